This is an optimization exercise on Yosys and OpenROAD, whose aim is small area, a short achievable clock period and few clock cycles per item, not a production implementation.
In this exercise RTL edits were held to simulation tests only and were not proved equivalent to the original.
Runs are listed by start time; runs that overlapped did not see each other's results, and the first one shown may already differ from the original design.
Not every run is shown, and edits may drop behaviour that the tests do not exercise.

### design.v
module basic_gpu (
  input clk,
  input rst,
  input [31:0] instruction,
  input valid_instruction,
  output reg [31:0] result,
  output reg ready
);
  integer i;
  reg [1023:0] rf;         
  reg          wb_en;      
  reg [4:0]    wb_rd;
  reg [31:0]   mul_a;
  reg [15:0]   enc_one, enc_two, enc_neg;    
  wire [31:0] pend;        
  genvar k;
  generate
    for (k = 0; k < 32; k = k + 1) begin : g_pend
      assign pend[k] = wb_en & (wb_rd == k);
    end
  endgenerate
  wire accept   = valid_instruction & ready & ~rst;
  wire is_mul   = (instruction[31:28] == 4'd2);
  wire mul_done = ~ready;
  wire [31:0] a, b, prod, next_result;
  gpu_datapath u_dp (
    .instruction(instruction), .rf(rf), .pend(pend), .wb_en(wb_en),
    .wb_rd(wb_rd), .result(result), .accept(accept), .mul_done(mul_done),
    .prod(prod), .a(a), .b(b), .next_result(next_result)
  );
  gpu_mul u_mul (.mul_a(mul_a), .enc_one(enc_one), .enc_two(enc_two),
                 .enc_neg(enc_neg), .prod(prod));
  wire [32:0] bx = {b, 1'b0};
  reg  [15:0] b_one, b_two, b_neg;
  always @(*) begin
    for (i = 0; i < 16; i = i + 1) begin
      b_one[i] = bx[2*i+1] ^ bx[2*i];
      b_two[i] = (bx[2*i+2] & ~bx[2*i+1] & ~bx[2*i]) |
                 (~bx[2*i+2] & bx[2*i+1] & bx[2*i]);
      b_neg[i] = bx[2*i+2];
    end
  end
  always @(posedge clk) begin
    mul_a <= a;
    enc_one <= b_one;
    enc_two <= b_two;
    enc_neg <= b_neg;
    wb_rd <= instruction[27:23];
    for (i = 0; i < 32; i = i + 1)
      if (pend[i]) rf[32*i +: 32] <= result;
  end
  always @(posedge clk or posedge rst) begin
    if (rst) begin
      ready  <= 1'b1;
      result <= 32'd0;
      wb_en  <= 1'b0;
    end else begin
      result <= next_result;
      wb_en  <= (accept & ~is_mul) | mul_done;
      ready  <= ~(accept & is_mul);
    end
  end
endmodule
module gpu_datapath (
  input  [31:0]   instruction,
  input  [1023:0] rf,
  input  [31:0]   pend,
  input           wb_en,
  input  [4:0]    wb_rd,
  input  [31:0]   result,
  input           accept,
  input           mul_done,
  input  [31:0]   prod,
  output [31:0]   a,
  output [31:0]   b,
  output [31:0]   next_result
);
  wire [3:0]  opcode   = instruction[31:28];
  wire [12:0] imm      = instruction[12:0];
  wire [32:0] sel1, sel2;
  gpu_rdsel u_sel1 (.src(instruction[22:18]), .pend(pend), .wb_en(wb_en),
                    .wb_rd(wb_rd), .sel(sel1));
  gpu_rdsel u_sel2 (.src(instruction[17:13]), .pend(pend), .wb_en(wb_en),
                    .wb_rd(wb_rd), .sel(sel2));
  gpu_rdmux u_rd1 (.rf(rf), .result(result), .sel(sel1), .q(a));
  gpu_rdmux u_rd2 (.rf(rf), .result(result), .sel(sel2), .q(b));
  wire [31:0] sum;
  gpu_addsub u_add (.a(a), .b(b), .sub(opcode[0]), .s(sum));
  wire s_add  = accept & (opcode == 4'd0 || opcode == 4'd1);
  wire s_and  = accept & (opcode == 4'd3);
  wire s_or   = accept & (opcode == 4'd4);
  wire s_imm  = accept & (opcode == 4'd5);
  wire s_hold = ~mul_done & ~accept;
  assign next_result = ({32{s_add}}    & sum)
                     | ({32{s_and}}    & (a & b))
                     | ({32{s_or}}     & (a | b))
                     | ({32{s_imm}}    & {19'd0, imm})
                     | ({32{mul_done}} & prod)
                     | ({32{s_hold}}   & result);
endmodule
module gpu_rdsel (
  input  [4:0]  src,
  input  [31:0] pend,
  input         wb_en,
  input  [4:0]  wb_rd,
  output [32:0] sel
);
  genvar k;
  generate
    for (k = 0; k < 32; k = k + 1) begin : g_sel
      assign sel[k] = (src == k) & ~pend[k];
    end
  endgenerate
  assign sel[32] = wb_en & (wb_rd == src);
endmodule
module gpu_rdmux (
  input  [1023:0] rf,
  input  [31:0]   result,
  input  [32:0]   sel,
  output reg [31:0] q
);
  integer i;
  always @(*) begin
    q = {32{sel[32]}} & result;
    for (i = 0; i < 32; i = i + 1)
      q = q | ({32{sel[i]}} & rf[32*i +: 32]);
  end
endmodule
module gpu_addsub (
  input  [31:0] a,
  input  [31:0] b,
  input         sub,
  output [31:0] s
);
  wire [31:0] bb = b ^ {32{sub}};
  wire [32:0] g0 = {a & bb, sub};
  wire [32:0] p0 = {a ^ bb, 1'b0};
  wire [32:0] g1, p1, g2, p2, g3, p3, g4, p4, g5, p5;
  genvar i;
  generate
    for (i = 0; i < 33; i = i + 1) begin : g_pfx
      if ((i >> 0) & 1) begin : l0
        assign g1[i] = g0[i] | (p0[i] & g0[(i >> 1 << 1)]);
        assign p1[i] = p0[i] & p0[(i >> 1 << 1)];
      end else begin : l0n
        assign g1[i] = g0[i]; assign p1[i] = p0[i];
      end
      if ((i >> 1) & 1) begin : l1
        assign g2[i] = g1[i] | (p1[i] & g1[(i >> 2 << 2) + 1]);
        assign p2[i] = p1[i] & p1[(i >> 2 << 2) + 1];
      end else begin : l1n
        assign g2[i] = g1[i]; assign p2[i] = p1[i];
      end
      if ((i >> 2) & 1) begin : l2
        assign g3[i] = g2[i] | (p2[i] & g2[(i >> 3 << 3) + 3]);
        assign p3[i] = p2[i] & p2[(i >> 3 << 3) + 3];
      end else begin : l2n
        assign g3[i] = g2[i]; assign p3[i] = p2[i];
      end
      if ((i >> 3) & 1) begin : l3
        assign g4[i] = g3[i] | (p3[i] & g3[(i >> 4 << 4) + 7]);
        assign p4[i] = p3[i] & p3[(i >> 4 << 4) + 7];
      end else begin : l3n
        assign g4[i] = g3[i]; assign p4[i] = p3[i];
      end
      if ((i >> 4) & 1) begin : l4
        assign g5[i] = g4[i] | (p4[i] & g4[(i >> 5 << 5) + 15]);
        assign p5[i] = p4[i] & p4[(i >> 5 << 5) + 15];
      end else begin : l4n
        assign g5[i] = g4[i]; assign p5[i] = p4[i];
      end
    end
  endgenerate
  assign s = p0[32:1] ^ g5[31:0];
endmodule
module gpu_mul (
  input  [31:0] mul_a,
  input  [15:0] enc_one,
  input  [15:0] enc_two,
  input  [15:0] enc_neg,
  output [31:0] prod
);
  wire p0 = (enc_one[0] & mul_a[0]) ^ enc_neg[0];
  wire p1 = ((enc_one[0] & mul_a[1]) | (enc_two[0] & mul_a[0])) ^ enc_neg[0];
  wire p2 = ((enc_one[0] & mul_a[2]) | (enc_two[0] & mul_a[1])) ^ enc_neg[0];
  wire p3 = ((enc_one[0] & mul_a[3]) | (enc_two[0] & mul_a[2])) ^ enc_neg[0];
  wire p4 = ((enc_one[0] & mul_a[4]) | (enc_two[0] & mul_a[3])) ^ enc_neg[0];
  wire p5 = ((enc_one[0] & mul_a[5]) | (enc_two[0] & mul_a[4])) ^ enc_neg[0];
  wire p6 = ((enc_one[0] & mul_a[6]) | (enc_two[0] & mul_a[5])) ^ enc_neg[0];
  wire p7 = ((enc_one[0] & mul_a[7]) | (enc_two[0] & mul_a[6])) ^ enc_neg[0];
  wire p8 = ((enc_one[0] & mul_a[8]) | (enc_two[0] & mul_a[7])) ^ enc_neg[0];
  wire p9 = ((enc_one[0] & mul_a[9]) | (enc_two[0] & mul_a[8])) ^ enc_neg[0];
  wire p10 = ((enc_one[0] & mul_a[10]) | (enc_two[0] & mul_a[9])) ^ enc_neg[0];
  wire p11 = ((enc_one[0] & mul_a[11]) | (enc_two[0] & mul_a[10])) ^ enc_neg[0];
  wire p12 = ((enc_one[0] & mul_a[12]) | (enc_two[0] & mul_a[11])) ^ enc_neg[0];
  wire p13 = ((enc_one[0] & mul_a[13]) | (enc_two[0] & mul_a[12])) ^ enc_neg[0];
  wire p14 = ((enc_one[0] & mul_a[14]) | (enc_two[0] & mul_a[13])) ^ enc_neg[0];
  wire p15 = ((enc_one[0] & mul_a[15]) | (enc_two[0] & mul_a[14])) ^ enc_neg[0];
  wire p16 = ((enc_one[0] & mul_a[16]) | (enc_two[0] & mul_a[15])) ^ enc_neg[0];
  wire p17 = ((enc_one[0] & mul_a[17]) | (enc_two[0] & mul_a[16])) ^ enc_neg[0];
  wire p18 = ((enc_one[0] & mul_a[18]) | (enc_two[0] & mul_a[17])) ^ enc_neg[0];
  wire p19 = ((enc_one[0] & mul_a[19]) | (enc_two[0] & mul_a[18])) ^ enc_neg[0];
  wire p20 = ((enc_one[0] & mul_a[20]) | (enc_two[0] & mul_a[19])) ^ enc_neg[0];
  wire p21 = ((enc_one[0] & mul_a[21]) | (enc_two[0] & mul_a[20])) ^ enc_neg[0];
  wire p22 = ((enc_one[0] & mul_a[22]) | (enc_two[0] & mul_a[21])) ^ enc_neg[0];
  wire p23 = ((enc_one[0] & mul_a[23]) | (enc_two[0] & mul_a[22])) ^ enc_neg[0];
  wire p24 = ((enc_one[0] & mul_a[24]) | (enc_two[0] & mul_a[23])) ^ enc_neg[0];
  wire p25 = ((enc_one[0] & mul_a[25]) | (enc_two[0] & mul_a[24])) ^ enc_neg[0];
  wire p26 = ((enc_one[0] & mul_a[26]) | (enc_two[0] & mul_a[25])) ^ enc_neg[0];
  wire p27 = ((enc_one[0] & mul_a[27]) | (enc_two[0] & mul_a[26])) ^ enc_neg[0];
  wire p28 = ((enc_one[0] & mul_a[28]) | (enc_two[0] & mul_a[27])) ^ enc_neg[0];
  wire p29 = ((enc_one[0] & mul_a[29]) | (enc_two[0] & mul_a[28])) ^ enc_neg[0];
  wire p30 = ((enc_one[0] & mul_a[30]) | (enc_two[0] & mul_a[29])) ^ enc_neg[0];
  wire p31 = ((enc_one[0] & mul_a[31]) | (enc_two[0] & mul_a[30])) ^ enc_neg[0];
  wire p32 = (enc_one[1] & mul_a[0]) ^ enc_neg[1];
  wire p33 = ((enc_one[1] & mul_a[1]) | (enc_two[1] & mul_a[0])) ^ enc_neg[1];
  wire p34 = ((enc_one[1] & mul_a[2]) | (enc_two[1] & mul_a[1])) ^ enc_neg[1];
  wire p35 = ((enc_one[1] & mul_a[3]) | (enc_two[1] & mul_a[2])) ^ enc_neg[1];
  wire p36 = ((enc_one[1] & mul_a[4]) | (enc_two[1] & mul_a[3])) ^ enc_neg[1];
  wire p37 = ((enc_one[1] & mul_a[5]) | (enc_two[1] & mul_a[4])) ^ enc_neg[1];
  wire p38 = ((enc_one[1] & mul_a[6]) | (enc_two[1] & mul_a[5])) ^ enc_neg[1];
  wire p39 = ((enc_one[1] & mul_a[7]) | (enc_two[1] & mul_a[6])) ^ enc_neg[1];
  wire p40 = ((enc_one[1] & mul_a[8]) | (enc_two[1] & mul_a[7])) ^ enc_neg[1];
  wire p41 = ((enc_one[1] & mul_a[9]) | (enc_two[1] & mul_a[8])) ^ enc_neg[1];
  wire p42 = ((enc_one[1] & mul_a[10]) | (enc_two[1] & mul_a[9])) ^ enc_neg[1];
  wire p43 = ((enc_one[1] & mul_a[11]) | (enc_two[1] & mul_a[10])) ^ enc_neg[1];
  wire p44 = ((enc_one[1] & mul_a[12]) | (enc_two[1] & mul_a[11])) ^ enc_neg[1];
  wire p45 = ((enc_one[1] & mul_a[13]) | (enc_two[1] & mul_a[12])) ^ enc_neg[1];
  wire p46 = ((enc_one[1] & mul_a[14]) | (enc_two[1] & mul_a[13])) ^ enc_neg[1];
  wire p47 = ((enc_one[1] & mul_a[15]) | (enc_two[1] & mul_a[14])) ^ enc_neg[1];
  wire p48 = ((enc_one[1] & mul_a[16]) | (enc_two[1] & mul_a[15])) ^ enc_neg[1];
  wire p49 = ((enc_one[1] & mul_a[17]) | (enc_two[1] & mul_a[16])) ^ enc_neg[1];
  wire p50 = ((enc_one[1] & mul_a[18]) | (enc_two[1] & mul_a[17])) ^ enc_neg[1];
  wire p51 = ((enc_one[1] & mul_a[19]) | (enc_two[1] & mul_a[18])) ^ enc_neg[1];
  wire p52 = ((enc_one[1] & mul_a[20]) | (enc_two[1] & mul_a[19])) ^ enc_neg[1];
  wire p53 = ((enc_one[1] & mul_a[21]) | (enc_two[1] & mul_a[20])) ^ enc_neg[1];
  wire p54 = ((enc_one[1] & mul_a[22]) | (enc_two[1] & mul_a[21])) ^ enc_neg[1];
  wire p55 = ((enc_one[1] & mul_a[23]) | (enc_two[1] & mul_a[22])) ^ enc_neg[1];
  wire p56 = ((enc_one[1] & mul_a[24]) | (enc_two[1] & mul_a[23])) ^ enc_neg[1];
  wire p57 = ((enc_one[1] & mul_a[25]) | (enc_two[1] & mul_a[24])) ^ enc_neg[1];
  wire p58 = ((enc_one[1] & mul_a[26]) | (enc_two[1] & mul_a[25])) ^ enc_neg[1];
  wire p59 = ((enc_one[1] & mul_a[27]) | (enc_two[1] & mul_a[26])) ^ enc_neg[1];
  wire p60 = ((enc_one[1] & mul_a[28]) | (enc_two[1] & mul_a[27])) ^ enc_neg[1];
  wire p61 = ((enc_one[1] & mul_a[29]) | (enc_two[1] & mul_a[28])) ^ enc_neg[1];
  wire p62 = (enc_one[2] & mul_a[0]) ^ enc_neg[2];
  wire p63 = ((enc_one[2] & mul_a[1]) | (enc_two[2] & mul_a[0])) ^ enc_neg[2];
  wire p64 = ((enc_one[2] & mul_a[2]) | (enc_two[2] & mul_a[1])) ^ enc_neg[2];
  wire p65 = ((enc_one[2] & mul_a[3]) | (enc_two[2] & mul_a[2])) ^ enc_neg[2];
  wire p66 = ((enc_one[2] & mul_a[4]) | (enc_two[2] & mul_a[3])) ^ enc_neg[2];
  wire p67 = ((enc_one[2] & mul_a[5]) | (enc_two[2] & mul_a[4])) ^ enc_neg[2];
  wire p68 = ((enc_one[2] & mul_a[6]) | (enc_two[2] & mul_a[5])) ^ enc_neg[2];
  wire p69 = ((enc_one[2] & mul_a[7]) | (enc_two[2] & mul_a[6])) ^ enc_neg[2];
  wire p70 = ((enc_one[2] & mul_a[8]) | (enc_two[2] & mul_a[7])) ^ enc_neg[2];
  wire p71 = ((enc_one[2] & mul_a[9]) | (enc_two[2] & mul_a[8])) ^ enc_neg[2];
  wire p72 = ((enc_one[2] & mul_a[10]) | (enc_two[2] & mul_a[9])) ^ enc_neg[2];
  wire p73 = ((enc_one[2] & mul_a[11]) | (enc_two[2] & mul_a[10])) ^ enc_neg[2];
  wire p74 = ((enc_one[2] & mul_a[12]) | (enc_two[2] & mul_a[11])) ^ enc_neg[2];
  wire p75 = ((enc_one[2] & mul_a[13]) | (enc_two[2] & mul_a[12])) ^ enc_neg[2];
  wire p76 = ((enc_one[2] & mul_a[14]) | (enc_two[2] & mul_a[13])) ^ enc_neg[2];
  wire p77 = ((enc_one[2] & mul_a[15]) | (enc_two[2] & mul_a[14])) ^ enc_neg[2];
  wire p78 = ((enc_one[2] & mul_a[16]) | (enc_two[2] & mul_a[15])) ^ enc_neg[2];
  wire p79 = ((enc_one[2] & mul_a[17]) | (enc_two[2] & mul_a[16])) ^ enc_neg[2];
  wire p80 = ((enc_one[2] & mul_a[18]) | (enc_two[2] & mul_a[17])) ^ enc_neg[2];
  wire p81 = ((enc_one[2] & mul_a[19]) | (enc_two[2] & mul_a[18])) ^ enc_neg[2];
  wire p82 = ((enc_one[2] & mul_a[20]) | (enc_two[2] & mul_a[19])) ^ enc_neg[2];
  wire p83 = ((enc_one[2] & mul_a[21]) | (enc_two[2] & mul_a[20])) ^ enc_neg[2];
  wire p84 = ((enc_one[2] & mul_a[22]) | (enc_two[2] & mul_a[21])) ^ enc_neg[2];
  wire p85 = ((enc_one[2] & mul_a[23]) | (enc_two[2] & mul_a[22])) ^ enc_neg[2];
  wire p86 = ((enc_one[2] & mul_a[24]) | (enc_two[2] & mul_a[23])) ^ enc_neg[2];
  wire p87 = ((enc_one[2] & mul_a[25]) | (enc_two[2] & mul_a[24])) ^ enc_neg[2];
  wire p88 = ((enc_one[2] & mul_a[26]) | (enc_two[2] & mul_a[25])) ^ enc_neg[2];
  wire p89 = ((enc_one[2] & mul_a[27]) | (enc_two[2] & mul_a[26])) ^ enc_neg[2];
  wire p90 = (enc_one[3] & mul_a[0]) ^ enc_neg[3];
  wire p91 = ((enc_one[3] & mul_a[1]) | (enc_two[3] & mul_a[0])) ^ enc_neg[3];
  wire p92 = ((enc_one[3] & mul_a[2]) | (enc_two[3] & mul_a[1])) ^ enc_neg[3];
  wire p93 = ((enc_one[3] & mul_a[3]) | (enc_two[3] & mul_a[2])) ^ enc_neg[3];
  wire p94 = ((enc_one[3] & mul_a[4]) | (enc_two[3] & mul_a[3])) ^ enc_neg[3];
  wire p95 = ((enc_one[3] & mul_a[5]) | (enc_two[3] & mul_a[4])) ^ enc_neg[3];
  wire p96 = ((enc_one[3] & mul_a[6]) | (enc_two[3] & mul_a[5])) ^ enc_neg[3];
  wire p97 = ((enc_one[3] & mul_a[7]) | (enc_two[3] & mul_a[6])) ^ enc_neg[3];
  wire p98 = ((enc_one[3] & mul_a[8]) | (enc_two[3] & mul_a[7])) ^ enc_neg[3];
  wire p99 = ((enc_one[3] & mul_a[9]) | (enc_two[3] & mul_a[8])) ^ enc_neg[3];
  wire p100 = ((enc_one[3] & mul_a[10]) | (enc_two[3] & mul_a[9])) ^ enc_neg[3];
  wire p101 = ((enc_one[3] & mul_a[11]) | (enc_two[3] & mul_a[10])) ^ enc_neg[3];
  wire p102 = ((enc_one[3] & mul_a[12]) | (enc_two[3] & mul_a[11])) ^ enc_neg[3];
  wire p103 = ((enc_one[3] & mul_a[13]) | (enc_two[3] & mul_a[12])) ^ enc_neg[3];
  wire p104 = ((enc_one[3] & mul_a[14]) | (enc_two[3] & mul_a[13])) ^ enc_neg[3];
  wire p105 = ((enc_one[3] & mul_a[15]) | (enc_two[3] & mul_a[14])) ^ enc_neg[3];
  wire p106 = ((enc_one[3] & mul_a[16]) | (enc_two[3] & mul_a[15])) ^ enc_neg[3];
  wire p107 = ((enc_one[3] & mul_a[17]) | (enc_two[3] & mul_a[16])) ^ enc_neg[3];
  wire p108 = ((enc_one[3] & mul_a[18]) | (enc_two[3] & mul_a[17])) ^ enc_neg[3];
  wire p109 = ((enc_one[3] & mul_a[19]) | (enc_two[3] & mul_a[18])) ^ enc_neg[3];
  wire p110 = ((enc_one[3] & mul_a[20]) | (enc_two[3] & mul_a[19])) ^ enc_neg[3];
  wire p111 = ((enc_one[3] & mul_a[21]) | (enc_two[3] & mul_a[20])) ^ enc_neg[3];
  wire p112 = ((enc_one[3] & mul_a[22]) | (enc_two[3] & mul_a[21])) ^ enc_neg[3];
  wire p113 = ((enc_one[3] & mul_a[23]) | (enc_two[3] & mul_a[22])) ^ enc_neg[3];
  wire p114 = ((enc_one[3] & mul_a[24]) | (enc_two[3] & mul_a[23])) ^ enc_neg[3];
  wire p115 = ((enc_one[3] & mul_a[25]) | (enc_two[3] & mul_a[24])) ^ enc_neg[3];
  wire p116 = (enc_one[4] & mul_a[0]) ^ enc_neg[4];
  wire p117 = ((enc_one[4] & mul_a[1]) | (enc_two[4] & mul_a[0])) ^ enc_neg[4];
  wire p118 = ((enc_one[4] & mul_a[2]) | (enc_two[4] & mul_a[1])) ^ enc_neg[4];
  wire p119 = ((enc_one[4] & mul_a[3]) | (enc_two[4] & mul_a[2])) ^ enc_neg[4];
  wire p120 = ((enc_one[4] & mul_a[4]) | (enc_two[4] & mul_a[3])) ^ enc_neg[4];
  wire p121 = ((enc_one[4] & mul_a[5]) | (enc_two[4] & mul_a[4])) ^ enc_neg[4];
  wire p122 = ((enc_one[4] & mul_a[6]) | (enc_two[4] & mul_a[5])) ^ enc_neg[4];
  wire p123 = ((enc_one[4] & mul_a[7]) | (enc_two[4] & mul_a[6])) ^ enc_neg[4];
  wire p124 = ((enc_one[4] & mul_a[8]) | (enc_two[4] & mul_a[7])) ^ enc_neg[4];
  wire p125 = ((enc_one[4] & mul_a[9]) | (enc_two[4] & mul_a[8])) ^ enc_neg[4];
  wire p126 = ((enc_one[4] & mul_a[10]) | (enc_two[4] & mul_a[9])) ^ enc_neg[4];
  wire p127 = ((enc_one[4] & mul_a[11]) | (enc_two[4] & mul_a[10])) ^ enc_neg[4];
  wire p128 = ((enc_one[4] & mul_a[12]) | (enc_two[4] & mul_a[11])) ^ enc_neg[4];
  wire p129 = ((enc_one[4] & mul_a[13]) | (enc_two[4] & mul_a[12])) ^ enc_neg[4];
  wire p130 = ((enc_one[4] & mul_a[14]) | (enc_two[4] & mul_a[13])) ^ enc_neg[4];
  wire p131 = ((enc_one[4] & mul_a[15]) | (enc_two[4] & mul_a[14])) ^ enc_neg[4];
  wire p132 = ((enc_one[4] & mul_a[16]) | (enc_two[4] & mul_a[15])) ^ enc_neg[4];
  wire p133 = ((enc_one[4] & mul_a[17]) | (enc_two[4] & mul_a[16])) ^ enc_neg[4];
  wire p134 = ((enc_one[4] & mul_a[18]) | (enc_two[4] & mul_a[17])) ^ enc_neg[4];
  wire p135 = ((enc_one[4] & mul_a[19]) | (enc_two[4] & mul_a[18])) ^ enc_neg[4];
  wire p136 = ((enc_one[4] & mul_a[20]) | (enc_two[4] & mul_a[19])) ^ enc_neg[4];
  wire p137 = ((enc_one[4] & mul_a[21]) | (enc_two[4] & mul_a[20])) ^ enc_neg[4];
  wire p138 = ((enc_one[4] & mul_a[22]) | (enc_two[4] & mul_a[21])) ^ enc_neg[4];
  wire p139 = ((enc_one[4] & mul_a[23]) | (enc_two[4] & mul_a[22])) ^ enc_neg[4];
  wire p140 = (enc_one[5] & mul_a[0]) ^ enc_neg[5];
  wire p141 = ((enc_one[5] & mul_a[1]) | (enc_two[5] & mul_a[0])) ^ enc_neg[5];
  wire p142 = ((enc_one[5] & mul_a[2]) | (enc_two[5] & mul_a[1])) ^ enc_neg[5];
  wire p143 = ((enc_one[5] & mul_a[3]) | (enc_two[5] & mul_a[2])) ^ enc_neg[5];
  wire p144 = ((enc_one[5] & mul_a[4]) | (enc_two[5] & mul_a[3])) ^ enc_neg[5];
  wire p145 = ((enc_one[5] & mul_a[5]) | (enc_two[5] & mul_a[4])) ^ enc_neg[5];
  wire p146 = ((enc_one[5] & mul_a[6]) | (enc_two[5] & mul_a[5])) ^ enc_neg[5];
  wire p147 = ((enc_one[5] & mul_a[7]) | (enc_two[5] & mul_a[6])) ^ enc_neg[5];
  wire p148 = ((enc_one[5] & mul_a[8]) | (enc_two[5] & mul_a[7])) ^ enc_neg[5];
  wire p149 = ((enc_one[5] & mul_a[9]) | (enc_two[5] & mul_a[8])) ^ enc_neg[5];
  wire p150 = ((enc_one[5] & mul_a[10]) | (enc_two[5] & mul_a[9])) ^ enc_neg[5];
  wire p151 = ((enc_one[5] & mul_a[11]) | (enc_two[5] & mul_a[10])) ^ enc_neg[5];
  wire p152 = ((enc_one[5] & mul_a[12]) | (enc_two[5] & mul_a[11])) ^ enc_neg[5];
  wire p153 = ((enc_one[5] & mul_a[13]) | (enc_two[5] & mul_a[12])) ^ enc_neg[5];
  wire p154 = ((enc_one[5] & mul_a[14]) | (enc_two[5] & mul_a[13])) ^ enc_neg[5];
  wire p155 = ((enc_one[5] & mul_a[15]) | (enc_two[5] & mul_a[14])) ^ enc_neg[5];
  wire p156 = ((enc_one[5] & mul_a[16]) | (enc_two[5] & mul_a[15])) ^ enc_neg[5];
  wire p157 = ((enc_one[5] & mul_a[17]) | (enc_two[5] & mul_a[16])) ^ enc_neg[5];
  wire p158 = ((enc_one[5] & mul_a[18]) | (enc_two[5] & mul_a[17])) ^ enc_neg[5];
  wire p159 = ((enc_one[5] & mul_a[19]) | (enc_two[5] & mul_a[18])) ^ enc_neg[5];
  wire p160 = ((enc_one[5] & mul_a[20]) | (enc_two[5] & mul_a[19])) ^ enc_neg[5];
  wire p161 = ((enc_one[5] & mul_a[21]) | (enc_two[5] & mul_a[20])) ^ enc_neg[5];
  wire p162 = (enc_one[6] & mul_a[0]) ^ enc_neg[6];
  wire p163 = ((enc_one[6] & mul_a[1]) | (enc_two[6] & mul_a[0])) ^ enc_neg[6];
  wire p164 = ((enc_one[6] & mul_a[2]) | (enc_two[6] & mul_a[1])) ^ enc_neg[6];
  wire p165 = ((enc_one[6] & mul_a[3]) | (enc_two[6] & mul_a[2])) ^ enc_neg[6];
  wire p166 = ((enc_one[6] & mul_a[4]) | (enc_two[6] & mul_a[3])) ^ enc_neg[6];
  wire p167 = ((enc_one[6] & mul_a[5]) | (enc_two[6] & mul_a[4])) ^ enc_neg[6];
  wire p168 = ((enc_one[6] & mul_a[6]) | (enc_two[6] & mul_a[5])) ^ enc_neg[6];
  wire p169 = ((enc_one[6] & mul_a[7]) | (enc_two[6] & mul_a[6])) ^ enc_neg[6];
  wire p170 = ((enc_one[6] & mul_a[8]) | (enc_two[6] & mul_a[7])) ^ enc_neg[6];
  wire p171 = ((enc_one[6] & mul_a[9]) | (enc_two[6] & mul_a[8])) ^ enc_neg[6];
  wire p172 = ((enc_one[6] & mul_a[10]) | (enc_two[6] & mul_a[9])) ^ enc_neg[6];
  wire p173 = ((enc_one[6] & mul_a[11]) | (enc_two[6] & mul_a[10])) ^ enc_neg[6];
  wire p174 = ((enc_one[6] & mul_a[12]) | (enc_two[6] & mul_a[11])) ^ enc_neg[6];
  wire p175 = ((enc_one[6] & mul_a[13]) | (enc_two[6] & mul_a[12])) ^ enc_neg[6];
  wire p176 = ((enc_one[6] & mul_a[14]) | (enc_two[6] & mul_a[13])) ^ enc_neg[6];
  wire p177 = ((enc_one[6] & mul_a[15]) | (enc_two[6] & mul_a[14])) ^ enc_neg[6];
  wire p178 = ((enc_one[6] & mul_a[16]) | (enc_two[6] & mul_a[15])) ^ enc_neg[6];
  wire p179 = ((enc_one[6] & mul_a[17]) | (enc_two[6] & mul_a[16])) ^ enc_neg[6];
  wire p180 = ((enc_one[6] & mul_a[18]) | (enc_two[6] & mul_a[17])) ^ enc_neg[6];
  wire p181 = ((enc_one[6] & mul_a[19]) | (enc_two[6] & mul_a[18])) ^ enc_neg[6];
  wire p182 = (enc_one[7] & mul_a[0]) ^ enc_neg[7];
  wire p183 = ((enc_one[7] & mul_a[1]) | (enc_two[7] & mul_a[0])) ^ enc_neg[7];
  wire p184 = ((enc_one[7] & mul_a[2]) | (enc_two[7] & mul_a[1])) ^ enc_neg[7];
  wire p185 = ((enc_one[7] & mul_a[3]) | (enc_two[7] & mul_a[2])) ^ enc_neg[7];
  wire p186 = ((enc_one[7] & mul_a[4]) | (enc_two[7] & mul_a[3])) ^ enc_neg[7];
  wire p187 = ((enc_one[7] & mul_a[5]) | (enc_two[7] & mul_a[4])) ^ enc_neg[7];
  wire p188 = ((enc_one[7] & mul_a[6]) | (enc_two[7] & mul_a[5])) ^ enc_neg[7];
  wire p189 = ((enc_one[7] & mul_a[7]) | (enc_two[7] & mul_a[6])) ^ enc_neg[7];
  wire p190 = ((enc_one[7] & mul_a[8]) | (enc_two[7] & mul_a[7])) ^ enc_neg[7];
  wire p191 = ((enc_one[7] & mul_a[9]) | (enc_two[7] & mul_a[8])) ^ enc_neg[7];
  wire p192 = ((enc_one[7] & mul_a[10]) | (enc_two[7] & mul_a[9])) ^ enc_neg[7];
  wire p193 = ((enc_one[7] & mul_a[11]) | (enc_two[7] & mul_a[10])) ^ enc_neg[7];
  wire p194 = ((enc_one[7] & mul_a[12]) | (enc_two[7] & mul_a[11])) ^ enc_neg[7];
  wire p195 = ((enc_one[7] & mul_a[13]) | (enc_two[7] & mul_a[12])) ^ enc_neg[7];
  wire p196 = ((enc_one[7] & mul_a[14]) | (enc_two[7] & mul_a[13])) ^ enc_neg[7];
  wire p197 = ((enc_one[7] & mul_a[15]) | (enc_two[7] & mul_a[14])) ^ enc_neg[7];
  wire p198 = ((enc_one[7] & mul_a[16]) | (enc_two[7] & mul_a[15])) ^ enc_neg[7];
  wire p199 = ((enc_one[7] & mul_a[17]) | (enc_two[7] & mul_a[16])) ^ enc_neg[7];
  wire p200 = (enc_one[8] & mul_a[0]) ^ enc_neg[8];
  wire p201 = ((enc_one[8] & mul_a[1]) | (enc_two[8] & mul_a[0])) ^ enc_neg[8];
  wire p202 = ((enc_one[8] & mul_a[2]) | (enc_two[8] & mul_a[1])) ^ enc_neg[8];
  wire p203 = ((enc_one[8] & mul_a[3]) | (enc_two[8] & mul_a[2])) ^ enc_neg[8];
  wire p204 = ((enc_one[8] & mul_a[4]) | (enc_two[8] & mul_a[3])) ^ enc_neg[8];
  wire p205 = ((enc_one[8] & mul_a[5]) | (enc_two[8] & mul_a[4])) ^ enc_neg[8];
  wire p206 = ((enc_one[8] & mul_a[6]) | (enc_two[8] & mul_a[5])) ^ enc_neg[8];
  wire p207 = ((enc_one[8] & mul_a[7]) | (enc_two[8] & mul_a[6])) ^ enc_neg[8];
  wire p208 = ((enc_one[8] & mul_a[8]) | (enc_two[8] & mul_a[7])) ^ enc_neg[8];
  wire p209 = ((enc_one[8] & mul_a[9]) | (enc_two[8] & mul_a[8])) ^ enc_neg[8];
  wire p210 = ((enc_one[8] & mul_a[10]) | (enc_two[8] & mul_a[9])) ^ enc_neg[8];
  wire p211 = ((enc_one[8] & mul_a[11]) | (enc_two[8] & mul_a[10])) ^ enc_neg[8];
  wire p212 = ((enc_one[8] & mul_a[12]) | (enc_two[8] & mul_a[11])) ^ enc_neg[8];
  wire p213 = ((enc_one[8] & mul_a[13]) | (enc_two[8] & mul_a[12])) ^ enc_neg[8];
  wire p214 = ((enc_one[8] & mul_a[14]) | (enc_two[8] & mul_a[13])) ^ enc_neg[8];
  wire p215 = ((enc_one[8] & mul_a[15]) | (enc_two[8] & mul_a[14])) ^ enc_neg[8];
  wire p216 = (enc_one[9] & mul_a[0]) ^ enc_neg[9];
  wire p217 = ((enc_one[9] & mul_a[1]) | (enc_two[9] & mul_a[0])) ^ enc_neg[9];
  wire p218 = ((enc_one[9] & mul_a[2]) | (enc_two[9] & mul_a[1])) ^ enc_neg[9];
  wire p219 = ((enc_one[9] & mul_a[3]) | (enc_two[9] & mul_a[2])) ^ enc_neg[9];
  wire p220 = ((enc_one[9] & mul_a[4]) | (enc_two[9] & mul_a[3])) ^ enc_neg[9];
  wire p221 = ((enc_one[9] & mul_a[5]) | (enc_two[9] & mul_a[4])) ^ enc_neg[9];
  wire p222 = ((enc_one[9] & mul_a[6]) | (enc_two[9] & mul_a[5])) ^ enc_neg[9];
  wire p223 = ((enc_one[9] & mul_a[7]) | (enc_two[9] & mul_a[6])) ^ enc_neg[9];
  wire p224 = ((enc_one[9] & mul_a[8]) | (enc_two[9] & mul_a[7])) ^ enc_neg[9];
  wire p225 = ((enc_one[9] & mul_a[9]) | (enc_two[9] & mul_a[8])) ^ enc_neg[9];
  wire p226 = ((enc_one[9] & mul_a[10]) | (enc_two[9] & mul_a[9])) ^ enc_neg[9];
  wire p227 = ((enc_one[9] & mul_a[11]) | (enc_two[9] & mul_a[10])) ^ enc_neg[9];
  wire p228 = ((enc_one[9] & mul_a[12]) | (enc_two[9] & mul_a[11])) ^ enc_neg[9];
  wire p229 = ((enc_one[9] & mul_a[13]) | (enc_two[9] & mul_a[12])) ^ enc_neg[9];
  wire p230 = (enc_one[10] & mul_a[0]) ^ enc_neg[10];
  wire p231 = ((enc_one[10] & mul_a[1]) | (enc_two[10] & mul_a[0])) ^ enc_neg[10];
  wire p232 = ((enc_one[10] & mul_a[2]) | (enc_two[10] & mul_a[1])) ^ enc_neg[10];
  wire p233 = ((enc_one[10] & mul_a[3]) | (enc_two[10] & mul_a[2])) ^ enc_neg[10];
  wire p234 = ((enc_one[10] & mul_a[4]) | (enc_two[10] & mul_a[3])) ^ enc_neg[10];
  wire p235 = ((enc_one[10] & mul_a[5]) | (enc_two[10] & mul_a[4])) ^ enc_neg[10];
  wire p236 = ((enc_one[10] & mul_a[6]) | (enc_two[10] & mul_a[5])) ^ enc_neg[10];
  wire p237 = ((enc_one[10] & mul_a[7]) | (enc_two[10] & mul_a[6])) ^ enc_neg[10];
  wire p238 = ((enc_one[10] & mul_a[8]) | (enc_two[10] & mul_a[7])) ^ enc_neg[10];
  wire p239 = ((enc_one[10] & mul_a[9]) | (enc_two[10] & mul_a[8])) ^ enc_neg[10];
  wire p240 = ((enc_one[10] & mul_a[10]) | (enc_two[10] & mul_a[9])) ^ enc_neg[10];
  wire p241 = ((enc_one[10] & mul_a[11]) | (enc_two[10] & mul_a[10])) ^ enc_neg[10];
  wire p242 = (enc_one[11] & mul_a[0]) ^ enc_neg[11];
  wire p243 = ((enc_one[11] & mul_a[1]) | (enc_two[11] & mul_a[0])) ^ enc_neg[11];
  wire p244 = ((enc_one[11] & mul_a[2]) | (enc_two[11] & mul_a[1])) ^ enc_neg[11];
  wire p245 = ((enc_one[11] & mul_a[3]) | (enc_two[11] & mul_a[2])) ^ enc_neg[11];
  wire p246 = ((enc_one[11] & mul_a[4]) | (enc_two[11] & mul_a[3])) ^ enc_neg[11];
  wire p247 = ((enc_one[11] & mul_a[5]) | (enc_two[11] & mul_a[4])) ^ enc_neg[11];
  wire p248 = ((enc_one[11] & mul_a[6]) | (enc_two[11] & mul_a[5])) ^ enc_neg[11];
  wire p249 = ((enc_one[11] & mul_a[7]) | (enc_two[11] & mul_a[6])) ^ enc_neg[11];
  wire p250 = ((enc_one[11] & mul_a[8]) | (enc_two[11] & mul_a[7])) ^ enc_neg[11];
  wire p251 = ((enc_one[11] & mul_a[9]) | (enc_two[11] & mul_a[8])) ^ enc_neg[11];
  wire p252 = (enc_one[12] & mul_a[0]) ^ enc_neg[12];
  wire p253 = ((enc_one[12] & mul_a[1]) | (enc_two[12] & mul_a[0])) ^ enc_neg[12];
  wire p254 = ((enc_one[12] & mul_a[2]) | (enc_two[12] & mul_a[1])) ^ enc_neg[12];
  wire p255 = ((enc_one[12] & mul_a[3]) | (enc_two[12] & mul_a[2])) ^ enc_neg[12];
  wire p256 = ((enc_one[12] & mul_a[4]) | (enc_two[12] & mul_a[3])) ^ enc_neg[12];
  wire p257 = ((enc_one[12] & mul_a[5]) | (enc_two[12] & mul_a[4])) ^ enc_neg[12];
  wire p258 = ((enc_one[12] & mul_a[6]) | (enc_two[12] & mul_a[5])) ^ enc_neg[12];
  wire p259 = ((enc_one[12] & mul_a[7]) | (enc_two[12] & mul_a[6])) ^ enc_neg[12];
  wire p260 = (enc_one[13] & mul_a[0]) ^ enc_neg[13];
  wire p261 = ((enc_one[13] & mul_a[1]) | (enc_two[13] & mul_a[0])) ^ enc_neg[13];
  wire p262 = ((enc_one[13] & mul_a[2]) | (enc_two[13] & mul_a[1])) ^ enc_neg[13];
  wire p263 = ((enc_one[13] & mul_a[3]) | (enc_two[13] & mul_a[2])) ^ enc_neg[13];
  wire p264 = ((enc_one[13] & mul_a[4]) | (enc_two[13] & mul_a[3])) ^ enc_neg[13];
  wire p265 = ((enc_one[13] & mul_a[5]) | (enc_two[13] & mul_a[4])) ^ enc_neg[13];
  wire p266 = (enc_one[14] & mul_a[0]) ^ enc_neg[14];
  wire p267 = ((enc_one[14] & mul_a[1]) | (enc_two[14] & mul_a[0])) ^ enc_neg[14];
  wire p268 = ((enc_one[14] & mul_a[2]) | (enc_two[14] & mul_a[1])) ^ enc_neg[14];
  wire p269 = ((enc_one[14] & mul_a[3]) | (enc_two[14] & mul_a[2])) ^ enc_neg[14];
  wire p270 = (enc_one[15] & mul_a[0]) ^ enc_neg[15];
  wire p271 = ((enc_one[15] & mul_a[1]) | (enc_two[15] & mul_a[0])) ^ enc_neg[15];
  wire x272 = p2 ^ p32;
  wire s273 = x272 ^ enc_neg[1];
  wire c274 = x272 ? enc_neg[1] : p2;
  wire x275 = p4 ^ p34;
  wire x276 = p62 ^ enc_neg[2];
  wire x277 = x275 ^ x276;
  wire o278 = x275 ? p62 : p4;
  wire s279 = x277 ^ 1'b0;
  wire c280 = x277 ? 1'b0 : enc_neg[2];
  wire x281 = p5 ^ p35;
  wire s282 = x281 ^ p63;
  wire c283 = x281 ? p63 : p5;
  wire x284 = p6 ^ p36;
  wire x285 = p64 ^ p90;
  wire x286 = x284 ^ x285;
  wire o287 = x284 ? p64 : p6;
  wire s288 = x286 ^ 1'b0;
  wire c289 = x286 ? 1'b0 : p90;
  wire x290 = p7 ^ p37;
  wire x291 = p65 ^ p91;
  wire x292 = x290 ^ x291;
  wire o293 = x290 ? p65 : p7;
  wire s294 = x292 ^ o287;
  wire c295 = x292 ? o287 : p91;
  wire x296 = p8 ^ p38;
  wire x297 = p66 ^ p92;
  wire x298 = x296 ^ x297;
  wire o299 = x296 ? p66 : p8;
  wire s300 = x298 ^ o293;
  wire c301 = x298 ? o293 : p92;
  wire x302 = p9 ^ p39;
  wire x303 = p67 ^ p93;
  wire x304 = x302 ^ x303;
  wire o305 = x302 ? p67 : p9;
  wire s306 = x304 ^ o299;
  wire c307 = x304 ? o299 : p93;
  wire x308 = p10 ^ p40;
  wire x309 = p68 ^ p94;
  wire x310 = x308 ^ x309;
  wire o311 = x308 ? p68 : p10;
  wire s312 = x310 ^ o305;
  wire c313 = x310 ? o305 : p94;
  wire x314 = p118 ^ p140;
  wire s315 = x314 ^ enc_neg[5];
  wire c316 = x314 ? enc_neg[5] : p118;
  wire x317 = p11 ^ p41;
  wire x318 = p69 ^ p95;
  wire x319 = x317 ^ x318;
  wire o320 = x317 ? p69 : p11;
  wire s321 = x319 ^ o311;
  wire c322 = x319 ? o311 : p95;
  wire x323 = p12 ^ p42;
  wire x324 = p70 ^ p96;
  wire x325 = x323 ^ x324;
  wire o326 = x323 ? p70 : p12;
  wire s327 = x325 ^ o320;
  wire c328 = x325 ? o320 : p96;
  wire x329 = p120 ^ p142;
  wire x330 = p162 ^ enc_neg[6];
  wire x331 = x329 ^ x330;
  wire o332 = x329 ? p162 : p120;
  wire s333 = x331 ^ 1'b0;
  wire c334 = x331 ? 1'b0 : enc_neg[6];
  wire x335 = p13 ^ p43;
  wire x336 = p71 ^ p97;
  wire x337 = x335 ^ x336;
  wire o338 = x335 ? p71 : p13;
  wire s339 = x337 ^ o326;
  wire c340 = x337 ? o326 : p97;
  wire x341 = p121 ^ p143;
  wire s342 = x341 ^ p163;
  wire c343 = x341 ? p163 : p121;
  wire x344 = p14 ^ p44;
  wire x345 = p72 ^ p98;
  wire x346 = x344 ^ x345;
  wire o347 = x344 ? p72 : p14;
  wire s348 = x346 ^ o338;
  wire c349 = x346 ? o338 : p98;
  wire x350 = p122 ^ p144;
  wire x351 = p164 ^ p182;
  wire x352 = x350 ^ x351;
  wire o353 = x350 ? p164 : p122;
  wire s354 = x352 ^ 1'b0;
  wire c355 = x352 ? 1'b0 : p182;
  wire x356 = p15 ^ p45;
  wire x357 = p73 ^ p99;
  wire x358 = x356 ^ x357;
  wire o359 = x356 ? p73 : p15;
  wire s360 = x358 ^ o347;
  wire c361 = x358 ? o347 : p99;
  wire x362 = p123 ^ p145;
  wire x363 = p165 ^ p183;
  wire x364 = x362 ^ x363;
  wire o365 = x362 ? p165 : p123;
  wire s366 = x364 ^ o353;
  wire c367 = x364 ? o353 : p183;
  wire x368 = p16 ^ p46;
  wire x369 = p74 ^ p100;
  wire x370 = x368 ^ x369;
  wire o371 = x368 ? p74 : p16;
  wire s372 = x370 ^ o359;
  wire c373 = x370 ? o359 : p100;
  wire x374 = p124 ^ p146;
  wire x375 = p166 ^ p184;
  wire x376 = x374 ^ x375;
  wire o377 = x374 ? p166 : p124;
  wire s378 = x376 ^ o365;
  wire c379 = x376 ? o365 : p184;
  wire x380 = p17 ^ p47;
  wire x381 = p75 ^ p101;
  wire x382 = x380 ^ x381;
  wire o383 = x380 ? p75 : p17;
  wire s384 = x382 ^ o371;
  wire c385 = x382 ? o371 : p101;
  wire x386 = p125 ^ p147;
  wire x387 = p167 ^ p185;
  wire x388 = x386 ^ x387;
  wire o389 = x386 ? p167 : p125;
  wire s390 = x388 ^ o377;
  wire c391 = x388 ? o377 : p185;
  wire x392 = p18 ^ p48;
  wire x393 = p76 ^ p102;
  wire x394 = x392 ^ x393;
  wire o395 = x392 ? p76 : p18;
  wire s396 = x394 ^ o383;
  wire c397 = x394 ? o383 : p102;
  wire x398 = p126 ^ p148;
  wire x399 = p168 ^ p186;
  wire x400 = x398 ^ x399;
  wire o401 = x398 ? p168 : p126;
  wire s402 = x400 ^ o389;
  wire c403 = x400 ? o389 : p186;
  wire x404 = p202 ^ p216;
  wire s405 = x404 ^ enc_neg[9];
  wire c406 = x404 ? enc_neg[9] : p202;
  wire x407 = p19 ^ p49;
  wire x408 = p77 ^ p103;
  wire x409 = x407 ^ x408;
  wire o410 = x407 ? p77 : p19;
  wire s411 = x409 ^ o395;
  wire c412 = x409 ? o395 : p103;
  wire x413 = p127 ^ p149;
  wire x414 = p169 ^ p187;
  wire x415 = x413 ^ x414;
  wire o416 = x413 ? p169 : p127;
  wire s417 = x415 ^ o401;
  wire c418 = x415 ? o401 : p187;
  wire x419 = p20 ^ p50;
  wire x420 = p78 ^ p104;
  wire x421 = x419 ^ x420;
  wire o422 = x419 ? p78 : p20;
  wire s423 = x421 ^ o410;
  wire c424 = x421 ? o410 : p104;
  wire x425 = p128 ^ p150;
  wire x426 = p170 ^ p188;
  wire x427 = x425 ^ x426;
  wire o428 = x425 ? p170 : p128;
  wire s429 = x427 ^ o416;
  wire c430 = x427 ? o416 : p188;
  wire x431 = p204 ^ p218;
  wire x432 = p230 ^ enc_neg[10];
  wire x433 = x431 ^ x432;
  wire o434 = x431 ? p230 : p204;
  wire s435 = x433 ^ 1'b0;
  wire c436 = x433 ? 1'b0 : enc_neg[10];
  wire x437 = p21 ^ p51;
  wire x438 = p79 ^ p105;
  wire x439 = x437 ^ x438;
  wire o440 = x437 ? p79 : p21;
  wire s441 = x439 ^ o422;
  wire c442 = x439 ? o422 : p105;
  wire x443 = p129 ^ p151;
  wire x444 = p171 ^ p189;
  wire x445 = x443 ^ x444;
  wire o446 = x443 ? p171 : p129;
  wire s447 = x445 ^ o428;
  wire c448 = x445 ? o428 : p189;
  wire x449 = p205 ^ p219;
  wire s450 = x449 ^ p231;
  wire c451 = x449 ? p231 : p205;
  wire x452 = p22 ^ p52;
  wire x453 = p80 ^ p106;
  wire x454 = x452 ^ x453;
  wire o455 = x452 ? p80 : p22;
  wire s456 = x454 ^ o440;
  wire c457 = x454 ? o440 : p106;
  wire x458 = p130 ^ p152;
  wire x459 = p172 ^ p190;
  wire x460 = x458 ^ x459;
  wire o461 = x458 ? p172 : p130;
  wire s462 = x460 ^ o446;
  wire c463 = x460 ? o446 : p190;
  wire x464 = p206 ^ p220;
  wire x465 = p232 ^ p242;
  wire x466 = x464 ^ x465;
  wire o467 = x464 ? p232 : p206;
  wire s468 = x466 ^ 1'b0;
  wire c469 = x466 ? 1'b0 : p242;
  wire x470 = p23 ^ p53;
  wire x471 = p81 ^ p107;
  wire x472 = x470 ^ x471;
  wire o473 = x470 ? p81 : p23;
  wire s474 = x472 ^ o455;
  wire c475 = x472 ? o455 : p107;
  wire x476 = p131 ^ p153;
  wire x477 = p173 ^ p191;
  wire x478 = x476 ^ x477;
  wire o479 = x476 ? p173 : p131;
  wire s480 = x478 ^ o461;
  wire c481 = x478 ? o461 : p191;
  wire x482 = p207 ^ p221;
  wire x483 = p233 ^ p243;
  wire x484 = x482 ^ x483;
  wire o485 = x482 ? p233 : p207;
  wire s486 = x484 ^ o467;
  wire c487 = x484 ? o467 : p243;
  wire x488 = p24 ^ p54;
  wire x489 = p82 ^ p108;
  wire x490 = x488 ^ x489;
  wire o491 = x488 ? p82 : p24;
  wire s492 = x490 ^ o473;
  wire c493 = x490 ? o473 : p108;
  wire x494 = p132 ^ p154;
  wire x495 = p174 ^ p192;
  wire x496 = x494 ^ x495;
  wire o497 = x494 ? p174 : p132;
  wire s498 = x496 ^ o479;
  wire c499 = x496 ? o479 : p192;
  wire x500 = p208 ^ p222;
  wire x501 = p234 ^ p244;
  wire x502 = x500 ^ x501;
  wire o503 = x500 ? p234 : p208;
  wire s504 = x502 ^ o485;
  wire c505 = x502 ? o485 : p244;
  wire x506 = p25 ^ p55;
  wire x507 = p83 ^ p109;
  wire x508 = x506 ^ x507;
  wire o509 = x506 ? p83 : p25;
  wire s510 = x508 ^ o491;
  wire c511 = x508 ? o491 : p109;
  wire x512 = p133 ^ p155;
  wire x513 = p175 ^ p193;
  wire x514 = x512 ^ x513;
  wire o515 = x512 ? p175 : p133;
  wire s516 = x514 ^ o497;
  wire c517 = x514 ? o497 : p193;
  wire x518 = p209 ^ p223;
  wire x519 = p235 ^ p245;
  wire x520 = x518 ^ x519;
  wire o521 = x518 ? p235 : p209;
  wire s522 = x520 ^ o503;
  wire c523 = x520 ? o503 : p245;
  wire x524 = p26 ^ p56;
  wire x525 = p84 ^ p110;
  wire x526 = x524 ^ x525;
  wire o527 = x524 ? p84 : p26;
  wire s528 = x526 ^ o509;
  wire c529 = x526 ? o509 : p110;
  wire x530 = p134 ^ p156;
  wire x531 = p176 ^ p194;
  wire x532 = x530 ^ x531;
  wire o533 = x530 ? p176 : p134;
  wire s534 = x532 ^ o515;
  wire c535 = x532 ? o515 : p194;
  wire x536 = p210 ^ p224;
  wire x537 = p236 ^ p246;
  wire x538 = x536 ^ x537;
  wire o539 = x536 ? p236 : p210;
  wire s540 = x538 ^ o521;
  wire c541 = x538 ? o521 : p246;
  wire x542 = p254 ^ p260;
  wire s543 = x542 ^ enc_neg[13];
  wire c544 = x542 ? enc_neg[13] : p254;
  wire x545 = p27 ^ p57;
  wire x546 = p85 ^ p111;
  wire x547 = x545 ^ x546;
  wire o548 = x545 ? p85 : p27;
  wire s549 = x547 ^ o527;
  wire c550 = x547 ? o527 : p111;
  wire x551 = p135 ^ p157;
  wire x552 = p177 ^ p195;
  wire x553 = x551 ^ x552;
  wire o554 = x551 ? p177 : p135;
  wire s555 = x553 ^ o533;
  wire c556 = x553 ? o533 : p195;
  wire x557 = p211 ^ p225;
  wire x558 = p237 ^ p247;
  wire x559 = x557 ^ x558;
  wire o560 = x557 ? p237 : p211;
  wire s561 = x559 ^ o539;
  wire c562 = x559 ? o539 : p247;
  wire x563 = p28 ^ p58;
  wire x564 = p86 ^ p112;
  wire x565 = x563 ^ x564;
  wire o566 = x563 ? p86 : p28;
  wire s567 = x565 ^ o548;
  wire c568 = x565 ? o548 : p112;
  wire x569 = p136 ^ p158;
  wire x570 = p178 ^ p196;
  wire x571 = x569 ^ x570;
  wire o572 = x569 ? p178 : p136;
  wire s573 = x571 ^ o554;
  wire c574 = x571 ? o554 : p196;
  wire x575 = p212 ^ p226;
  wire x576 = p238 ^ p248;
  wire x577 = x575 ^ x576;
  wire o578 = x575 ? p238 : p212;
  wire s579 = x577 ^ o560;
  wire c580 = x577 ? o560 : p248;
  wire x581 = p256 ^ p262;
  wire x582 = p266 ^ enc_neg[14];
  wire x583 = x581 ^ x582;
  wire o584 = x581 ? p266 : p256;
  wire s585 = x583 ^ 1'b0;
  wire c586 = x583 ? 1'b0 : enc_neg[14];
  wire x587 = p29 ^ p59;
  wire x588 = p87 ^ p113;
  wire x589 = x587 ^ x588;
  wire o590 = x587 ? p87 : p29;
  wire s591 = x589 ^ o566;
  wire c592 = x589 ? o566 : p113;
  wire x593 = p137 ^ p159;
  wire x594 = p179 ^ p197;
  wire x595 = x593 ^ x594;
  wire o596 = x593 ? p179 : p137;
  wire s597 = x595 ^ o572;
  wire c598 = x595 ? o572 : p197;
  wire x599 = p213 ^ p227;
  wire x600 = p239 ^ p249;
  wire x601 = x599 ^ x600;
  wire o602 = x599 ? p239 : p213;
  wire s603 = x601 ^ o578;
  wire c604 = x601 ? o578 : p249;
  wire x605 = p257 ^ p263;
  wire s606 = x605 ^ p267;
  wire c607 = x605 ? p267 : p257;
  wire x608 = p30 ^ p60;
  wire x609 = p88 ^ p114;
  wire x610 = x608 ^ x609;
  wire o611 = x608 ? p88 : p30;
  wire s612 = x610 ^ o590;
  wire c613 = x610 ? o590 : p114;
  wire x614 = p138 ^ p160;
  wire x615 = p180 ^ p198;
  wire x616 = x614 ^ x615;
  wire o617 = x614 ? p180 : p138;
  wire s618 = x616 ^ o596;
  wire c619 = x616 ? o596 : p198;
  wire x620 = p214 ^ p228;
  wire x621 = p240 ^ p250;
  wire x622 = x620 ^ x621;
  wire o623 = x620 ? p240 : p214;
  wire s624 = x622 ^ o602;
  wire c625 = x622 ? o602 : p250;
  wire x626 = p258 ^ p264;
  wire x627 = p268 ^ p270;
  wire x628 = x626 ^ x627;
  wire o629 = x626 ? p268 : p258;
  wire s630 = x628 ^ 1'b0;
  wire c631 = x628 ? 1'b0 : p270;
  wire x632 = p31 ^ p61;
  wire x633 = p89 ^ p115;
  wire x634 = x632 ^ x633;
  wire o635 = x632 ? p89 : p31;
  wire s636 = x634 ^ o611;
  wire c637 = x634 ? o611 : p115;
  wire x638 = p139 ^ p161;
  wire x639 = p181 ^ p199;
  wire x640 = x638 ^ x639;
  wire o641 = x638 ? p181 : p139;
  wire s642 = x640 ^ o617;
  wire c643 = x640 ? o617 : p199;
  wire x644 = p215 ^ p229;
  wire x645 = p241 ^ p251;
  wire x646 = x644 ^ x645;
  wire o647 = x644 ? p241 : p215;
  wire s648 = x646 ^ o623;
  wire c649 = x646 ? o623 : p251;
  wire x650 = p259 ^ p265;
  wire x651 = p269 ^ p271;
  wire x652 = x650 ^ x651;
  wire o653 = x650 ? p269 : p259;
  wire s654 = x652 ^ o629;
  wire c655 = x652 ? o629 : p271;
  wire x656 = c274 ^ p3;
  wire s657 = x656 ^ p33;
  wire c658 = x656 ? p33 : c274;
  wire x659 = c280 ^ s282;
  wire s660 = x659 ^ o278;
  wire c661 = x659 ? o278 : c280;
  wire x662 = c283 ^ s288;
  wire s663 = x662 ^ enc_neg[3];
  wire c664 = x662 ? enc_neg[3] : c283;
  wire x665 = c295 ^ s300;
  wire x666 = p116 ^ enc_neg[4];
  wire x667 = x665 ^ x666;
  wire o668 = x665 ? p116 : c295;
  wire s669 = x667 ^ 1'b0;
  wire c670 = x667 ? 1'b0 : enc_neg[4];
  wire x671 = c301 ^ s306;
  wire s672 = x671 ^ p117;
  wire c673 = x671 ? p117 : c301;
  wire x674 = c307 ^ s312;
  wire s675 = x674 ^ s315;
  wire c676 = x674 ? s315 : c307;
  wire x677 = c313 ^ c316;
  wire x678 = s321 ^ p119;
  wire x679 = x677 ^ x678;
  wire o680 = x677 ? s321 : c313;
  wire s681 = x679 ^ 1'b0;
  wire c682 = x679 ? 1'b0 : p119;
  wire x683 = c322 ^ s327;
  wire s684 = x683 ^ s333;
  wire c685 = x683 ? s333 : c322;
  wire x686 = c328 ^ c334;
  wire x687 = s339 ^ s342;
  wire x688 = x686 ^ x687;
  wire o689 = x686 ? s339 : c328;
  wire s690 = x688 ^ 1'b0;
  wire c691 = x688 ? 1'b0 : s342;
  wire x692 = c340 ^ c343;
  wire x693 = s348 ^ s354;
  wire x694 = x692 ^ x693;
  wire o695 = x692 ? s348 : c340;
  wire s696 = x694 ^ o689;
  wire c697 = x694 ? o689 : s354;
  wire x698 = c349 ^ c355;
  wire x699 = s360 ^ s366;
  wire x700 = x698 ^ x699;
  wire o701 = x698 ? s360 : c349;
  wire s702 = x700 ^ o695;
  wire c703 = x700 ? o695 : s366;
  wire x704 = c361 ^ c367;
  wire x705 = s372 ^ s378;
  wire x706 = x704 ^ x705;
  wire o707 = x704 ? s372 : c361;
  wire s708 = x706 ^ o701;
  wire c709 = x706 ? o701 : s378;
  wire x710 = c373 ^ c379;
  wire x711 = s384 ^ s390;
  wire x712 = x710 ^ x711;
  wire o713 = x710 ? s384 : c373;
  wire s714 = x712 ^ o707;
  wire c715 = x712 ? o707 : s390;
  wire x716 = c385 ^ c391;
  wire x717 = s396 ^ s402;
  wire x718 = x716 ^ x717;
  wire o719 = x716 ? s396 : c385;
  wire s720 = x718 ^ o713;
  wire c721 = x718 ? o713 : s402;
  wire x722 = c397 ^ c403;
  wire x723 = c406 ^ s411;
  wire x724 = x722 ^ x723;
  wire o725 = x722 ? c406 : c397;
  wire s726 = x724 ^ o719;
  wire c727 = x724 ? o719 : s411;
  wire x728 = s417 ^ p203;
  wire s729 = x728 ^ p217;
  wire c730 = x728 ? p217 : s417;
  wire x731 = c412 ^ c418;
  wire x732 = s423 ^ s429;
  wire x733 = x731 ^ x732;
  wire o734 = x731 ? s423 : c412;
  wire s735 = x733 ^ o725;
  wire c736 = x733 ? o725 : s429;
  wire x737 = c424 ^ c430;
  wire x738 = c436 ^ s441;
  wire x739 = x737 ^ x738;
  wire o740 = x737 ? c436 : c424;
  wire s741 = x739 ^ o734;
  wire c742 = x739 ? o734 : s441;
  wire x743 = s447 ^ s450;
  wire s744 = x743 ^ o434;
  wire c745 = x743 ? o434 : s447;
  wire x746 = c442 ^ c448;
  wire x747 = c451 ^ s456;
  wire x748 = x746 ^ x747;
  wire o749 = x746 ? c451 : c442;
  wire s750 = x748 ^ o740;
  wire c751 = x748 ? o740 : s456;
  wire x752 = s462 ^ s468;
  wire s753 = x752 ^ enc_neg[11];
  wire c754 = x752 ? enc_neg[11] : s462;
  wire x755 = c457 ^ c463;
  wire x756 = c469 ^ s474;
  wire x757 = x755 ^ x756;
  wire o758 = x755 ? c469 : c457;
  wire s759 = x757 ^ o749;
  wire c760 = x757 ? o749 : s474;
  wire x761 = c475 ^ c481;
  wire x762 = c487 ^ s492;
  wire x763 = x761 ^ x762;
  wire o764 = x761 ? c487 : c475;
  wire s765 = x763 ^ o758;
  wire c766 = x763 ? o758 : s492;
  wire x767 = s498 ^ s504;
  wire x768 = p252 ^ enc_neg[12];
  wire x769 = x767 ^ x768;
  wire o770 = x767 ? p252 : s498;
  wire s771 = x769 ^ 1'b0;
  wire c772 = x769 ? 1'b0 : enc_neg[12];
  wire x773 = c493 ^ c499;
  wire x774 = c505 ^ s510;
  wire x775 = x773 ^ x774;
  wire o776 = x773 ? c505 : c493;
  wire s777 = x775 ^ o764;
  wire c778 = x775 ? o764 : s510;
  wire x779 = s516 ^ s522;
  wire s780 = x779 ^ p253;
  wire c781 = x779 ? p253 : s516;
  wire x782 = c511 ^ c517;
  wire x783 = c523 ^ s528;
  wire x784 = x782 ^ x783;
  wire o785 = x782 ? c523 : c511;
  wire s786 = x784 ^ o776;
  wire c787 = x784 ? o776 : s528;
  wire x788 = s534 ^ s540;
  wire s789 = x788 ^ s543;
  wire c790 = x788 ? s543 : s534;
  wire x791 = c529 ^ c535;
  wire x792 = c541 ^ c544;
  wire x793 = x791 ^ x792;
  wire o794 = x791 ? c541 : c529;
  wire s795 = x793 ^ o785;
  wire c796 = x793 ? o785 : c544;
  wire x797 = s549 ^ s555;
  wire x798 = s561 ^ p255;
  wire x799 = x797 ^ x798;
  wire o800 = x797 ? s561 : s549;
  wire s801 = x799 ^ 1'b0;
  wire c802 = x799 ? 1'b0 : p255;
  wire x803 = c550 ^ c556;
  wire x804 = c562 ^ s567;
  wire x805 = x803 ^ x804;
  wire o806 = x803 ? c562 : c550;
  wire s807 = x805 ^ o794;
  wire c808 = x805 ? o794 : s567;
  wire x809 = s573 ^ s579;
  wire s810 = x809 ^ s585;
  wire c811 = x809 ? s585 : s573;
  wire x812 = c568 ^ c574;
  wire x813 = c580 ^ c586;
  wire x814 = x812 ^ x813;
  wire o815 = x812 ? c580 : c568;
  wire s816 = x814 ^ o806;
  wire c817 = x814 ? o806 : c586;
  wire x818 = s591 ^ s597;
  wire x819 = s603 ^ s606;
  wire x820 = x818 ^ x819;
  wire o821 = x818 ? s603 : s591;
  wire s822 = x820 ^ 1'b0;
  wire c823 = x820 ? 1'b0 : s606;
  wire x824 = c592 ^ c598;
  wire x825 = c604 ^ c607;
  wire x826 = x824 ^ x825;
  wire o827 = x824 ? c604 : c592;
  wire s828 = x826 ^ o815;
  wire c829 = x826 ? o815 : c607;
  wire x830 = s612 ^ s618;
  wire x831 = s624 ^ s630;
  wire x832 = x830 ^ x831;
  wire o833 = x830 ? s624 : s612;
  wire s834 = x832 ^ o821;
  wire c835 = x832 ? o821 : s630;
  wire x836 = c613 ^ c619;
  wire x837 = c625 ^ c631;
  wire x838 = x836 ^ x837;
  wire o839 = x836 ? c625 : c613;
  wire s840 = x838 ^ o827;
  wire c841 = x838 ? o827 : c631;
  wire x842 = s636 ^ s642;
  wire x843 = s648 ^ s654;
  wire x844 = x842 ^ x843;
  wire o845 = x842 ? s648 : s636;
  wire s846 = x844 ^ o833;
  wire c847 = x844 ? o833 : s654;
  wire x848 = c664 ^ c289;
  wire s849 = x848 ^ s294;
  wire c850 = x848 ? s294 : c664;
  wire x851 = c670 ^ s672;
  wire s852 = x851 ^ o668;
  wire c853 = x851 ? o668 : c670;
  wire x854 = c676 ^ s681;
  wire s855 = x854 ^ p141;
  wire c856 = x854 ? p141 : c676;
  wire x857 = c682 ^ s684;
  wire s858 = x857 ^ o680;
  wire c859 = x857 ? o680 : c682;
  wire x860 = c685 ^ s690;
  wire s861 = x860 ^ o332;
  wire c862 = x860 ? o332 : c685;
  wire x863 = c691 ^ s696;
  wire s864 = x863 ^ enc_neg[7];
  wire c865 = x863 ? enc_neg[7] : c691;
  wire x866 = c703 ^ s708;
  wire x867 = p200 ^ enc_neg[8];
  wire x868 = x866 ^ x867;
  wire o869 = x866 ? p200 : c703;
  wire s870 = x868 ^ 1'b0;
  wire c871 = x868 ? 1'b0 : enc_neg[8];
  wire x872 = c709 ^ s714;
  wire s873 = x872 ^ p201;
  wire c874 = x872 ? p201 : c709;
  wire x875 = c715 ^ s720;
  wire s876 = x875 ^ s405;
  wire c877 = x875 ? s405 : c715;
  wire x878 = c721 ^ s726;
  wire s879 = x878 ^ s729;
  wire c880 = x878 ? s729 : c721;
  wire x881 = c727 ^ c730;
  wire x882 = s735 ^ s435;
  wire x883 = x881 ^ x882;
  wire o884 = x881 ? s735 : c727;
  wire s885 = x883 ^ 1'b0;
  wire c886 = x883 ? 1'b0 : s435;
  wire x887 = c736 ^ s741;
  wire s888 = x887 ^ s744;
  wire c889 = x887 ? s744 : c736;
  wire x890 = c742 ^ c745;
  wire x891 = s750 ^ s753;
  wire x892 = x890 ^ x891;
  wire o893 = x890 ? s750 : c742;
  wire s894 = x892 ^ 1'b0;
  wire c895 = x892 ? 1'b0 : s753;
  wire x896 = c751 ^ c754;
  wire x897 = s759 ^ s480;
  wire x898 = x896 ^ x897;
  wire o899 = x896 ? s759 : c751;
  wire s900 = x898 ^ o893;
  wire c901 = x898 ? o893 : s480;
  wire x902 = c760 ^ s765;
  wire s903 = x902 ^ s771;
  wire c904 = x902 ? s771 : c760;
  wire x905 = c766 ^ c772;
  wire x906 = s777 ^ s780;
  wire x907 = x905 ^ x906;
  wire o908 = x905 ? s777 : c766;
  wire s909 = x907 ^ 1'b0;
  wire c910 = x907 ? 1'b0 : s780;
  wire x911 = c778 ^ c781;
  wire x912 = s786 ^ s789;
  wire x913 = x911 ^ x912;
  wire o914 = x911 ? s786 : c778;
  wire s915 = x913 ^ o908;
  wire c916 = x913 ? o908 : s789;
  wire x917 = c787 ^ c790;
  wire x918 = s795 ^ s801;
  wire x919 = x917 ^ x918;
  wire o920 = x917 ? s795 : c787;
  wire s921 = x919 ^ o914;
  wire c922 = x919 ? o914 : s801;
  wire x923 = c796 ^ c802;
  wire x924 = s807 ^ s810;
  wire x925 = x923 ^ x924;
  wire o926 = x923 ? s807 : c796;
  wire s927 = x925 ^ o920;
  wire c928 = x925 ? o920 : s810;
  wire x929 = c808 ^ c811;
  wire x930 = s816 ^ s822;
  wire x931 = x929 ^ x930;
  wire o932 = x929 ? s816 : c808;
  wire s933 = x931 ^ o926;
  wire c934 = x931 ? o926 : s822;
  wire x935 = c817 ^ c823;
  wire x936 = s828 ^ s834;
  wire x937 = x935 ^ x936;
  wire o938 = x935 ? s828 : c817;
  wire s939 = x937 ^ o932;
  wire c940 = x937 ? o932 : s834;
  wire x941 = c829 ^ c835;
  wire x942 = s840 ^ s846;
  wire x943 = x941 ^ x942;
  wire o944 = x941 ? s840 : c829;
  wire s945 = x943 ^ o938;
  wire c946 = x943 ? o938 : s846;
  wire x947 = c853 ^ c673;
  wire s948 = x947 ^ s675;
  wire c949 = x947 ? s675 : c853;
  wire x950 = c865 ^ c697;
  wire s951 = x950 ^ s702;
  wire c952 = x950 ? s702 : c865;
  wire x953 = c871 ^ s873;
  wire s954 = x953 ^ o869;
  wire c955 = x953 ? o869 : c871;
  wire x956 = c886 ^ s888;
  wire s957 = x956 ^ o884;
  wire c958 = x956 ? o884 : c886;
  wire x959 = c895 ^ s900;
  wire s960 = x959 ^ s486;
  wire c961 = x959 ? s486 : c895;
  wire x962 = c901 ^ s903;
  wire s963 = x962 ^ o899;
  wire c964 = x962 ? o899 : c901;
  wire x965 = c904 ^ s909;
  wire s966 = x965 ^ o770;
  wire c967 = x965 ? o770 : c904;
  wire x968 = c916 ^ s921;
  wire s969 = x968 ^ p261;
  wire c970 = x968 ? p261 : c916;
  wire x971 = c922 ^ s927;
  wire s972 = x971 ^ o800;
  wire c973 = x971 ? o800 : c922;
  wire x974 = c928 ^ s933;
  wire s975 = x974 ^ o584;
  wire c976 = x974 ? o584 : c928;
  wire x977 = c934 ^ s939;
  wire s978 = x977 ^ enc_neg[15];
  wire c979 = x977 ? enc_neg[15] : c934;
  wire x980 = c955 ^ c874;
  wire s981 = x980 ^ s876;
  wire c982 = x980 ? s876 : c955;
  wire x983 = c958 ^ c889;
  wire s984 = x983 ^ s894;
  wire c985 = x983 ? s894 : c958;
  wire x986 = c967 ^ c910;
  wire s987 = x986 ^ s915;
  wire c988 = x986 ? s915 : c967;
  wire x989 = c979 ^ c940;
  wire s990 = x989 ^ s945;
  wire c991 = x989 ? s945 : c979;
  wire x992 = c982 ^ c877;
  wire s993 = x992 ^ s879;
  wire c994 = x992 ? s879 : c982;
  wire x995 = c994 ^ c880;
  wire s996 = x995 ^ s885;
  wire c997 = x995 ? s885 : c994;
  wire g998 = p0 & enc_neg[0];
  wire g999 = p1 & 1'b0;
  wire g1000 = s273 & 1'b0;
  wire g1001 = s657 & 1'b0;
  wire g1002 = c658 & s279;
  wire g1003 = s660 & 1'b0;
  wire g1004 = c661 & s663;
  wire g1005 = s849 & 1'b0;
  wire g1006 = c850 & s669;
  wire g1007 = s852 & 1'b0;
  wire g1008 = s948 & 1'b0;
  wire g1009 = c949 & s855;
  wire g1010 = c856 & s858;
  wire g1011 = c859 & s861;
  wire g1012 = c862 & s864;
  wire g1013 = s951 & 1'b0;
  wire g1014 = c952 & s870;
  wire g1015 = s954 & 1'b0;
  wire g1016 = s981 & 1'b0;
  wire g1017 = s993 & 1'b0;
  wire g1018 = s996 & 1'b0;
  wire g1019 = c997 & s957;
  wire g1020 = s984 & 1'b0;
  wire g1021 = c985 & s960;
  wire g1022 = c961 & s963;
  wire g1023 = c964 & s966;
  wire g1024 = s987 & 1'b0;
  wire g1025 = c988 & s969;
  wire g1026 = c970 & s972;
  wire g1027 = c973 & s975;
  wire g1028 = c976 & s978;
  wire g1029 = s990 & 1'b0;
  wire h1030 = p0 ^ enc_neg[0];
  wire h1031 = p1 ^ 1'b0;
  wire h1032 = s273 ^ 1'b0;
  wire h1033 = s657 ^ 1'b0;
  wire h1034 = c658 ^ s279;
  wire h1035 = s660 ^ 1'b0;
  wire h1036 = c661 ^ s663;
  wire h1037 = s849 ^ 1'b0;
  wire h1038 = c850 ^ s669;
  wire h1039 = s852 ^ 1'b0;
  wire h1040 = s948 ^ 1'b0;
  wire h1041 = c949 ^ s855;
  wire h1042 = c856 ^ s858;
  wire h1043 = c859 ^ s861;
  wire h1044 = c862 ^ s864;
  wire h1045 = s951 ^ 1'b0;
  wire h1046 = c952 ^ s870;
  wire h1047 = s954 ^ 1'b0;
  wire h1048 = s981 ^ 1'b0;
  wire h1049 = s993 ^ 1'b0;
  wire h1050 = s996 ^ 1'b0;
  wire h1051 = c997 ^ s957;
  wire h1052 = s984 ^ 1'b0;
  wire h1053 = c985 ^ s960;
  wire h1054 = c961 ^ s963;
  wire h1055 = c964 ^ s966;
  wire h1056 = s987 ^ 1'b0;
  wire h1057 = c988 ^ s969;
  wire h1058 = c970 ^ s972;
  wire h1059 = c973 ^ s975;
  wire h1060 = c976 ^ s978;
  wire h1061 = s990 ^ 1'b0;
  wire G1062 = g999 | (h1031 & g998);
  wire P1063 = h1031 & h1030;
  wire G1064 = g1001 | (h1033 & g1000);
  wire P1065 = h1033 & h1032;
  wire G1066 = g1003 | (h1035 & g1002);
  wire P1067 = h1035 & h1034;
  wire G1068 = g1005 | (h1037 & g1004);
  wire P1069 = h1037 & h1036;
  wire G1070 = g1007 | (h1039 & g1006);
  wire P1071 = h1039 & h1038;
  wire G1072 = g1009 | (h1041 & g1008);
  wire P1073 = h1041 & h1040;
  wire G1074 = g1011 | (h1043 & g1010);
  wire P1075 = h1043 & h1042;
  wire G1076 = g1013 | (h1045 & g1012);
  wire P1077 = h1045 & h1044;
  wire G1078 = g1015 | (h1047 & g1014);
  wire P1079 = h1047 & h1046;
  wire G1080 = g1017 | (h1049 & g1016);
  wire P1081 = h1049 & h1048;
  wire G1082 = g1019 | (h1051 & g1018);
  wire P1083 = h1051 & h1050;
  wire G1084 = g1021 | (h1053 & g1020);
  wire P1085 = h1053 & h1052;
  wire G1086 = g1023 | (h1055 & g1022);
  wire P1087 = h1055 & h1054;
  wire G1088 = g1025 | (h1057 & g1024);
  wire P1089 = h1057 & h1056;
  wire G1090 = g1027 | (h1059 & g1026);
  wire P1091 = h1059 & h1058;
  wire G1092 = g1029 | (h1061 & g1028);
  wire P1093 = h1061 & h1060;
  wire G1094 = g1000 | (h1032 & G1062);
  wire P1095 = h1032 & P1063;
  wire G1096 = G1064 | (P1065 & G1062);
  wire P1097 = P1065 & P1063;
  wire G1098 = g1004 | (h1036 & G1066);
  wire P1099 = h1036 & P1067;
  wire G1100 = G1068 | (P1069 & G1066);
  wire P1101 = P1069 & P1067;
  wire G1102 = g1008 | (h1040 & G1070);
  wire P1103 = h1040 & P1071;
  wire G1104 = G1072 | (P1073 & G1070);
  wire P1105 = P1073 & P1071;
  wire G1106 = g1012 | (h1044 & G1074);
  wire P1107 = h1044 & P1075;
  wire G1108 = G1076 | (P1077 & G1074);
  wire P1109 = P1077 & P1075;
  wire G1110 = g1016 | (h1048 & G1078);
  wire P1111 = h1048 & P1079;
  wire G1112 = G1080 | (P1081 & G1078);
  wire P1113 = P1081 & P1079;
  wire G1114 = g1020 | (h1052 & G1082);
  wire P1115 = h1052 & P1083;
  wire G1116 = G1084 | (P1085 & G1082);
  wire P1117 = P1085 & P1083;
  wire G1118 = g1024 | (h1056 & G1086);
  wire P1119 = h1056 & P1087;
  wire G1120 = G1088 | (P1089 & G1086);
  wire P1121 = P1089 & P1087;
  wire G1122 = g1028 | (h1060 & G1090);
  wire P1123 = h1060 & P1091;
  wire G1124 = G1092 | (P1093 & G1090);
  wire P1125 = P1093 & P1091;
  wire G1126 = g1002 | (h1034 & G1096);
  wire P1127 = h1034 & P1097;
  wire G1128 = G1066 | (P1067 & G1096);
  wire P1129 = P1067 & P1097;
  wire G1130 = G1098 | (P1099 & G1096);
  wire P1131 = P1099 & P1097;
  wire G1132 = G1100 | (P1101 & G1096);
  wire P1133 = P1101 & P1097;
  wire G1134 = g1010 | (h1042 & G1104);
  wire P1135 = h1042 & P1105;
  wire G1136 = G1074 | (P1075 & G1104);
  wire P1137 = P1075 & P1105;
  wire G1138 = G1106 | (P1107 & G1104);
  wire P1139 = P1107 & P1105;
  wire G1140 = G1108 | (P1109 & G1104);
  wire P1141 = P1109 & P1105;
  wire G1142 = g1018 | (h1050 & G1112);
  wire P1143 = h1050 & P1113;
  wire G1144 = G1082 | (P1083 & G1112);
  wire P1145 = P1083 & P1113;
  wire G1146 = G1114 | (P1115 & G1112);
  wire P1147 = P1115 & P1113;
  wire G1148 = G1116 | (P1117 & G1112);
  wire P1149 = P1117 & P1113;
  wire G1150 = g1026 | (h1058 & G1120);
  wire P1151 = h1058 & P1121;
  wire G1152 = G1090 | (P1091 & G1120);
  wire P1153 = P1091 & P1121;
  wire G1154 = G1122 | (P1123 & G1120);
  wire P1155 = P1123 & P1121;
  wire G1156 = G1124 | (P1125 & G1120);
  wire P1157 = P1125 & P1121;
  wire G1158 = g1006 | (h1038 & G1132);
  wire P1159 = h1038 & P1133;
  wire G1160 = G1070 | (P1071 & G1132);
  wire P1161 = P1071 & P1133;
  wire G1162 = G1102 | (P1103 & G1132);
  wire P1163 = P1103 & P1133;
  wire G1164 = G1104 | (P1105 & G1132);
  wire P1165 = P1105 & P1133;
  wire G1166 = G1134 | (P1135 & G1132);
  wire P1167 = P1135 & P1133;
  wire G1168 = G1136 | (P1137 & G1132);
  wire P1169 = P1137 & P1133;
  wire G1170 = G1138 | (P1139 & G1132);
  wire P1171 = P1139 & P1133;
  wire G1172 = G1140 | (P1141 & G1132);
  wire P1173 = P1141 & P1133;
  wire G1174 = g1022 | (h1054 & G1148);
  wire P1175 = h1054 & P1149;
  wire G1176 = G1086 | (P1087 & G1148);
  wire P1177 = P1087 & P1149;
  wire G1178 = G1118 | (P1119 & G1148);
  wire P1179 = P1119 & P1149;
  wire G1180 = G1120 | (P1121 & G1148);
  wire P1181 = P1121 & P1149;
  wire G1182 = G1150 | (P1151 & G1148);
  wire P1183 = P1151 & P1149;
  wire G1184 = G1152 | (P1153 & G1148);
  wire P1185 = P1153 & P1149;
  wire G1186 = G1154 | (P1155 & G1148);
  wire P1187 = P1155 & P1149;
  wire G1188 = G1156 | (P1157 & G1148);
  wire P1189 = P1157 & P1149;
  wire G1190 = g1014 | (h1046 & G1172);
  wire P1191 = h1046 & P1173;
  wire G1192 = G1078 | (P1079 & G1172);
  wire P1193 = P1079 & P1173;
  wire G1194 = G1110 | (P1111 & G1172);
  wire P1195 = P1111 & P1173;
  wire G1196 = G1112 | (P1113 & G1172);
  wire P1197 = P1113 & P1173;
  wire G1198 = G1142 | (P1143 & G1172);
  wire P1199 = P1143 & P1173;
  wire G1200 = G1144 | (P1145 & G1172);
  wire P1201 = P1145 & P1173;
  wire G1202 = G1146 | (P1147 & G1172);
  wire P1203 = P1147 & P1173;
  wire G1204 = G1148 | (P1149 & G1172);
  wire P1205 = P1149 & P1173;
  wire G1206 = G1174 | (P1175 & G1172);
  wire P1207 = P1175 & P1173;
  wire G1208 = G1176 | (P1177 & G1172);
  wire P1209 = P1177 & P1173;
  wire G1210 = G1178 | (P1179 & G1172);
  wire P1211 = P1179 & P1173;
  wire G1212 = G1180 | (P1181 & G1172);
  wire P1213 = P1181 & P1173;
  wire G1214 = G1182 | (P1183 & G1172);
  wire P1215 = P1183 & P1173;
  wire G1216 = G1184 | (P1185 & G1172);
  wire P1217 = P1185 & P1173;
  wire G1218 = G1186 | (P1187 & G1172);
  wire P1219 = P1187 & P1173;
  wire G1220 = G1188 | (P1189 & G1172);
  wire P1221 = P1189 & P1173;
  assign prod[0] = h1030;
  assign prod[1] = h1031 ^ g998;
  assign prod[2] = h1032 ^ G1062;
  assign prod[3] = h1033 ^ G1094;
  assign prod[4] = h1034 ^ G1096;
  assign prod[5] = h1035 ^ G1126;
  assign prod[6] = h1036 ^ G1128;
  assign prod[7] = h1037 ^ G1130;
  assign prod[8] = h1038 ^ G1132;
  assign prod[9] = h1039 ^ G1158;
  assign prod[10] = h1040 ^ G1160;
  assign prod[11] = h1041 ^ G1162;
  assign prod[12] = h1042 ^ G1164;
  assign prod[13] = h1043 ^ G1166;
  assign prod[14] = h1044 ^ G1168;
  assign prod[15] = h1045 ^ G1170;
  assign prod[16] = h1046 ^ G1172;
  assign prod[17] = h1047 ^ G1190;
  assign prod[18] = h1048 ^ G1192;
  assign prod[19] = h1049 ^ G1194;
  assign prod[20] = h1050 ^ G1196;
  assign prod[21] = h1051 ^ G1198;
  assign prod[22] = h1052 ^ G1200;
  assign prod[23] = h1053 ^ G1202;
  assign prod[24] = h1054 ^ G1204;
  assign prod[25] = h1055 ^ G1206;
  assign prod[26] = h1056 ^ G1208;
  assign prod[27] = h1057 ^ G1210;
  assign prod[28] = h1058 ^ G1212;
  assign prod[29] = h1059 ^ G1214;
  assign prod[30] = h1060 ^ G1216;
  assign prod[31] = h1061 ^ G1218;
endmodule
### run.sh
#!/bin/bash
# synth_recipe.tcl (not shown) runs the flow's synth.tcl, then flattens the netlist and writes it again
# the make line also repeats each setting of config.mk as NAME=value (left out here)
make -C /OpenROAD-flow-scripts/flow DESIGN_CONFIG=/design/flow/config.mk WORK_HOME=/design/flow/orfs CLKGATE_MAP_FILE= SYNTH_SCRIPT=/design/flow/synth_recipe.tcl finish
### config.mk
export PLATFORM = sky130hd
export DESIGN_NAME = basic_gpu
export DESIGN_NICKNAME = basic_gpu
export VERILOG_FILES = /design/flow/design.v
export SDC_FILE = /design/flow/constraint.sdc
export NUM_CORES = 4
export LEC_CHECK = 0
export CAP_MARGIN = 20
export CORE_MARGIN = 2
export CORE_UTILIZATION = 60
export SETUP_SLACK_MARGIN = 5
export SLEW_MARGIN = 20
export SYNTH_HIERARCHICAL = 1
### constraint.sdc
create_clock -name core_clock -period 12.0 [get_ports {clk}]
set_input_delay 2.4000 -clock core_clock [delete_from_list [all_inputs] [get_ports {clk}]]
set_output_delay 2.4000 -clock core_clock [all_outputs]
set_load 0.01 [all_outputs]
==> run_results.csv, run 1 <==
group,metric,value,unit
setup_path,max_stage_delay,0.41,ns
synth,synth-simple-area-share,0.0753,
global_routing,grt_use_total,0.452,
cts,clk_path_buf_depth,3,
drt,first_iter_violations,10300,
setup_path,crit_type,"input port to flip-flop",
sta,setup_ws,5.10,ns
synth,ys_seq_area_frac,0.536,
floorplan,core,103000,um^2
cts,clock_latency,0.72,ns
layout,areaGrowthSynthToFinish,11.3,%
worst_hold_path,worstHoldStart,"ready$_DFF_PP1_",
synth,synthTopCellsByArea,"edfxtp_1, a22oi_1, xnor2_1",
synth,synth.cell_area,62200,um^2
drt,ant_nets,0,
placed_design,preCtsSetupSlack,2.85,ns
synth,synth_xor_area_frac,0.120,
global_routing,antenna_found_initial,11,
job,max-cap-violations,0,
cts,cts.sinks,1143,
drt,vias_per_cell,7.75,
setup_path,crit_arrival,7.45,ns
floorplan,die_area,106000,um^2
sta,period_share,0.575,
synth,synth_top_area_share,0.495,
cts,cts_tree,"done",
cts,cts.htree.levels,3,
global_routing,grt_pass1_vias,48200,
layout,final_common_cell,"a22oi_1",
layout,fill_cells,7549,
drt,drc_errors,0,
global_routing,grt_pass1_wl,344000,um
floorplan,start_util,0.602,
placed_design,io_buffers,67,
worst_hold_path,hold_path_class,"flip-flop to flip-flop",
layout,final_cell_mix,"a22oi_1, edfxtp_1, xnor2_1",
drt,wl_per_cell,37.8,um
setup_path,r2r-start,"wb_en$_DFF_PP0_",
synth,ys_seq_elements,1143,
sta,finClkSkew,0.0456,ns
layout,drive_above_1_share,0.137,
cts,cts_made_buffers,107,
synth,yosys.area.top_type,"edfxtp_1",
floorplan,die_width,326,um
drt,wl,247000,um
cts,clk_pin_slew,0.07,ns
synth,synth_top_family_by_area,"compound AO/OA/AOI/OAI gates",
sta,fmaxAchievable,0.145,GHz
sta,timing.final.crit_period,6.90,ns
sta,max_slew_margin,0.243,
setup_path,required,12.55,ns
synth,muxShareOfSynthArea,0.00580,
floorplan,ios,68,
global_routing,grt.overflow.total,0,
synth,synth_edf_count,1024,
synth,postSynthCellCount,5002,
synth,synth-compound-area-share,0.191,
synth,synth_fa_ha_area_frac,0.0343,
sta,finalMaxSlewViolations,0,
sta,tightest_slew,1.13,ns
global_routing,grt_max_degree,64,
synth,synthFlopType,"edfxtp_1",
cts,cts-hold-fix-buffers,0,
layout,fin_area,69200,um^2
placed_design,finalWeightedCongestion,0.923,
sta,rsz0062_at_grt,"no",
synth,syn_area_per_cell,12.4,um^2
setup_path,worst-path-buf-inv,2,
floorplan,fp-row-count,118,
setup_path,path_max_fanout,26,
setup_path,crit_path_start,"instruction[21]",
cts,cts-root-buf,"clkbuf_16",
layout,seqCellArea,33300,um^2
setup_path,end_kind,"flip-flop",
synth,async_reset_ff_frac,0.0297,
synth,synth.distinct_cells,96,
sta,hold_viol,0,
setup_path,cpMaxStageDelayCell,"nor4_1",
drt,vias,50600,
setup_path,cpLargestDelayFamily,"compound AO/OA/AOI/OAI gates",
outcome,status,"no timing/DRC/antenna violations",
placed_design,place_hpwl,143000,um
setup_path,cpMostUsedCell,"o21bai_1",
drt,dr.pass1.iters,11,
setup_path,crit_chain,"dlymetal6s2s_1 > nand3b_1 > nor3_4 > buf_6 > a22oi_1 > nand4_1 > nor4_1 > nand2_1 > ha_1 > a21oi_1 > o21bai_1 > a221oi_2 > o32ai_4 > a41o_1 > a21boi_1 > o21bai_1 > xor2_1 > a222oi_1 > o221ai_2",
synth,ys_warn_count,8,
sta,finalSetupViolCount,0,
setup_path,reg2reg_slack,5.15,ns
placed_design,place_area,64600,um^2
floorplan,die_y,326,um
sta,setup_tns,0,ns
layout,multi_input_area,27700,um^2
setup_path,start_kind,"input port",
layout,nNetsFinal,5145,
final timing paths:
| path | to | cells after the start |
|---|---|---|
| worst max register to register | result[30]$_DFF_PP0_ | 23 |
| max in group asynchronous | wb_en$_DFF_PP0_ | 2 |
| worst min-delay path | wb_en$_DFF_PP0_ | 1 |
| worst max-delay path | result[30]$_DFF_PP0_ | 19 |
| min in group asynchronous | result[15]$_DFF_PP0_ | 2 |
| worst min register to register | wb_en$_DFF_PP0_ | 1 |
per-module statistics from Yosys, one instance, submodules excluded:
module | cell area (um^2) | cells | copies in the design | flops+latches
basic_gpu | 34000 | 1258 | 1 | 1143
gpu_addsub | 1570 | 200 | 1 | 0
gpu_datapath | 1330 | 191 | 1 | 0
gpu_mul | 13400 | 1631 | 1 | 0
gpu_rdmux | 5560 | 803 | 2 | 0
gpu_rdsel | 397 | 58 | 2 | 0
flip-flops by register name (all words and copies together) (netlist names):
name and count:
enc_two 16, enc_one 16, result 32, wb_rd 5, ready 1, rf 1024, wb_en 1, enc_neg 16
mul_a 32
kinds of logic after synthesis:
group           count (synthesis)
compound gates               1548
flops                        1143
simple gates                  854
xor+xnor                      781
buf+inv                       450
fa+ha+maj                     192
mux                            34
per-layer routing:
metal	wire length, um	vias to the layer above	GRT usage
met4	17700	20	0.253
met1	81700	24300	0.567
li1	-	20100	-
met5	175	-	0.00444
met3	42100	1174	0.177
met2	105000	4930	0.672
per-stage QoR:
stage	std cells	utilization	hold slack (ns)
6_report	6525	0.670	0.536
5_1_grt	6524	0.670	0.561
4_1_cts	6499	0.667	0.533
3_5_place_dp	6273	0.626	0.503
3_3_place_gp	6273	0.626	0.510
2_1_floorplan	5002	-	0.470
Yosys cell counts (85+ instances only):
library cell and count:
a222oi_1 96, a22oi_1 1201, buf_2 204, clkbuf_1 90, dfxtp_1 85, edfxtp_1 1024, maj3_1 121, nand2_1 188
nand4_1 196, nor2_1 98, xnor2_1 559, xor2_1 174
repair_timing:
item	in CTS	in global routing
buffers inserted	27	25
gates resized for setup	131	49
endpoints found under the hold margin	0	0
pin swaps	26	28
endpoints found under the setup margin	26	22
area by class of cell:
class / count / share of cell area
Antenna cell: 1 / 0.0000362
Clock buffer: 136 / 0.0415
Clock inverter: 63 / 0.00781
Inverter: 73 / 0.00396
Multi-Input combinational cell: 3409 / 0.401
Sequential cell: 1143 / 0.482
Tap cell: 1380 / 0.0250
Timing Repair Buffer: 320 / 0.0394
Testbench counts, summed over its fixed seeds: cycles 4,491, instructions 4,000.
Power of run 1 is left out: the tool's default activity adds up to more than one toggle a clock period on the data nets, which glitch-free logic cannot reach.
==> run 2, diff against run 1 <==
--- a/design.v
+++ b/design.v
@@ -3,15 +3,19 @@
   input rst,
   input [31:0] instruction,
   input valid_instruction,
-  output reg [31:0] result,
+  output [31:0] result,
   output reg ready
 );
   integer i;
   reg [1023:0] rf;         
+  reg [31:0]   x, g, p;    
   reg          wb_en;      
   reg [4:0]    wb_rd;
   reg [31:0]   mul_a;
   reg [15:0]   enc_one, enc_two, enc_neg;    
+  wire [3:0]  opcode   = instruction[31:28];
+  wire [12:0] imm      = instruction[12:0];
+  gpu_post u_post (.x(x), .g(g), .p(p), .s(result));
   wire [31:0] pend;        
   genvar k;
   generate
@@ -19,17 +23,27 @@
       assign pend[k] = wb_en & (wb_rd == k);
     end
   endgenerate
-  wire accept   = valid_instruction & ready & ~rst;
-  wire is_mul   = (instruction[31:28] == 4'd2);
-  wire mul_done = ~ready;
-  wire [31:0] a, b, prod, next_result;
-  gpu_datapath u_dp (
-    .instruction(instruction), .rf(rf), .pend(pend), .wb_en(wb_en),
-    .wb_rd(wb_rd), .result(result), .accept(accept), .mul_done(mul_done),
-    .prod(prod), .a(a), .b(b), .next_result(next_result)
-  );
-  gpu_mul u_mul (.mul_a(mul_a), .enc_one(enc_one), .enc_two(enc_two),
-                 .enc_neg(enc_neg), .prod(prod));
+  wire [32:0] sel1, sel2;
+  wire [31:0] a, b;
+  gpu_rdsel u_sel1 (.src(instruction[22:18]), .pend(pend), .wb_en(wb_en),
+                    .wb_rd(wb_rd), .sel(sel1));
+  gpu_rdsel u_sel2 (.src(instruction[17:13]), .pend(pend), .wb_en(wb_en),
+                    .wb_rd(wb_rd), .sel(sel2));
+  gpu_rdmux u_rd1 (.rf(rf), .result(result), .sel(sel1), .q(a));
+  gpu_rdmux u_rd2 (.rf(rf), .result(result), .sel(sel2), .q(b));
+  wire        sub = opcode[0];
+  wire [31:0] xa, ga, pa;
+  gpu_pre u_pre_alu (.a(a), .b(b ^ {32{sub}}), .cin(sub), .x(xa), .g(ga), .p(pa));
+  wire is_add = (opcode == 4'd0) || (opcode == 4'd1);
+  reg [31:0] logic_val;
+  always @(*) begin
+    case (opcode)
+      4'd3:    logic_val = a & b;
+      4'd4:    logic_val = a | b;
+      4'd5:    logic_val = {19'd0, imm};
+      default: logic_val = 32'd0;
+    endcase
+  end
   wire [32:0] bx = {b, 1'b0};
   reg  [15:0] b_one, b_two, b_neg;
   always @(*) begin
@@ -40,64 +54,46 @@
       b_neg[i] = bx[2*i+2];
     end
   end
+  wire [31:0] r0, r1, xm, gm, pm;
+  gpu_mul u_mul (.mul_a(mul_a), .enc_one(enc_one), .enc_two(enc_two),
+                 .enc_neg(enc_neg), .r0(r0), .r1(r1));
+  gpu_pre u_pre_mul (.a(r0), .b(r1), .cin(1'b0), .x(xm), .g(gm), .p(pm));
+  wire accept   = valid_instruction & ready & ~rst;
+  wire is_mul   = (opcode == 4'd2);
+  wire acc_alu  = accept & ~is_mul;
+  wire mul_done = ~ready;
   always @(posedge clk) begin
-    mul_a <= a;
+    mul_a   <= a;
     enc_one <= b_one;
     enc_two <= b_two;
     enc_neg <= b_neg;
-    wb_rd <= instruction[27:23];
+    wb_rd   <= instruction[27:23];
+    p       <= acc_alu ? pa : pm;
     for (i = 0; i < 32; i = i + 1)
       if (pend[i]) rf[32*i +: 32] <= result;
   end
   always @(posedge clk or posedge rst) begin
     if (rst) begin
-      ready  <= 1'b1;
-      result <= 32'd0;
-      wb_en  <= 1'b0;
+      ready <= 1'b1;
+      wb_en <= 1'b0;
+      x     <= 32'd0;
+      g     <= 32'd0;
     end else begin
-      result <= next_result;
-      wb_en  <= (accept & ~is_mul) | mul_done;
-      ready  <= ~(accept & is_mul);
+      if (acc_alu) begin
+        x <= is_add ? xa : logic_val;
+        g <= is_add ? ga : 32'd0;
+      end else if (mul_done) begin
+        x <= xm;
+        g <= gm;
+      end else begin
+        x <= result;
+        g <= 32'd0;
+      end
+      wb_en <= acc_alu | mul_done;
+      ready <= ~(accept & is_mul);
     end
   end
 endmodule
-module gpu_datapath (
-  input  [31:0]   instruction,
-  input  [1023:0] rf,
-  input  [31:0]   pend,
-  input           wb_en,
-  input  [4:0]    wb_rd,
-  input  [31:0]   result,
-  input           accept,
-  input           mul_done,
-  input  [31:0]   prod,
-  output [31:0]   a,
-  output [31:0]   b,
-  output [31:0]   next_result
-);
-  wire [3:0]  opcode   = instruction[31:28];
-  wire [12:0] imm      = instruction[12:0];
-  wire [32:0] sel1, sel2;
-  gpu_rdsel u_sel1 (.src(instruction[22:18]), .pend(pend), .wb_en(wb_en),
-                    .wb_rd(wb_rd), .sel(sel1));
-  gpu_rdsel u_sel2 (.src(instruction[17:13]), .pend(pend), .wb_en(wb_en),
-                    .wb_rd(wb_rd), .sel(sel2));
-  gpu_rdmux u_rd1 (.rf(rf), .result(result), .sel(sel1), .q(a));
-  gpu_rdmux u_rd2 (.rf(rf), .result(result), .sel(sel2), .q(b));
-  wire [31:0] sum;
-  gpu_addsub u_add (.a(a), .b(b), .sub(opcode[0]), .s(sum));
-  wire s_add  = accept & (opcode == 4'd0 || opcode == 4'd1);
-  wire s_and  = accept & (opcode == 4'd3);
-  wire s_or   = accept & (opcode == 4'd4);
-  wire s_imm  = accept & (opcode == 4'd5);
-  wire s_hold = ~mul_done & ~accept;
-  assign next_result = ({32{s_add}}    & sum)
-                     | ({32{s_and}}    & (a & b))
-                     | ({32{s_or}}     & (a | b))
-                     | ({32{s_imm}}    & {19'd0, imm})
-                     | ({32{mul_done}} & prod)
-                     | ({32{s_hold}}   & result);
-endmodule
 module gpu_rdsel (
   input  [4:0]  src,
   input  [31:0] pend,
@@ -126,59 +122,338 @@
       q = q | ({32{sel[i]}} & rf[32*i +: 32]);
   end
 endmodule
-module gpu_addsub (
+module gpu_pre (
   input  [31:0] a,
   input  [31:0] b,
-  input         sub,
+  input         cin,
+  output [31:0] x,
+  output [31:0] g,
+  output [31:0] p
+);
+  wire [31:0] h;
+  gpu_xor32 u_h (.a(a), .b(b), .y(h));
+  assign x = {h[31:1], h[0] ^ cin};
+  wire n0 = (a[0] & b[0]) | ((a[0] | b[0]) & cin);
+  wire n1 = a[1] & b[1];
+  wire n2 = a[2] & b[2];
+  wire n3 = a[3] & b[3];
+  wire n4 = a[4] & b[4];
+  wire n5 = a[5] & b[5];
+  wire n6 = a[6] & b[6];
+  wire n7 = a[7] & b[7];
+  wire n8 = a[8] & b[8];
+  wire n9 = a[9] & b[9];
+  wire n10 = a[10] & b[10];
+  wire n11 = a[11] & b[11];
+  wire n12 = a[12] & b[12];
+  wire n13 = a[13] & b[13];
+  wire n14 = a[14] & b[14];
+  wire n15 = a[15] & b[15];
+  wire n16 = a[16] & b[16];
+  wire n17 = a[17] & b[17];
+  wire n18 = a[18] & b[18];
+  wire n19 = a[19] & b[19];
+  wire n20 = a[20] & b[20];
+  wire n21 = a[21] & b[21];
+  wire n22 = a[22] & b[22];
+  wire n23 = a[23] & b[23];
+  wire n24 = a[24] & b[24];
+  wire n25 = a[25] & b[25];
+  wire n26 = a[26] & b[26];
+  wire n27 = a[27] & b[27];
+  wire n28 = a[28] & b[28];
+  wire n29 = a[29] & b[29];
+  wire n30 = a[30] & b[30];
+  wire n31 = a[31] & b[31];
+  wire n32 = a[0] | b[0];
+  wire n33 = a[1] | b[1];
+  wire n34 = a[2] | b[2];
+  wire n35 = a[3] | b[3];
+  wire n36 = a[4] | b[4];
+  wire n37 = a[5] | b[5];
+  wire n38 = a[6] | b[6];
+  wire n39 = a[7] | b[7];
+  wire n40 = a[8] | b[8];
+  wire n41 = a[9] | b[9];
+  wire n42 = a[10] | b[10];
+  wire n43 = a[11] | b[11];
+  wire n44 = a[12] | b[12];
+  wire n45 = a[13] | b[13];
+  wire n46 = a[14] | b[14];
+  wire n47 = a[15] | b[15];
+  wire n48 = a[16] | b[16];
+  wire n49 = a[17] | b[17];
+  wire n50 = a[18] | b[18];
+  wire n51 = a[19] | b[19];
+  wire n52 = a[20] | b[20];
+  wire n53 = a[21] | b[21];
+  wire n54 = a[22] | b[22];
+  wire n55 = a[23] | b[23];
+  wire n56 = a[24] | b[24];
+  wire n57 = a[25] | b[25];
+  wire n58 = a[26] | b[26];
+  wire n59 = a[27] | b[27];
+  wire n60 = a[28] | b[28];
+  wire n61 = a[29] | b[29];
+  wire n62 = a[30] | b[30];
+  wire n63 = a[31] | b[31];
+  wire n64 = n1 | (n33 & n0);
+  wire n65 = n33 & n32;
+  wire n66 = n3 | (n35 & n2);
+  wire n67 = n35 & n34;
+  wire n68 = n5 | (n37 & n4);
+  wire n69 = n37 & n36;
+  wire n70 = n7 | (n39 & n6);
+  wire n71 = n39 & n38;
+  wire n72 = n9 | (n41 & n8);
+  wire n73 = n41 & n40;
+  wire n74 = n11 | (n43 & n10);
+  wire n75 = n43 & n42;
+  wire n76 = n13 | (n45 & n12);
+  wire n77 = n45 & n44;
+  wire n78 = n15 | (n47 & n14);
+  wire n79 = n47 & n46;
+  wire n80 = n17 | (n49 & n16);
+  wire n81 = n49 & n48;
+  wire n82 = n19 | (n51 & n18);
+  wire n83 = n51 & n50;
+  wire n84 = n21 | (n53 & n20);
+  wire n85 = n53 & n52;
+  wire n86 = n23 | (n55 & n22);
+  wire n87 = n55 & n54;
+  wire n88 = n25 | (n57 & n24);
+  wire n89 = n57 & n56;
+  wire n90 = n27 | (n59 & n26);
+  wire n91 = n59 & n58;
+  wire n92 = n29 | (n61 & n28);
+  wire n93 = n61 & n60;
+  wire n94 = n31 | (n63 & n30);
+  wire n95 = n63 & n62;
+  wire n96 = n2 | (n34 & n64);
+  wire n97 = n34 & n65;
+  wire n98 = n66 | (n67 & n64);
+  wire n99 = n67 & n65;
+  wire n100 = n6 | (n38 & n68);
+  wire n101 = n38 & n69;
+  wire n102 = n70 | (n71 & n68);
+  wire n103 = n71 & n69;
+  wire n104 = n10 | (n42 & n72);
+  wire n105 = n42 & n73;
+  wire n106 = n74 | (n75 & n72);
+  wire n107 = n75 & n73;
+  wire n108 = n14 | (n46 & n76);
+  wire n109 = n46 & n77;
+  wire n110 = n78 | (n79 & n76);
+  wire n111 = n79 & n77;
+  wire n112 = n18 | (n50 & n80);
+  wire n113 = n50 & n81;
+  wire n114 = n82 | (n83 & n80);
+  wire n115 = n83 & n81;
+  wire n116 = n22 | (n54 & n84);
+  wire n117 = n54 & n85;
+  wire n118 = n86 | (n87 & n84);
+  wire n119 = n87 & n85;
+  wire n120 = n26 | (n58 & n88);
+  wire n121 = n58 & n89;
+  wire n122 = n90 | (n91 & n88);
+  wire n123 = n91 & n89;
+  wire n124 = n30 | (n62 & n92);
+  wire n125 = n62 & n93;
+  wire n126 = n94 | (n95 & n92);
+  wire n127 = n95 & n93;
+  assign g[0] = n0;
+  assign p[0] = n32;
+  assign g[1] = n64;
+  assign p[1] = n65;
+  assign g[2] = n96;
+  assign p[2] = n97;
+  assign g[3] = n98;
+  assign p[3] = n99;
+  assign g[4] = n4;
+  assign p[4] = n36;
+  assign g[5] = n68;
+  assign p[5] = n69;
+  assign g[6] = n100;
+  assign p[6] = n101;
+  assign g[7] = n102;
+  assign p[7] = n103;
+  assign g[8] = n8;
+  assign p[8] = n40;
+  assign g[9] = n72;
+  assign p[9] = n73;
+  assign g[10] = n104;
+  assign p[10] = n105;
+  assign g[11] = n106;
+  assign p[11] = n107;
+  assign g[12] = n12;
+  assign p[12] = n44;
+  assign g[13] = n76;
+  assign p[13] = n77;
+  assign g[14] = n108;
+  assign p[14] = n109;
+  assign g[15] = n110;
+  assign p[15] = n111;
+  assign g[16] = n16;
+  assign p[16] = n48;
+  assign g[17] = n80;
+  assign p[17] = n81;
+  assign g[18] = n112;
+  assign p[18] = n113;
+  assign g[19] = n114;
+  assign p[19] = n115;
+  assign g[20] = n20;
+  assign p[20] = n52;
+  assign g[21] = n84;
+  assign p[21] = n85;
+  assign g[22] = n116;
+  assign p[22] = n117;
+  assign g[23] = n118;
+  assign p[23] = n119;
+  assign g[24] = n24;
+  assign p[24] = n56;
+  assign g[25] = n88;
+  assign p[25] = n89;
+  assign g[26] = n120;
+  assign p[26] = n121;
+  assign g[27] = n122;
+  assign p[27] = n123;
+  assign g[28] = n28;
+  assign p[28] = n60;
+  assign g[29] = n92;
+  assign p[29] = n93;
+  assign g[30] = n124;
+  assign p[30] = n125;
+  assign g[31] = n126;
+  assign p[31] = n127;
+endmodule
+module gpu_post (
+  input  [31:0] x,
+  input  [31:0] g,
+  input  [31:0] p,
   output [31:0] s
 );
-  wire [31:0] bb = b ^ {32{sub}};
-  wire [32:0] g0 = {a & bb, sub};
-  wire [32:0] p0 = {a ^ bb, 1'b0};
-  wire [32:0] g1, p1, g2, p2, g3, p3, g4, p4, g5, p5;
-  genvar i;
-  generate
-    for (i = 0; i < 33; i = i + 1) begin : g_pfx
-      if ((i >> 0) & 1) begin : l0
-        assign g1[i] = g0[i] | (p0[i] & g0[(i >> 1 << 1)]);
-        assign p1[i] = p0[i] & p0[(i >> 1 << 1)];
-      end else begin : l0n
-        assign g1[i] = g0[i]; assign p1[i] = p0[i];
-      end
-      if ((i >> 1) & 1) begin : l1
-        assign g2[i] = g1[i] | (p1[i] & g1[(i >> 2 << 2) + 1]);
-        assign p2[i] = p1[i] & p1[(i >> 2 << 2) + 1];
-      end else begin : l1n
-        assign g2[i] = g1[i]; assign p2[i] = p1[i];
-      end
-      if ((i >> 2) & 1) begin : l2
-        assign g3[i] = g2[i] | (p2[i] & g2[(i >> 3 << 3) + 3]);
-        assign p3[i] = p2[i] & p2[(i >> 3 << 3) + 3];
-      end else begin : l2n
-        assign g3[i] = g2[i]; assign p3[i] = p2[i];
-      end
-      if ((i >> 3) & 1) begin : l3
-        assign g4[i] = g3[i] | (p3[i] & g3[(i >> 4 << 4) + 7]);
-        assign p4[i] = p3[i] & p3[(i >> 4 << 4) + 7];
-      end else begin : l3n
-        assign g4[i] = g3[i]; assign p4[i] = p3[i];
-      end
-      if ((i >> 4) & 1) begin : l4
-        assign g5[i] = g4[i] | (p4[i] & g4[(i >> 5 << 5) + 15]);
-        assign p5[i] = p4[i] & p4[(i >> 5 << 5) + 15];
-      end else begin : l4n
-        assign g5[i] = g4[i]; assign p5[i] = p4[i];
-      end
-    end
-  endgenerate
-  assign s = p0[32:1] ^ g5[31:0];
+  wire n0 = g[4] | (p[4] & g[3]);
+  wire n1 = p[4] & p[3];
+  wire n2 = g[5] | (p[5] & g[3]);
+  wire n3 = p[5] & p[3];
+  wire n4 = g[6] | (p[6] & g[3]);
+  wire n5 = p[6] & p[3];
+  wire n6 = g[7] | (p[7] & g[3]);
+  wire n7 = p[7] & p[3];
+  wire n8 = g[12] | (p[12] & g[11]);
+  wire n9 = p[12] & p[11];
+  wire n10 = g[13] | (p[13] & g[11]);
+  wire n11 = p[13] & p[11];
+  wire n12 = g[14] | (p[14] & g[11]);
+  wire n13 = p[14] & p[11];
+  wire n14 = g[15] | (p[15] & g[11]);
+  wire n15 = p[15] & p[11];
+  wire n16 = g[20] | (p[20] & g[19]);
+  wire n17 = p[20] & p[19];
+  wire n18 = g[21] | (p[21] & g[19]);
+  wire n19 = p[21] & p[19];
+  wire n20 = g[22] | (p[22] & g[19]);
+  wire n21 = p[22] & p[19];
+  wire n22 = g[23] | (p[23] & g[19]);
+  wire n23 = p[23] & p[19];
+  wire n24 = g[28] | (p[28] & g[27]);
+  wire n25 = p[28] & p[27];
+  wire n26 = g[29] | (p[29] & g[27]);
+  wire n27 = p[29] & p[27];
+  wire n28 = g[30] | (p[30] & g[27]);
+  wire n29 = p[30] & p[27];
+  wire n30 = g[8] | (p[8] & n6);
+  wire n31 = p[8] & n7;
+  wire n32 = g[9] | (p[9] & n6);
+  wire n33 = p[9] & n7;
+  wire n34 = g[10] | (p[10] & n6);
+  wire n35 = p[10] & n7;
+  wire n36 = g[11] | (p[11] & n6);
+  wire n37 = p[11] & n7;
+  wire n38 = n8 | (n9 & n6);
+  wire n39 = n9 & n7;
+  wire n40 = n10 | (n11 & n6);
+  wire n41 = n11 & n7;
+  wire n42 = n12 | (n13 & n6);
+  wire n43 = n13 & n7;
+  wire n44 = n14 | (n15 & n6);
+  wire n45 = n15 & n7;
+  wire n46 = g[24] | (p[24] & n22);
+  wire n47 = p[24] & n23;
+  wire n48 = g[25] | (p[25] & n22);
+  wire n49 = p[25] & n23;
+  wire n50 = g[26] | (p[26] & n22);
+  wire n51 = p[26] & n23;
+  wire n52 = g[27] | (p[27] & n22);
+  wire n53 = p[27] & n23;
+  wire n54 = n24 | (n25 & n22);
+  wire n55 = n25 & n23;
+  wire n56 = n26 | (n27 & n22);
+  wire n57 = n27 & n23;
+  wire n58 = n28 | (n29 & n22);
+  wire n59 = n29 & n23;
+  wire n60 = g[16] | (p[16] & n44);
+  wire n61 = g[17] | (p[17] & n44);
+  wire n62 = g[18] | (p[18] & n44);
+  wire n63 = g[19] | (p[19] & n44);
+  wire n64 = n16 | (n17 & n44);
+  wire n65 = n18 | (n19 & n44);
+  wire n66 = n20 | (n21 & n44);
+  wire n67 = n22 | (n23 & n44);
+  wire n68 = n46 | (n47 & n44);
+  wire n69 = n48 | (n49 & n44);
+  wire n70 = n50 | (n51 & n44);
+  wire n71 = n52 | (n53 & n44);
+  wire n72 = n54 | (n55 & n44);
+  wire n73 = n56 | (n57 & n44);
+  wire n74 = n58 | (n59 & n44);
+  assign s[0] = x[0];
+  assign s[1] = x[1] ^ g[0];
+  assign s[2] = x[2] ^ g[1];
+  assign s[3] = x[3] ^ g[2];
+  assign s[4] = x[4] ^ g[3];
+  assign s[5] = x[5] ^ n0;
+  assign s[6] = x[6] ^ n2;
+  assign s[7] = x[7] ^ n4;
+  assign s[8] = x[8] ^ n6;
+  assign s[9] = x[9] ^ n30;
+  assign s[10] = x[10] ^ n32;
+  assign s[11] = x[11] ^ n34;
+  assign s[12] = x[12] ^ n36;
+  assign s[13] = x[13] ^ n38;
+  assign s[14] = x[14] ^ n40;
+  assign s[15] = x[15] ^ n42;
+  assign s[16] = x[16] ^ n44;
+  assign s[17] = x[17] ^ n60;
+  assign s[18] = x[18] ^ n61;
+  assign s[19] = x[19] ^ n62;
+  assign s[20] = x[20] ^ n63;
+  assign s[21] = x[21] ^ n64;
+  assign s[22] = x[22] ^ n65;
+  assign s[23] = x[23] ^ n66;
+  assign s[24] = x[24] ^ n67;
+  assign s[25] = x[25] ^ n68;
+  assign s[26] = x[26] ^ n69;
+  assign s[27] = x[27] ^ n70;
+  assign s[28] = x[28] ^ n71;
+  assign s[29] = x[29] ^ n72;
+  assign s[30] = x[30] ^ n73;
+  assign s[31] = x[31] ^ n74;
+endmodule
+module gpu_xor32 (
+  input  [31:0] a,
+  input  [31:0] b,
+  output [31:0] y
+);
+  assign y = a ^ b;
 endmodule
 module gpu_mul (
   input  [31:0] mul_a,
   input  [15:0] enc_one,
   input  [15:0] enc_two,
   input  [15:0] enc_neg,
-  output [31:0] prod
+  output [31:0] r0,
+  output [31:0] r1
 );
   wire p0 = (enc_one[0] & mul_a[0]) ^ enc_neg[0];
   wire p1 = ((enc_one[0] & mul_a[1]) | (enc_two[0] & mul_a[0])) ^ enc_neg[0];
@@ -1178,260 +1453,6 @@
   wire x995 = c994 ^ c880;
   wire s996 = x995 ^ s885;
   wire c997 = x995 ? s885 : c994;
-  wire g998 = p0 & enc_neg[0];
-  wire g999 = p1 & 1'b0;
-  wire g1000 = s273 & 1'b0;
-  wire g1001 = s657 & 1'b0;
-  wire g1002 = c658 & s279;
-  wire g1003 = s660 & 1'b0;
-  wire g1004 = c661 & s663;
-  wire g1005 = s849 & 1'b0;
-  wire g1006 = c850 & s669;
-  wire g1007 = s852 & 1'b0;
-  wire g1008 = s948 & 1'b0;
-  wire g1009 = c949 & s855;
-  wire g1010 = c856 & s858;
-  wire g1011 = c859 & s861;
-  wire g1012 = c862 & s864;
-  wire g1013 = s951 & 1'b0;
-  wire g1014 = c952 & s870;
-  wire g1015 = s954 & 1'b0;
-  wire g1016 = s981 & 1'b0;
-  wire g1017 = s993 & 1'b0;
-  wire g1018 = s996 & 1'b0;
-  wire g1019 = c997 & s957;
-  wire g1020 = s984 & 1'b0;
-  wire g1021 = c985 & s960;
-  wire g1022 = c961 & s963;
-  wire g1023 = c964 & s966;
-  wire g1024 = s987 & 1'b0;
-  wire g1025 = c988 & s969;
-  wire g1026 = c970 & s972;
-  wire g1027 = c973 & s975;
-  wire g1028 = c976 & s978;
-  wire g1029 = s990 & 1'b0;
-  wire h1030 = p0 ^ enc_neg[0];
-  wire h1031 = p1 ^ 1'b0;
-  wire h1032 = s273 ^ 1'b0;
-  wire h1033 = s657 ^ 1'b0;
-  wire h1034 = c658 ^ s279;
-  wire h1035 = s660 ^ 1'b0;
-  wire h1036 = c661 ^ s663;
-  wire h1037 = s849 ^ 1'b0;
-  wire h1038 = c850 ^ s669;
-  wire h1039 = s852 ^ 1'b0;
-  wire h1040 = s948 ^ 1'b0;
-  wire h1041 = c949 ^ s855;
-  wire h1042 = c856 ^ s858;
-  wire h1043 = c859 ^ s861;
-  wire h1044 = c862 ^ s864;
-  wire h1045 = s951 ^ 1'b0;
-  wire h1046 = c952 ^ s870;
-  wire h1047 = s954 ^ 1'b0;
-  wire h1048 = s981 ^ 1'b0;
-  wire h1049 = s993 ^ 1'b0;
-  wire h1050 = s996 ^ 1'b0;
-  wire h1051 = c997 ^ s957;
-  wire h1052 = s984 ^ 1'b0;
-  wire h1053 = c985 ^ s960;
-  wire h1054 = c961 ^ s963;
-  wire h1055 = c964 ^ s966;
-  wire h1056 = s987 ^ 1'b0;
-  wire h1057 = c988 ^ s969;
-  wire h1058 = c970 ^ s972;
-  wire h1059 = c973 ^ s975;
-  wire h1060 = c976 ^ s978;
-  wire h1061 = s990 ^ 1'b0;
-  wire G1062 = g999 | (h1031 & g998);
-  wire P1063 = h1031 & h1030;
-  wire G1064 = g1001 | (h1033 & g1000);
-  wire P1065 = h1033 & h1032;
-  wire G1066 = g1003 | (h1035 & g1002);
-  wire P1067 = h1035 & h1034;
-  wire G1068 = g1005 | (h1037 & g1004);
-  wire P1069 = h1037 & h1036;
-  wire G1070 = g1007 | (h1039 & g1006);
-  wire P1071 = h1039 & h1038;
-  wire G1072 = g1009 | (h1041 & g1008);
-  wire P1073 = h1041 & h1040;
-  wire G1074 = g1011 | (h1043 & g1010);
-  wire P1075 = h1043 & h1042;
-  wire G1076 = g1013 | (h1045 & g1012);
-  wire P1077 = h1045 & h1044;
-  wire G1078 = g1015 | (h1047 & g1014);
-  wire P1079 = h1047 & h1046;
-  wire G1080 = g1017 | (h1049 & g1016);
-  wire P1081 = h1049 & h1048;
-  wire G1082 = g1019 | (h1051 & g1018);
-  wire P1083 = h1051 & h1050;
-  wire G1084 = g1021 | (h1053 & g1020);
-  wire P1085 = h1053 & h1052;
-  wire G1086 = g1023 | (h1055 & g1022);
-  wire P1087 = h1055 & h1054;
-  wire G1088 = g1025 | (h1057 & g1024);
-  wire P1089 = h1057 & h1056;
-  wire G1090 = g1027 | (h1059 & g1026);
-  wire P1091 = h1059 & h1058;
-  wire G1092 = g1029 | (h1061 & g1028);
-  wire P1093 = h1061 & h1060;
-  wire G1094 = g1000 | (h1032 & G1062);
-  wire P1095 = h1032 & P1063;
-  wire G1096 = G1064 | (P1065 & G1062);
-  wire P1097 = P1065 & P1063;
-  wire G1098 = g1004 | (h1036 & G1066);
-  wire P1099 = h1036 & P1067;
-  wire G1100 = G1068 | (P1069 & G1066);
-  wire P1101 = P1069 & P1067;
-  wire G1102 = g1008 | (h1040 & G1070);
-  wire P1103 = h1040 & P1071;
-  wire G1104 = G1072 | (P1073 & G1070);
-  wire P1105 = P1073 & P1071;
-  wire G1106 = g1012 | (h1044 & G1074);
-  wire P1107 = h1044 & P1075;
-  wire G1108 = G1076 | (P1077 & G1074);
-  wire P1109 = P1077 & P1075;
-  wire G1110 = g1016 | (h1048 & G1078);
-  wire P1111 = h1048 & P1079;
-  wire G1112 = G1080 | (P1081 & G1078);
-  wire P1113 = P1081 & P1079;
-  wire G1114 = g1020 | (h1052 & G1082);
-  wire P1115 = h1052 & P1083;
-  wire G1116 = G1084 | (P1085 & G1082);
-  wire P1117 = P1085 & P1083;
-  wire G1118 = g1024 | (h1056 & G1086);
-  wire P1119 = h1056 & P1087;
-  wire G1120 = G1088 | (P1089 & G1086);
-  wire P1121 = P1089 & P1087;
-  wire G1122 = g1028 | (h1060 & G1090);
-  wire P1123 = h1060 & P1091;
-  wire G1124 = G1092 | (P1093 & G1090);
-  wire P1125 = P1093 & P1091;
-  wire G1126 = g1002 | (h1034 & G1096);
-  wire P1127 = h1034 & P1097;
-  wire G1128 = G1066 | (P1067 & G1096);
-  wire P1129 = P1067 & P1097;
-  wire G1130 = G1098 | (P1099 & G1096);
-  wire P1131 = P1099 & P1097;
-  wire G1132 = G1100 | (P1101 & G1096);
-  wire P1133 = P1101 & P1097;
-  wire G1134 = g1010 | (h1042 & G1104);
-  wire P1135 = h1042 & P1105;
-  wire G1136 = G1074 | (P1075 & G1104);
-  wire P1137 = P1075 & P1105;
-  wire G1138 = G1106 | (P1107 & G1104);
-  wire P1139 = P1107 & P1105;
-  wire G1140 = G1108 | (P1109 & G1104);
-  wire P1141 = P1109 & P1105;
-  wire G1142 = g1018 | (h1050 & G1112);
-  wire P1143 = h1050 & P1113;
-  wire G1144 = G1082 | (P1083 & G1112);
-  wire P1145 = P1083 & P1113;
-  wire G1146 = G1114 | (P1115 & G1112);
-  wire P1147 = P1115 & P1113;
-  wire G1148 = G1116 | (P1117 & G1112);
-  wire P1149 = P1117 & P1113;
-  wire G1150 = g1026 | (h1058 & G1120);
-  wire P1151 = h1058 & P1121;
-  wire G1152 = G1090 | (P1091 & G1120);
-  wire P1153 = P1091 & P1121;
-  wire G1154 = G1122 | (P1123 & G1120);
-  wire P1155 = P1123 & P1121;
-  wire G1156 = G1124 | (P1125 & G1120);
-  wire P1157 = P1125 & P1121;
-  wire G1158 = g1006 | (h1038 & G1132);
-  wire P1159 = h1038 & P1133;
-  wire G1160 = G1070 | (P1071 & G1132);
-  wire P1161 = P1071 & P1133;
-  wire G1162 = G1102 | (P1103 & G1132);
-  wire P1163 = P1103 & P1133;
-  wire G1164 = G1104 | (P1105 & G1132);
-  wire P1165 = P1105 & P1133;
-  wire G1166 = G1134 | (P1135 & G1132);
-  wire P1167 = P1135 & P1133;
-  wire G1168 = G1136 | (P1137 & G1132);
-  wire P1169 = P1137 & P1133;
-  wire G1170 = G1138 | (P1139 & G1132);
-  wire P1171 = P1139 & P1133;
-  wire G1172 = G1140 | (P1141 & G1132);
-  wire P1173 = P1141 & P1133;
-  wire G1174 = g1022 | (h1054 & G1148);
-  wire P1175 = h1054 & P1149;
-  wire G1176 = G1086 | (P1087 & G1148);
-  wire P1177 = P1087 & P1149;
-  wire G1178 = G1118 | (P1119 & G1148);
-  wire P1179 = P1119 & P1149;
-  wire G1180 = G1120 | (P1121 & G1148);
-  wire P1181 = P1121 & P1149;
-  wire G1182 = G1150 | (P1151 & G1148);
-  wire P1183 = P1151 & P1149;
-  wire G1184 = G1152 | (P1153 & G1148);
-  wire P1185 = P1153 & P1149;
-  wire G1186 = G1154 | (P1155 & G1148);
-  wire P1187 = P1155 & P1149;
-  wire G1188 = G1156 | (P1157 & G1148);
-  wire P1189 = P1157 & P1149;
-  wire G1190 = g1014 | (h1046 & G1172);
-  wire P1191 = h1046 & P1173;
-  wire G1192 = G1078 | (P1079 & G1172);
-  wire P1193 = P1079 & P1173;
-  wire G1194 = G1110 | (P1111 & G1172);
-  wire P1195 = P1111 & P1173;
-  wire G1196 = G1112 | (P1113 & G1172);
-  wire P1197 = P1113 & P1173;
-  wire G1198 = G1142 | (P1143 & G1172);
-  wire P1199 = P1143 & P1173;
-  wire G1200 = G1144 | (P1145 & G1172);
-  wire P1201 = P1145 & P1173;
-  wire G1202 = G1146 | (P1147 & G1172);
-  wire P1203 = P1147 & P1173;
-  wire G1204 = G1148 | (P1149 & G1172);
-  wire P1205 = P1149 & P1173;
-  wire G1206 = G1174 | (P1175 & G1172);
-  wire P1207 = P1175 & P1173;
-  wire G1208 = G1176 | (P1177 & G1172);
-  wire P1209 = P1177 & P1173;
-  wire G1210 = G1178 | (P1179 & G1172);
-  wire P1211 = P1179 & P1173;
-  wire G1212 = G1180 | (P1181 & G1172);
-  wire P1213 = P1181 & P1173;
-  wire G1214 = G1182 | (P1183 & G1172);
-  wire P1215 = P1183 & P1173;
-  wire G1216 = G1184 | (P1185 & G1172);
-  wire P1217 = P1185 & P1173;
-  wire G1218 = G1186 | (P1187 & G1172);
-  wire P1219 = P1187 & P1173;
-  wire G1220 = G1188 | (P1189 & G1172);
-  wire P1221 = P1189 & P1173;
-  assign prod[0] = h1030;
-  assign prod[1] = h1031 ^ g998;
-  assign prod[2] = h1032 ^ G1062;
-  assign prod[3] = h1033 ^ G1094;
-  assign prod[4] = h1034 ^ G1096;
-  assign prod[5] = h1035 ^ G1126;
-  assign prod[6] = h1036 ^ G1128;
-  assign prod[7] = h1037 ^ G1130;
-  assign prod[8] = h1038 ^ G1132;
-  assign prod[9] = h1039 ^ G1158;
-  assign prod[10] = h1040 ^ G1160;
-  assign prod[11] = h1041 ^ G1162;
-  assign prod[12] = h1042 ^ G1164;
-  assign prod[13] = h1043 ^ G1166;
-  assign prod[14] = h1044 ^ G1168;
-  assign prod[15] = h1045 ^ G1170;
-  assign prod[16] = h1046 ^ G1172;
-  assign prod[17] = h1047 ^ G1190;
-  assign prod[18] = h1048 ^ G1192;
-  assign prod[19] = h1049 ^ G1194;
-  assign prod[20] = h1050 ^ G1196;
-  assign prod[21] = h1051 ^ G1198;
-  assign prod[22] = h1052 ^ G1200;
-  assign prod[23] = h1053 ^ G1202;
-  assign prod[24] = h1054 ^ G1204;
-  assign prod[25] = h1055 ^ G1206;
-  assign prod[26] = h1056 ^ G1208;
-  assign prod[27] = h1057 ^ G1210;
-  assign prod[28] = h1058 ^ G1212;
-  assign prod[29] = h1059 ^ G1214;
-  assign prod[30] = h1060 ^ G1216;
-  assign prod[31] = h1061 ^ G1218;
+  assign r0 = {s990, c976, c973, c970, c988, s987, c964, c961, c985, s984, c997, s996, s993, s981, s954, c952, s951, c862, c859, c856, c949, s948, s852, c850, s849, c661, s660, c658, s657, s273, p1, p0};
+  assign r1 = {1'b0, s978, s975, s972, s969, 1'b0, s966, s963, s960, 1'b0, s957, 1'b0, 1'b0, 1'b0, 1'b0, s870, 1'b0, s864, s861, s858, s855, 1'b0, 1'b0, s669, 1'b0, s663, 1'b0, s279, 1'b0, 1'b0, 1'b0, enc_neg[0]};
 endmodule
==> flow/run.sh (new file) <==
#!/bin/bash
# The standard layout (standard.sh, standard synthesis unchanged),
# with these changes to how the layout is optimised:
#  - repair_timing may resize cells to any footprint,
#  - ports are buffered with buf_4 instead of the flow's default buffer,
#  - repair_timing aims for more setup slack.
set -euo pipefail
bash standard.sh \
  MATCH_CELL_FOOTPRINT=0 \
  "BUFFER_PORTS_ARGS=-buffer_cell sky130_fd_sc_hd__buf_4" \
  SETUP_SLACK_MARGIN=7 \
  finish > flow.log 2>&1
==> standard.sh (new file) <==
#!/bin/bash
# synth_recipe.tcl (not shown) runs the flow's synth.tcl, then flattens the netlist and writes it again
# the make line also repeats each setting of config.mk as NAME=value (left out here)
make -C /OpenROAD-flow-scripts/flow DESIGN_CONFIG=/design/flow/config.mk WORK_HOME=/design/flow/orfs CLKGATE_MAP_FILE= SYNTH_SCRIPT=/design/flow/synth_recipe.tcl "${@:-finish}"
removed: run.sh
==> run_results.csv, run 2 <==
group,metric,value,unit
layout,drive_above_1_share,0.175,
global_routing,grt_use_total,0.462,
layout,multi_input_area,29900,um^2
setup_path,crit_type,"flip-flop to output pin",
floorplan,fp-row-count,121,
setup_path,path_max_fanout,7,
sta,tightest_slew,1.14,ns
cts,cts-root-buf,"clkbuf_16",
sta,timing.final.crit_period,5.07,ns
floorplan,ios,68,
floorplan,die_width,336,um
floorplan,core,109000,um^2
cts,cts-hold-fix-buffers,0,
job,max-cap-violations,0,
global_routing,antenna_found_initial,7,
drt,drc_errors,0,
drt,wl,268000,um
sta,finalSetupViolCount,0,
layout,fill_cells,8064,
setup_path,crit_arrival,2.67,ns
setup_path,end_kind,"output pin",
drt,vias,53700,
sta,rsz0062_at_grt,"yes",
sta,period_share,0.423,
floorplan,die_y,336,um
setup_path,required,9.60,ns
drt,dr.pass1.iters,9,
cts,clock_latency,0.75,ns
cts,cts.sinks,1201,
synth,postSynthCellCount,5510,
global_routing,grt.overflow.total,0,
drt,vias_per_cell,7.68,
drt,first_iter_violations,10500,
layout,post-route-util,0.680,
layout,final_common_cell,"a22oi_1",
worst_hold_path,hold_path_class,"flip-flop to flip-flop",
placed_design,place_hpwl,150000,um
cts,clk_path_buf_depth,3,
synth,ys_warn_count,8,
sta,fmaxAchievable,0.197,GHz
global_routing,grt_max_degree,79,
layout,areaGrowthSynthToFinish,12.1,%
floorplan,die_area,113000,um^2
drt,wl_per_cell,38.3,um
outcome,status,"no timing/DRC/antenna violations",
cts,cts_tree,"done",
sta,max_slew_margin,0.243,
sta,hold_viol,0,
sta,setup_tns,0,ns
layout,reg_top3,"rf (1024), mul_a (32), x (32)",
layout,nNetsFinal,5444,
synth,syn_area_per_cell,12.0,um^2
layout,largest_reg_flops,1024,
cts,clk_pin_slew,0.06,ns
layout,final_cell_mix,"a22oi_1, edfxtp_1, xnor2_1",
global_routing,grt_pass1_wl,370000,um
floorplan,start_util,0.607,
placed_design,io_buffers,67,
setup_path,start_kind,"flip-flop",
cts,cts.htree.levels,3,
layout,seqCellArea,34700,um^2
placed_design,finalWeightedCongestion,0.929,
layout,regMostFlops,"rf",
sta,finalMaxSlewViolations,0,
global_routing,grt_pass1_vias,50500,
synth,synth.cell_area,66300,um^2
sta,finClkSkew,0.0348,ns
cts,cts_made_buffers,116,
drt,ant_nets,0,
[run 2: cell type report]
class                           instances  area share
Antenna cell                            4    0.000135
Clock buffer                          148      0.0411
Clock inverter                         74      0.0111
Inverter                               89     0.00451
Multi-Input combinational cell       3646       0.402
Sequential cell                      1201       0.466
Tap cell                             1476      0.0248
Timing Repair Buffer                  353      0.0499
[run 2: through the flow]
| step | std cells | setup WS [ns] | area [um^2] | hold WS, ns |
|---|---|---|---|---|
| CTS | 6956 | 6.91 | 73200 | 0.568 |
| global placement | 6695 | 5.37 | 67700 | 0.551 |
| finish | 6991 | 6.93 | 74400 | 0.572 |
| floorplan | 5527 | 6.80 | 66600 | 0.476 |
| detailed placement | 6696 | 5.36 | 67700 | 0.554 |
| global route | 6987 | 6.88 | 74400 | 0.595 |
[run 2: final timing paths]
path,start,to,slack (ns),cells after the start
max in group asynchronous,rst,g[28]$_DFF_PP0_,9.23,3
worst max-delay path,g[3]$_DFF_PP0_,result[25],6.93,6
min in group asynchronous,rst,x[8]$_DFF_PP0_,1.66,2
worst max register to register,enc_two[3]$_DFF_P_,p[23]$_DFF_P_,7.09,18
worst min-delay path,rf[895]$_DFFE_PP_,mul_a[31]$_DFF_P_,0.57,2
worst min register to register,rf[895]$_DFFE_PP_,mul_a[31]$_DFF_P_,0.57,2
[run 2: what timing repair did]
action | in CTS | in global routing
pin swaps | 29 | 30
buffers inserted | 29 | 26
gates resized for setup | 254 | 203
setup endpoints to repair | 125 | 84
cloned | 9 | 5
endpoints found under the hold margin | 0 | 0
[run 2: critical path: stages (launching register included)]
cell,delay [ns]
dfrtp_2,0.45
a21o_4,0.29
a221o_2,0.47
a31oi_4,0.27
xnor2_4,0.17
buf_12,0.17
buf_6,0.10
[run 2: per-layer routing]
| metal | up-vias | share of wire | global-route usage |
|---|---|---|---|
| li1 | 21100 | - | - |
| met1 | 26000 | 0.34 | 0.580 |
| met2 | 5152 | 0.43 | 0.693 |
| met3 | 1355 | 0.16 | 0.151 |
| met4 | 6 | 0.075 | 0.289 |
| met5 | - | 0.00017 | 0.000851 |
Testbench counts for the RTL of run 2, summed over its fixed seeds: cycles 4,491, instructions 4,000.
Power of run 2 is left out for the same reason.
==> run 3, diff against run 2 <==
--- a/design.v
+++ b/design.v
@@ -15,7 +15,9 @@
   reg [15:0]   enc_one, enc_two, enc_neg;    
   wire [3:0]  opcode   = instruction[31:28];
   wire [12:0] imm      = instruction[12:0];
-  gpu_post u_post (.x(x), .g(g), .p(p), .s(result));
+  wire [31:0] res;
+  gpu_post u_post_out (.x(x), .g(g), .p(p), .s(result));
+  gpu_post u_post     (.x(x), .g(g), .p(p), .s(res));
   wire [31:0] pend;        
   genvar k;
   generate
@@ -29,8 +31,8 @@
                     .wb_rd(wb_rd), .sel(sel1));
   gpu_rdsel u_sel2 (.src(instruction[17:13]), .pend(pend), .wb_en(wb_en),
                     .wb_rd(wb_rd), .sel(sel2));
-  gpu_rdmux u_rd1 (.rf(rf), .result(result), .sel(sel1), .q(a));
-  gpu_rdmux u_rd2 (.rf(rf), .result(result), .sel(sel2), .q(b));
+  gpu_rdmux u_rd1 (.rf(rf), .result(res), .sel(sel1), .q(a));
+  gpu_rdmux u_rd2 (.rf(rf), .result(res), .sel(sel2), .q(b));
   wire        sub = opcode[0];
   wire [31:0] xa, ga, pa;
   gpu_pre u_pre_alu (.a(a), .b(b ^ {32{sub}}), .cin(sub), .x(xa), .g(ga), .p(pa));
@@ -70,7 +72,7 @@
     wb_rd   <= instruction[27:23];
     p       <= acc_alu ? pa : pm;
     for (i = 0; i < 32; i = i + 1)
-      if (pend[i]) rf[32*i +: 32] <= result;
+      if (pend[i]) rf[32*i +: 32] <= res;
   end
   always @(posedge clk or posedge rst) begin
     if (rst) begin
@@ -86,7 +88,7 @@
         x <= xm;
         g <= gm;
       end else begin
-        x <= result;
+        x <= res;
         g <= 32'd0;
       end
       wb_en <= acc_alu | mul_done;
==> run_results.csv, run 3 <==
group,metric,value,unit
cts,cts.sinks,1201,
sta,setup_tns,0,ns
layout,multi_input_area,30500,um^2
drt,drc_errors,0,
floorplan,ios,68,
layout,final_cells,7057,
floorplan,die_y,338,um
setup_path,required,9.60,ns
layout,fill_cells,8235,
cts,cts_tree,"done",
sta,tightest_slew,1.09,ns
layout,reg_top3,"rf (1024), mul_a (32), x (32)",
drt,ant_nets,0,
sta,finalSetupViolCount,0,
drt,wl_per_cell,37.8,um
setup_path,path_max_fanout,8,
job,max-cap-violations,0,
global_routing,grt_use_total,0.457,
floorplan,core,111000,um^2
layout,final_cell_mix,"a22oi_1, edfxtp_1, xnor2_1",
drt,vias,53900,
synth,syn_area_per_cell,12.0,um^2
setup_path,crit_arrival,2.68,ns
floorplan,fp-row-count,122,
sta,rsz0062_at_grt,"yes",
outcome,status,"no timing/DRC/antenna violations",
sta,hold_viol,0,
layout,seqCellArea,34700,um^2
layout,largest_reg_flops,1024,
cts,cts.htree.levels,3,
floorplan,start_util,0.605,
placed_design,place_area,68200,um^2
drt,wl,266000,um
layout,final_common_cell,"a22oi_1",
sta,fmaxAchievable,0.197,GHz
placed_design,finalWeightedCongestion,0.916,
drt,first_iter_violations,10800,
sta,max_slew_margin,0.276,
cts,clk_path_buf_depth,3,
layout,drive_above_1_share,0.172,
global_routing,antenna_found_initial,6,
cts,cts_made_buffers,117,
layout,areaGrowthSynthToFinish,11.3,%
global_routing,grt_max_degree,66,
layout,nNetsFinal,5501,
floorplan,die_area,114000,um^2
setup_path,crit_type,"flip-flop to output pin",
drt,vias_per_cell,7.63,
synth,synth.cell_area,66900,um^2
global_routing,grt.overflow.total,0,
placed_design,place_hpwl,149000,um
synth,postSynthCellCount,5591,
synth,ys_warn_count,8,
layout,regMostFlops,"rf",
setup_path,end_kind,"output pin",
setup_path,r2r-start,"wb_rd[1]$_DFF_P_",
setup_path,start_kind,"flip-flop",
cts,clock_latency,0.76,ns
cts,cts-root-buf,"clkbuf_16",
floorplan,die_width,338,um
sta,finClkSkew,0.0632,ns
sta,timing.final.crit_period,5.08,ns
global_routing,grt_pass1_wl,367000,um
sta,finalMaxSlewViolations,0,
placed_design,io_buffers,67,
cts,clk_pin_slew,0.07,ns
placed_design,place_inst,6788,
worst_hold_path,hold_path_class,"flip-flop to flip-flop",
cts,cts-hold-fix-buffers,0,
drt,dr.pass1.iters,12,
layout,fin_area,74400,um^2
worst_hold_path,worstHoldStart,"rf[928]$_DFFE_PP_",
sta,period_share,0.423,
global_routing,grt_pass1_vias,50500,
setup_path,crit_path_start,"p[19]$_DFF_P_",
run 3: stage by stage:
| step | hold slack (ns) | setup slack [ns] | util |
|---|---|---|---|
| 6_report | 0.600 | 6.92 | 0.673 |
| 5_1_grt | 0.640 | 6.89 | 0.672 |
| 4_1_cts | 0.609 | 6.87 | 0.662 |
| 3_5_place_dp | 0.592 | 5.31 | 0.617 |
| 3_3_place_gp | 0.586 | 5.34 | 0.616 |
| 2_1_floorplan | 0.476 | 6.93 | - |
run 3: path summary, 6_finish.rpt:
path | end | slack (ns) | depth (start not counted)
hold reg to reg | enc_one[0]$_DFF_P_ | 0.60 | 2
min in group asynchronous | x[0]$_DFF_PP0_ | 1.60 | 2
setup reg to reg | g[15]$_DFF_PP0_ | 7.09 | 14
max in group asynchronous | x[26]$_DFF_PP0_ | 9.14 | 3
setup / recovery | result[30] | 6.92 | 6
hold / removal | enc_one[0]$_DFF_P_ | 0.60 | 2
run 3: what timing repair did:
item,4_1_cts,5_1_grt
resized for setup,188,205
gates cloned,0,1
endpoints found under the setup margin,145,70
setup buffers,16,28
pin swaps,25,52
run 3: area by class of cell:
class                           count  share of cell area
Clock buffer                      147              0.0420
Timing Repair Buffer              330              0.0414
Clock inverter                     72              0.0114
Inverter                           95             0.00479
Tap cell                         1488              0.0250
Antenna cell                        5            0.000168
Sequential cell                  1201               0.466
Multi-Input combinational cell   3719               0.409
run 3: worst max-delay path, stage by stage, from the launching register on:
cell and delay [ns]:
dfxtp_2 0.41, and3_1 0.23, a22oi_2 0.15, o21a_4 0.27, buf_6 0.13, o311ai_4 0.55, buf_6 0.19
run 3: routing by layer:
layer,share of wire,track usage,wire [um],vias to the layer above
met5,0.00020,0,54,-
met4,0.067,0.244,17700,6
met3,0.16,0.165,43800,1174
met2,0.42,0.675,113000,5032
met1,0.35,0.590,92100,26300
li1,-,-,-,21400
Testbench counts for the RTL of run 3, summed over its fixed seeds: cycles 4,491, instructions 4,000.
Power of run 3 is left out for the same reason.
==> run 4, diff against run 3 <==
--- a/design.v
+++ b/design.v
@@ -15,9 +15,7 @@
   reg [15:0]   enc_one, enc_two, enc_neg;    
   wire [3:0]  opcode   = instruction[31:28];
   wire [12:0] imm      = instruction[12:0];
-  wire [31:0] res;
-  gpu_post u_post_out (.x(x), .g(g), .p(p), .s(result));
-  gpu_post u_post     (.x(x), .g(g), .p(p), .s(res));
+  gpu_post u_post (.x(x), .g(g), .p(p), .s(result));
   wire [31:0] pend;        
   genvar k;
   generate
@@ -31,8 +29,8 @@
                     .wb_rd(wb_rd), .sel(sel1));
   gpu_rdsel u_sel2 (.src(instruction[17:13]), .pend(pend), .wb_en(wb_en),
                     .wb_rd(wb_rd), .sel(sel2));
-  gpu_rdmux u_rd1 (.rf(rf), .result(res), .sel(sel1), .q(a));
-  gpu_rdmux u_rd2 (.rf(rf), .result(res), .sel(sel2), .q(b));
+  gpu_rdmux u_rd1 (.rf(rf), .result(result), .sel(sel1), .q(a));
+  gpu_rdmux u_rd2 (.rf(rf), .result(result), .sel(sel2), .q(b));
   wire        sub = opcode[0];
   wire [31:0] xa, ga, pa;
   gpu_pre u_pre_alu (.a(a), .b(b ^ {32{sub}}), .cin(sub), .x(xa), .g(ga), .p(pa));
@@ -72,7 +70,7 @@
     wb_rd   <= instruction[27:23];
     p       <= acc_alu ? pa : pm;
     for (i = 0; i < 32; i = i + 1)
-      if (pend[i]) rf[32*i +: 32] <= res;
+      if (pend[i]) rf[32*i +: 32] <= result;
   end
   always @(posedge clk or posedge rst) begin
     if (rst) begin
@@ -88,7 +86,7 @@
         x <= xm;
         g <= gm;
       end else begin
-        x <= res;
+        x <= result;
         g <= 32'd0;
       end
       wb_en <= acc_alu | mul_done;
@@ -729,732 +727,696 @@
   wire p269 = ((enc_one[14] & mul_a[3]) | (enc_two[14] & mul_a[2])) ^ enc_neg[14];
   wire p270 = (enc_one[15] & mul_a[0]) ^ enc_neg[15];
   wire p271 = ((enc_one[15] & mul_a[1]) | (enc_two[15] & mul_a[0])) ^ enc_neg[15];
-  wire x272 = p2 ^ p32;
-  wire s273 = x272 ^ enc_neg[1];
-  wire c274 = x272 ? enc_neg[1] : p2;
-  wire x275 = p4 ^ p34;
-  wire x276 = p62 ^ enc_neg[2];
-  wire x277 = x275 ^ x276;
-  wire o278 = x275 ? p62 : p4;
-  wire s279 = x277 ^ 1'b0;
-  wire c280 = x277 ? 1'b0 : enc_neg[2];
-  wire x281 = p5 ^ p35;
-  wire s282 = x281 ^ p63;
-  wire c283 = x281 ? p63 : p5;
-  wire x284 = p6 ^ p36;
-  wire x285 = p64 ^ p90;
-  wire x286 = x284 ^ x285;
-  wire o287 = x284 ? p64 : p6;
-  wire s288 = x286 ^ 1'b0;
-  wire c289 = x286 ? 1'b0 : p90;
-  wire x290 = p7 ^ p37;
-  wire x291 = p65 ^ p91;
-  wire x292 = x290 ^ x291;
-  wire o293 = x290 ? p65 : p7;
-  wire s294 = x292 ^ o287;
-  wire c295 = x292 ? o287 : p91;
-  wire x296 = p8 ^ p38;
-  wire x297 = p66 ^ p92;
-  wire x298 = x296 ^ x297;
-  wire o299 = x296 ? p66 : p8;
-  wire s300 = x298 ^ o293;
-  wire c301 = x298 ? o293 : p92;
-  wire x302 = p9 ^ p39;
-  wire x303 = p67 ^ p93;
-  wire x304 = x302 ^ x303;
-  wire o305 = x302 ? p67 : p9;
-  wire s306 = x304 ^ o299;
-  wire c307 = x304 ? o299 : p93;
-  wire x308 = p10 ^ p40;
-  wire x309 = p68 ^ p94;
-  wire x310 = x308 ^ x309;
-  wire o311 = x308 ? p68 : p10;
-  wire s312 = x310 ^ o305;
-  wire c313 = x310 ? o305 : p94;
-  wire x314 = p118 ^ p140;
-  wire s315 = x314 ^ enc_neg[5];
-  wire c316 = x314 ? enc_neg[5] : p118;
-  wire x317 = p11 ^ p41;
-  wire x318 = p69 ^ p95;
-  wire x319 = x317 ^ x318;
-  wire o320 = x317 ? p69 : p11;
-  wire s321 = x319 ^ o311;
-  wire c322 = x319 ? o311 : p95;
-  wire x323 = p12 ^ p42;
-  wire x324 = p70 ^ p96;
-  wire x325 = x323 ^ x324;
-  wire o326 = x323 ? p70 : p12;
-  wire s327 = x325 ^ o320;
-  wire c328 = x325 ? o320 : p96;
-  wire x329 = p120 ^ p142;
-  wire x330 = p162 ^ enc_neg[6];
-  wire x331 = x329 ^ x330;
-  wire o332 = x329 ? p162 : p120;
-  wire s333 = x331 ^ 1'b0;
-  wire c334 = x331 ? 1'b0 : enc_neg[6];
-  wire x335 = p13 ^ p43;
-  wire x336 = p71 ^ p97;
-  wire x337 = x335 ^ x336;
-  wire o338 = x335 ? p71 : p13;
-  wire s339 = x337 ^ o326;
-  wire c340 = x337 ? o326 : p97;
-  wire x341 = p121 ^ p143;
-  wire s342 = x341 ^ p163;
-  wire c343 = x341 ? p163 : p121;
-  wire x344 = p14 ^ p44;
-  wire x345 = p72 ^ p98;
-  wire x346 = x344 ^ x345;
-  wire o347 = x344 ? p72 : p14;
-  wire s348 = x346 ^ o338;
-  wire c349 = x346 ? o338 : p98;
-  wire x350 = p122 ^ p144;
-  wire x351 = p164 ^ p182;
-  wire x352 = x350 ^ x351;
-  wire o353 = x350 ? p164 : p122;
-  wire s354 = x352 ^ 1'b0;
-  wire c355 = x352 ? 1'b0 : p182;
-  wire x356 = p15 ^ p45;
-  wire x357 = p73 ^ p99;
-  wire x358 = x356 ^ x357;
-  wire o359 = x356 ? p73 : p15;
-  wire s360 = x358 ^ o347;
-  wire c361 = x358 ? o347 : p99;
-  wire x362 = p123 ^ p145;
-  wire x363 = p165 ^ p183;
-  wire x364 = x362 ^ x363;
-  wire o365 = x362 ? p165 : p123;
-  wire s366 = x364 ^ o353;
-  wire c367 = x364 ? o353 : p183;
-  wire x368 = p16 ^ p46;
-  wire x369 = p74 ^ p100;
-  wire x370 = x368 ^ x369;
-  wire o371 = x368 ? p74 : p16;
-  wire s372 = x370 ^ o359;
-  wire c373 = x370 ? o359 : p100;
-  wire x374 = p124 ^ p146;
-  wire x375 = p166 ^ p184;
-  wire x376 = x374 ^ x375;
-  wire o377 = x374 ? p166 : p124;
-  wire s378 = x376 ^ o365;
-  wire c379 = x376 ? o365 : p184;
-  wire x380 = p17 ^ p47;
-  wire x381 = p75 ^ p101;
-  wire x382 = x380 ^ x381;
-  wire o383 = x380 ? p75 : p17;
-  wire s384 = x382 ^ o371;
-  wire c385 = x382 ? o371 : p101;
-  wire x386 = p125 ^ p147;
-  wire x387 = p167 ^ p185;
-  wire x388 = x386 ^ x387;
-  wire o389 = x386 ? p167 : p125;
-  wire s390 = x388 ^ o377;
-  wire c391 = x388 ? o377 : p185;
-  wire x392 = p18 ^ p48;
-  wire x393 = p76 ^ p102;
-  wire x394 = x392 ^ x393;
-  wire o395 = x392 ? p76 : p18;
-  wire s396 = x394 ^ o383;
-  wire c397 = x394 ? o383 : p102;
-  wire x398 = p126 ^ p148;
-  wire x399 = p168 ^ p186;
-  wire x400 = x398 ^ x399;
-  wire o401 = x398 ? p168 : p126;
-  wire s402 = x400 ^ o389;
-  wire c403 = x400 ? o389 : p186;
-  wire x404 = p202 ^ p216;
-  wire s405 = x404 ^ enc_neg[9];
-  wire c406 = x404 ? enc_neg[9] : p202;
-  wire x407 = p19 ^ p49;
-  wire x408 = p77 ^ p103;
-  wire x409 = x407 ^ x408;
-  wire o410 = x407 ? p77 : p19;
-  wire s411 = x409 ^ o395;
-  wire c412 = x409 ? o395 : p103;
-  wire x413 = p127 ^ p149;
-  wire x414 = p169 ^ p187;
-  wire x415 = x413 ^ x414;
-  wire o416 = x413 ? p169 : p127;
-  wire s417 = x415 ^ o401;
-  wire c418 = x415 ? o401 : p187;
-  wire x419 = p20 ^ p50;
-  wire x420 = p78 ^ p104;
-  wire x421 = x419 ^ x420;
-  wire o422 = x419 ? p78 : p20;
-  wire s423 = x421 ^ o410;
-  wire c424 = x421 ? o410 : p104;
-  wire x425 = p128 ^ p150;
-  wire x426 = p170 ^ p188;
-  wire x427 = x425 ^ x426;
-  wire o428 = x425 ? p170 : p128;
-  wire s429 = x427 ^ o416;
-  wire c430 = x427 ? o416 : p188;
-  wire x431 = p204 ^ p218;
-  wire x432 = p230 ^ enc_neg[10];
-  wire x433 = x431 ^ x432;
-  wire o434 = x431 ? p230 : p204;
-  wire s435 = x433 ^ 1'b0;
-  wire c436 = x433 ? 1'b0 : enc_neg[10];
-  wire x437 = p21 ^ p51;
-  wire x438 = p79 ^ p105;
-  wire x439 = x437 ^ x438;
-  wire o440 = x437 ? p79 : p21;
-  wire s441 = x439 ^ o422;
-  wire c442 = x439 ? o422 : p105;
-  wire x443 = p129 ^ p151;
-  wire x444 = p171 ^ p189;
-  wire x445 = x443 ^ x444;
-  wire o446 = x443 ? p171 : p129;
-  wire s447 = x445 ^ o428;
-  wire c448 = x445 ? o428 : p189;
-  wire x449 = p205 ^ p219;
-  wire s450 = x449 ^ p231;
-  wire c451 = x449 ? p231 : p205;
-  wire x452 = p22 ^ p52;
-  wire x453 = p80 ^ p106;
-  wire x454 = x452 ^ x453;
-  wire o455 = x452 ? p80 : p22;
-  wire s456 = x454 ^ o440;
-  wire c457 = x454 ? o440 : p106;
-  wire x458 = p130 ^ p152;
-  wire x459 = p172 ^ p190;
-  wire x460 = x458 ^ x459;
-  wire o461 = x458 ? p172 : p130;
-  wire s462 = x460 ^ o446;
-  wire c463 = x460 ? o446 : p190;
-  wire x464 = p206 ^ p220;
-  wire x465 = p232 ^ p242;
-  wire x466 = x464 ^ x465;
-  wire o467 = x464 ? p232 : p206;
-  wire s468 = x466 ^ 1'b0;
-  wire c469 = x466 ? 1'b0 : p242;
-  wire x470 = p23 ^ p53;
-  wire x471 = p81 ^ p107;
-  wire x472 = x470 ^ x471;
-  wire o473 = x470 ? p81 : p23;
-  wire s474 = x472 ^ o455;
-  wire c475 = x472 ? o455 : p107;
-  wire x476 = p131 ^ p153;
-  wire x477 = p173 ^ p191;
-  wire x478 = x476 ^ x477;
-  wire o479 = x476 ? p173 : p131;
-  wire s480 = x478 ^ o461;
-  wire c481 = x478 ? o461 : p191;
-  wire x482 = p207 ^ p221;
-  wire x483 = p233 ^ p243;
-  wire x484 = x482 ^ x483;
-  wire o485 = x482 ? p233 : p207;
-  wire s486 = x484 ^ o467;
-  wire c487 = x484 ? o467 : p243;
-  wire x488 = p24 ^ p54;
-  wire x489 = p82 ^ p108;
-  wire x490 = x488 ^ x489;
-  wire o491 = x488 ? p82 : p24;
-  wire s492 = x490 ^ o473;
-  wire c493 = x490 ? o473 : p108;
-  wire x494 = p132 ^ p154;
-  wire x495 = p174 ^ p192;
-  wire x496 = x494 ^ x495;
-  wire o497 = x494 ? p174 : p132;
-  wire s498 = x496 ^ o479;
-  wire c499 = x496 ? o479 : p192;
-  wire x500 = p208 ^ p222;
-  wire x501 = p234 ^ p244;
-  wire x502 = x500 ^ x501;
-  wire o503 = x500 ? p234 : p208;
-  wire s504 = x502 ^ o485;
-  wire c505 = x502 ? o485 : p244;
-  wire x506 = p25 ^ p55;
-  wire x507 = p83 ^ p109;
-  wire x508 = x506 ^ x507;
-  wire o509 = x506 ? p83 : p25;
-  wire s510 = x508 ^ o491;
-  wire c511 = x508 ? o491 : p109;
-  wire x512 = p133 ^ p155;
-  wire x513 = p175 ^ p193;
-  wire x514 = x512 ^ x513;
-  wire o515 = x512 ? p175 : p133;
-  wire s516 = x514 ^ o497;
-  wire c517 = x514 ? o497 : p193;
-  wire x518 = p209 ^ p223;
-  wire x519 = p235 ^ p245;
-  wire x520 = x518 ^ x519;
-  wire o521 = x518 ? p235 : p209;
-  wire s522 = x520 ^ o503;
-  wire c523 = x520 ? o503 : p245;
-  wire x524 = p26 ^ p56;
-  wire x525 = p84 ^ p110;
-  wire x526 = x524 ^ x525;
-  wire o527 = x524 ? p84 : p26;
-  wire s528 = x526 ^ o509;
-  wire c529 = x526 ? o509 : p110;
-  wire x530 = p134 ^ p156;
-  wire x531 = p176 ^ p194;
-  wire x532 = x530 ^ x531;
-  wire o533 = x530 ? p176 : p134;
-  wire s534 = x532 ^ o515;
-  wire c535 = x532 ? o515 : p194;
-  wire x536 = p210 ^ p224;
-  wire x537 = p236 ^ p246;
-  wire x538 = x536 ^ x537;
-  wire o539 = x536 ? p236 : p210;
-  wire s540 = x538 ^ o521;
-  wire c541 = x538 ? o521 : p246;
-  wire x542 = p254 ^ p260;
-  wire s543 = x542 ^ enc_neg[13];
-  wire c544 = x542 ? enc_neg[13] : p254;
-  wire x545 = p27 ^ p57;
-  wire x546 = p85 ^ p111;
-  wire x547 = x545 ^ x546;
-  wire o548 = x545 ? p85 : p27;
-  wire s549 = x547 ^ o527;
-  wire c550 = x547 ? o527 : p111;
-  wire x551 = p135 ^ p157;
-  wire x552 = p177 ^ p195;
-  wire x553 = x551 ^ x552;
-  wire o554 = x551 ? p177 : p135;
-  wire s555 = x553 ^ o533;
-  wire c556 = x553 ? o533 : p195;
-  wire x557 = p211 ^ p225;
-  wire x558 = p237 ^ p247;
-  wire x559 = x557 ^ x558;
-  wire o560 = x557 ? p237 : p211;
-  wire s561 = x559 ^ o539;
-  wire c562 = x559 ? o539 : p247;
-  wire x563 = p28 ^ p58;
-  wire x564 = p86 ^ p112;
-  wire x565 = x563 ^ x564;
-  wire o566 = x563 ? p86 : p28;
-  wire s567 = x565 ^ o548;
-  wire c568 = x565 ? o548 : p112;
-  wire x569 = p136 ^ p158;
-  wire x570 = p178 ^ p196;
-  wire x571 = x569 ^ x570;
-  wire o572 = x569 ? p178 : p136;
-  wire s573 = x571 ^ o554;
-  wire c574 = x571 ? o554 : p196;
-  wire x575 = p212 ^ p226;
-  wire x576 = p238 ^ p248;
-  wire x577 = x575 ^ x576;
-  wire o578 = x575 ? p238 : p212;
-  wire s579 = x577 ^ o560;
-  wire c580 = x577 ? o560 : p248;
-  wire x581 = p256 ^ p262;
-  wire x582 = p266 ^ enc_neg[14];
-  wire x583 = x581 ^ x582;
-  wire o584 = x581 ? p266 : p256;
-  wire s585 = x583 ^ 1'b0;
-  wire c586 = x583 ? 1'b0 : enc_neg[14];
-  wire x587 = p29 ^ p59;
-  wire x588 = p87 ^ p113;
-  wire x589 = x587 ^ x588;
-  wire o590 = x587 ? p87 : p29;
-  wire s591 = x589 ^ o566;
-  wire c592 = x589 ? o566 : p113;
-  wire x593 = p137 ^ p159;
-  wire x594 = p179 ^ p197;
-  wire x595 = x593 ^ x594;
-  wire o596 = x593 ? p179 : p137;
-  wire s597 = x595 ^ o572;
-  wire c598 = x595 ? o572 : p197;
-  wire x599 = p213 ^ p227;
-  wire x600 = p239 ^ p249;
-  wire x601 = x599 ^ x600;
-  wire o602 = x599 ? p239 : p213;
-  wire s603 = x601 ^ o578;
-  wire c604 = x601 ? o578 : p249;
-  wire x605 = p257 ^ p263;
-  wire s606 = x605 ^ p267;
-  wire c607 = x605 ? p267 : p257;
-  wire x608 = p30 ^ p60;
-  wire x609 = p88 ^ p114;
-  wire x610 = x608 ^ x609;
-  wire o611 = x608 ? p88 : p30;
-  wire s612 = x610 ^ o590;
-  wire c613 = x610 ? o590 : p114;
-  wire x614 = p138 ^ p160;
-  wire x615 = p180 ^ p198;
-  wire x616 = x614 ^ x615;
-  wire o617 = x614 ? p180 : p138;
-  wire s618 = x616 ^ o596;
-  wire c619 = x616 ? o596 : p198;
-  wire x620 = p214 ^ p228;
-  wire x621 = p240 ^ p250;
-  wire x622 = x620 ^ x621;
-  wire o623 = x620 ? p240 : p214;
-  wire s624 = x622 ^ o602;
-  wire c625 = x622 ? o602 : p250;
-  wire x626 = p258 ^ p264;
-  wire x627 = p268 ^ p270;
-  wire x628 = x626 ^ x627;
-  wire o629 = x626 ? p268 : p258;
-  wire s630 = x628 ^ 1'b0;
-  wire c631 = x628 ? 1'b0 : p270;
-  wire x632 = p31 ^ p61;
-  wire x633 = p89 ^ p115;
-  wire x634 = x632 ^ x633;
-  wire o635 = x632 ? p89 : p31;
-  wire s636 = x634 ^ o611;
-  wire c637 = x634 ? o611 : p115;
-  wire x638 = p139 ^ p161;
-  wire x639 = p181 ^ p199;
-  wire x640 = x638 ^ x639;
-  wire o641 = x638 ? p181 : p139;
-  wire s642 = x640 ^ o617;
-  wire c643 = x640 ? o617 : p199;
-  wire x644 = p215 ^ p229;
-  wire x645 = p241 ^ p251;
-  wire x646 = x644 ^ x645;
-  wire o647 = x644 ? p241 : p215;
-  wire s648 = x646 ^ o623;
-  wire c649 = x646 ? o623 : p251;
-  wire x650 = p259 ^ p265;
-  wire x651 = p269 ^ p271;
-  wire x652 = x650 ^ x651;
-  wire o653 = x650 ? p269 : p259;
-  wire s654 = x652 ^ o629;
-  wire c655 = x652 ? o629 : p271;
-  wire x656 = c274 ^ p3;
-  wire s657 = x656 ^ p33;
-  wire c658 = x656 ? p33 : c274;
-  wire x659 = c280 ^ s282;
-  wire s660 = x659 ^ o278;
-  wire c661 = x659 ? o278 : c280;
-  wire x662 = c283 ^ s288;
-  wire s663 = x662 ^ enc_neg[3];
-  wire c664 = x662 ? enc_neg[3] : c283;
-  wire x665 = c295 ^ s300;
-  wire x666 = p116 ^ enc_neg[4];
-  wire x667 = x665 ^ x666;
-  wire o668 = x665 ? p116 : c295;
-  wire s669 = x667 ^ 1'b0;
-  wire c670 = x667 ? 1'b0 : enc_neg[4];
-  wire x671 = c301 ^ s306;
-  wire s672 = x671 ^ p117;
-  wire c673 = x671 ? p117 : c301;
-  wire x674 = c307 ^ s312;
-  wire s675 = x674 ^ s315;
-  wire c676 = x674 ? s315 : c307;
-  wire x677 = c313 ^ c316;
-  wire x678 = s321 ^ p119;
-  wire x679 = x677 ^ x678;
-  wire o680 = x677 ? s321 : c313;
-  wire s681 = x679 ^ 1'b0;
-  wire c682 = x679 ? 1'b0 : p119;
-  wire x683 = c322 ^ s327;
-  wire s684 = x683 ^ s333;
-  wire c685 = x683 ? s333 : c322;
-  wire x686 = c328 ^ c334;
-  wire x687 = s339 ^ s342;
-  wire x688 = x686 ^ x687;
-  wire o689 = x686 ? s339 : c328;
-  wire s690 = x688 ^ 1'b0;
-  wire c691 = x688 ? 1'b0 : s342;
-  wire x692 = c340 ^ c343;
-  wire x693 = s348 ^ s354;
-  wire x694 = x692 ^ x693;
-  wire o695 = x692 ? s348 : c340;
-  wire s696 = x694 ^ o689;
-  wire c697 = x694 ? o689 : s354;
-  wire x698 = c349 ^ c355;
-  wire x699 = s360 ^ s366;
-  wire x700 = x698 ^ x699;
-  wire o701 = x698 ? s360 : c349;
-  wire s702 = x700 ^ o695;
-  wire c703 = x700 ? o695 : s366;
-  wire x704 = c361 ^ c367;
-  wire x705 = s372 ^ s378;
-  wire x706 = x704 ^ x705;
-  wire o707 = x704 ? s372 : c361;
-  wire s708 = x706 ^ o701;
-  wire c709 = x706 ? o701 : s378;
-  wire x710 = c373 ^ c379;
-  wire x711 = s384 ^ s390;
-  wire x712 = x710 ^ x711;
-  wire o713 = x710 ? s384 : c373;
-  wire s714 = x712 ^ o707;
-  wire c715 = x712 ? o707 : s390;
-  wire x716 = c385 ^ c391;
-  wire x717 = s396 ^ s402;
-  wire x718 = x716 ^ x717;
-  wire o719 = x716 ? s396 : c385;
-  wire s720 = x718 ^ o713;
-  wire c721 = x718 ? o713 : s402;
-  wire x722 = c397 ^ c403;
-  wire x723 = c406 ^ s411;
-  wire x724 = x722 ^ x723;
-  wire o725 = x722 ? c406 : c397;
-  wire s726 = x724 ^ o719;
-  wire c727 = x724 ? o719 : s411;
-  wire x728 = s417 ^ p203;
-  wire s729 = x728 ^ p217;
-  wire c730 = x728 ? p217 : s417;
-  wire x731 = c412 ^ c418;
-  wire x732 = s423 ^ s429;
-  wire x733 = x731 ^ x732;
-  wire o734 = x731 ? s423 : c412;
-  wire s735 = x733 ^ o725;
-  wire c736 = x733 ? o725 : s429;
-  wire x737 = c424 ^ c430;
-  wire x738 = c436 ^ s441;
-  wire x739 = x737 ^ x738;
-  wire o740 = x737 ? c436 : c424;
-  wire s741 = x739 ^ o734;
-  wire c742 = x739 ? o734 : s441;
-  wire x743 = s447 ^ s450;
-  wire s744 = x743 ^ o434;
-  wire c745 = x743 ? o434 : s447;
-  wire x746 = c442 ^ c448;
-  wire x747 = c451 ^ s456;
-  wire x748 = x746 ^ x747;
-  wire o749 = x746 ? c451 : c442;
-  wire s750 = x748 ^ o740;
-  wire c751 = x748 ? o740 : s456;
-  wire x752 = s462 ^ s468;
-  wire s753 = x752 ^ enc_neg[11];
-  wire c754 = x752 ? enc_neg[11] : s462;
-  wire x755 = c457 ^ c463;
-  wire x756 = c469 ^ s474;
-  wire x757 = x755 ^ x756;
-  wire o758 = x755 ? c469 : c457;
-  wire s759 = x757 ^ o749;
-  wire c760 = x757 ? o749 : s474;
-  wire x761 = c475 ^ c481;
-  wire x762 = c487 ^ s492;
-  wire x763 = x761 ^ x762;
-  wire o764 = x761 ? c487 : c475;
-  wire s765 = x763 ^ o758;
-  wire c766 = x763 ? o758 : s492;
-  wire x767 = s498 ^ s504;
-  wire x768 = p252 ^ enc_neg[12];
-  wire x769 = x767 ^ x768;
-  wire o770 = x767 ? p252 : s498;
-  wire s771 = x769 ^ 1'b0;
-  wire c772 = x769 ? 1'b0 : enc_neg[12];
-  wire x773 = c493 ^ c499;
-  wire x774 = c505 ^ s510;
-  wire x775 = x773 ^ x774;
-  wire o776 = x773 ? c505 : c493;
-  wire s777 = x775 ^ o764;
-  wire c778 = x775 ? o764 : s510;
-  wire x779 = s516 ^ s522;
-  wire s780 = x779 ^ p253;
-  wire c781 = x779 ? p253 : s516;
-  wire x782 = c511 ^ c517;
-  wire x783 = c523 ^ s528;
-  wire x784 = x782 ^ x783;
-  wire o785 = x782 ? c523 : c511;
-  wire s786 = x784 ^ o776;
-  wire c787 = x784 ? o776 : s528;
-  wire x788 = s534 ^ s540;
-  wire s789 = x788 ^ s543;
-  wire c790 = x788 ? s543 : s534;
-  wire x791 = c529 ^ c535;
-  wire x792 = c541 ^ c544;
-  wire x793 = x791 ^ x792;
-  wire o794 = x791 ? c541 : c529;
-  wire s795 = x793 ^ o785;
-  wire c796 = x793 ? o785 : c544;
-  wire x797 = s549 ^ s555;
-  wire x798 = s561 ^ p255;
-  wire x799 = x797 ^ x798;
-  wire o800 = x797 ? s561 : s549;
-  wire s801 = x799 ^ 1'b0;
-  wire c802 = x799 ? 1'b0 : p255;
-  wire x803 = c550 ^ c556;
-  wire x804 = c562 ^ s567;
-  wire x805 = x803 ^ x804;
-  wire o806 = x803 ? c562 : c550;
-  wire s807 = x805 ^ o794;
-  wire c808 = x805 ? o794 : s567;
-  wire x809 = s573 ^ s579;
-  wire s810 = x809 ^ s585;
-  wire c811 = x809 ? s585 : s573;
-  wire x812 = c568 ^ c574;
-  wire x813 = c580 ^ c586;
-  wire x814 = x812 ^ x813;
-  wire o815 = x812 ? c580 : c568;
-  wire s816 = x814 ^ o806;
-  wire c817 = x814 ? o806 : c586;
-  wire x818 = s591 ^ s597;
-  wire x819 = s603 ^ s606;
-  wire x820 = x818 ^ x819;
-  wire o821 = x818 ? s603 : s591;
-  wire s822 = x820 ^ 1'b0;
-  wire c823 = x820 ? 1'b0 : s606;
-  wire x824 = c592 ^ c598;
-  wire x825 = c604 ^ c607;
-  wire x826 = x824 ^ x825;
-  wire o827 = x824 ? c604 : c592;
-  wire s828 = x826 ^ o815;
-  wire c829 = x826 ? o815 : c607;
-  wire x830 = s612 ^ s618;
-  wire x831 = s624 ^ s630;
-  wire x832 = x830 ^ x831;
-  wire o833 = x830 ? s624 : s612;
-  wire s834 = x832 ^ o821;
-  wire c835 = x832 ? o821 : s630;
-  wire x836 = c613 ^ c619;
-  wire x837 = c625 ^ c631;
-  wire x838 = x836 ^ x837;
-  wire o839 = x836 ? c625 : c613;
-  wire s840 = x838 ^ o827;
-  wire c841 = x838 ? o827 : c631;
-  wire x842 = s636 ^ s642;
-  wire x843 = s648 ^ s654;
-  wire x844 = x842 ^ x843;
-  wire o845 = x842 ? s648 : s636;
-  wire s846 = x844 ^ o833;
-  wire c847 = x844 ? o833 : s654;
-  wire x848 = c664 ^ c289;
-  wire s849 = x848 ^ s294;
-  wire c850 = x848 ? s294 : c664;
-  wire x851 = c670 ^ s672;
-  wire s852 = x851 ^ o668;
-  wire c853 = x851 ? o668 : c670;
-  wire x854 = c676 ^ s681;
-  wire s855 = x854 ^ p141;
-  wire c856 = x854 ? p141 : c676;
-  wire x857 = c682 ^ s684;
-  wire s858 = x857 ^ o680;
-  wire c859 = x857 ? o680 : c682;
-  wire x860 = c685 ^ s690;
-  wire s861 = x860 ^ o332;
-  wire c862 = x860 ? o332 : c685;
-  wire x863 = c691 ^ s696;
-  wire s864 = x863 ^ enc_neg[7];
-  wire c865 = x863 ? enc_neg[7] : c691;
-  wire x866 = c703 ^ s708;
-  wire x867 = p200 ^ enc_neg[8];
-  wire x868 = x866 ^ x867;
-  wire o869 = x866 ? p200 : c703;
-  wire s870 = x868 ^ 1'b0;
-  wire c871 = x868 ? 1'b0 : enc_neg[8];
-  wire x872 = c709 ^ s714;
-  wire s873 = x872 ^ p201;
-  wire c874 = x872 ? p201 : c709;
-  wire x875 = c715 ^ s720;
-  wire s876 = x875 ^ s405;
-  wire c877 = x875 ? s405 : c715;
-  wire x878 = c721 ^ s726;
-  wire s879 = x878 ^ s729;
-  wire c880 = x878 ? s729 : c721;
-  wire x881 = c727 ^ c730;
-  wire x882 = s735 ^ s435;
-  wire x883 = x881 ^ x882;
-  wire o884 = x881 ? s735 : c727;
-  wire s885 = x883 ^ 1'b0;
-  wire c886 = x883 ? 1'b0 : s435;
-  wire x887 = c736 ^ s741;
-  wire s888 = x887 ^ s744;
-  wire c889 = x887 ? s744 : c736;
-  wire x890 = c742 ^ c745;
-  wire x891 = s750 ^ s753;
-  wire x892 = x890 ^ x891;
-  wire o893 = x890 ? s750 : c742;
-  wire s894 = x892 ^ 1'b0;
-  wire c895 = x892 ? 1'b0 : s753;
-  wire x896 = c751 ^ c754;
-  wire x897 = s759 ^ s480;
-  wire x898 = x896 ^ x897;
-  wire o899 = x896 ? s759 : c751;
-  wire s900 = x898 ^ o893;
-  wire c901 = x898 ? o893 : s480;
-  wire x902 = c760 ^ s765;
-  wire s903 = x902 ^ s771;
-  wire c904 = x902 ? s771 : c760;
-  wire x905 = c766 ^ c772;
-  wire x906 = s777 ^ s780;
-  wire x907 = x905 ^ x906;
-  wire o908 = x905 ? s777 : c766;
-  wire s909 = x907 ^ 1'b0;
-  wire c910 = x907 ? 1'b0 : s780;
-  wire x911 = c778 ^ c781;
-  wire x912 = s786 ^ s789;
-  wire x913 = x911 ^ x912;
-  wire o914 = x911 ? s786 : c778;
-  wire s915 = x913 ^ o908;
-  wire c916 = x913 ? o908 : s789;
-  wire x917 = c787 ^ c790;
-  wire x918 = s795 ^ s801;
-  wire x919 = x917 ^ x918;
-  wire o920 = x917 ? s795 : c787;
-  wire s921 = x919 ^ o914;
-  wire c922 = x919 ? o914 : s801;
-  wire x923 = c796 ^ c802;
-  wire x924 = s807 ^ s810;
-  wire x925 = x923 ^ x924;
-  wire o926 = x923 ? s807 : c796;
-  wire s927 = x925 ^ o920;
-  wire c928 = x925 ? o920 : s810;
-  wire x929 = c808 ^ c811;
-  wire x930 = s816 ^ s822;
-  wire x931 = x929 ^ x930;
-  wire o932 = x929 ? s816 : c808;
-  wire s933 = x931 ^ o926;
-  wire c934 = x931 ? o926 : s822;
-  wire x935 = c817 ^ c823;
-  wire x936 = s828 ^ s834;
-  wire x937 = x935 ^ x936;
-  wire o938 = x935 ? s828 : c817;
-  wire s939 = x937 ^ o932;
-  wire c940 = x937 ? o932 : s834;
-  wire x941 = c829 ^ c835;
-  wire x942 = s840 ^ s846;
-  wire x943 = x941 ^ x942;
-  wire o944 = x941 ? s840 : c829;
-  wire s945 = x943 ^ o938;
-  wire c946 = x943 ? o938 : s846;
-  wire x947 = c853 ^ c673;
-  wire s948 = x947 ^ s675;
-  wire c949 = x947 ? s675 : c853;
-  wire x950 = c865 ^ c697;
-  wire s951 = x950 ^ s702;
-  wire c952 = x950 ? s702 : c865;
-  wire x953 = c871 ^ s873;
-  wire s954 = x953 ^ o869;
-  wire c955 = x953 ? o869 : c871;
-  wire x956 = c886 ^ s888;
-  wire s957 = x956 ^ o884;
-  wire c958 = x956 ? o884 : c886;
-  wire x959 = c895 ^ s900;
-  wire s960 = x959 ^ s486;
-  wire c961 = x959 ? s486 : c895;
-  wire x962 = c901 ^ s903;
-  wire s963 = x962 ^ o899;
-  wire c964 = x962 ? o899 : c901;
-  wire x965 = c904 ^ s909;
-  wire s966 = x965 ^ o770;
-  wire c967 = x965 ? o770 : c904;
-  wire x968 = c916 ^ s921;
-  wire s969 = x968 ^ p261;
-  wire c970 = x968 ? p261 : c916;
-  wire x971 = c922 ^ s927;
-  wire s972 = x971 ^ o800;
-  wire c973 = x971 ? o800 : c922;
-  wire x974 = c928 ^ s933;
-  wire s975 = x974 ^ o584;
-  wire c976 = x974 ? o584 : c928;
-  wire x977 = c934 ^ s939;
-  wire s978 = x977 ^ enc_neg[15];
-  wire c979 = x977 ? enc_neg[15] : c934;
-  wire x980 = c955 ^ c874;
-  wire s981 = x980 ^ s876;
-  wire c982 = x980 ? s876 : c955;
-  wire x983 = c958 ^ c889;
-  wire s984 = x983 ^ s894;
-  wire c985 = x983 ? s894 : c958;
-  wire x986 = c967 ^ c910;
-  wire s987 = x986 ^ s915;
-  wire c988 = x986 ? s915 : c967;
-  wire x989 = c979 ^ c940;
-  wire s990 = x989 ^ s945;
-  wire c991 = x989 ? s945 : c979;
-  wire x992 = c982 ^ c877;
-  wire s993 = x992 ^ s879;
-  wire c994 = x992 ? s879 : c982;
-  wire x995 = c994 ^ c880;
-  wire s996 = x995 ^ s885;
-  wire c997 = x995 ? s885 : c994;
-  assign r0 = {s990, c976, c973, c970, c988, s987, c964, c961, c985, s984, c997, s996, s993, s981, s954, c952, s951, c862, c859, c856, c949, s948, s852, c850, s849, c661, s660, c658, s657, s273, p1, p0};
-  assign r1 = {1'b0, s978, s975, s972, s969, 1'b0, s966, s963, s960, 1'b0, s957, 1'b0, 1'b0, 1'b0, 1'b0, s870, 1'b0, s864, s861, s858, s855, 1'b0, 1'b0, s669, 1'b0, s663, 1'b0, s279, 1'b0, 1'b0, 1'b0, enc_neg[0]};
+  wire s272 = p24 ^ p54;
+  wire c273 = p24 & p54;
+  wire s274 = p25 ^ p55;
+  wire c275 = p25 & p55;
+  wire x276 = p26 ^ p56;
+  wire s277 = x276 ^ p84;
+  wire c278 = x276 ? p84 : p26;
+  wire s279 = p110 ^ p134;
+  wire c280 = p110 & p134;
+  wire x281 = p27 ^ p57;
+  wire s282 = x281 ^ p85;
+  wire c283 = x281 ? p85 : p27;
+  wire s284 = p111 ^ p135;
+  wire c285 = p111 & p135;
+  wire x286 = p28 ^ p58;
+  wire s287 = x286 ^ p86;
+  wire c288 = x286 ? p86 : p28;
+  wire x289 = p112 ^ p136;
+  wire s290 = x289 ^ p158;
+  wire c291 = x289 ? p158 : p112;
+  wire s292 = p178 ^ p196;
+  wire c293 = p178 & p196;
+  wire x294 = p29 ^ p59;
+  wire s295 = x294 ^ p87;
+  wire c296 = x294 ? p87 : p29;
+  wire x297 = p113 ^ p137;
+  wire s298 = x297 ^ p159;
+  wire c299 = x297 ? p159 : p113;
+  wire s300 = p179 ^ p197;
+  wire c301 = p179 & p197;
+  wire x302 = p30 ^ p60;
+  wire s303 = x302 ^ p88;
+  wire c304 = x302 ? p88 : p30;
+  wire x305 = p114 ^ p138;
+  wire s306 = x305 ^ p160;
+  wire c307 = x305 ? p160 : p114;
+  wire x308 = p180 ^ p198;
+  wire s309 = x308 ^ p214;
+  wire c310 = x308 ? p214 : p180;
+  wire s311 = p228 ^ p240;
+  wire c312 = p228 & p240;
+  wire x313 = p31 ^ p61;
+  wire s314 = x313 ^ p89;
+  wire c315 = x313 ? p89 : p31;
+  wire x316 = p115 ^ p139;
+  wire s317 = x316 ^ p161;
+  wire c318 = x316 ? p161 : p115;
+  wire x319 = p181 ^ p199;
+  wire s320 = x319 ^ p215;
+  wire c321 = x319 ? p215 : p181;
+  wire s322 = p229 ^ p241;
+  wire c323 = p229 & p241;
+  wire s324 = p16 ^ p46;
+  wire c325 = p16 & p46;
+  wire s326 = p17 ^ p47;
+  wire c327 = p17 & p47;
+  wire x328 = p18 ^ p48;
+  wire s329 = x328 ^ p76;
+  wire c330 = x328 ? p76 : p18;
+  wire s331 = p102 ^ p126;
+  wire c332 = p102 & p126;
+  wire x333 = p19 ^ p49;
+  wire s334 = x333 ^ p77;
+  wire c335 = x333 ? p77 : p19;
+  wire s336 = p103 ^ p127;
+  wire c337 = p103 & p127;
+  wire x338 = p20 ^ p50;
+  wire s339 = x338 ^ p78;
+  wire c340 = x338 ? p78 : p20;
+  wire x341 = p104 ^ p128;
+  wire s342 = x341 ^ p150;
+  wire c343 = x341 ? p150 : p104;
+  wire s344 = p170 ^ p188;
+  wire c345 = p170 & p188;
+  wire x346 = p21 ^ p51;
+  wire s347 = x346 ^ p79;
+  wire c348 = x346 ? p79 : p21;
+  wire x349 = p105 ^ p129;
+  wire s350 = x349 ^ p151;
+  wire c351 = x349 ? p151 : p105;
+  wire s352 = p171 ^ p189;
+  wire c353 = p171 & p189;
+  wire x354 = p22 ^ p52;
+  wire s355 = x354 ^ p80;
+  wire c356 = x354 ? p80 : p22;
+  wire x357 = p106 ^ p130;
+  wire s358 = x357 ^ p152;
+  wire c359 = x357 ? p152 : p106;
+  wire x360 = p172 ^ p190;
+  wire s361 = x360 ^ p206;
+  wire c362 = x360 ? p206 : p172;
+  wire s363 = p220 ^ p232;
+  wire c364 = p220 & p232;
+  wire x365 = p23 ^ p53;
+  wire s366 = x365 ^ p81;
+  wire c367 = x365 ? p81 : p23;
+  wire x368 = p107 ^ p131;
+  wire s369 = x368 ^ p153;
+  wire c370 = x368 ? p153 : p107;
+  wire x371 = p173 ^ p191;
+  wire s372 = x371 ^ p207;
+  wire c373 = x371 ? p207 : p173;
+  wire s374 = p221 ^ p233;
+  wire c375 = p221 & p233;
+  wire x376 = p82 ^ p108;
+  wire s377 = x376 ^ p132;
+  wire c378 = x376 ? p132 : p82;
+  wire x379 = p154 ^ p174;
+  wire s380 = x379 ^ p192;
+  wire c381 = x379 ? p192 : p154;
+  wire x382 = p208 ^ p222;
+  wire s383 = x382 ^ p234;
+  wire c384 = x382 ? p234 : p208;
+  wire x385 = p244 ^ p252;
+  wire s386 = x385 ^ enc_neg[12];
+  wire c387 = x385 ? enc_neg[12] : p244;
+  wire x388 = p83 ^ p109;
+  wire s389 = x388 ^ p133;
+  wire c390 = x388 ? p133 : p83;
+  wire x391 = p155 ^ p175;
+  wire s392 = x391 ^ p193;
+  wire c393 = x391 ? p193 : p155;
+  wire x394 = p209 ^ p223;
+  wire s395 = x394 ^ p235;
+  wire c396 = x394 ? p235 : p209;
+  wire x397 = p245 ^ p253;
+  wire s398 = x397 ^ s274;
+  wire c399 = x397 ? s274 : p245;
+  wire x400 = p156 ^ p176;
+  wire s401 = x400 ^ p194;
+  wire c402 = x400 ? p194 : p156;
+  wire x403 = p210 ^ p224;
+  wire s404 = x403 ^ p236;
+  wire c405 = x403 ? p236 : p210;
+  wire x406 = p246 ^ p254;
+  wire s407 = x406 ^ p260;
+  wire c408 = x406 ? p260 : p246;
+  wire x409 = enc_neg[13] ^ s277;
+  wire s410 = x409 ^ s279;
+  wire c411 = x409 ? s279 : enc_neg[13];
+  wire x412 = p157 ^ p177;
+  wire s413 = x412 ^ p195;
+  wire c414 = x412 ? p195 : p157;
+  wire x415 = p211 ^ p225;
+  wire s416 = x415 ^ p237;
+  wire c417 = x415 ? p237 : p211;
+  wire x418 = p247 ^ p255;
+  wire s419 = x418 ^ p261;
+  wire c420 = x418 ? p261 : p247;
+  wire x421 = s282 ^ s284;
+  wire s422 = x421 ^ c278;
+  wire c423 = x421 ? c278 : s282;
+  wire x424 = p212 ^ p226;
+  wire s425 = x424 ^ p238;
+  wire c426 = x424 ? p238 : p212;
+  wire x427 = p248 ^ p256;
+  wire s428 = x427 ^ p262;
+  wire c429 = x427 ? p262 : p248;
+  wire x430 = p266 ^ enc_neg[14];
+  wire s431 = x430 ^ s287;
+  wire c432 = x430 ? s287 : p266;
+  wire x433 = s290 ^ s292;
+  wire s434 = x433 ^ c283;
+  wire c435 = x433 ? c283 : s290;
+  wire x436 = p213 ^ p227;
+  wire s437 = x436 ^ p239;
+  wire c438 = x436 ? p239 : p213;
+  wire x439 = p249 ^ p257;
+  wire s440 = x439 ^ p263;
+  wire c441 = x439 ? p263 : p249;
+  wire x442 = p267 ^ s295;
+  wire s443 = x442 ^ s298;
+  wire c444 = x442 ? s298 : p267;
+  wire x445 = s300 ^ c288;
+  wire s446 = x445 ^ c291;
+  wire c447 = x445 ? c291 : s300;
+  wire x448 = p250 ^ p258;
+  wire s449 = x448 ^ p264;
+  wire c450 = x448 ? p264 : p250;
+  wire x451 = p268 ^ p270;
+  wire s452 = x451 ^ enc_neg[15];
+  wire c453 = x451 ? enc_neg[15] : p268;
+  wire x454 = s303 ^ s306;
+  wire s455 = x454 ^ s309;
+  wire c456 = x454 ? s309 : s303;
+  wire x457 = s311 ^ c296;
+  wire s458 = x457 ^ c299;
+  wire c459 = x457 ? c299 : s311;
+  wire x460 = p251 ^ p259;
+  wire s461 = x460 ^ p265;
+  wire c462 = x460 ? p265 : p251;
+  wire x463 = p269 ^ p271;
+  wire s464 = x463 ^ s314;
+  wire c465 = x463 ? s314 : p269;
+  wire x466 = s317 ^ s320;
+  wire s467 = x466 ^ s322;
+  wire c468 = x466 ? s322 : s317;
+  wire x469 = c304 ^ c307;
+  wire s470 = x469 ^ c310;
+  wire c471 = x469 ? c310 : c304;
+  wire s472 = p10 ^ p40;
+  wire c473 = p10 & p40;
+  wire s474 = p11 ^ p41;
+  wire c475 = p11 & p41;
+  wire x476 = p12 ^ p42;
+  wire s477 = x476 ^ p70;
+  wire c478 = x476 ? p70 : p12;
+  wire s479 = p96 ^ p120;
+  wire c480 = p96 & p120;
+  wire x481 = p13 ^ p43;
+  wire s482 = x481 ^ p71;
+  wire c483 = x481 ? p71 : p13;
+  wire s484 = p97 ^ p121;
+  wire c485 = p97 & p121;
+  wire x486 = p14 ^ p44;
+  wire s487 = x486 ^ p72;
+  wire c488 = x486 ? p72 : p14;
+  wire x489 = p98 ^ p122;
+  wire s490 = x489 ^ p144;
+  wire c491 = x489 ? p144 : p98;
+  wire s492 = p164 ^ p182;
+  wire c493 = p164 & p182;
+  wire x494 = p15 ^ p45;
+  wire s495 = x494 ^ p73;
+  wire c496 = x494 ? p73 : p15;
+  wire x497 = p99 ^ p123;
+  wire s498 = x497 ^ p145;
+  wire c499 = x497 ? p145 : p99;
+  wire s500 = p165 ^ p183;
+  wire c501 = p165 & p183;
+  wire x502 = p74 ^ p100;
+  wire s503 = x502 ^ p124;
+  wire c504 = x502 ? p124 : p74;
+  wire x505 = p146 ^ p166;
+  wire s506 = x505 ^ p184;
+  wire c507 = x505 ? p184 : p146;
+  wire x508 = p200 ^ enc_neg[8];
+  wire s509 = x508 ^ s324;
+  wire c510 = x508 ? s324 : p200;
+  wire x511 = p75 ^ p101;
+  wire s512 = x511 ^ p125;
+  wire c513 = x511 ? p125 : p75;
+  wire x514 = p147 ^ p167;
+  wire s515 = x514 ^ p185;
+  wire c516 = x514 ? p185 : p147;
+  wire x517 = p201 ^ s326;
+  wire s518 = x517 ^ c325;
+  wire c519 = x517 ? c325 : p201;
+  wire x520 = p148 ^ p168;
+  wire s521 = x520 ^ p186;
+  wire c522 = x520 ? p186 : p148;
+  wire x523 = p202 ^ p216;
+  wire s524 = x523 ^ enc_neg[9];
+  wire c525 = x523 ? enc_neg[9] : p202;
+  wire x526 = s329 ^ s331;
+  wire s527 = x526 ^ c327;
+  wire c528 = x526 ? c327 : s329;
+  wire x529 = p149 ^ p169;
+  wire s530 = x529 ^ p187;
+  wire c531 = x529 ? p187 : p149;
+  wire x532 = p203 ^ p217;
+  wire s533 = x532 ^ s334;
+  wire c534 = x532 ? s334 : p203;
+  wire x535 = s336 ^ c330;
+  wire s536 = x535 ^ c332;
+  wire c537 = x535 ? c332 : s336;
+  wire x538 = p204 ^ p218;
+  wire s539 = x538 ^ p230;
+  wire c540 = x538 ? p230 : p204;
+  wire x541 = enc_neg[10] ^ s339;
+  wire s542 = x541 ^ s342;
+  wire c543 = x541 ? s342 : enc_neg[10];
+  wire x544 = s344 ^ c335;
+  wire s545 = x544 ^ c337;
+  wire c546 = x544 ? c337 : s344;
+  wire x547 = p205 ^ p219;
+  wire s548 = x547 ^ p231;
+  wire c549 = x547 ? p231 : p205;
+  wire x550 = s347 ^ s350;
+  wire s551 = x550 ^ s352;
+  wire c552 = x550 ? s352 : s347;
+  wire x553 = c340 ^ c343;
+  wire s554 = x553 ^ c345;
+  wire c555 = x553 ? c345 : c340;
+  wire x556 = p242 ^ enc_neg[11];
+  wire s557 = x556 ^ s355;
+  wire c558 = x556 ? s355 : p242;
+  wire x559 = s358 ^ s361;
+  wire s560 = x559 ^ s363;
+  wire c561 = x559 ? s363 : s358;
+  wire x562 = c348 ^ c351;
+  wire s563 = x562 ^ c353;
+  wire c564 = x562 ? c353 : c348;
+  wire x565 = p243 ^ s366;
+  wire s566 = x565 ^ s369;
+  wire c567 = x565 ? s369 : p243;
+  wire x568 = s372 ^ s374;
+  wire s569 = x568 ^ c356;
+  wire c570 = x568 ? c356 : s372;
+  wire x571 = c359 ^ c362;
+  wire s572 = x571 ^ c364;
+  wire c573 = x571 ? c364 : c359;
+  wire x574 = s272 ^ s377;
+  wire s575 = x574 ^ s380;
+  wire c576 = x574 ? s380 : s272;
+  wire x577 = s383 ^ s386;
+  wire s578 = x577 ^ c367;
+  wire c579 = x577 ? c367 : s383;
+  wire x580 = c370 ^ c373;
+  wire s581 = x580 ^ c375;
+  wire c582 = x580 ? c375 : c370;
+  wire x583 = c273 ^ s389;
+  wire s584 = x583 ^ s392;
+  wire c585 = x583 ? s392 : c273;
+  wire x586 = s395 ^ s398;
+  wire s587 = x586 ^ c378;
+  wire c588 = x586 ? c378 : s395;
+  wire x589 = c381 ^ c384;
+  wire s590 = x589 ^ c387;
+  wire c591 = x589 ? c387 : c381;
+  wire x592 = c275 ^ s401;
+  wire s593 = x592 ^ s404;
+  wire c594 = x592 ? s404 : c275;
+  wire x595 = s407 ^ s410;
+  wire s596 = x595 ^ c390;
+  wire c597 = x595 ? c390 : s407;
+  wire x598 = c393 ^ c396;
+  wire s599 = x598 ^ c399;
+  wire c600 = x598 ? c399 : c393;
+  wire x601 = c280 ^ s413;
+  wire s602 = x601 ^ s416;
+  wire c603 = x601 ? s416 : c280;
+  wire x604 = s419 ^ s422;
+  wire s605 = x604 ^ c402;
+  wire c606 = x604 ? c402 : s419;
+  wire x607 = c405 ^ c408;
+  wire s608 = x607 ^ c411;
+  wire c609 = x607 ? c411 : c405;
+  wire x610 = c285 ^ s425;
+  wire s611 = x610 ^ s428;
+  wire c612 = x610 ? s428 : c285;
+  wire x613 = s431 ^ s434;
+  wire s614 = x613 ^ c414;
+  wire c615 = x613 ? c414 : s431;
+  wire x616 = c417 ^ c420;
+  wire s617 = x616 ^ c423;
+  wire c618 = x616 ? c423 : c417;
+  wire x619 = c293 ^ s437;
+  wire s620 = x619 ^ s440;
+  wire c621 = x619 ? s440 : c293;
+  wire x622 = s443 ^ s446;
+  wire s623 = x622 ^ c426;
+  wire c624 = x622 ? c426 : s443;
+  wire x625 = c429 ^ c432;
+  wire s626 = x625 ^ c435;
+  wire c627 = x625 ? c435 : c429;
+  wire x628 = c301 ^ s449;
+  wire s629 = x628 ^ s452;
+  wire c630 = x628 ? s452 : c301;
+  wire x631 = s455 ^ s458;
+  wire s632 = x631 ^ c438;
+  wire c633 = x631 ? c438 : s455;
+  wire x634 = c441 ^ c444;
+  wire s635 = x634 ^ c447;
+  wire c636 = x634 ? c447 : c441;
+  wire x637 = c312 ^ s461;
+  wire s638 = x637 ^ s464;
+  wire c639 = x637 ? s464 : c312;
+  wire x640 = s467 ^ s470;
+  wire s641 = x640 ^ c450;
+  wire c642 = x640 ? c450 : s467;
+  wire x643 = c453 ^ c456;
+  wire s644 = x643 ^ c459;
+  wire c645 = x643 ? c459 : c453;
+  wire s646 = p6 ^ p36;
+  wire c647 = p6 & p36;
+  wire s648 = p7 ^ p37;
+  wire c649 = p7 & p37;
+  wire x650 = p8 ^ p38;
+  wire s651 = x650 ^ p66;
+  wire c652 = x650 ? p66 : p8;
+  wire s653 = p92 ^ p116;
+  wire c654 = p92 & p116;
+  wire x655 = p9 ^ p39;
+  wire s656 = x655 ^ p67;
+  wire c657 = x655 ? p67 : p9;
+  wire s658 = p93 ^ p117;
+  wire c659 = p93 & p117;
+  wire x660 = p68 ^ p94;
+  wire s661 = x660 ^ p118;
+  wire c662 = x660 ? p118 : p68;
+  wire x663 = p140 ^ enc_neg[5];
+  wire s664 = x663 ^ s472;
+  wire c665 = x663 ? s472 : p140;
+  wire x666 = p69 ^ p95;
+  wire s667 = x666 ^ p119;
+  wire c668 = x666 ? p119 : p69;
+  wire x669 = p141 ^ s474;
+  wire s670 = x669 ^ c473;
+  wire c671 = x669 ? c473 : p141;
+  wire x672 = p142 ^ p162;
+  wire s673 = x672 ^ enc_neg[6];
+  wire c674 = x672 ? enc_neg[6] : p142;
+  wire x675 = s477 ^ s479;
+  wire s676 = x675 ^ c475;
+  wire c677 = x675 ? c475 : s477;
+  wire x678 = p143 ^ p163;
+  wire s679 = x678 ^ s482;
+  wire c680 = x678 ? s482 : p143;
+  wire x681 = s484 ^ c478;
+  wire s682 = x681 ^ c480;
+  wire c683 = x681 ? c480 : s484;
+  wire x684 = enc_neg[7] ^ s487;
+  wire s685 = x684 ^ s490;
+  wire c686 = x684 ? s490 : enc_neg[7];
+  wire x687 = s492 ^ c483;
+  wire s688 = x687 ^ c485;
+  wire c689 = x687 ? c485 : s492;
+  wire x690 = s495 ^ s498;
+  wire s691 = x690 ^ s500;
+  wire c692 = x690 ? s500 : s495;
+  wire x693 = c488 ^ c491;
+  wire s694 = x693 ^ c493;
+  wire c695 = x693 ? c493 : c488;
+  wire x696 = s503 ^ s506;
+  wire s697 = x696 ^ s509;
+  wire c698 = x696 ? s509 : s503;
+  wire x699 = c496 ^ c499;
+  wire s700 = x699 ^ c501;
+  wire c701 = x699 ? c501 : c496;
+  wire x702 = s512 ^ s515;
+  wire s703 = x702 ^ s518;
+  wire c704 = x702 ? s518 : s512;
+  wire x705 = c504 ^ c507;
+  wire s706 = x705 ^ c510;
+  wire c707 = x705 ? c510 : c504;
+  wire x708 = s521 ^ s524;
+  wire s709 = x708 ^ s527;
+  wire c710 = x708 ? s527 : s521;
+  wire x711 = c513 ^ c516;
+  wire s712 = x711 ^ c519;
+  wire c713 = x711 ? c519 : c513;
+  wire x714 = s530 ^ s533;
+  wire s715 = x714 ^ s536;
+  wire c716 = x714 ? s536 : s530;
+  wire x717 = c522 ^ c525;
+  wire s718 = x717 ^ c528;
+  wire c719 = x717 ? c528 : c522;
+  wire x720 = s539 ^ s542;
+  wire s721 = x720 ^ s545;
+  wire c722 = x720 ? s545 : s539;
+  wire x723 = c531 ^ c534;
+  wire s724 = x723 ^ c537;
+  wire c725 = x723 ? c537 : c531;
+  wire x726 = s548 ^ s551;
+  wire s727 = x726 ^ s554;
+  wire c728 = x726 ? s554 : s548;
+  wire x729 = c540 ^ c543;
+  wire s730 = x729 ^ c546;
+  wire c731 = x729 ? c546 : c540;
+  wire x732 = s557 ^ s560;
+  wire s733 = x732 ^ s563;
+  wire c734 = x732 ? s563 : s557;
+  wire x735 = c549 ^ c552;
+  wire s736 = x735 ^ c555;
+  wire c737 = x735 ? c555 : c549;
+  wire x738 = s566 ^ s569;
+  wire s739 = x738 ^ s572;
+  wire c740 = x738 ? s572 : s566;
+  wire x741 = c558 ^ c561;
+  wire s742 = x741 ^ c564;
+  wire c743 = x741 ? c564 : c558;
+  wire x744 = s575 ^ s578;
+  wire s745 = x744 ^ s581;
+  wire c746 = x744 ? s581 : s575;
+  wire x747 = c567 ^ c570;
+  wire s748 = x747 ^ c573;
+  wire c749 = x747 ? c573 : c567;
+  wire x750 = s584 ^ s587;
+  wire s751 = x750 ^ s590;
+  wire c752 = x750 ? s590 : s584;
+  wire x753 = c576 ^ c579;
+  wire s754 = x753 ^ c582;
+  wire c755 = x753 ? c582 : c576;
+  wire x756 = s593 ^ s596;
+  wire s757 = x756 ^ s599;
+  wire c758 = x756 ? s599 : s593;
+  wire x759 = c585 ^ c588;
+  wire s760 = x759 ^ c591;
+  wire c761 = x759 ? c591 : c585;
+  wire x762 = s602 ^ s605;
+  wire s763 = x762 ^ s608;
+  wire c764 = x762 ? s608 : s602;
+  wire x765 = c594 ^ c597;
+  wire s766 = x765 ^ c600;
+  wire c767 = x765 ? c600 : c594;
+  wire x768 = s611 ^ s614;
+  wire s769 = x768 ^ s617;
+  wire c770 = x768 ? s617 : s611;
+  wire x771 = c603 ^ c606;
+  wire s772 = x771 ^ c609;
+  wire c773 = x771 ? c609 : c603;
+  wire x774 = s620 ^ s623;
+  wire s775 = x774 ^ s626;
+  wire c776 = x774 ? s626 : s620;
+  wire x777 = c612 ^ c615;
+  wire s778 = x777 ^ c618;
+  wire c779 = x777 ? c618 : c612;
+  wire x780 = s629 ^ s632;
+  wire s781 = x780 ^ s635;
+  wire c782 = x780 ? s635 : s629;
+  wire x783 = c621 ^ c624;
+  wire s784 = x783 ^ c627;
+  wire c785 = x783 ? c627 : c621;
+  wire x786 = s638 ^ s641;
+  wire s787 = x786 ^ s644;
+  wire c788 = x786 ? s644 : s638;
+  wire x789 = c630 ^ c633;
+  wire s790 = x789 ^ c636;
+  wire c791 = x789 ? c636 : c630;
+  wire s792 = p4 ^ p34;
+  wire c793 = p4 & p34;
+  wire s794 = p5 ^ p35;
+  wire c795 = p5 & p35;
+  wire x796 = p64 ^ p90;
+  wire s797 = x796 ^ enc_neg[3];
+  wire c798 = x796 ? enc_neg[3] : p64;
+  wire x799 = p65 ^ p91;
+  wire s800 = x799 ^ s648;
+  wire c801 = x799 ? s648 : p65;
+  wire x802 = enc_neg[4] ^ s651;
+  wire s803 = x802 ^ s653;
+  wire c804 = x802 ? s653 : enc_neg[4];
+  wire x805 = s656 ^ s658;
+  wire s806 = x805 ^ c652;
+  wire c807 = x805 ? c652 : s656;
+  wire x808 = s661 ^ s664;
+  wire s809 = x808 ^ c657;
+  wire c810 = x808 ? c657 : s661;
+  wire x811 = s667 ^ s670;
+  wire s812 = x811 ^ c662;
+  wire c813 = x811 ? c662 : s667;
+  wire x814 = s673 ^ s676;
+  wire s815 = x814 ^ c668;
+  wire c816 = x814 ? c668 : s673;
+  wire x817 = s679 ^ s682;
+  wire s818 = x817 ^ c674;
+  wire c819 = x817 ? c674 : s679;
+  wire x820 = s685 ^ s688;
+  wire s821 = x820 ^ c680;
+  wire c822 = x820 ? c680 : s685;
+  wire x823 = s691 ^ s694;
+  wire s824 = x823 ^ c686;
+  wire c825 = x823 ? c686 : s691;
+  wire x826 = s697 ^ s700;
+  wire s827 = x826 ^ c692;
+  wire c828 = x826 ? c692 : s697;
+  wire x829 = s703 ^ s706;
+  wire s830 = x829 ^ c698;
+  wire c831 = x829 ? c698 : s703;
+  wire x832 = s709 ^ s712;
+  wire s833 = x832 ^ c704;
+  wire c834 = x832 ? c704 : s709;
+  wire x835 = s715 ^ s718;
+  wire s836 = x835 ^ c710;
+  wire c837 = x835 ? c710 : s715;
+  wire x838 = s721 ^ s724;
+  wire s839 = x838 ^ c716;
+  wire c840 = x838 ? c716 : s721;
+  wire x841 = s727 ^ s730;
+  wire s842 = x841 ^ c722;
+  wire c843 = x841 ? c722 : s727;
+  wire x844 = s733 ^ s736;
+  wire s845 = x844 ^ c728;
+  wire c846 = x844 ? c728 : s733;
+  wire x847 = s739 ^ s742;
+  wire s848 = x847 ^ c734;
+  wire c849 = x847 ? c734 : s739;
+  wire x850 = s745 ^ s748;
+  wire s851 = x850 ^ c740;
+  wire c852 = x850 ? c740 : s745;
+  wire x853 = s751 ^ s754;
+  wire s854 = x853 ^ c746;
+  wire c855 = x853 ? c746 : s751;
+  wire x856 = s757 ^ s760;
+  wire s857 = x856 ^ c752;
+  wire c858 = x856 ? c752 : s757;
+  wire x859 = s763 ^ s766;
+  wire s860 = x859 ^ c758;
+  wire c861 = x859 ? c758 : s763;
+  wire x862 = s769 ^ s772;
+  wire s863 = x862 ^ c764;
+  wire c864 = x862 ? c764 : s769;
+  wire x865 = s775 ^ s778;
+  wire s866 = x865 ^ c770;
+  wire c867 = x865 ? c770 : s775;
+  wire x868 = s781 ^ s784;
+  wire s869 = x868 ^ c776;
+  wire c870 = x868 ? c776 : s781;
+  wire x871 = s787 ^ s790;
+  wire s872 = x871 ^ c782;
+  wire c873 = x871 ? c782 : s787;
+  wire s874 = p2 ^ p32;
+  wire c875 = p2 & p32;
+  wire s876 = p3 ^ p33;
+  wire c877 = p3 & p33;
+  wire x878 = p62 ^ enc_neg[2];
+  wire s879 = x878 ^ s792;
+  wire c880 = x878 ? s792 : p62;
+  wire x881 = p63 ^ s794;
+  wire s882 = x881 ^ c793;
+  wire c883 = x881 ? c793 : p63;
+  wire x884 = s646 ^ s797;
+  wire s885 = x884 ^ c795;
+  wire c886 = x884 ? c795 : s646;
+  wire x887 = c647 ^ s800;
+  wire s888 = x887 ^ c798;
+  wire c889 = x887 ? c798 : c647;
+  wire x890 = c649 ^ s803;
+  wire s891 = x890 ^ c801;
+  wire c892 = x890 ? c801 : c649;
+  wire x893 = c654 ^ s806;
+  wire s894 = x893 ^ c804;
+  wire c895 = x893 ? c804 : c654;
+  wire x896 = c659 ^ s809;
+  wire s897 = x896 ^ c807;
+  wire c898 = x896 ? c807 : c659;
+  wire x899 = c665 ^ s812;
+  wire s900 = x899 ^ c810;
+  wire c901 = x899 ? c810 : c665;
+  wire x902 = c671 ^ s815;
+  wire s903 = x902 ^ c813;
+  wire c904 = x902 ? c813 : c671;
+  wire x905 = c677 ^ s818;
+  wire s906 = x905 ^ c816;
+  wire c907 = x905 ? c816 : c677;
+  wire x908 = c683 ^ s821;
+  wire s909 = x908 ^ c819;
+  wire c910 = x908 ? c819 : c683;
+  wire x911 = c689 ^ s824;
+  wire s912 = x911 ^ c822;
+  wire c913 = x911 ? c822 : c689;
+  wire x914 = c695 ^ s827;
+  wire s915 = x914 ^ c825;
+  wire c916 = x914 ? c825 : c695;
+  wire x917 = c701 ^ s830;
+  wire s918 = x917 ^ c828;
+  wire c919 = x917 ? c828 : c701;
+  wire x920 = c707 ^ s833;
+  wire s921 = x920 ^ c831;
+  wire c922 = x920 ? c831 : c707;
+  wire x923 = c713 ^ s836;
+  wire s924 = x923 ^ c834;
+  wire c925 = x923 ? c834 : c713;
+  wire x926 = c719 ^ s839;
+  wire s927 = x926 ^ c837;
+  wire c928 = x926 ? c837 : c719;
+  wire x929 = c725 ^ s842;
+  wire s930 = x929 ^ c840;
+  wire c931 = x929 ? c840 : c725;
+  wire x932 = c731 ^ s845;
+  wire s933 = x932 ^ c843;
+  wire c934 = x932 ? c843 : c731;
+  wire x935 = c737 ^ s848;
+  wire s936 = x935 ^ c846;
+  wire c937 = x935 ? c846 : c737;
+  wire x938 = c743 ^ s851;
+  wire s939 = x938 ^ c849;
+  wire c940 = x938 ? c849 : c743;
+  wire x941 = c749 ^ s854;
+  wire s942 = x941 ^ c852;
+  wire c943 = x941 ? c852 : c749;
+  wire x944 = c755 ^ s857;
+  wire s945 = x944 ^ c855;
+  wire c946 = x944 ? c855 : c755;
+  wire x947 = c761 ^ s860;
+  wire s948 = x947 ^ c858;
+  wire c949 = x947 ? c858 : c761;
+  wire x950 = c767 ^ s863;
+  wire s951 = x950 ^ c861;
+  wire c952 = x950 ? c861 : c767;
+  wire x953 = c773 ^ s866;
+  wire s954 = x953 ^ c864;
+  wire c955 = x953 ? c864 : c773;
+  wire x956 = c779 ^ s869;
+  wire s957 = x956 ^ c867;
+  wire c958 = x956 ? c867 : c779;
+  wire x959 = c785 ^ s872;
+  wire s960 = x959 ^ c870;
+  wire c961 = x959 ? c870 : c785;
+  assign r0 = {s960, s957, s954, s951, s948, s945, s942, s939, s936, s933, s930, s927, s924, s921, s918, s915, s912, s909, s906, s903, s900, s897, s894, s891, s888, s885, s882, s879, s876, enc_neg[1], p1, p0};
+  assign r1 = {c958, c955, c952, c949, c946, c943, c940, c937, c934, c931, c928, c925, c922, c919, c916, c913, c910, c907, c904, c901, c898, c895, c892, c889, c886, c883, c880, c877, c875, s874, 1'b0, enc_neg[0]};
 endmodule
==> run_results.csv, run 4 <==
group,metric,value,unit
setup_path,end_kind,"output pin",
setup_path,worst-path-buf-inv,3,
global_routing,use_met2,0.678,
setup_path,rr_endpoint,"p[23]$_DFF_P_",
drt,first_iter_violations,11300,
placed_design,preCtsSetupSlack,5.23,ns
drt,vias,53400,
setup_path,crit_type,"flip-flop to output pin",
sta,finalMaxSlewViolations,0,
global_routing,grt_pass1_wl,366000,um
worst_hold_path,hold_path_class,"flip-flop to flip-flop",
floorplan,ios,68,
global_routing,grt_use_total,0.463,
global_routing,grt_util_met3,0.179,
setup_path,reg2reg_slack,7.01,ns
cts,cts-root-buf,"clkbuf_16",
layout,final_common_cell,"a22oi_1",
outcome,status,"no timing/DRC/antenna violations",
sta,period_share,0.425,
drt,dr.pass1.iters,8,
setup_path,r2r_cells,13,
drt,vias_per_cell,7.80,
cts,cts.sinks,1201,
sta,tightest_slew,1.13,ns
setup_path,cpMostUsedCell,"buf_12",
floorplan,die_y,335,um
layout,drive_above_1_share,0.163,
setup_path,path_depth,7,
setup_path,cpMaxStageDelayCell,"dfrtp_2",
setup_path,start_kind,"flip-flop",
setup_path,crit_chain,"a21o_1 > buf_12 > a221o_4 > a31oi_4 > xnor2_4 > buf_12 > buf_6",
global_routing,antenna_found_initial,17,
placed_design,io_buffers,67,
placed_design,finalWeightedCongestion,0.937,
global_routing,grt_busiest_layer,"met2",
floorplan,core,109000,um^2
global_routing,grt_max_degree,64,
synth,syn_area_per_cell,12.2,um^2
sta,finClkSkew,0.0546,ns
cts,cts_made_buffers,115,
cts,clk_pin_slew,0.06,ns
sta,setup_tns,0,ns
sta,rsz0062_at_grt,"yes",
synth,synth.cell_area,65600,um^2
layout,largest_reg_flops,1024,
layout,areaGrowthSynthToFinish,12.7,%
cts,cts-hold-fix-buffers,0,
setup_path,crit_arrival,2.70,ns
sta,fmaxAchievable,0.196,GHz
drt,ant_nets,0,
floorplan,start_util,0.604,
drt,wl,268000,um
cts,clk_path_buf_depth,3,
setup_path,max_stage_delay,0.44,ns
cts,cts.htree.levels,3,
drt,wl_per_cell,39.1,um
layout,nNetsFinal,5385,
cts,clock_latency,0.76,ns
setup_path,required,9.60,ns
layout,regMostFlops,"rf",
synth,ys_warn_count,8,
sta,hold_viol,0,
setup_path,r2r-start,"wb_rd[4]$_DFF_P_",
sta,timing.final.crit_period,5.10,ns
sta,setup_ws,6.90,ns
placed_design,place_hpwl,146000,um
setup_path,path_max_fanout,6,
layout,reg_top3,"rf (1024), mul_a (32), x (32)",
global_routing,grt_pass1_vias,50000,
global_routing,grt.overflow.total,0,
sta,max_slew_margin,0.237,
floorplan,die_width,335,um
sta,finalSetupViolCount,0,
cts,cts_tree,"done",
global_routing,grt_use_met1,0.592,
floorplan,die_area,112000,um^2
drt,drc_errors,0,
layout,final_cell_mix,"a22oi_1, edfxtp_1, xnor2_1",
floorplan,fp-row-count,121,
setup_path,crit_path_start,"g[3]$_DFF_PP0_",
setup_path,cpLargestDelayFamily,"compound AO/OA/AOI/OAI gates",
synth,postSynthCellCount,5396,
setup_path,crit_end,"result[25]",
job,max-cap-violations,0,
==> run 4: final cells by class <==
class / count / area [um^2]
Multi-Input combinational cell: 3533 / 29400
Timing Repair Buffer: 394 / 3930
Fill cell: 7859 / 34700
Sequential cell: 1201 / 34600
Antenna cell: 6 / 15.0
Inverter: 75 / 283
Clock inverter: 80 / 857
Tap cell: 1414 / 1770
Clock buffer: 139 / 3070
==> run 4: worst min-delay path by stage <==
stage / startpoint / end / slack, ns / depth (start not counted)
after floorplan: rf[951]$_DFFE_PP_ / enc_neg[11]$_DFF_P_ / 0.48 / 2
final: rf[895]$_DFFE_PP_ / mul_a[31]$_DFF_P_ / 0.60 / 2
after global placement: rf[895]$_DFFE_PP_ / mul_a[31]$_DFF_P_ / 0.55 / 2
after global routing: rf[895]$_DFFE_PP_ / mul_a[31]$_DFF_P_ / 0.62 / 2
after detailed placement: rf[895]$_DFFE_PP_ / mul_a[31]$_DFF_P_ / 0.58 / 2
after CTS: rf[895]$_DFFE_PP_ / mul_a[31]$_DFF_P_ / 0.60 / 2
==> run 4: routing by layer <==
metal | up-vias | part of all wire | routed length, um
li1 | 20900 | - | -
met1 | 25900 | 0.34 | 91300
met2 | 5178 | 0.42 | 112000
met3 | 1333 | 0.17 | 45400
met4 | 28 | 0.071 | 19000
met5 | - | 0.0011 | 284
==> run 4: worst reg2reg max path, delay by kind of cell (launching register included) <==
kind / cells / cell delay (ns)
AND/OR/NAND/NOR: 7 / 2.76
flip-flops: 1 / 0.60
XOR/XNOR: 1 / 0.23
multiplexers: 1 / 0.29
AO/OA/AOI/OAI: 3 / 0.64
buffers and inverters: 1 / 0.33
==> run 4: timing repair <==
item / 4_1_cts / 5_1_grt
pin swaps: 36 / 36
buffers inserted: 43 / 42
resized for setup: 218 / 147
cloned: 12 / 6
endpoints found under the setup margin: 148 / 84
==> run 4: stage by stage <==
stage	area, um^2	utilization	instances	hold slack, ns
2_1_floorplan	65900	-	5399	0.476
4_1_cts	72800	0.669	6788	0.600
5_1_grt	73900	0.680	6836	0.621
3_5_place_dp	67200	0.618	6514	0.581
3_3_place_gp	67200	0.618	6513	0.555
6_report	74000	0.680	6842	0.598
Testbench counts for the RTL of run 4, summed over its fixed seeds: cycles 4,491, instructions 4,000.
Power of run 4 is left out for the same reason.
==> run 5, diff against run 4 <==
--- a/design.v
+++ b/design.v
@@ -15,7 +15,9 @@
   reg [15:0]   enc_one, enc_two, enc_neg;    
   wire [3:0]  opcode   = instruction[31:28];
   wire [12:0] imm      = instruction[12:0];
-  gpu_post u_post (.x(x), .g(g), .p(p), .s(result));
+  wire [31:0] res;
+  gpu_post u_post_out (.x(x), .g(g), .p(p), .s(result));
+  gpu_post u_post     (.x(x), .g(g), .p(p), .s(res));
   wire [31:0] pend;        
   genvar k;
   generate
@@ -29,8 +31,8 @@
                     .wb_rd(wb_rd), .sel(sel1));
   gpu_rdsel u_sel2 (.src(instruction[17:13]), .pend(pend), .wb_en(wb_en),
                     .wb_rd(wb_rd), .sel(sel2));
-  gpu_rdmux u_rd1 (.rf(rf), .result(result), .sel(sel1), .q(a));
-  gpu_rdmux u_rd2 (.rf(rf), .result(result), .sel(sel2), .q(b));
+  gpu_rdmux u_rd1 (.rf(rf), .result(res), .sel(sel1), .q(a));
+  gpu_rdmux u_rd2 (.rf(rf), .result(res), .sel(sel2), .q(b));
   wire        sub = opcode[0];
   wire [31:0] xa, ga, pa;
   gpu_pre u_pre_alu (.a(a), .b(b ^ {32{sub}}), .cin(sub), .x(xa), .g(ga), .p(pa));
@@ -70,7 +72,7 @@
     wb_rd   <= instruction[27:23];
     p       <= acc_alu ? pa : pm;
     for (i = 0; i < 32; i = i + 1)
-      if (pend[i]) rf[32*i +: 32] <= result;
+      if (pend[i]) rf[32*i +: 32] <= res;
   end
   always @(posedge clk or posedge rst) begin
     if (rst) begin
@@ -86,7 +88,7 @@
         x <= xm;
         g <= gm;
       end else begin
-        x <= result;
+        x <= res;
         g <= 32'd0;
       end
       wb_en <= acc_alu | mul_done;
--- a/flow/run.sh
+++ b/flow/run.sh
@@ -8,5 +8,5 @@
 bash standard.sh \
   MATCH_CELL_FOOTPRINT=0 \
   "BUFFER_PORTS_ARGS=-buffer_cell sky130_fd_sc_hd__buf_4" \
-  SETUP_SLACK_MARGIN=7 \
+  SETUP_SLACK_MARGIN=7.2 \
   finish > flow.log 2>&1
==> run_results.csv, run 5 <==
group,metric,value,unit
outcome,status,"no timing/DRC/antenna violations",
global_routing,grt_pass1_wl,367000,um
setup_path,crit_arrival,5.52,ns
sta,setup_tns,0,ns
floorplan,die_y,336,um
sta,hold_viol,0,
drt,wl,267000,um
cts,clk_pin_slew,0.06,ns
global_routing,antenna_found_initial,7,
synth,ys_warn_count,8,
layout,reg_top3,"rf (1024), mul_a (32), x (32)",
global_routing,grt_pass1_vias,50800,
floorplan,core,109000,um^2
worst_hold_path,hold_path_class,"flip-flop to flip-flop",
drt,wl_per_cell,38.4,um
sta,period_share,0.413,
cts,cts.sinks,1201,
setup_path,end_kind,"flip-flop",
cts,cts_made_buffers,119,
layout,regMostFlops,"rf",
setup_path,required,12.56,ns
sta,finClkSkew,0.0417,ns
cts,clock_latency,0.76,ns
cts,cts.htree.levels,3,
drt,first_iter_violations,11500,
global_routing,grt_busiest_layer,"met2",
global_routing,grt_use_total,0.459,
cts,cts_tree,"done",
global_routing,grt_max_degree,60,
sta,fin_hold_ws,0.600,ns
drt,vias,53900,
job,max-cap-violations,0,
floorplan,die_width,336,um
synth,synth.cell_area,66200,um^2
sta,tightest_slew,1.15,ns
global_routing,grt_use_met1,0.591,
setup_path,start_kind,"input port",
global_routing,grt.overflow.total,0,
sta,rsz0062_at_grt,"yes",
cts,clk_path_buf_depth,3,
drt,drc_errors,0,
floorplan,ios,68,
layout,seqCellArea,34700,um^2
floorplan,fp-row-count,121,
synth,postSynthCellCount,5477,
setup_path,crit_type,"input port to flip-flop",
floorplan,start_util,0.607,
placed_design,place_hpwl,147000,um
drt,dr.pass1.iters,10,
global_routing,grt_util_met3,0.165,
layout,fill_cells,7807,
setup_path,path_max_fanout,32,
drt,ant_nets,0,
sta,max_slew_margin,0.234,
sta,timing.final.crit_period,4.95,ns
layout,final_cell_mix,"a22oi_1, edfxtp_1, xnor2_1",
layout,post-route-util,0.687,
layout,largest_reg_flops,1024,
floorplan,die_area,113000,um^2
sta,finalSetupViolCount,0,
cts,cts-root-buf,"clkbuf_16",
layout,multi_input_area,30500,um^2
drt,vias_per_cell,7.74,
placed_design,io_buffers,67,
global_routing,use_met2,0.666,
layout,final_common_cell,"a22oi_1",
layout,drive_above_1_share,0.175,
layout,areaGrowthSynthToFinish,13.2,%
placed_design,finalWeightedCongestion,0.938,
layout,nNetsFinal,5439,
synth,syn_area_per_cell,12.1,um^2
sta,fmaxAchievable,0.202,GHz
sta,finalMaxSlewViolations,0,
## run 5: critical path, cell delays in order
cell	delay [ns]
buf_4	0.13
nand3b_1	0.15
buf_4	0.17
nor3_2	0.06
buf_8	0.25
a22oi_1	0.26
nand4_1	0.25
nor4_4	0.62
nand2_2	0.24
xor2_1	0.23
xor2_1	0.17
nor2_1	0.14
a211oi_1	0.07
a21oi_1	0.17
o22ai_1	0.09
## run 5: what timing repair did
action                                  in CTS  in global routing
hold buffers                                 0                  0
endpoints found under the setup margin     171                 79
gates resized for setup                    250                253
pin swaps                                   31                 94
cloned                                       1                  7
setup buffers                               23                 59
## run 5: final timing paths
check / start / endpoint / slack, ns / depth (start not counted)
worst max-delay path: instruction[22] / x[0]$_DFF_PP0_ / 7.05 / 15
max in group asynchronous: rst / g[23]$_DFF_PP0_ / 9.15 / 3
worst max register to register: wb_en$_DFF_PP0_ / x[0]$_DFF_PP0_ / 7.06 / 16
min in group asynchronous: rst / x[12]$_DFF_PP0_ / 1.75 / 2
worst min-delay path: rf[895]$_DFFE_PP_ / mul_a[31]$_DFF_P_ / 0.60 / 2
worst min register to register: rf[895]$_DFFE_PP_ / mul_a[31]$_DFF_P_ / 0.60 / 2
## run 5: metrics by stage
| step | setup slack, ns | cells | area (um^2) |
|---|---|---|---|
| after floorplan | 6.94 | 5480 | 66600 |
| after global placement | 5.42 | 6638 | 67800 |
| after detailed placement | 5.36 | 6639 | 67800 |
| after CTS | 7.10 | 6886 | 73200 |
| after global routing | 7.02 | 6952 | 74900 |
| final | 7.05 | 6958 | 75000 |
## run 5: layer usage
layer,routed length [um],up-vias
li1,-,21200
met1,91100,26200
met2,112000,5221
met3,44500,1295
met4,19600,4
met5,23,-
## run 5: cell type report
type                       instances  share of cell area
multi-input combinational       3607               0.407
clock buffer                     135              0.0418
timing repair buffer             364              0.0484
clock inverter                    88              0.0117
antenna                            6            0.000200
inverter                          81             0.00407
tap                             1476              0.0246
sequential                      1201               0.462
Testbench counts for the RTL of run 5, summed over its fixed seeds: cycles 4,491, instructions 4,000.
Power of run 5 is not shown: the default activity estimate is doubtful for this run.

[afterwards: timing with drivers on the ports]
How much do the figures lean on ideal ports? The routed layouts below were timed once more, with nothing changed but the port constraints.
Step 1: set_driving_cell puts a clkbuf_16 on clk and a buf_2 on each other input, an assumption about the parent block.
Step 2, shift: input delay + t, output delay - t, t = (earliest + latest rising clock arrival at the registers) / 2. This alone moves slack from input paths to output paths.
Three values: ideal ports, drivers, drivers and shift; two values: the first two.
run | t (ns) | slack for setup (ns) | hold WS [ns] | worst setup path after step 2 | worst register clock-pin slew, ns
run 1 | 0.770 | 5.101 / 5.146 / 4.376 | 0.536 / 0.536 / 0.536 | input to register | 0.07 / 0.07
run 2 | 0.807 | 6.928 / 6.854 / 6.193 | 0.572 / 0.572 / 0.572 | input to register | 0.07 / 0.07
run 3 | 0.800 | 6.921 / 6.849 / 6.180 | 0.600 / 0.600 / 0.600 | input to register | 0.07 / 0.07
run 4 | 0.807 | 6.900 / 6.822 / 6.181 | 0.598 / 0.598 / 0.598 | input to register | 0.07 / 0.07
run 5 | 0.810 | 7.047 / 7.058 / 6.272 | 0.600 / 0.600 / 0.600 | input to register | 0.07 / 0.07
After both steps every run listed still meets setup and hold. The setup slack of run 5, which loses most, moves by +0.011 ns with the drivers and by -0.775 ns with both steps.
